What follows belongs to an exercise in optimizing a design on an open flow for small area; a production flow would make more cautious choices.
Only simulation tests tie the RTL to the original design; equivalence was not proved.
Runs are listed by start time; runs that overlapped did not see each other's results, and the first one shown may already differ from the original design.
Some runs may be left out. An edit can pass the tests and still lose a function that they never use.
Power is estimated from default activity; no workload was simulated.

===== run.sh =====
#!/bin/bash
# synth_recipe.tcl (not shown) runs the flow's synth.tcl, then flattens the netlist and writes it again
# the make line also repeats each setting of config.mk as NAME=value (left out here)
make -C /OpenROAD-flow-scripts/flow DESIGN_CONFIG=/design/flow/config.mk WORK_HOME=/design/flow/orfs CLKGATE_MAP_FILE= SYNTH_SCRIPT=/design/flow/synth_recipe.tcl finish

===== config.mk =====
export PLATFORM = sky130hd
export DESIGN_NAME = mips_top
export DESIGN_NICKNAME = mips_top
export VERILOG_FILES = /design/flow/design.v
export SDC_FILE = /design/flow/constraint.sdc
export NUM_CORES = 8
export LEC_CHECK = 0
export CAP_MARGIN = 20
export CORE_MARGIN = 2
export CORE_UTILIZATION = 35
export SLEW_MARGIN = 20

===== constraint.sdc =====
create_clock -name core_clock -period 20.0 [get_ports {clk}]
set_input_delay 4.0000 -clock core_clock [delete_from_list [all_inputs] [get_ports {clk}]]
set_output_delay 4.0000 -clock core_clock [all_outputs]
set_load 0.01 [all_outputs]

===== design.v =====
`timescale 1ns / 1ps
module regfile(
    input   wire        clk,
    input   wire        rst,
    input   wire        regfile_write_enable,
    input   wire[4:0]   regfile_write_addr,
    input   wire[31:0]  regfile_write_data,
    input   wire[4:0]   rs_read_addr,
    input   wire[4:0]   rt_read_addr,
    output  reg [31:0]  rs_data_o,
    output  reg [31:0]  rt_data_o
);
reg[31:0] regfile[31:0];
always @ (posedge clk) begin
    if(rst == 1'b1)
        if(regfile_write_enable == 1'b1 && regfile_write_addr != 5'h0) 
            regfile[regfile_write_addr] = regfile_write_data;
end
always @ (*) begin
    if(rst == 1'b0)
        rs_data_o <= 32'h0;
    else if(rs_read_addr == 5'h0)
        rs_data_o <= 32'h0;
    else if(rs_read_addr == regfile_write_addr && regfile_write_enable == 1'b1)
        rs_data_o <= regfile_write_data;
    else
        rs_data_o <= regfile[rs_read_addr];
end 
always @ (*) begin
    if(rst == 1'b0)
        rt_data_o <= 32'h0;
    else if(rt_read_addr == 5'h0)
        rt_data_o <= 32'h0;
    else if(rt_read_addr == regfile_write_addr && regfile_write_enable == 1'b1)
        rt_data_o <= regfile_write_data;
    else
        rt_data_o <= regfile[rt_read_addr];
end
endmodule
module hilo(
    input  wire         clk,
    input  wire         rst,
    input  wire         hi_write_enable_i,
    input  wire[31:0]   hi_write_data_i,
    input  wire         lo_write_enable_i,
    input  wire[31:0]   lo_write_data_i,
    input  wire         hilo_read_addr_i,    
    output wire[31:0]   hilo_read_data_o
);
reg [31:0] hi;
reg [31:0] lo;
assign hilo_read_data_o = (hilo_read_addr_i == 1'b1) ? (hi_write_enable_i ? hi_write_data_i : hi ): (lo_write_enable_i ? lo_write_data_i : lo);
always @ (posedge clk) begin
    if(rst == 1'b0) begin
        hi <= 32'b0;
        lo <= 32'b0;
    end else begin
        if(hi_write_enable_i == 1'b1)
            hi <= hi_write_data_i;
        if(lo_write_enable_i == 1'b1)
            lo <= lo_write_data_i;
    end
end
endmodule
`timescale 1ns / 1ps
module tlb(
    input   wire            clk,
    input   wire            rst,
    input   wire[4:0]       r_index,
    output  wire[89:0]      r_resp,
    input   wire            w_valid,
    input   wire[4:0]       w_index,
    input   wire[89:0]      w_data,
    input   wire[18:0]      p_vpn2,
    input   wire[7:0]       p_asid,
    output  wire[4:0]       p_index,
    output  wire            p_miss,
    input   wire[7:0]       qi_asid,
    input   wire[31:0]      qi_vaddr,
    output  reg [31:0]      qi_paddr,
    output  reg             qi_miss,
    output  reg             qi_invalid,
    output  reg             qi_cache,
    input   wire[7:0]       qd_asid,
    input   wire[31:0]      qd_vaddr,
    input   wire            qd_ren,
    input   wire            qd_wen,
    output  reg [31:0]      qd_paddr,
    output  reg             qd_miss,
    output  reg             qd_invalid,
    output  reg             qd_modified,
    output  reg             qd_cache
    );
reg[89:0] tlb_entry[31:0];
reg[89:0] get_r_resp;
assign r_resp = get_r_resp;
always @ (*)
begin
    case (r_index)
    5'd0: get_r_resp = tlb_entry[0];
    5'd1: get_r_resp = tlb_entry[1];
    5'd2: get_r_resp = tlb_entry[2];
    5'd3: get_r_resp = tlb_entry[3];
    5'd4: get_r_resp = tlb_entry[4];
    5'd5: get_r_resp = tlb_entry[5];
    5'd6: get_r_resp = tlb_entry[6];
    5'd7: get_r_resp = tlb_entry[7];
    5'd8: get_r_resp = tlb_entry[8];
    5'd9: get_r_resp = tlb_entry[9];
    5'd10: get_r_resp = tlb_entry[10];
    5'd11: get_r_resp = tlb_entry[11];
    5'd12: get_r_resp = tlb_entry[12];
    5'd13: get_r_resp = tlb_entry[13];
    5'd14: get_r_resp = tlb_entry[14];
    5'd15: get_r_resp = tlb_entry[15];
    5'd16: get_r_resp = tlb_entry[16];
    5'd17: get_r_resp = tlb_entry[17];
    5'd18: get_r_resp = tlb_entry[18];
    5'd19: get_r_resp = tlb_entry[19];
    5'd20: get_r_resp = tlb_entry[20];
    5'd21: get_r_resp = tlb_entry[21];
    5'd22: get_r_resp = tlb_entry[22];
    5'd23: get_r_resp = tlb_entry[23];
    5'd24: get_r_resp = tlb_entry[24];
    5'd25: get_r_resp = tlb_entry[25];
    5'd26: get_r_resp = tlb_entry[26];
    5'd27: get_r_resp = tlb_entry[27];
    5'd28: get_r_resp = tlb_entry[28];
    5'd29: get_r_resp = tlb_entry[29];
    5'd30: get_r_resp = tlb_entry[30];
    5'd31: get_r_resp = tlb_entry[31];
    default: get_r_resp = 90'b0;
    endcase
end
always @ (posedge clk) begin
    if (rst == 1'b0) begin
        tlb_entry[0] <= 90'b0;
        tlb_entry[1] <= 90'b0;
        tlb_entry[2] <= 90'b0;
        tlb_entry[3] <= 90'b0;
        tlb_entry[4] <= 90'b0;
        tlb_entry[5] <= 90'b0;
        tlb_entry[6] <= 90'b0;
        tlb_entry[7] <= 90'b0;
        tlb_entry[8] <= 90'b0;
        tlb_entry[9] <= 90'b0;
        tlb_entry[10] <= 90'b0;
        tlb_entry[11] <= 90'b0;
        tlb_entry[12] <= 90'b0;
        tlb_entry[13] <= 90'b0;
        tlb_entry[14] <= 90'b0;
        tlb_entry[15] <= 90'b0;
        tlb_entry[16] <= 90'b0;
        tlb_entry[17] <= 90'b0;
        tlb_entry[18] <= 90'b0;
        tlb_entry[19] <= 90'b0;
        tlb_entry[20] <= 90'b0;
        tlb_entry[21] <= 90'b0;
        tlb_entry[22] <= 90'b0;
        tlb_entry[23] <= 90'b0;
        tlb_entry[24] <= 90'b0;
        tlb_entry[25] <= 90'b0;
        tlb_entry[26] <= 90'b0;
        tlb_entry[27] <= 90'b0;
        tlb_entry[28] <= 90'b0;
        tlb_entry[29] <= 90'b0;
        tlb_entry[30] <= 90'b0;
        tlb_entry[31] <= 90'b0;
    end else begin
        if (w_valid == 1'b1) begin
            tlb_entry[w_index] = w_data;
        end
    end
end
reg[5:0] p_index_temp;
assign p_index = p_index_temp[4:0];
assign p_miss = p_index_temp[5] == 1'b1 ? 1'b1 : 1'b0;
always @ (*)
begin
    p_index_temp = (tlb_entry[0][89:71] == p_vpn2 && (tlb_entry[0][50] == 1'b1 || tlb_entry[0][70:63] == p_asid)) ? 6'd0 :
                   (tlb_entry[1][89:71] == p_vpn2 && (tlb_entry[1][50] == 1'b1 || tlb_entry[1][70:63] == p_asid)) ? 6'd1 :
                   (tlb_entry[2][89:71] == p_vpn2 && (tlb_entry[2][50] == 1'b1 || tlb_entry[2][70:63] == p_asid)) ? 6'd2 :
                   (tlb_entry[3][89:71] == p_vpn2 && (tlb_entry[3][50] == 1'b1 || tlb_entry[3][70:63] == p_asid)) ? 6'd3 :
                   (tlb_entry[4][89:71] == p_vpn2 && (tlb_entry[4][50] == 1'b1 || tlb_entry[4][70:63] == p_asid)) ? 6'd4 :
                   (tlb_entry[5][89:71] == p_vpn2 && (tlb_entry[5][50] == 1'b1 || tlb_entry[5][70:63] == p_asid)) ? 6'd5 :
                   (tlb_entry[6][89:71] == p_vpn2 && (tlb_entry[6][50] == 1'b1 || tlb_entry[6][70:63] == p_asid)) ? 6'd6 :
                   (tlb_entry[7][89:71] == p_vpn2 && (tlb_entry[7][50] == 1'b1 || tlb_entry[7][70:63] == p_asid)) ? 6'd7 :
                   (tlb_entry[8][89:71] == p_vpn2 && (tlb_entry[8][50] == 1'b1 || tlb_entry[8][70:63] == p_asid)) ? 6'd8 :
                   (tlb_entry[9][89:71] == p_vpn2 && (tlb_entry[9][50] == 1'b1 || tlb_entry[9][70:63] == p_asid)) ? 6'd9 :
                   (tlb_entry[10][89:71] == p_vpn2 && (tlb_entry[10][50] == 1'b1 || tlb_entry[10][70:63] == p_asid)) ? 6'd10 :
                   (tlb_entry[11][89:71] == p_vpn2 && (tlb_entry[11][50] == 1'b1 || tlb_entry[11][70:63] == p_asid)) ? 6'd11 :
                   (tlb_entry[12][89:71] == p_vpn2 && (tlb_entry[12][50] == 1'b1 || tlb_entry[12][70:63] == p_asid)) ? 6'd12 :
                   (tlb_entry[13][89:71] == p_vpn2 && (tlb_entry[13][50] == 1'b1 || tlb_entry[13][70:63] == p_asid)) ? 6'd13 :
                   (tlb_entry[14][89:71] == p_vpn2 && (tlb_entry[14][50] == 1'b1 || tlb_entry[14][70:63] == p_asid)) ? 6'd14 :
                   (tlb_entry[15][89:71] == p_vpn2 && (tlb_entry[15][50] == 1'b1 || tlb_entry[15][70:63] == p_asid)) ? 6'd15 :
                   (tlb_entry[16][89:71] == p_vpn2 && (tlb_entry[16][50] == 1'b1 || tlb_entry[16][70:63] == p_asid)) ? 6'd16 :
                   (tlb_entry[17][89:71] == p_vpn2 && (tlb_entry[17][50] == 1'b1 || tlb_entry[17][70:63] == p_asid)) ? 6'd17 :
                   (tlb_entry[18][89:71] == p_vpn2 && (tlb_entry[18][50] == 1'b1 || tlb_entry[18][70:63] == p_asid)) ? 6'd18 :
                   (tlb_entry[19][89:71] == p_vpn2 && (tlb_entry[19][50] == 1'b1 || tlb_entry[19][70:63] == p_asid)) ? 6'd19 :
                   (tlb_entry[20][89:71] == p_vpn2 && (tlb_entry[20][50] == 1'b1 || tlb_entry[20][70:63] == p_asid)) ? 6'd20 :
                   (tlb_entry[21][89:71] == p_vpn2 && (tlb_entry[21][50] == 1'b1 || tlb_entry[21][70:63] == p_asid)) ? 6'd21 :
                   (tlb_entry[22][89:71] == p_vpn2 && (tlb_entry[22][50] == 1'b1 || tlb_entry[22][70:63] == p_asid)) ? 6'd22 :
                   (tlb_entry[23][89:71] == p_vpn2 && (tlb_entry[23][50] == 1'b1 || tlb_entry[23][70:63] == p_asid)) ? 6'd23 :
                   (tlb_entry[24][89:71] == p_vpn2 && (tlb_entry[24][50] == 1'b1 || tlb_entry[24][70:63] == p_asid)) ? 6'd24 :
                   (tlb_entry[25][89:71] == p_vpn2 && (tlb_entry[25][50] == 1'b1 || tlb_entry[25][70:63] == p_asid)) ? 6'd25 :
                   (tlb_entry[26][89:71] == p_vpn2 && (tlb_entry[26][50] == 1'b1 || tlb_entry[26][70:63] == p_asid)) ? 6'd26 :
                   (tlb_entry[27][89:71] == p_vpn2 && (tlb_entry[27][50] == 1'b1 || tlb_entry[27][70:63] == p_asid)) ? 6'd27 :
                   (tlb_entry[28][89:71] == p_vpn2 && (tlb_entry[28][50] == 1'b1 || tlb_entry[28][70:63] == p_asid)) ? 6'd28 :
                   (tlb_entry[29][89:71] == p_vpn2 && (tlb_entry[29][50] == 1'b1 || tlb_entry[29][70:63] == p_asid)) ? 6'd29 :
                   (tlb_entry[30][89:71] == p_vpn2 && (tlb_entry[30][50] == 1'b1 || tlb_entry[30][70:63] == p_asid)) ? 6'd30 :
                   (tlb_entry[31][89:71] == p_vpn2 && (tlb_entry[31][50] == 1'b1 || tlb_entry[31][70:63] == p_asid)) ? 6'd31 :
                   6'd32;
end
reg[5:0] itlb_hit_index;
always @ (*) begin
    if (rst == 1'b0) begin
        qi_paddr = 32'b0;
        qi_miss  = 1'b0;
        qi_invalid = 1'b0;
        qi_cache = 1'b0;
        itlb_hit_index = 6'b0;
    end else begin
        if (qi_vaddr[31:29] == 3'b100) begin
            qi_paddr = {3'b000, qi_vaddr[28:0]};
            qi_miss = 1'b0;
            qi_invalid = 1'b0;
            qi_cache = 1'b1;
            itlb_hit_index = 6'b0;
        end else if (qi_vaddr[31:29] == 3'b101) begin
            qi_paddr = {3'b000, qi_vaddr[28:0]};
            qi_miss = 1'b0;
            qi_invalid = 1'b0;
            qi_cache = 1'b0;
            itlb_hit_index = 6'b0;
        end else begin
            itlb_hit_index = (tlb_entry[0][89:71] == qi_vaddr[31:13] && (tlb_entry[0][50] == 1'b1 || tlb_entry[0][70:63] == qi_asid)) ? 6'd0 :
                             (tlb_entry[1][89:71] == qi_vaddr[31:13] && (tlb_entry[1][50] == 1'b1 || tlb_entry[1][70:63] == qi_asid)) ? 6'd1 :
                             (tlb_entry[2][89:71] == qi_vaddr[31:13] && (tlb_entry[2][50] == 1'b1 || tlb_entry[2][70:63] == qi_asid)) ? 6'd2 :
                             (tlb_entry[3][89:71] == qi_vaddr[31:13] && (tlb_entry[3][50] == 1'b1 || tlb_entry[3][70:63] == qi_asid)) ? 6'd3 :
                             (tlb_entry[4][89:71] == qi_vaddr[31:13] && (tlb_entry[4][50] == 1'b1 || tlb_entry[4][70:63] == qi_asid)) ? 6'd4 :
                             (tlb_entry[5][89:71] == qi_vaddr[31:13] && (tlb_entry[5][50] == 1'b1 || tlb_entry[5][70:63] == qi_asid)) ? 6'd5 :
                             (tlb_entry[6][89:71] == qi_vaddr[31:13] && (tlb_entry[6][50] == 1'b1 || tlb_entry[6][70:63] == qi_asid)) ? 6'd6 :
                             (tlb_entry[7][89:71] == qi_vaddr[31:13] && (tlb_entry[7][50] == 1'b1 || tlb_entry[7][70:63] == qi_asid)) ? 6'd7 :
                             (tlb_entry[8][89:71] == qi_vaddr[31:13] && (tlb_entry[8][50] == 1'b1 || tlb_entry[8][70:63] == qi_asid)) ? 6'd8 :
                             (tlb_entry[9][89:71] == qi_vaddr[31:13] && (tlb_entry[9][50] == 1'b1 || tlb_entry[9][70:63] == qi_asid)) ? 6'd9 :
                             (tlb_entry[10][89:71] == qi_vaddr[31:13] && (tlb_entry[10][50] == 1'b1 || tlb_entry[10][70:63] == qi_asid)) ? 6'd10 :
                             (tlb_entry[11][89:71] == qi_vaddr[31:13] && (tlb_entry[11][50] == 1'b1 || tlb_entry[11][70:63] == qi_asid)) ? 6'd11 :
                             (tlb_entry[12][89:71] == qi_vaddr[31:13] && (tlb_entry[12][50] == 1'b1 || tlb_entry[12][70:63] == qi_asid)) ? 6'd12 :
                             (tlb_entry[13][89:71] == qi_vaddr[31:13] && (tlb_entry[13][50] == 1'b1 || tlb_entry[13][70:63] == qi_asid)) ? 6'd13 :
                             (tlb_entry[14][89:71] == qi_vaddr[31:13] && (tlb_entry[14][50] == 1'b1 || tlb_entry[14][70:63] == qi_asid)) ? 6'd14 :
                             (tlb_entry[15][89:71] == qi_vaddr[31:13] && (tlb_entry[15][50] == 1'b1 || tlb_entry[15][70:63] == qi_asid)) ? 6'd15 :
                             (tlb_entry[16][89:71] == qi_vaddr[31:13] && (tlb_entry[16][50] == 1'b1 || tlb_entry[16][70:63] == qi_asid)) ? 6'd16 :
                             (tlb_entry[17][89:71] == qi_vaddr[31:13] && (tlb_entry[17][50] == 1'b1 || tlb_entry[17][70:63] == qi_asid)) ? 6'd17 :
                             (tlb_entry[18][89:71] == qi_vaddr[31:13] && (tlb_entry[18][50] == 1'b1 || tlb_entry[18][70:63] == qi_asid)) ? 6'd18 :
                             (tlb_entry[19][89:71] == qi_vaddr[31:13] && (tlb_entry[19][50] == 1'b1 || tlb_entry[19][70:63] == qi_asid)) ? 6'd19 :
                             (tlb_entry[20][89:71] == qi_vaddr[31:13] && (tlb_entry[20][50] == 1'b1 || tlb_entry[20][70:63] == qi_asid)) ? 6'd20 :
                             (tlb_entry[21][89:71] == qi_vaddr[31:13] && (tlb_entry[21][50] == 1'b1 || tlb_entry[21][70:63] == qi_asid)) ? 6'd21 :
                             (tlb_entry[22][89:71] == qi_vaddr[31:13] && (tlb_entry[22][50] == 1'b1 || tlb_entry[22][70:63] == qi_asid)) ? 6'd22 :
                             (tlb_entry[23][89:71] == qi_vaddr[31:13] && (tlb_entry[23][50] == 1'b1 || tlb_entry[23][70:63] == qi_asid)) ? 6'd23 :
                             (tlb_entry[24][89:71] == qi_vaddr[31:13] && (tlb_entry[24][50] == 1'b1 || tlb_entry[24][70:63] == qi_asid)) ? 6'd24 :
                             (tlb_entry[25][89:71] == qi_vaddr[31:13] && (tlb_entry[25][50] == 1'b1 || tlb_entry[25][70:63] == qi_asid)) ? 6'd25 :
                             (tlb_entry[26][89:71] == qi_vaddr[31:13] && (tlb_entry[26][50] == 1'b1 || tlb_entry[26][70:63] == qi_asid)) ? 6'd26 :
                             (tlb_entry[27][89:71] == qi_vaddr[31:13] && (tlb_entry[27][50] == 1'b1 || tlb_entry[27][70:63] == qi_asid)) ? 6'd27 :
                             (tlb_entry[28][89:71] == qi_vaddr[31:13] && (tlb_entry[28][50] == 1'b1 || tlb_entry[28][70:63] == qi_asid)) ? 6'd28 :
                             (tlb_entry[29][89:71] == qi_vaddr[31:13] && (tlb_entry[29][50] == 1'b1 || tlb_entry[29][70:63] == qi_asid)) ? 6'd29 :
                             (tlb_entry[30][89:71] == qi_vaddr[31:13] && (tlb_entry[30][50] == 1'b1 || tlb_entry[30][70:63] == qi_asid)) ? 6'd30 :
                             (tlb_entry[31][89:71] == qi_vaddr[31:13] && (tlb_entry[31][50] == 1'b1 || tlb_entry[31][70:63] == qi_asid)) ? 6'd31 :
                             6'd32;
            qi_miss = itlb_hit_index[5] == 1'b1 ? 1'b1 : 1'b0;
            if (qi_vaddr[12] == 1'b0) begin
                qi_paddr = {tlb_entry[itlb_hit_index[4:0]][49:30], qi_vaddr[11:0]};
                qi_invalid = tlb_entry[itlb_hit_index[4:0]][25] == 1'b0 ? 1'b1 : 1'b0;
                qi_cache = tlb_entry[itlb_hit_index[4:0]][29:27] == 3'b011 ? 1'b1 : 1'b0;
            end else begin
                qi_paddr = {tlb_entry[itlb_hit_index[4:0]][24:5], qi_vaddr[11:0]};
                qi_invalid = tlb_entry[itlb_hit_index[4:0]][0] == 1'b0 ? 1'b1 : 1'b0;
                qi_cache = tlb_entry[itlb_hit_index[4:0]][4:2] == 3'b011 ? 1'b1 : 1'b0;
            end
        end
    end
end
reg[5:0] dtlb_hit_index;
always @ (*) begin
    if (rst == 1'b0) begin
        qd_paddr = 32'b0;
        qd_miss  = 1'b0;
        qd_invalid = 1'b0;
        qd_modified = 1'b0;
        qd_cache = 1'b0;
        dtlb_hit_index = 6'b0;
    end else begin
        if (qd_vaddr[31:29] == 3'b100) begin
            qd_paddr = {3'b000, qd_vaddr[28:0]};
            qd_miss = 1'b0;
            qd_invalid = 1'b0;
            qd_modified = 1'b0;
            qd_cache = 1'b1;
            dtlb_hit_index = 6'b0;
        end else if (qd_vaddr[31:29] == 3'b101) begin
            qd_paddr = {3'b000, qd_vaddr[28:0]};
            qd_miss = 1'b0;
            qd_invalid = 1'b0;
            qd_modified = 1'b0;
            qd_cache = 1'b0;
            dtlb_hit_index = 6'b0;
        end else begin
            dtlb_hit_index = (tlb_entry[0][89:71] == qd_vaddr[31:13] && (tlb_entry[0][50] == 1'b1 || tlb_entry[0][70:63] == qd_asid)) ? 6'd0 :
                             (tlb_entry[1][89:71] == qd_vaddr[31:13] && (tlb_entry[1][50] == 1'b1 || tlb_entry[1][70:63] == qd_asid)) ? 6'd1 :
                             (tlb_entry[2][89:71] == qd_vaddr[31:13] && (tlb_entry[2][50] == 1'b1 || tlb_entry[2][70:63] == qd_asid)) ? 6'd2 :
                             (tlb_entry[3][89:71] == qd_vaddr[31:13] && (tlb_entry[3][50] == 1'b1 || tlb_entry[3][70:63] == qd_asid)) ? 6'd3 :
                             (tlb_entry[4][89:71] == qd_vaddr[31:13] && (tlb_entry[4][50] == 1'b1 || tlb_entry[4][70:63] == qd_asid)) ? 6'd4 :
                             (tlb_entry[5][89:71] == qd_vaddr[31:13] && (tlb_entry[5][50] == 1'b1 || tlb_entry[5][70:63] == qd_asid)) ? 6'd5 :
                             (tlb_entry[6][89:71] == qd_vaddr[31:13] && (tlb_entry[6][50] == 1'b1 || tlb_entry[6][70:63] == qd_asid)) ? 6'd6 :
                             (tlb_entry[7][89:71] == qd_vaddr[31:13] && (tlb_entry[7][50] == 1'b1 || tlb_entry[7][70:63] == qd_asid)) ? 6'd7 :
                             (tlb_entry[8][89:71] == qd_vaddr[31:13] && (tlb_entry[8][50] == 1'b1 || tlb_entry[8][70:63] == qd_asid)) ? 6'd8 :
                             (tlb_entry[9][89:71] == qd_vaddr[31:13] && (tlb_entry[9][50] == 1'b1 || tlb_entry[9][70:63] == qd_asid)) ? 6'd9 :
                             (tlb_entry[10][89:71] == qd_vaddr[31:13] && (tlb_entry[10][50] == 1'b1 || tlb_entry[10][70:63] == qd_asid)) ? 6'd10 :
                             (tlb_entry[11][89:71] == qd_vaddr[31:13] && (tlb_entry[11][50] == 1'b1 || tlb_entry[11][70:63] == qd_asid)) ? 6'd11 :
                             (tlb_entry[12][89:71] == qd_vaddr[31:13] && (tlb_entry[12][50] == 1'b1 || tlb_entry[12][70:63] == qd_asid)) ? 6'd12 :
                             (tlb_entry[13][89:71] == qd_vaddr[31:13] && (tlb_entry[13][50] == 1'b1 || tlb_entry[13][70:63] == qd_asid)) ? 6'd13 :
                             (tlb_entry[14][89:71] == qd_vaddr[31:13] && (tlb_entry[14][50] == 1'b1 || tlb_entry[14][70:63] == qd_asid)) ? 6'd14 :
                             (tlb_entry[15][89:71] == qd_vaddr[31:13] && (tlb_entry[15][50] == 1'b1 || tlb_entry[15][70:63] == qd_asid)) ? 6'd15 :
                             (tlb_entry[16][89:71] == qd_vaddr[31:13] && (tlb_entry[16][50] == 1'b1 || tlb_entry[16][70:63] == qd_asid)) ? 6'd16 :
                             (tlb_entry[17][89:71] == qd_vaddr[31:13] && (tlb_entry[17][50] == 1'b1 || tlb_entry[17][70:63] == qd_asid)) ? 6'd17 :
                             (tlb_entry[18][89:71] == qd_vaddr[31:13] && (tlb_entry[18][50] == 1'b1 || tlb_entry[18][70:63] == qd_asid)) ? 6'd18 :
                             (tlb_entry[19][89:71] == qd_vaddr[31:13] && (tlb_entry[19][50] == 1'b1 || tlb_entry[19][70:63] == qd_asid)) ? 6'd19 :
                             (tlb_entry[20][89:71] == qd_vaddr[31:13] && (tlb_entry[20][50] == 1'b1 || tlb_entry[20][70:63] == qd_asid)) ? 6'd20 :
                             (tlb_entry[21][89:71] == qd_vaddr[31:13] && (tlb_entry[21][50] == 1'b1 || tlb_entry[21][70:63] == qd_asid)) ? 6'd21 :
                             (tlb_entry[22][89:71] == qd_vaddr[31:13] && (tlb_entry[22][50] == 1'b1 || tlb_entry[22][70:63] == qd_asid)) ? 6'd22 :
                             (tlb_entry[23][89:71] == qd_vaddr[31:13] && (tlb_entry[23][50] == 1'b1 || tlb_entry[23][70:63] == qd_asid)) ? 6'd23 :
                             (tlb_entry[24][89:71] == qd_vaddr[31:13] && (tlb_entry[24][50] == 1'b1 || tlb_entry[24][70:63] == qd_asid)) ? 6'd24 :
                             (tlb_entry[25][89:71] == qd_vaddr[31:13] && (tlb_entry[25][50] == 1'b1 || tlb_entry[25][70:63] == qd_asid)) ? 6'd25 :
                             (tlb_entry[26][89:71] == qd_vaddr[31:13] && (tlb_entry[26][50] == 1'b1 || tlb_entry[26][70:63] == qd_asid)) ? 6'd26 :
                             (tlb_entry[27][89:71] == qd_vaddr[31:13] && (tlb_entry[27][50] == 1'b1 || tlb_entry[27][70:63] == qd_asid)) ? 6'd27 :
                             (tlb_entry[28][89:71] == qd_vaddr[31:13] && (tlb_entry[28][50] == 1'b1 || tlb_entry[28][70:63] == qd_asid)) ? 6'd28 :
                             (tlb_entry[29][89:71] == qd_vaddr[31:13] && (tlb_entry[29][50] == 1'b1 || tlb_entry[29][70:63] == qd_asid)) ? 6'd29 :
                             (tlb_entry[30][89:71] == qd_vaddr[31:13] && (tlb_entry[30][50] == 1'b1 || tlb_entry[30][70:63] == qd_asid)) ? 6'd30 :
                             (tlb_entry[31][89:71] == qd_vaddr[31:13] && (tlb_entry[31][50] == 1'b1 || tlb_entry[31][70:63] == qd_asid)) ? 6'd31 :
                             6'd32;
            if (qd_ren || qd_wen) begin
                qd_miss = dtlb_hit_index[5] == 1'b1 ? 1'b1 : 1'b0;
                if (qd_vaddr[12] == 1'b0) begin
                    qd_paddr = {tlb_entry[dtlb_hit_index[4:0]][49:30], qd_vaddr[11:0]};
                    qd_invalid = tlb_entry[dtlb_hit_index[4:0]][25] == 1'b0 ? 1'b1 : 1'b0;
                    qd_modified = (tlb_entry[dtlb_hit_index[4:0]][26] == 1'b0 && qd_wen == 1'b1) ? 1'b1 : 1'b0;
                    qd_cache = tlb_entry[dtlb_hit_index[4:0]][29:27] == 3'b011 ? 1'b1 : 1'b0;
                end else begin
                    qd_paddr = {tlb_entry[dtlb_hit_index[4:0]][24:5], qd_vaddr[11:0]};
                    qd_invalid = tlb_entry[dtlb_hit_index[4:0]][0] == 1'b0 ? 1'b1 : 1'b0;
                    qd_modified = (tlb_entry[dtlb_hit_index[4:0]][1] == 1'b0 && qd_wen == 1'b1) ? 1'b1 : 1'b0;
                    qd_cache = tlb_entry[dtlb_hit_index[4:0]][4:2] == 3'b011 ? 1'b1 : 1'b0;
                end
            end else begin
                qd_paddr = 32'b0;
                qd_miss  = 1'b0;
                qd_invalid = 1'b0;
                qd_modified = 1'b0;
                qd_cache = 1'b0;
                dtlb_hit_index = 6'b0;
            end
        end
    end
end
endmodule
`default_nettype wire
`timescale 1ns / 10ps
module div_uu(clk, ena, z, d, q, s, div0, ovf);
	parameter z_width = 16;
	parameter d_width = z_width /2;
	input clk;                
	input ena;                
	input  [z_width -1:0] z;  
	input  [d_width -1:0] d;  
	output [d_width -1:0] q;  
	output [d_width -1:0] s;  
	output div0;
	output ovf;
	reg [d_width-1:0] q;
	reg [d_width-1:0] s;
	reg div0;
	reg ovf;
	function [z_width:0] gen_s;
		input [z_width:0] si;
		input [z_width:0] di;
	begin
	  if(si[z_width])
	    gen_s = {si[z_width-1:0], 1'b0} + di;
	  else
	    gen_s = {si[z_width-1:0], 1'b0} - di;
	end
	endfunction
	function [d_width-1:0] gen_q;
		input [d_width-1:0] qi;
		input [z_width:0] si;
	begin
	  gen_q = {qi[d_width-2:0], ~si[z_width]};
	end
	endfunction
	function [d_width-1:0] assign_s;
		input [z_width:0] si;
		input [z_width:0] di;
		reg [z_width:0] tmp;
	begin
	  if(si[z_width])
	    tmp = si + di;
	  else
	    tmp = si;
	  assign_s = tmp[z_width-1:z_width-d_width];
	end
	endfunction
	reg [d_width-1:0] q_pipe  [d_width-1:0];
	reg [z_width:0] s_pipe  [d_width:0];
	reg [z_width:0] d_pipe  [d_width:0];
	reg [d_width:0] div0_pipe, ovf_pipe;
	initial
	begin
	  if(d_width !== z_width / 2)
	    $display("div.v parameter error (d_width != z_width/2).");
	end
	integer n0, n1, n2, n3;
	always @(*)
	  d_pipe[0] <= {1'b0, d, {(z_width-d_width){1'b0}} };
	always @(posedge clk)
	  if(ena)
	    for(n0=1; n0 <= d_width; n0=n0+1)
	       d_pipe[n0] <= d_pipe[n0-1];
	always @(*)
	  s_pipe[0] <= z;
	always @(posedge clk)
	  if(ena)
	    for(n1=1; n1 <= d_width; n1=n1+1)
	       s_pipe[n1] <= gen_s(s_pipe[n1-1], d_pipe[n1-1]);
	always @(posedge clk)
	  q_pipe[0] <= 0;
	always @(posedge clk)
	  if(ena)
	    for(n2=1; n2 < d_width; n2=n2+1)
	       q_pipe[n2] <= gen_q(q_pipe[n2-1], s_pipe[n2]);
	always @(*)
	begin
	  ovf_pipe[0]  <= !(z[z_width-1:d_width] < d);
	  div0_pipe[0] <= ~|d;
	end
	always @(posedge clk)
	  if(ena)
	    for(n3=1; n3 <= d_width; n3=n3+1)
	    begin
	        ovf_pipe[n3] <= ovf_pipe[n3-1];
	        div0_pipe[n3] <= div0_pipe[n3-1];
	    end
	always @(posedge clk)
	  if(ena)
	    ovf <= ovf_pipe[d_width];
	always @(posedge clk)
	  if(ena)
	    div0 <= div0_pipe[d_width];
	always @(posedge clk)
	  if(ena)
	    q <= gen_q(q_pipe[d_width-1], s_pipe[d_width]);
	always @(posedge clk)
	  if(ena)
	    s <= assign_s(s_pipe[d_width], d_pipe[d_width]);
endmodule
`timescale 1ns / 1ps
module div_wrapper(
		input             clock,
		input             reset,
		input             start,
		input             flag_unsigned,
		input      [31:0] operand1,
		input      [31:0] operand2,
		output     [63:0] result,
		output            done
);
parameter DIV_CYCLES = 36;
wire [31:0] abs_opa1;
wire [31:0] abs_opa2;
wire [31:0] tmp_quotient;
wire [31:0] tmp_remain;
wire [31:0] dquotient;
wire [31:0] dremain;
wire div_done;
reg [DIV_CYCLES:0] div_stage;
div_uu #(.z_width(64)) div_uu0(
    .clk (clock),
    .ena (start),
    .z   ({32'h0, abs_opa1}),
    .d   (abs_opa2),
    .q   (tmp_quotient),
    .s   (tmp_remain),
    .div0(),
    .ovf ()
);
assign abs_opa1 = (flag_unsigned || !operand1[31]) ? operand1 : -operand1;
assign abs_opa2 = (flag_unsigned || !operand2[31]) ? operand2 : -operand2;
assign div_done = div_stage[0];
assign dquotient = (flag_unsigned || !(operand1[31]^operand2[31])) ? tmp_quotient : -tmp_quotient;
assign dremain = (flag_unsigned || !(operand1[31]^tmp_remain[31])) ? tmp_remain : -tmp_remain;
assign done = div_done;
assign result = {dremain, dquotient};
always @(posedge clock) begin
    if (reset == 1'b0) begin
        div_stage <= 'b0;
    end
    else if(!start) begin
        div_stage <= 'b0;
    end
    else if(div_stage != 'b0) begin
        div_stage <= div_stage >> 1; 
    end
	else begin
        div_stage <= 'b1 << (DIV_CYCLES-1);
    end
end
endmodule
`timescale 1ns / 1ps
module pc(
    input   wire        rst,
    input   wire        clk,
    input   wire        exception,
    input   wire[31:0]  exception_pc,
    input   wire        branch,
    input   wire[31:0]  branch_pc,
    output  reg [31:0]  pc,
    output  wire[31:0]  exception_type,
    input   wire[3:0]   stall,
    input   wire        inst_paddr_refill,
    input   wire        inst_paddr_invalid
    );
    always @ (posedge clk) begin
        if (rst == 1'b0) begin
            pc <= 32'hbfc0_0000;
        end else if (exception == 1'b1) begin
            pc <= exception_pc;
        end else begin
            if (branch == 1'b1) begin
                if (stall == 4'b0000) pc <= branch_pc;
            end else begin
                if (stall == 4'b0000) pc <= pc + 4;
            end
        end 
    end
    wire non_word_aligned = (pc[1:0] == 2'b00) ? 1'b0 : 1'b1;
    assign exception_type = {1'b0, non_word_aligned, inst_paddr_refill, inst_paddr_invalid, 28'b0};
endmodule
`timescale 1ns / 1ps
module if_id(
    input   wire        rst,
    input   wire        clk,
    input   wire        exception,
    input   wire[3:0]   stall,
    input   wire[31:0]  pc_i,
    input   wire[31:0]  exception_type_i,
    output  reg [31:0]  pc_o,
    output  reg [31:0]  exception_type_o
    );
    always @ (posedge clk) begin
        if (rst == 1'b0) begin
            pc_o <= 32'b0;
            exception_type_o <= 32'b0;
        end else if (exception == 1'b1)begin
            pc_o <= 32'b0;
            exception_type_o <= 32'b0;
        end else begin
            if (stall == 4'b0000) begin
                pc_o <= pc_i;
                exception_type_o <= exception_type_i;
            end
        end
    end
endmodule
`timescale 1ns / 1ps
module id(
    input   wire[31:0]  pc_i,
    input   wire[31:0]  exception_type_i,
    input   wire[31:0]  instruction_i,
    input   wire[31:0]  rs_data_i,
    input   wire[31:0]  rt_data_i,
    input   wire[31:0]  bypass_ex_regfile_wdata_i,
    input   wire[4:0]   bypass_ex_regfile_waddr_i,
    input   wire        bypass_ex_regfile_wen_i,
    input   wire[31:0]  bypass_mem_regfile_wdata_i,
    input   wire[4:0]   bypass_mem_regfile_waddr_i,
    input   wire        bypass_mem_regfile_wen_i,
    input   wire        ex_mem_to_reg_i,   
    input   wire        mem_mem_to_reg_i,  
    input   wire        now_in_delayslot_i,
    output  wire        id_stall_o,
    output  wire[31:0]  pc_o,
    output  wire[31:0]  exception_type_o,
    output  wire[31:0]  instruction_o,
    output  wire        next_in_delayslot_o,
    output  wire        in_delayslot_o,
    output  wire[7:0]   aluop_o,
    output  wire        regfile_wen_o,
    output  wire[4:0]   regfile_waddr_o,
    output  wire        hi_wen_o,
    output  wire        lo_wen_o,
    output  wire        hilo_addr_o,
    output  wire        mem_en_o,
    output  wire        mem_to_reg_o,
    output  wire        cp0_wen_o,
    output  wire[4:0]   cp0_addr_o,
    output  wire[2:0]   cp0_sel_o,
    output  wire[31:0]  rs_data_o,
    output  wire[31:0]  rt_data_o,
    output  wire        branch,
    output  wire[31:0]  branch_pc
    );
    wire[7:0] aluop;
    wire[5:0] op;
    wire[5:0] funct;
    wire[4:0] rs,rt,rd,sa;
    assign op = instruction_i[31:26];
    assign rs = instruction_i[25:21];
    assign rt = instruction_i[20:16];
    assign rd = instruction_i[15:11];
    assign sa = instruction_i[10:6];
    assign funct = instruction_i[5:0];
    assign in_delayslot_o = now_in_delayslot_i;
    assign pc_o = pc_i;
    assign aluop_o = aluop;
    assign instruction_o = instruction_i;
    assign aluop = get_aluop(op, rs, rt, rd, sa, funct);
function [7:0] get_aluop(input [5:0] op, input [4:0] rs, input [4:0] rt, input [4:0] rd, input [4:0] sa, input [5:0] funct);
begin
    if ({op, rs, rt, rd, sa, funct} == 32'b00000000_00000000_00000000_00000000) get_aluop = 8'b11111110;
    else begin
        case (op)
        6'b000000: begin
            case (funct)
            6'b100100     : get_aluop = 8'b00001110     ;
            6'b100000     : get_aluop = 8'b00000000     ;
            6'b100001    : get_aluop = 8'b00000010    ;
            6'b100111     : get_aluop = 8'b00010001     ;
            6'b100101      : get_aluop = 8'b00010010      ;
            6'b100110     : get_aluop = 8'b00010100     ;
            6'b000000     : get_aluop = 8'b00010111     ;
            6'b000100    : get_aluop = 8'b00010110    ;
            6'b000010     : get_aluop = 8'b00011011     ;
            6'b000110    : get_aluop = 8'b00011010    ;
            6'b000011     : get_aluop = 8'b00011001     ;
            6'b000111    : get_aluop = 8'b00011000    ;
            6'b101010     : get_aluop = 8'b00000110     ;
            6'b101011    : get_aluop = 8'b00001000    ;
            6'b100010     : get_aluop = 8'b00000100     ;
            6'b100011    : get_aluop = 8'b00000101    ;
            6'b011000    : get_aluop = 8'b00001100    ;
            6'b011001   : get_aluop = 8'b00001101   ;
            6'b011010     : get_aluop = 8'b00001010     ;
            6'b011011    : get_aluop = 8'b00001011    ;
            6'b001001    : get_aluop = 8'b00100110    ;
            6'b001000      : get_aluop = 8'b00100101      ;
            6'b001100 : get_aluop = 8'b00101100 ;
            6'b001101   : get_aluop = 8'b00101011   ;
            6'b010000    : get_aluop = 8'b00100111    ;
            6'b010001    : get_aluop = 8'b00101001    ;
            6'b010010    : get_aluop = 8'b00101000    ;
            6'b010011    : get_aluop = 8'b00101010    ;
            6'b110100     : get_aluop = 8'b00111101     ;
            6'b110000     : get_aluop = 8'b00111110     ;
            6'b110001    : get_aluop = 8'b00111111    ;
            6'b110010     : get_aluop = 8'b01000000     ;
            6'b110011    : get_aluop = 8'b01000001    ;
            6'b110110     : get_aluop = 8'b01000010     ;
            6'b001011    : get_aluop = 8'b00111001    ;
            6'b001010    : get_aluop = 8'b00111010    ;
            default: get_aluop = 8'b11111111;
            endcase
        end
        6'b011100: begin
            if (funct == 6'b100001 && sa == 5'b0) get_aluop = 8'b00111011;
            else if (funct == 6'b100000 && sa == 5'b0) get_aluop = 8'b00111100;
            else get_aluop = 8'b11111111;
        end
        6'b000001: begin
            case (rt)
            5'b00001    : get_aluop = 8'b00011110    ;
            5'b10001  : get_aluop = 8'b00100001  ;
            5'b00000    : get_aluop = 8'b00111000    ;
            5'b10000  : get_aluop = 8'b00100010  ;
            5'b01100    : get_aluop = 8'b01000011    ;
            5'b01000    : get_aluop = 8'b01000100    ;
            5'b01001   : get_aluop = 8'b01000101   ;
            5'b01010    : get_aluop = 8'b01000110    ;
            5'b01011   : get_aluop = 8'b01000111   ;
            5'b01110    : get_aluop = 8'b01001000    ;
            default: get_aluop = 8'b11111111;
            endcase
        end
        6'b010000: begin
            if (rs == 5'b00000) get_aluop = 8'b00110110;
            else if (rs == 5'b00100) get_aluop = 8'b00110111;
            else if ({op, rs, rt, rd, sa, funct} == 32'b01000010_00000000_00000000_00011000) get_aluop = 8'b00110101;
            else if ({op, rs, rt, rd, sa, funct} == 32'b01000010_00000000_00000000_00001000) get_aluop = 8'b01001111;
            else if ({op, rs, rt, rd, sa, funct} == 32'b01000010_00000000_00000000_00000001) get_aluop = 8'b01010000;
            else if ({op, rs, rt, rd, sa, funct} == 32'b01000010_00000000_00000000_00000010) get_aluop = 8'b01010001;
            else if ({op, rs, rt, rd, sa, funct} == 32'b01000010_00000000_00000000_00000110) get_aluop = 8'b01010010;
            else get_aluop = 8'b11111111;
        end
        6'b001000    : get_aluop = 8'b00000001    ;
        6'b001001   : get_aluop = 8'b00000011   ;
        6'b001100    : get_aluop = 8'b00001111    ;
        6'b001101     : get_aluop = 8'b00010011     ;
        6'b001110    : get_aluop = 8'b00010101    ;
        6'b001111     : get_aluop = 8'b00010000     ;
        6'b001010    : get_aluop = 8'b00000111    ;
        6'b001011   : get_aluop = 8'b00001001   ;
        6'b000100     : get_aluop = 8'b00011100     ;
        6'b000101     : get_aluop = 8'b00011101     ;
        6'b000111    : get_aluop = 8'b00011111    ;
        6'b000110    : get_aluop = 8'b00100000    ;
        6'b100000      : get_aluop = 8'b00101101      ;
        6'b100100     : get_aluop = 8'b00101110     ;
        6'b100001      : get_aluop = 8'b00101111      ;
        6'b100101     : get_aluop = 8'b00110000     ;
        6'b100011      : get_aluop = 8'b00110001      ;
        6'b101000      : get_aluop = 8'b00110010      ;
        6'b101001      : get_aluop = 8'b00110011      ;
        6'b101011      : get_aluop = 8'b00110100      ;
        6'b100010     : get_aluop = 8'b01001001     ;
        6'b100110     : get_aluop = 8'b01001010     ;
        6'b101010     : get_aluop = 8'b01001011     ;
        6'b101110     : get_aluop = 8'b01001100     ;
        6'b000010       : get_aluop = 8'b00100011       ;
        6'b000011     : get_aluop = 8'b00100100     ;
        default: get_aluop = 8'b11111111;
        endcase
    end
end
endfunction
    wire is_NOP      = aluop == 8'b11111110      ? 1'b1 : 1'b0;
    wire is_AND      = aluop == 8'b00001110      ? 1'b1 : 1'b0;
    wire is_ADD      = aluop == 8'b00000000      ? 1'b1 : 1'b0;
    wire is_ADDU     = aluop == 8'b00000010     ? 1'b1 : 1'b0;
    wire is_NOR      = aluop == 8'b00010001      ? 1'b1 : 1'b0;
    wire is_OR       = aluop == 8'b00010010       ? 1'b1 : 1'b0;
    wire is_XOR      = aluop == 8'b00010100      ? 1'b1 : 1'b0;
    wire is_SLL      = aluop == 8'b00010111      ? 1'b1 : 1'b0;
    wire is_SLLV     = aluop == 8'b00010110     ? 1'b1 : 1'b0;
    wire is_SRL      = aluop == 8'b00011011      ? 1'b1 : 1'b0;
    wire is_SRLV     = aluop == 8'b00011010     ? 1'b1 : 1'b0;
    wire is_SRA      = aluop == 8'b00011001      ? 1'b1 : 1'b0;
    wire is_SRAV     = aluop == 8'b00011000     ? 1'b1 : 1'b0;
    wire is_SLT      = aluop == 8'b00000110      ? 1'b1 : 1'b0;
    wire is_SLTU     = aluop == 8'b00001000     ? 1'b1 : 1'b0;
    wire is_SUB      = aluop == 8'b00000100      ? 1'b1 : 1'b0;
    wire is_SUBU     = aluop == 8'b00000101     ? 1'b1 : 1'b0;
    wire is_MULT     = aluop == 8'b00001100     ? 1'b1 : 1'b0;
    wire is_MULTU    = aluop == 8'b00001101    ? 1'b1 : 1'b0;
    wire is_DIV      = aluop == 8'b00001010      ? 1'b1 : 1'b0;
    wire is_DIVU     = aluop == 8'b00001011     ? 1'b1 : 1'b0;
    wire is_JALR     = aluop == 8'b00100110     ? 1'b1 : 1'b0;
    wire is_JR       = aluop == 8'b00100101       ? 1'b1 : 1'b0;
    wire is_SYSCALL  = aluop == 8'b00101100  ? 1'b1 : 1'b0;
    wire is_BREAK    = aluop == 8'b00101011    ? 1'b1 : 1'b0;
    wire is_MFHI     = aluop == 8'b00100111     ? 1'b1 : 1'b0;
    wire is_MTHI     = aluop == 8'b00101001     ? 1'b1 : 1'b0;
    wire is_MFLO     = aluop == 8'b00101000     ? 1'b1 : 1'b0;
    wire is_MTLO     = aluop == 8'b00101010     ? 1'b1 : 1'b0;
    wire is_TEQ      = aluop == 8'b00111101      ? 1'b1 : 1'b0;
    wire is_TGE      = aluop == 8'b00111110      ? 1'b1 : 1'b0;
    wire is_TGEU     = aluop == 8'b00111111     ? 1'b1 : 1'b0;
    wire is_TLT      = aluop == 8'b01000000      ? 1'b1 : 1'b0;
    wire is_TLTU     = aluop == 8'b01000001     ? 1'b1 : 1'b0;
    wire is_TNE      = aluop == 8'b01000010      ? 1'b1 : 1'b0;
    wire is_MOVN     = aluop == 8'b00111001     ? 1'b1 : 1'b0;
    wire is_MOVZ     = aluop == 8'b00111010     ? 1'b1 : 1'b0;
    wire is_CLO      = aluop == 8'b00111011      ? 1'b1 : 1'b0;
    wire is_CLZ      = aluop == 8'b00111100      ? 1'b1 : 1'b0;
    wire is_BGEZ     = aluop == 8'b00011110     ? 1'b1 : 1'b0;
    wire is_BGEZAL   = aluop == 8'b00100001   ? 1'b1 : 1'b0;
    wire is_BLTZ     = aluop == 8'b00111000     ? 1'b1 : 1'b0;
    wire is_BLTZAL   = aluop == 8'b00100010   ? 1'b1 : 1'b0;
    wire is_TEQI     = aluop == 8'b01000011     ? 1'b1 : 1'b0;
    wire is_TGEI     = aluop == 8'b01000100     ? 1'b1 : 1'b0;
    wire is_TGEIU    = aluop == 8'b01000101    ? 1'b1 : 1'b0;
    wire is_TLTI     = aluop == 8'b01000110     ? 1'b1 : 1'b0;
    wire is_TLTIU    = aluop == 8'b01000111    ? 1'b1 : 1'b0;
    wire is_TNEI     = aluop == 8'b01001000     ? 1'b1 : 1'b0;
    wire is_MFC0     = aluop == 8'b00110110     ? 1'b1 : 1'b0;
    wire is_MTC0     = aluop == 8'b00110111     ? 1'b1 : 1'b0;
    wire is_ERET     = aluop == 8'b00110101     ? 1'b1 : 1'b0; 
    wire is_TLBP     = aluop == 8'b01001111     ? 1'b1 : 1'b0;
    wire is_TLBR     = aluop == 8'b01010000     ? 1'b1 : 1'b0;
    wire is_TLBWR    = aluop == 8'b01010010    ? 1'b1 : 1'b0;
    wire is_TLBWI    = aluop == 8'b01010001    ? 1'b1 : 1'b0; 
    wire is_ADDI     = aluop == 8'b00000001     ? 1'b1 : 1'b0;
    wire is_ADDIU    = aluop == 8'b00000011    ? 1'b1 : 1'b0;
    wire is_ANDI     = aluop == 8'b00001111     ? 1'b1 : 1'b0;
    wire is_ORI      = aluop == 8'b00010011      ? 1'b1 : 1'b0;
    wire is_XORI     = aluop == 8'b00010101     ? 1'b1 : 1'b0;
    wire is_LUI      = aluop == 8'b00010000      ? 1'b1 : 1'b0;
    wire is_SLTI     = aluop == 8'b00000111     ? 1'b1 : 1'b0;
    wire is_SLTIU    = aluop == 8'b00001001    ? 1'b1 : 1'b0;
    wire is_BEQ      = aluop == 8'b00011100      ? 1'b1 : 1'b0;
    wire is_BNE      = aluop == 8'b00011101      ? 1'b1 : 1'b0;
    wire is_BGTZ     = aluop == 8'b00011111     ? 1'b1 : 1'b0;
    wire is_BLEZ     = aluop == 8'b00100000     ? 1'b1 : 1'b0;
    wire is_LB       = aluop == 8'b00101101       ? 1'b1 : 1'b0;
    wire is_LBU      = aluop == 8'b00101110      ? 1'b1 : 1'b0;
    wire is_LH       = aluop == 8'b00101111       ? 1'b1 : 1'b0;
    wire is_LHU      = aluop == 8'b00110000      ? 1'b1 : 1'b0;
    wire is_LW       = aluop == 8'b00110001       ? 1'b1 : 1'b0;
    wire is_SB       = aluop == 8'b00110010       ? 1'b1 : 1'b0;
    wire is_SH       = aluop == 8'b00110011       ? 1'b1 : 1'b0;
    wire is_SW       = aluop == 8'b00110100       ? 1'b1 : 1'b0;
    wire is_LWL      = aluop == 8'b01001001      ? 1'b1 : 1'b0;
    wire is_LWR      = aluop == 8'b01001010      ? 1'b1 : 1'b0;
    wire is_SWL      = aluop == 8'b01001011      ? 1'b1 : 1'b0;
    wire is_SWR      = aluop == 8'b01001100      ? 1'b1 : 1'b0;
    wire is_J        = aluop == 8'b00100011        ? 1'b1 : 1'b0;
    wire is_JAL      = aluop == 8'b00100100      ? 1'b1 : 1'b0;
    wire is_RI       = aluop == 8'b11111111       ? 1'b1 : 1'b0;
    wire rs_read_en, rt_read_en;
    assign rs_read_en = is_AND | is_ADD | is_ADDU | is_NOR | is_OR | is_XOR | is_SLLV | is_SRLV | is_SRAV | is_SLT | is_SLTU |
                        is_SUB | is_SUBU | is_MULT | is_MULTU | is_DIV | is_DIVU | is_JR | is_JALR | is_MTHI | is_MTLO | is_TEQ |
                        is_TGE | is_TGEU | is_TLT | is_TLTU | is_TNE | is_MOVN | is_MOVZ | is_CLO | is_CLZ | is_BGEZ | is_BGEZAL |
                        is_BLTZ | is_BLTZAL | is_TEQI | is_TGEI | is_TGEIU | is_TLTI | is_TLTIU | is_TNEI | is_ADDI | is_ADDIU |
                        is_ANDI | is_ORI | is_XORI | is_SLTI | is_SLTIU | is_BEQ | is_BNE | is_BGTZ | is_BLEZ | is_LB | is_LBU | 
                        is_LH | is_LHU | is_LW | is_SB | is_SH | is_SW | is_LWL | is_LWR | is_SWL | is_SWR;
    assign rt_read_en = is_AND | is_ADD | is_ADDU | is_NOR | is_OR | is_XOR | is_SLL | is_SLLV | is_SRL | is_SRLV | is_SRA | is_SRAV |
                        is_SLT | is_SLTU | is_SUB | is_SUBU | is_MULT | is_MULTU | is_DIV | is_DIVU | is_TEQ | is_TGE | is_TGEU | is_TLT |
                        is_TLTU | is_TNE | is_MOVN | is_MOVZ | is_MTC0 | is_BEQ | is_BNE | is_BGTZ | is_BLEZ | is_SB | is_SH | is_SW | 
                        is_LWL | is_LWR | is_SWL | is_SWR;
    wire[4:0] ex_mem_reg_waddr, mem_mem_reg_waddr;
    wire[4:0] rs_reg_read_addr, rt_reg_read_addr;
    assign ex_mem_reg_waddr = bypass_ex_regfile_waddr_i & {5{ex_mem_to_reg_i}};
    assign mem_mem_reg_waddr = bypass_mem_regfile_waddr_i & {5{mem_mem_to_reg_i}};
    assign rs_reg_read_addr = {5{rs_read_en}} & rs;
    assign rt_reg_read_addr = {5{rt_read_en}} & rt;
    assign id_stall_o = (ex_mem_reg_waddr != 5'b0 && (ex_mem_reg_waddr == rs_reg_read_addr || ex_mem_reg_waddr == rt_reg_read_addr)) ||
                        (mem_mem_reg_waddr != 5'b0 && (mem_mem_reg_waddr == rs_reg_read_addr || mem_mem_reg_waddr == rt_reg_read_addr));
    assign rs_data_o = get_reg_data_o(rs_data_i, rs_reg_read_addr,
                                     bypass_ex_regfile_wdata_i, bypass_ex_regfile_waddr_i, bypass_ex_regfile_wen_i,
                                     bypass_mem_regfile_wdata_i, bypass_mem_regfile_waddr_i, bypass_mem_regfile_wen_i);
    assign rt_data_o = get_reg_data_o(rt_data_i, rt_reg_read_addr,
                                     bypass_ex_regfile_wdata_i, bypass_ex_regfile_waddr_i, bypass_ex_regfile_wen_i,
                                     bypass_mem_regfile_wdata_i, bypass_mem_regfile_waddr_i, bypass_mem_regfile_wen_i);
function [31:0] get_reg_data_o(input [31:0] reg_data, input [4:0] reg_read_addr, 
                              input [31:0] ex_regfile_wdata,  input [4:0] ex_regfile_waddr, input ex_regfile_wen,
                              input [31:0] mem_regfile_wdata,  input [4:0] mem_regfile_waddr, input mem_regfile_wen);
    begin
        if (reg_read_addr != 5'b0 && reg_read_addr == ex_regfile_waddr && ex_regfile_wen)
            get_reg_data_o = ex_regfile_wdata;
        else if (reg_read_addr != 5'b0 && reg_read_addr == mem_regfile_waddr && mem_regfile_wen)
            get_reg_data_o = mem_regfile_wdata;
        else get_reg_data_o = reg_data;
    end
endfunction
    assign regfile_wen_o = is_AND | is_ADD | is_ADDU | is_NOR | is_OR | is_XOR | is_SLL | is_SLLV | is_SRL | is_SRLV | is_SRA | is_SRAV |
                           is_SLT | is_SLTU | is_SUB | is_SUBU | is_JALR | is_MFHI | is_MFLO | is_MOVN | is_MOVZ | is_CLO | is_CLZ | 
                           is_BGEZAL | is_BLTZAL | is_MFC0 | is_ADDI | is_ADDIU | is_ANDI | is_ORI | is_XORI | is_LUI | is_SLTI | is_SLTIU |
                           is_LB | is_LBU | is_LH | is_LHU | is_LW | is_LWL | is_LWR | is_JAL;
    wire waddr_is_rt, waddr_is_31;
    assign waddr_is_rt = is_MFC0 | is_ADDI | is_ADDIU | is_ANDI | is_ORI | is_XORI | is_LUI | is_SLTI | is_SLTIU | is_LB | is_LBU | is_LH | 
                         is_LHU | is_LW | is_LWL | is_LWR;
    assign waddr_is_31 = is_BGEZAL | is_BLTZAL | is_JAL;
    assign regfile_waddr_o = waddr_is_31 ? 5'b11111 : (waddr_is_rt ? rt : rd);
    assign hi_wen_o = is_DIV || is_DIVU || is_MULT || is_MULTU || is_MTHI;
    assign lo_wen_o = is_DIV || is_DIVU || is_MULT || is_MULTU || is_MTLO;
    assign hilo_addr_o = (is_MFHI == 1'b1) ? 1'b1 : 1'b0;
    assign mem_to_reg_o = is_LB || is_LBU || is_LH || is_LHU || is_LW || is_LWL || is_LWR;
    assign cp0_wen_o = is_MTC0;
    assign cp0_addr_o = rd;
    assign cp0_sel_o = instruction_i[2:0];
    wire is_jump, is_branch;
    wire exe_BEQ, exe_BNE, exe_BGEZ, exe_BGEZAL, exe_BLTZ, exe_BLTZAL, exe_BGTZ, exe_BLEZ, exe_branch;
    wire exe_jump;
    wire[31:0] pc_add4 = pc_i + 4;
    assign next_in_delayslot_o = is_jump || is_branch;
    assign is_jump = is_J || is_JAL || is_JR || is_JALR;
    assign is_branch = is_BEQ || is_BNE || is_BGEZ || is_BGEZAL || is_BLTZ || is_BLTZAL || is_BGTZ || is_BLEZ;
    assign exe_jump = is_jump;
    assign exe_branch = exe_BEQ | exe_BNE | exe_BGEZ | exe_BGEZAL | exe_BLTZ | exe_BLTZAL | exe_BGTZ | exe_BLEZ;
    assign branch = exe_jump || exe_branch;
    assign branch_pc = (exe_branch == 1'b1) ? pc_add4 + {{14{instruction_i[15]}}, instruction_i[15:0], 2'b00} : 
                       (is_JR || is_JALR) ? rs_data_o : {pc_add4[31:28], instruction_i[25:0], 2'b00};
    assign exe_BEQ = (rs_data_o == rt_data_o && is_BEQ == 1'b1) ? 1'b1 : 1'b0;
    assign exe_BNE = (rs_data_o != rt_data_o && is_BNE == 1'b1) ? 1'b1 : 1'b0;
    assign exe_BGEZ = (rs_data_o[31] == 1'b0 && is_BGEZ == 1'b1) ? 1'b1 : 1'b0;
    assign exe_BGEZAL = (rs_data_o[31] == 1'b0 && is_BGEZAL == 1'b1) ? 1'b1 : 1'b0;
    assign exe_BLTZ = (rs_data_o[31] == 1'b1 && is_BLTZ == 1'b1) ? 1'b1 : 1'b0;
    assign exe_BLTZAL = (rs_data_o[31] == 1'b1 && is_BLTZAL == 1'b1) ? 1'b1 : 1'b0;
    assign exe_BGTZ = (rs_data_o[31] == 1'b0 && rs_data_o != 32'b0 && is_BGTZ == 1'b1) ? 1'b1 : 1'b0;
    assign exe_BLEZ = ((rs_data_o[31] == 1'b1 || rs_data_o == 32'b0) && is_BLEZ == 1'b1) ? 1'b1 : 1'b0;
    wire is_write_mem;
    assign mem_en_o = is_write_mem || is_LW || is_LH || is_LHU || is_LB || is_LBU || is_LWL || is_LWR;
    assign is_write_mem = is_SB || is_SH || is_SW || is_SWL || is_SWR;
    assign exception_type_o = {exception_type_i[31:28], is_RI, exception_type_i[26:25], is_SYSCALL, is_BREAK, exception_type_i[22:2], is_write_mem, is_ERET};
endmodule
`timescale 1ns / 1ps
module id_ex(
    input   wire        clk,
    input   wire        rst,
    input   wire        exception,
    input   wire[3:0]   stall,
    input   wire[31:0]  pc_i,
    input   wire[31:0]  exception_type_i,
    input   wire[31:0]  instruction_i,
    input   wire        next_in_delayslot_i,
    input   wire        in_delayslot_i,
    input   wire[7:0]   aluop_i,
    input   wire        regfile_wen_i,
    input   wire[4:0]   regfile_waddr_i,
    input   wire        hi_wen_i,
    input   wire        lo_wen_i,
    input   wire        hilo_addr_i,
    input   wire        mem_en_i,
    input   wire        mem_to_reg_i,
    input   wire        cp0_wen_i,
    input   wire[4:0]   cp0_addr_i,
    input   wire[2:0]   cp0_sel_i,
    input   wire[31:0]  rs_data_i,
    input   wire[31:0]  rt_data_i,
    output  reg [31:0]  pc_o,
    output  reg [31:0]  exception_type_o,
    output  reg [31:0]  instruction_o,
    output  reg         next_in_delayslot_o,
    output  reg         in_delayslot_o,
    output  reg [7:0]   aluop_o,
    output  reg         regfile_wen_o,
    output  reg [4:0]   regfile_waddr_o,
    output  reg         hi_wen_o,
    output  reg         lo_wen_o,
    output  reg         hilo_addr_o,
    output  reg         mem_en_o,
    output  reg         mem_to_reg_o,
    output  reg         cp0_wen_o,
    output  reg [4:0]   cp0_addr_o,
    output  reg [2:0]   cp0_sel_o,
    output  reg [31:0]  rs_data_o,
    output  reg [31:0]  rt_data_o
    );
    wire inst_stall = stall[3];
    wire id_stall = stall[2];
    wire ex_stall = stall[1];
    wire data_stall = stall[0];
    always @ (posedge clk) begin
        if (rst == 1'b0) begin
            pc_o <= 32'b0;
            exception_type_o <= 32'b0;
            instruction_o <= 32'b0;
            next_in_delayslot_o <= 1'b0;
            in_delayslot_o <= 1'b0;
            aluop_o <= 8'b0;
            regfile_wen_o <= 1'b0;
            regfile_waddr_o <= 5'b0;
            hi_wen_o <= 1'b0;
            lo_wen_o <= 1'b0;
            hilo_addr_o <= 1'b0;
            mem_en_o <= 1'b0;
            mem_to_reg_o <= 1'b0;
            cp0_wen_o <= 1'b0;
            cp0_addr_o <= 5'b0;
            cp0_sel_o <= 3'b0;
            rs_data_o <= 32'b0;
            rt_data_o <= 32'b0;
        end else if (exception == 1'b1) begin
            pc_o <= 32'b0;
            exception_type_o <= 32'b0;
            instruction_o <= 32'b0;
            next_in_delayslot_o <= 1'b0;
            in_delayslot_o <= 1'b0;
            aluop_o <= 8'b0;
            regfile_wen_o <= 1'b0;
            regfile_waddr_o <= 5'b0;
            hi_wen_o <= 1'b0;
            lo_wen_o <= 1'b0;
            hilo_addr_o <= 1'b0;
            mem_en_o <= 1'b0;
            mem_to_reg_o <= 1'b0;
            cp0_wen_o <= 1'b0;
            cp0_addr_o <= 5'b0;
            cp0_sel_o <= 3'b0;
            rs_data_o <= 32'b0;
            rt_data_o <= 32'b0;
        end else begin
            if (ex_stall || data_stall) begin  
            end else if (inst_stall || id_stall) begin
                pc_o <= 32'b0;
                exception_type_o <= 32'b0;
                instruction_o <= 32'b0;
                in_delayslot_o <= 1'b0;
                aluop_o <= 8'b0;
                regfile_wen_o <= 1'b0;
                regfile_waddr_o <= 5'b0;
                hi_wen_o <= 1'b0;
                lo_wen_o <= 1'b0;
                hilo_addr_o <= 1'b0;
                mem_en_o <= 1'b0;
                mem_to_reg_o <= 1'b0;
                cp0_wen_o <= 1'b0;
                cp0_addr_o <= 5'b0;
                cp0_sel_o <= 3'b0;
                rs_data_o <= 32'b0;
                rt_data_o <= 32'b0;
            end else begin
                pc_o <= pc_i;
                exception_type_o <= exception_type_i;
                instruction_o <= instruction_i;
                next_in_delayslot_o <= next_in_delayslot_i;
                in_delayslot_o <= in_delayslot_i;
                aluop_o <= aluop_i;
                regfile_wen_o <= regfile_wen_i;
                regfile_waddr_o <= regfile_waddr_i;
                hi_wen_o <= hi_wen_i;
                lo_wen_o <= lo_wen_i;
                hilo_addr_o <= hilo_addr_i;
                mem_en_o <= mem_en_i;
                mem_to_reg_o <= mem_to_reg_i;
                cp0_wen_o <= cp0_wen_i;
                cp0_addr_o <= cp0_addr_i;
                cp0_sel_o <= cp0_sel_i;
                rs_data_o <= rs_data_i;
                rt_data_o <= rt_data_i;
            end
        end
    end
endmodule
`timescale 1ns / 1ps
module ex(
    input   wire        rst,
    input   wire        clk,  
    input   wire[31:0]  pc_i,
    input   wire[31:0]  exception_type_i,
    input   wire[31:0]  instruction_i,
    input   wire        in_delayslot_i,
    input   wire[7:0]   aluop_i,
    input   wire        regfile_wen_i,
    input   wire[4:0]   regfile_waddr_i,
    input   wire        hi_wen_i,
    input   wire        lo_wen_i,
    input   wire        mem_en_i,
    input   wire        mem_to_reg_i,
    input   wire        cp0_wen_i,
    input   wire[4:0]   cp0_addr_i,
    input   wire[2:0]   cp0_sel_i,
    input   wire[31:0]  rs_data_i,
    input   wire[31:0]  rt_data_i,
    input   wire[31:0]  cp0_rdata_i,
    input   wire[31:0]  hilo_rdata_i,
    output  wire[31:0]  pc_o,
    output  wire[31:0]  exception_type_o,
    output  wire[31:0]  instruction_o,
    output  wire        in_delayslot_o,
    output  wire[7:0]   aluop_o,
    output  wire        regfile_wen_o,
    output  wire[4:0]   regfile_waddr_o,
    output  wire        hi_wen_o,
    output  wire[31:0]  hi_wdata_o,
    output  wire        lo_wen_o,
    output  wire[31:0]  lo_wdata_o,
    output  wire        cp0_wen_o,
    output  wire[4:0]   cp0_addr_o,
    output  wire[2:0]   cp0_sel_o,
    output  wire        mem_en_o,
    output  wire        mem_to_reg_o,
    output  wire[31:0]  alu_data_o,
    output  wire[31:0]  rt_data_o,
    output  wire        ex_stall_o
    );
    wire[31:0] sign_extend_imm16;
    assign sign_extend_imm16 = {{16{instruction_i[15]}}, instruction_i[15:0]};
    wire[15:0] imm16;
    assign imm16 = instruction_i[15:0];
    wire[4:0] sa;
    assign sa = instruction_i[10:6];
    wire[31:0] pc_return_addr;
    assign pc_return_addr = pc_i + 8;
    wire[31:0] alu_output_data;
    wire is_overflow;
    wire[63:0] mul_data, div_data, hilo_write_data;
    assign pc_o = pc_i;
    assign instruction_o = instruction_i;
    assign in_delayslot_o = in_delayslot_i;
    assign aluop_o = aluop_i;
    assign regfile_wen_o = regfile_wen_i;
    assign hi_wen_o = hi_wen_i;
    assign hi_wdata_o = hilo_write_data[63:32];
    assign lo_wen_o = lo_wen_i;
    assign lo_wdata_o = hilo_write_data[31:0];
    assign cp0_wen_o = cp0_wen_i;
    assign cp0_addr_o = cp0_addr_i;
    assign cp0_sel_o = cp0_sel_i;
    assign mem_en_o = mem_en_i;
    assign mem_to_reg_o = mem_to_reg_i;
    assign alu_data_o = alu_output_data;
    assign rt_data_o = rt_data_i;
    wire div_stall, start, flag_unsigned, div_done;
    assign start = (aluop_i == 8'b00001010 || aluop_i == 8'b00001011) ? 1 : 0;
    assign flag_unsigned = (aluop_i == 8'b00001011) ? 1 : 0;
    assign div_stall = (aluop_i == 8'b00001010 || aluop_i == 8'b00001011) ? !div_done : 0;
    assign ex_stall_o  = rst == 1'b0 ? 1'b0 : div_stall;
    div_wrapper div_wrapper0(
        .clock(clk),
        .reset(rst),
        .start(start),
        .flag_unsigned(flag_unsigned),
        .operand1(rs_data_i),
        .operand2(rt_data_i),
        .result(div_data),
        .done(div_done)
    );
    assign alu_output_data = get_alu_data(aluop_i, sa, rs_data_i, rt_data_i, imm16, pc_return_addr, hilo_rdata_i, cp0_rdata_i);
function [31:0] get_alu_data(input [7:0] aluop, input [4:0] sa, input [31:0] rs_value, input [31:0] rt_value,
                             input [15:0] imm16, input [31:0] pc_return_addr, input [31:0] hilo_rdata, input [31:0] cp0_rdata);
    case (aluop)
        8'b00000000, 8'b00000010 : begin
            get_alu_data = rs_value + rt_value;
        end
        8'b00000001 : begin
            get_alu_data = rs_value + {{16{imm16[15]}}, imm16};
        end
        8'b00000011 : begin
            get_alu_data = rs_value + {{16{imm16[15]}}, imm16};
        end
        8'b00000100, 8'b00000101 : begin
            get_alu_data = rs_value - rt_value;
        end
        8'b00000110 : begin
            get_alu_data = $signed(rs_value) < $signed(rt_value);
        end
        8'b00000111 : begin
            get_alu_data = $signed(rs_value) < $signed({{16{imm16[15]}}, imm16});
        end
        8'b00001000 : begin
            get_alu_data = $unsigned(rs_value) < $unsigned(rt_value);
        end
        8'b00001001 : begin
            get_alu_data = $unsigned(rs_value) < $unsigned({{16{imm16[15]}}, imm16});
        end
        8'b00001110 : begin
            get_alu_data = rs_value & rt_value;
        end
        8'b00001111 : begin
            get_alu_data = rs_value & {16'b0, imm16};
        end
        8'b00010000 : begin
            get_alu_data = {imm16, 16'b0};
        end
        8'b00010001 : begin
            get_alu_data = ~(rs_value | rt_value);
        end
        8'b00010010 : begin
            get_alu_data = rs_value | rt_value;
        end
        8'b00010011 : begin
            get_alu_data = rs_value | {16'b0, imm16};
        end
        8'b00010100 : begin
            get_alu_data = rs_value ^ rt_value;
        end
        8'b00010101 : begin
            get_alu_data = rs_value ^ {16'b0, imm16};
        end
        8'b00010111 : begin
            get_alu_data = rt_value << sa;
        end
        8'b00010110 : begin
            get_alu_data = rt_value << rs_value[4:0];
        end
        8'b00011001 : begin
            get_alu_data = $signed(rt_value) >>> sa;
        end
        8'b00011000 : begin
            get_alu_data = $signed(rt_value) >>> rs_value[4:0];
        end
        8'b00011011 : begin
            get_alu_data = rt_value >> sa;
        end
        8'b00011010 : begin
            get_alu_data = rt_value >> rs_value[4:0];
        end
        8'b00100001, 8'b00100010, 8'b00100100, 8'b00100110 : begin
            get_alu_data = pc_return_addr;
        end
        8'b00100111, 8'b00101000: begin
            get_alu_data = hilo_rdata;
        end
        8'b00101101, 8'b00101110, 8'b00101111, 8'b00110000, 8'b00110001, 8'b01001001, 8'b01001010,
        8'b00110010, 8'b00110011, 8'b00110100, 8'b01001011, 8'b01001100 : begin
            get_alu_data = rs_value + {{16{imm16[15]}}, imm16};
        end
        8'b00110110 : begin
            get_alu_data = cp0_rdata;
        end
        8'b00111001, 8'b00111010 : begin
            get_alu_data = rs_value;
        end
        8'b00111100 : begin
            get_alu_data =  rs_value[31] ? 0 : rs_value[30] ? 1 : rs_value[29] ? 2 : rs_value[28] ? 3 :
                            rs_value[27] ? 4 : rs_value[26] ? 5 : rs_value[25] ? 6 : rs_value[24] ? 7 :
                            rs_value[23] ? 8 : rs_value[22] ? 9 : rs_value[21] ? 10 : rs_value[20] ? 11 :
                            rs_value[19] ? 12 : rs_value[18] ? 13 : rs_value[17] ? 14 : rs_value[16] ? 15 :
                            rs_value[15] ? 16 : rs_value[14] ? 17 : rs_value[13] ? 18 : rs_value[12] ? 19 :
                            rs_value[11] ? 20 : rs_value[10] ? 21 : rs_value[9] ? 22 : rs_value[8] ? 23 :
                            rs_value[7] ? 24 : rs_value[6] ? 25 : rs_value[5] ? 26 : rs_value[4] ? 27 :
                            rs_value[3] ? 28 : rs_value[2] ? 29 : rs_value[1] ? 30 : rs_value[0] ? 31 : 32;
        end
        8'b00111011 : begin
            get_alu_data =  ~rs_value[31] ? 0 : ~rs_value[30] ? 1 : ~rs_value[29] ? 2 : ~rs_value[28] ? 3 :
                            ~rs_value[27] ? 4 : ~rs_value[26] ? 5 : ~rs_value[25] ? 6 : ~rs_value[24] ? 7 :
                            ~rs_value[23] ? 8 : ~rs_value[22] ? 9 : ~rs_value[21] ? 10 : ~rs_value[20] ? 11 :
                            ~rs_value[19] ? 12 : ~rs_value[18] ? 13 : ~rs_value[17] ? 14 : ~rs_value[16] ? 15 :
                            ~rs_value[15] ? 16 : ~rs_value[14] ? 17 : ~rs_value[13] ? 18 : ~rs_value[12] ? 19 :
                            ~rs_value[11] ? 20 : ~rs_value[10] ? 21 : ~rs_value[9] ? 22 : ~rs_value[8] ? 23 :
                            ~rs_value[7] ? 24 : ~rs_value[6] ? 25 : ~rs_value[5] ? 26 : ~rs_value[4] ? 27 :
                            ~rs_value[3] ? 28 : ~rs_value[2] ? 29 : ~rs_value[1] ? 30 : ~rs_value[0] ? 31 : 32;
        end
        default : begin
            get_alu_data = 0;
        end
    endcase
endfunction
    assign is_overflow = get_is_overflow(aluop_i, rs_data_i, rt_data_i, sign_extend_imm16, alu_output_data);
function get_is_overflow(input [7:0] aluop, input [31:0] rs_value, input [31:0] rt_value, 
                         input [31:0] sign_extend_imm16, input [31:0] alu_output_data);
    begin
        if (aluop == 8'b00000000) begin
            if ((rs_value[31] == 0 && rt_value[31] == 0 && alu_output_data[31] == 1) 
	    		|| (rs_value[31] == 1 && rt_value[31] == 1 && alu_output_data[31] == 0)) begin
	            get_is_overflow = 1;
	        end else get_is_overflow = 0;
        end
        else if (aluop == 8'b00000001) begin
            if ((rs_value[31] == 0 && sign_extend_imm16[31] == 0 && alu_output_data[31] == 1) 
	    		|| (rs_value[31] == 1 && sign_extend_imm16[31] == 1 && alu_output_data[31] == 0)) begin
	            get_is_overflow = 1;
	        end else get_is_overflow = 0;
        end
        else if (aluop == 8'b00000100) begin
            if ((rs_value[31] == 0 && rt_value[31] == 1 && alu_output_data[31] == 1)
                || rs_value[31] == 1 && rt_value[31] == 0 && alu_output_data[31] == 0) begin
                get_is_overflow = 1;
            end else get_is_overflow = 0;
        end else get_is_overflow = 0;
    end
endfunction
    assign regfile_waddr_o = (is_overflow == 1'b1 || (aluop_i == 8'b00111001 && rt_data_i == 32'b0) || 
                                (aluop_i == 8'b00111010 && rt_data_i != 32'b0)) ? 5'b0 : regfile_waddr_i;
    assign hilo_write_data = get_hilo_write_data(aluop_i, mul_data, div_data, rs_data_i);
function [63:0] get_hilo_write_data(input [7:0] aluop, input [63:0] mul_data, input [63:0] div_data, input [31:0] rs_value);
    begin
        case (aluop)
            8'b00101001, 8'b00101010 : begin
                get_hilo_write_data = {rs_value, rs_value};
            end
            8'b00001100, 8'b00001101 : begin
                get_hilo_write_data = mul_data;
            end
            8'b00001010, 8'b00001011 : begin
                get_hilo_write_data = div_data;
            end
            default : begin
                get_hilo_write_data = 0;
            end
        endcase
    end
endfunction
    assign mul_data = get_mult_data(aluop_i, rs_data_i, rt_data_i); 
function [63:0] get_mult_data(input [7:0] aluop, input [31:0] rs_value, input [31:0] rt_value);
    begin
        case (aluop)
            8'b00001100 : begin
                get_mult_data = $signed(rs_value) * $signed(rt_value);
            end
            8'b00001101 : begin
                get_mult_data = $unsigned(rs_value) * $unsigned(rt_value);
            end
            default : begin
                get_mult_data = 0;
            end
        endcase
    end
endfunction
    wire is_trap;
    assign is_trap = get_is_trap(aluop_i, rs_data_i, rt_data_i, sign_extend_imm16);
function get_is_trap(input [7:0] aluop, input [31:0] rs_value, input [31:0] rt_value, input [31:0] sign_extend_imm16);
begin
    case (aluop)
        8'b00111101 : begin
            get_is_trap = (rs_value == rt_value) ? 1'b1 : 1'b0;
        end
        8'b00111110 : begin
            get_is_trap = ($signed(rs_value) >= $signed(rt_value)) ? 1'b1 : 1'b0;
        end
        8'b00111111 : begin
            get_is_trap = ($unsigned(rs_value) >= $unsigned(rt_value)) ? 1'b1 : 1'b0;
        end
        8'b01000000  : begin
            get_is_trap = ($signed(rs_value) < $signed(rt_value)) ? 1'b1 : 1'b0;
        end
        8'b01000001 : begin
            get_is_trap = ($unsigned(rs_value) < $unsigned(rt_value)) ? 1'b1 : 1'b0;
        end
        8'b01000010  : begin
            get_is_trap = (rs_value != rt_value) ? 1'b1 : 1'b0;
        end
        8'b01000011 : begin
            get_is_trap = (rs_value == sign_extend_imm16) ? 1'b1 : 1'b0;
        end
        8'b01000100 : begin
            get_is_trap = ($signed(rs_value) >= $signed(sign_extend_imm16)) ? 1'b1 : 1'b0;
        end
        8'b01000101: begin
            get_is_trap = ($unsigned(rs_value) >= $unsigned(sign_extend_imm16)) ? 1'b1 : 1'b0;
        end
        8'b01000110 : begin
            get_is_trap = ($signed(rs_value) < $signed(sign_extend_imm16)) ? 1'b1 : 1'b0;
        end
        8'b01000111: begin
            get_is_trap = ($unsigned(rs_value) < $unsigned(sign_extend_imm16)) ? 1'b1 : 1'b0;
        end
        8'b01001000 : begin
            get_is_trap = (rs_value != sign_extend_imm16) ? 1'b1 : 1'b0;
        end
        default : begin
            get_is_trap = 1'b0;
        end
    endcase
end
endfunction
    assign exception_type_o = {exception_type_i[31:27], is_overflow, is_trap, exception_type_i[24:0]};
endmodule
`timescale 1ns / 1ps
module ex_mem(
    input   wire        clk,
    input   wire        rst,
    input   wire        exception,
    input   wire[3:0]   stall,
    input   wire[31:0]  pc_i,
    input   wire[31:0]  exception_type_i,
    input   wire[31:0]  instruction_i,
    input   wire        in_delayslot_i,
    input   wire[7:0]   aluop_i,
    input   wire        regfile_wen_i,
    input   wire[4:0]   regfile_waddr_i,
    input   wire        hi_wen_i,
    input   wire[31:0]  hi_wdata_i,
    input   wire        lo_wen_i,
    input   wire[31:0]  lo_wdata_i,
    input   wire        cp0_wen_i,
    input   wire[4:0]   cp0_addr_i,
    input   wire[2:0]   cp0_sel_i,
    input   wire        mem_en_i,
    input   wire        mem_to_reg_i,
    input   wire[31:0]  alu_data_i,
    input   wire[31:0]  rt_data_i,
    output  reg [31:0]  pc_o,
    output  reg [31:0]  exception_type_o,
    output  reg [31:0]  instruction_o,
    output  reg         in_delayslot_o,
    output  reg [7:0]   aluop_o,
    output  reg         regfile_wen_o,
    output  reg [4:0]   regfile_waddr_o,
    output  reg         hi_wen_o,
    output  reg [31:0]  hi_wdata_o,
    output  reg         lo_wen_o,
    output  reg [31:0]  lo_wdata_o,
    output  reg         cp0_wen_o,
    output  reg [4:0]   cp0_addr_o,
    output  reg [2:0]   cp0_sel_o,
    output  reg         mem_en_o,
    output  reg         mem_to_reg_o,
    output  reg [31:0]  alu_data_o,
    output  reg [31:0]  rt_data_o
    );
    wire inst_stall = stall[3];
    wire id_stall = stall[2];
    wire ex_stall = stall[1];
    wire data_stall = stall[0];
    always @ (posedge clk) begin
        if (rst == 1'b0) begin
            pc_o <= 32'b0;
            exception_type_o <= 32'b0;
            instruction_o <= 32'b0;
            in_delayslot_o <= 1'b0;
            aluop_o <= 8'b0;
            regfile_wen_o <= 1'b0;
            regfile_waddr_o <= 5'b0;
            hi_wen_o <= 1'b0;
            hi_wdata_o <= 32'b0;
            lo_wen_o <= 1'b0;
            lo_wdata_o <= 32'b0;
            cp0_wen_o <= 1'b0;
            cp0_addr_o <= 5'b0;
            cp0_sel_o <= 3'b0;
            mem_en_o <= 1'b0;
            mem_to_reg_o <= 1'b0;
            alu_data_o <= 32'b0;
            rt_data_o <= 32'b0;
        end else if (exception) begin
            pc_o <= 32'b0;
            exception_type_o <= 32'b0;
            instruction_o <= 32'b0;
            in_delayslot_o <= 1'b0;
            aluop_o <= 8'b0;
            regfile_wen_o <= 1'b0;
            regfile_waddr_o <= 5'b0;
            hi_wen_o <= 1'b0;
            hi_wdata_o <= 32'b0;
            lo_wen_o <= 1'b0;
            lo_wdata_o <= 32'b0;
            cp0_wen_o <= 1'b0;
            cp0_addr_o <= 5'b0;
            cp0_sel_o <= 3'b0;
            mem_en_o <= 1'b0;
            mem_to_reg_o <= 1'b0;
            alu_data_o <= 32'b0;
            rt_data_o <= 32'b0;
        end else if (data_stall) begin
        end else if (ex_stall == 1'b1) begin
            pc_o <= 32'b0;
            exception_type_o <= 32'b0;
            instruction_o <= 32'b0;
            in_delayslot_o <= 1'b0;
            aluop_o <= 8'b0;
            regfile_wen_o <= 1'b0;
            regfile_waddr_o <= 5'b0;
            hi_wen_o <= 1'b0;
            hi_wdata_o <= 32'b0;
            lo_wen_o <= 1'b0;
            lo_wdata_o <= 32'b0;
            cp0_wen_o <= 1'b0;
            cp0_addr_o <= 5'b0;
            cp0_sel_o <= 3'b0;
            mem_en_o <= 1'b0;
            mem_to_reg_o <= 1'b0;
            alu_data_o <= 32'b0;
            rt_data_o <= 32'b0;
        end else begin
            pc_o <= pc_i;
            exception_type_o <= exception_type_i;
            instruction_o <= instruction_i;
            in_delayslot_o <= in_delayslot_i;
            aluop_o <= aluop_i;
            regfile_wen_o <= regfile_wen_i;
            regfile_waddr_o <= regfile_waddr_i;
            hi_wen_o <= hi_wen_i;
            hi_wdata_o <= hi_wdata_i;
            lo_wen_o <= lo_wen_i;
            lo_wdata_o <= lo_wdata_i;
            cp0_wen_o <= cp0_wen_i;
            cp0_addr_o <= cp0_addr_i;
            cp0_sel_o <= cp0_sel_i;
            mem_en_o <= mem_en_i;
            mem_to_reg_o <= mem_to_reg_i;
            alu_data_o <= alu_data_i;
            rt_data_o <= rt_data_i;
        end
    end
endmodule
`timescale 1ns / 1ps
module mem(
    input   wire        exception_i,
    input   wire[31:0]  pc_i,
    input   wire[31:0]  exception_type_i,
    input   wire[31:0]  instruction_i,
    input   wire[7:0]   aluop_i,
    input   wire        regfile_wen_i,
    input   wire[4:0]   regfile_waddr_i,
    input   wire        mem_en_i,
    input   wire        mem_to_reg_i,
    input   wire[31:0]  alu_data_i,
    input   wire[31:0]  rt_data_i,
    input   wire        data_paddr_refill_i,
    input   wire        data_paddr_invalid_i,
    input   wire        data_paddr_modify_i,
    output  wire[31:0]  pc_o,
    output  wire[31:0]  exception_type_o,
    output  wire[31:0]  instruction_o,
    output  wire[7:0]   aluop_o,
    output  wire        regfile_wen_o,
    output  wire[4:0]   regfile_waddr_o,
    output  wire[31:0]  alu_data_o,
    output  wire        mem_to_reg_o,
    output  wire[31:0]  rt_data_o,
    output  wire        mem_en_o,
    output  wire[3:0]   mem_wen_o,
    output  wire[31:0]  mem_wdata_o,
    output  wire[31:0]  mem_addr_o
    );
    assign pc_o = pc_i;
    assign instruction_o = instruction_i;
    assign aluop_o = aluop_i;
    assign regfile_wen_o = regfile_wen_i;
    assign regfile_waddr_o = regfile_waddr_i;
    assign alu_data_o = alu_data_i;
    assign mem_to_reg_o = mem_to_reg_i;
    assign rt_data_o = rt_data_i;
    assign mem_addr_o = alu_data_i;
    assign mem_en_o = exception_i ? 1'b0 : mem_en_i;
    assign mem_wen_o = get_mem_wen_o(aluop_i, mem_addr_o);
function [3:0] get_mem_wen_o(input [7:0] aluop, input [31:0] mem_addr);
    begin
        case(aluop)
        8'b00110010: begin
            case(mem_addr[1:0])
            2'b00: get_mem_wen_o = 4'b0001;
            2'b01: get_mem_wen_o = 4'b0010;
            2'b10: get_mem_wen_o = 4'b0100;
            2'b11: get_mem_wen_o = 4'b1000;
            default: get_mem_wen_o = 4'b0000;
            endcase
        end
        8'b00110011: begin
            get_mem_wen_o = mem_addr[1] == 1'b0 ? 4'b0011 : 4'b1100;
        end
        8'b00110100: get_mem_wen_o = 4'b1111;
        8'b01001011: begin
            case(mem_addr[1:0])
            2'b00: get_mem_wen_o = 4'b0001;
            2'b01: get_mem_wen_o = 4'b0011;
            2'b10: get_mem_wen_o = 4'b0111;
            2'b11: get_mem_wen_o = 4'b1111;
            default: get_mem_wen_o = 4'b0000;
            endcase
        end 
        8'b01001100: begin
            case(mem_addr[1:0])
            2'b00: get_mem_wen_o = 4'b1111;
            2'b01: get_mem_wen_o = 4'b1110;
            2'b10: get_mem_wen_o = 4'b1100;
            2'b11: get_mem_wen_o = 4'b1000;
            default: get_mem_wen_o = 4'b0000;
            endcase
        end
        default: get_mem_wen_o = 4'b0000;
        endcase
    end
endfunction
    assign mem_wdata_o = get_mem_wdata_o(aluop_i, rt_data_i, mem_addr_o);
function [31:0] get_mem_wdata_o(input [7:0] aluop, input [31:0] rt_data, input [31:0] mem_addr);
begin
    case(aluop)
    8'b00110010: begin
        get_mem_wdata_o = {rt_data[7:0], rt_data[7:0], rt_data[7:0], rt_data[7:0]};
    end
    8'b00110011: begin
        get_mem_wdata_o = {rt_data[15:0], rt_data[15:0]};
    end
    8'b00110100: begin
        get_mem_wdata_o = rt_data;
    end
    8'b01001011: begin
        case(mem_addr[1:0])
        2'b00: get_mem_wdata_o = {24'b0, rt_data[31:24]};
        2'b01: get_mem_wdata_o = {16'b0, rt_data[31:16]};
        2'b10: get_mem_wdata_o = {8'b0,  rt_data[31:8]};
        2'b11: get_mem_wdata_o = rt_data;
        default: get_mem_wdata_o = 32'b0;
        endcase
    end
    8'b01001100: begin
        case(mem_addr[1:0])
        2'b00: get_mem_wdata_o = rt_data;
        2'b01: get_mem_wdata_o = {rt_data[23:0], 8'b0};
        2'b10: get_mem_wdata_o = {rt_data[15:0], 16'b0};
        2'b11: get_mem_wdata_o = {rt_data[7:0],  24'b0};
        default: get_mem_wdata_o = 32'b0;
        endcase
    end
    default: get_mem_wdata_o = 32'b0;
    endcase
end
endfunction
    wire is_mem_ADE;
    assign exception_type_o = {exception_type_i[31:23], is_mem_ADE, data_paddr_refill_i, data_paddr_invalid_i, data_paddr_modify_i, 
                               exception_type_i[18:0]};
    assign is_mem_ADE = get_is_mem_ADE(aluop_i, mem_addr_o);
function get_is_mem_ADE(input [7:0] aluop, input [31:0] mem_addr);
    begin
        case(aluop)
        8'b00110011, 8'b00101111, 8'b00110000: begin
            get_is_mem_ADE = mem_addr[0] == 1'b0 ? 1'b0 : 1'b1;
        end
        8'b00110100, 8'b00110001: begin
            get_is_mem_ADE = mem_addr[1:0] == 2'b00 ? 1'b0 : 1'b1;
        end
        default: get_is_mem_ADE = 1'b0;
        endcase
    end
endfunction
endmodule
`timescale 1ns / 1ps
module mem_wb(
    input   wire        clk,
    input   wire        rst,
    input   wire        exception,
    input   wire[3:0]   stall,
    input   wire[31:0]  pc_i,
    input   wire[31:0]  instruction_i,
    input   wire[7:0]   aluop_i,
    input   wire        regfile_wen_i,
    input   wire[4:0]   regfile_waddr_i,
    input   wire[31:0]  alu_data_i,
    input   wire[31:0]  rt_data_i,
    input   wire        mem_to_reg_i,
    input   wire[31:0]  mem_addr_i,
    output  reg [31:0]  pc_o,
    output  reg [31:0]  instruction_o,
    output  reg [7:0]   aluop_o,
    output  reg         regfile_wen_o,
    output  reg [4:0]   regfile_waddr_o,
    output  reg [31:0]  alu_data_o,
    output  reg [31:0]  rt_data_o,
    output  reg         mem_to_reg_o,
    output  reg [31:0]  mem_addr_o
    );
    wire inst_stall = stall[3];
    wire id_stall = stall[2];
    wire ex_stall = stall[1];
    wire data_stall = stall[0];
    always @ (posedge clk) begin
        if (rst == 1'b0) begin
            pc_o <= 32'b0;
            instruction_o <= 32'b0;
            aluop_o <= 8'b0;
            regfile_wen_o <= 1'b0;
            regfile_waddr_o <= 5'b0;
            alu_data_o <= 32'b0;
            rt_data_o <= 32'b0;
            mem_to_reg_o <= 1'b0;
            mem_addr_o <= 32'b0;
        end else begin
            if (data_stall) begin
            end else begin
                if (exception) begin
                    pc_o <= 32'b0;
                    instruction_o <= 32'b0;
                    aluop_o <= 8'b0;
                    regfile_wen_o <= 1'b0;
                    regfile_waddr_o <= 5'b0;
                    alu_data_o <= 32'b0;
                    rt_data_o <= 32'b0;
                    mem_to_reg_o <= 1'b0;
                    mem_addr_o <= 32'b0;
                end else begin
                    pc_o <= pc_i;
                    instruction_o <= instruction_i;
                    aluop_o <= aluop_i;
                    regfile_wen_o <= regfile_wen_i;
                    regfile_waddr_o <= regfile_waddr_i;
                    alu_data_o <= alu_data_i;
                    rt_data_o <= rt_data_i;
                    mem_to_reg_o <= mem_to_reg_i;
                    mem_addr_o <= mem_addr_i;
                end
            end
        end
    end
endmodule
`timescale 1ns / 1ps
module wb(
    input   wire[3:0]   stall,
    input   wire[31:0]  pc_i,
    input   wire[31:0]  instruction_i,
    input   wire[7:0]   aluop_i,
    input   wire        regfile_wen_i,
    input   wire[4:0]   regfile_waddr_i,
    input   wire[31:0]  alu_data_i,
    input   wire[31:0]  rt_data_i,
    input   wire[31:0]  mem_rdata_i,
    input   wire[31:0]  mem_addr_i,
    input   wire        mem_to_reg_i,
    output  wire        regfile_wen_o,
    output  wire[4:0]   regfile_waddr_o,
    output  wire[31:0]  regfile_wdata_o,
    output  wire[31:0]  debug_pc,
    output  wire[3:0]   debug_regfile_wen,
    output  wire[4:0]   debug_regfile_waddr,
    output  wire[31:0]  debug_regfile_wdata
    );
    wire data_stall = stall[0];
    assign regfile_wen_o = data_stall ? 1'b0 : regfile_wen_i;
    assign regfile_waddr_o = regfile_waddr_i;
    assign regfile_wdata_o = (mem_to_reg_i == 1'b0) ? alu_data_i : get_load_data(aluop_i, rt_data_i, mem_rdata_i, mem_addr_i);
function [31:0] get_load_data(input [7:0] aluop, input [31:0] rt_data, input [31:0] mem_rdata, input [31:0] mem_addr);
    begin
        case(aluop)
        8'b00101101: begin
            case(mem_addr[1:0])
            2'b00: get_load_data = {{24{mem_rdata[7]}}, mem_rdata[7:0]};
            2'b01: get_load_data = {{24{mem_rdata[15]}}, mem_rdata[15:8]};
            2'b10: get_load_data = {{24{mem_rdata[23]}}, mem_rdata[23:16]};
            2'b11: get_load_data = {{24{mem_rdata[31]}}, mem_rdata[31:24]};
            default: get_load_data = 32'b0;
            endcase
        end
        8'b00101110: begin
            case(mem_addr[1:0])
            2'b00: get_load_data = {24'b0, mem_rdata[7:0]};
            2'b01: get_load_data = {24'b0, mem_rdata[15:8]};
            2'b10: get_load_data = {24'b0, mem_rdata[23:16]};
            2'b11: get_load_data = {24'b0, mem_rdata[31:24]};
            default: get_load_data = 32'b0;
            endcase
        end
        8'b00101111: begin
            case(mem_addr[1])
            1'b0: get_load_data = {{16{mem_rdata[15]}}, mem_rdata[15:0]};
            1'b1: get_load_data = {{16{mem_rdata[31]}}, mem_rdata[31:16]};
            default: get_load_data = 32'b0;
            endcase
        end
        8'b00110000: begin
            case(mem_addr[1])
            1'b0: get_load_data = {16'b0, mem_rdata[15:0]};
            1'b1: get_load_data = {16'b0, mem_rdata[31:16]};
            default: get_load_data = 32'b0;
            endcase
        end
        8'b00110001: begin
            get_load_data = mem_rdata;
        end
        8'b01001001: begin
            case(mem_addr[1:0])
            2'b00: get_load_data = {mem_rdata[7:0], rt_data[23:0]};
            2'b01: get_load_data = {mem_rdata[15:0], rt_data[15:0]};
            2'b10: get_load_data = {mem_rdata[23:0], rt_data[7:0]};
            2'b11: get_load_data = mem_rdata;
            default: get_load_data = 32'b0;
            endcase
        end
        8'b01001010: begin
            case(mem_addr[1:0])
            2'b00: get_load_data = mem_rdata;
            2'b01: get_load_data = {rt_data[31:24], mem_rdata[31:8]};
            2'b10: get_load_data = {rt_data[31:16], mem_rdata[31:16]};
            2'b11: get_load_data = {rt_data[31:8], mem_rdata[31:24]};
            default: get_load_data = 32'b0;
            endcase
        end
        default: get_load_data = 32'b0;
        endcase
    end
endfunction
    assign debug_pc = pc_i;
    assign debug_regfile_wen = data_stall ? 4'b0000 : {4{regfile_wen_i}};
    assign debug_regfile_waddr = regfile_waddr_o;
    assign debug_regfile_wdata = regfile_wdata_o;
endmodule
`timescale 1ns / 1ps
module cp0 (
    input   wire        rst,
    input   wire        clk,
    input   wire[4:0]   cp0_read_addr,
    input   wire[2:0]   cp0_read_sel,
    output  wire[31:0]  cp0_read_data,
    input   wire[4:0]   cp0_write_addr,
    input   wire[2:0]   cp0_write_sel,
    input   wire[31:0]  cp0_write_data,
    input   wire        cp0_write_enable,
    input   wire[7:0]   aluop,
    input   wire[5:0]   int_i,
    input   wire[31:0]  pc,
    input   wire[31:0]  mem_bad_vaddr,
    input   wire[31:0]  exception_type,
    input   wire        in_delayslot,
    output  wire[31:0]  return_pc,
    output  wire        exception,
    input   wire[31:0]  inst_vaddr,
    output  wire[31:0]  inst_paddr,
    output  wire        inst_miss,
    output  wire        inst_invalid,
    output  wire        inst_cache,
    input   wire[31:0]  data_vaddr,
    input   wire        data_ren,
    input   wire        data_wen,
    output  wire[31:0]  data_paddr,
    output  wire        data_miss,
    output  wire        data_invalid,
    output  wire        data_modified,
    output  wire        data_cache
    );
    reg[31:0] cp0_index;     
    reg[31:0] cp0_random;    
    reg[31:0] cp0_entrylo0;  
    reg[31:0] cp0_entrylo1;  
    reg[31:0] cp0_pagemask;  
    reg[31:0] cp0_badvaddr;  
    reg[31:0] cp0_count;     
    reg[31:0] cp0_entryhi;   
    reg[31:0] cp0_compare;   
    reg[31:0] cp0_status;    
    reg[31:0] cp0_cause;     
    reg[31:0] cp0_epc;       
    reg[31:0] cp0_prid;      
    reg[31:0] cp0_config0;   
    reg[31:0] cp0_config1;   
    reg[31:0] pc_r;
    reg in_delayslot_r;
    always @ (posedge clk) begin
        pc_r <= pc;
        in_delayslot_r <= in_delayslot;
    end
    wire[89:0] r_resp;
    wire w_valid;
    wire[4:0] w_index;
    wire[4:0] p_index;
    wire p_miss;
    wire[5:0] interrupt;
    wire timer_int;
    assign timer_int = (cp0_compare != 32'b0 && cp0_count == cp0_compare) ? 1'b1 : 1'b0;
    assign interrupt = {timer_int | int_i[5], int_i[4:0]};
    wire int_sig;
    assign int_sig = cp0_cause[15:8] & cp0_status[15:8] && !cp0_status[1] && cp0_status[0];
    wire[31:0] exception_type_final;
    assign exception_type_final = {int_sig, exception_type[30:0]};
    wire commit_exception, commit_bd, commit_eret;
    assign exception = commit_exception || commit_eret;
    assign commit_exception = |exception_type_final[31:2] && !cp0_status[1];
    assign commit_bd = (int_sig) ? in_delayslot_r : in_delayslot;
    assign commit_eret = (exception_type_final == 31'b1) ? 1'b1 : 1'b0;
    wire[31:0] commit_epc;
    assign commit_epc = (int_sig) ? ((in_delayslot_r == 1'b1) ? pc_r - 4  : pc_r + 4) : 
                        (in_delayslot == 1'b1) ? pc - 4 : pc;
    reg exception_tlb;
    reg[31:0] commit_bvaddr;
    reg[4:0] commit_code;
    reg[31:0] return_pc_r;
    assign return_pc = return_pc_r;
    always @ (*) begin
        if (exception_type_final[31] == 1'b1) begin
            commit_code <= 5'h0;
            return_pc_r <= 32'hbfc00380;
            exception_tlb <= 1'b0;
            commit_bvaddr <= 32'b0;
        end else if (exception_type_final[30] == 1'b1) begin
            commit_code <= 5'h4;
            return_pc_r <= 32'hbfc00380;
            exception_tlb <= 1'b0;
            commit_bvaddr <= pc;
        end else if (exception_type_final[29] == 1'b1) begin
            commit_code <= 5'h2;
            return_pc_r <= 32'hbfc00200;
            exception_tlb <= 1'b1;
            commit_bvaddr <= pc;
        end else if (exception_type_final[28] == 1'b1) begin
            commit_code <= 5'h2;
            return_pc_r <= 32'hbfc00380;
            exception_tlb <= 1'b1;
            commit_bvaddr <= pc;
        end else if (exception_type_final[27] == 1'b1) begin
            commit_code <= 5'ha;
            return_pc_r <= 32'hbfc00380;
            exception_tlb <= 1'b0;
            commit_bvaddr <= 32'b0;
        end else if (exception_type_final[26] == 1'b1) begin
            commit_code <= 5'hc;
            return_pc_r <= 32'hbfc00380;
            exception_tlb <= 1'b0;
            commit_bvaddr <= 32'b0;
        end else if (exception_type_final[25] == 1'b1) begin
            commit_code <= 5'hd;
            return_pc_r <= 32'hbfc00380;
            exception_tlb <= 1'b0;
            commit_bvaddr <= 32'b0;
        end else if (exception_type_final[24] == 1'b1) begin
            commit_code <= 5'h8;
            return_pc_r <= 32'hbfc00380;
            exception_tlb <= 1'b0;
            commit_bvaddr <= 32'b0;
        end else if (exception_type_final[23] == 1'b1) begin
            commit_code <= 5'h9;
            return_pc_r <= 32'hbfc00380;
            exception_tlb <= 1'b0;
            commit_bvaddr <= 32'b0;
        end else if (exception_type_final[22] == 1'b1) begin
            if (exception_type_final[1] == 1'b0) begin
                commit_code <= 5'h4;
            end else begin
                commit_code <= 5'h5;
            end
            return_pc_r <= 32'hbfc00380;
            exception_tlb <= 1'b0;
            commit_bvaddr <= mem_bad_vaddr;
        end else if (exception_type_final[21] == 1'b1) begin
            if (exception_type_final[1] == 1'b0) begin
                commit_code <= 5'h2;
            end else begin
                commit_code <= 5'h3;
            end
            return_pc_r <= 32'hbfc00200;
            exception_tlb <= 1'b1;
            commit_bvaddr <= mem_bad_vaddr;
        end else if (exception_type_final[20] == 1'b1) begin
            if (exception_type_final[1] == 1'b0) begin
                commit_code <= 5'h2;
            end else begin
                commit_code <= 5'h3;
            end
            return_pc_r <= 32'hbfc00380;
            exception_tlb <= 1'b1;
            commit_bvaddr <= mem_bad_vaddr;
        end else if (exception_type_final[19] == 1'b1) begin
            commit_code <= 5'b1;
            return_pc_r <= 32'hbfc00380;
            exception_tlb <= 1'b1;
            commit_bvaddr <= mem_bad_vaddr;
        end else if (exception_type_final[0] == 1'b1) begin
            commit_code <= 5'h1f;
            return_pc_r <= cp0_epc;
            exception_tlb <= 1'b0;
            commit_bvaddr <= 32'b0;
        end else begin
            commit_code <= 5'h0;
            return_pc_r <= 32'h0;
            exception_tlb <= 1'b0;
            commit_bvaddr <= 32'b0;
        end
    end
    reg[31:0] cp0_read_data_r;
    wire[7:0] read_addr_sel;
    wire[7:0] write_addr_sel;
    assign read_addr_sel = {cp0_read_addr, cp0_read_sel};
    assign write_addr_sel = {cp0_write_addr, cp0_write_sel};
    assign cp0_read_data = cp0_read_data_r;
    always @ (*) begin
        case(read_addr_sel)
        {5'b00000, 3'b000}: begin
            if (cp0_write_enable && write_addr_sel == read_addr_sel) cp0_read_data_r = {cp0_index[31:5], cp0_write_data[4:0]};
            else if (aluop == 8'b01001111) cp0_read_data_r = {p_miss, cp0_index[30:5], p_index};
            else cp0_read_data_r = cp0_index;
        end
        {5'b00001, 3'b000}: begin
            cp0_read_data_r = cp0_random;
        end
        {5'b00010, 3'b000}: begin
            if (cp0_write_enable && write_addr_sel == read_addr_sel) cp0_read_data_r = {cp0_entrylo0[31:26], cp0_write_data[25:0]};
            else if (aluop == 8'b01010000) cp0_read_data_r = {cp0_entrylo0[31:26], r_resp[49:25], r_resp[50]};
            else cp0_read_data_r = cp0_entrylo0;
        end
        {5'b00011, 3'b000}: begin
            if (cp0_write_enable && write_addr_sel == read_addr_sel) cp0_read_data_r = {cp0_entrylo1[31:26], cp0_write_data[25:0]};
            else if (aluop == 8'b01010000) cp0_read_data_r = {cp0_entrylo1[31:26], r_resp[24:0], r_resp[50]};
            else cp0_read_data_r = cp0_entrylo1;
        end
        {5'b00101, 3'b000}: begin
            if (cp0_write_enable && write_addr_sel == read_addr_sel) cp0_read_data_r = {cp0_pagemask[31:25], cp0_write_data[24:13], cp0_pagemask[12:0]};
            else if (aluop == 8'b01010000) cp0_read_data_r = {cp0_pagemask[31:25], r_resp[62:51], cp0_pagemask[12:0]};
            else cp0_read_data_r = cp0_pagemask;
        end
        {5'b01000, 3'b000}: begin
            cp0_read_data_r = cp0_badvaddr;
        end
        {5'b01001, 3'b000}: begin
            if (cp0_write_enable && write_addr_sel == read_addr_sel) cp0_read_data_r = cp0_write_data;
            else cp0_read_data_r = cp0_count;
        end
        {5'b01010, 3'b000}: begin
            if (cp0_write_enable && write_addr_sel == read_addr_sel) cp0_read_data_r = {cp0_write_data[31:13], cp0_entryhi[12:8], cp0_write_data[7:0]};
            else if (aluop == 8'b01010000) cp0_read_data_r = {r_resp[89:71], cp0_entryhi[12:8], r_resp[70:63]};
            else cp0_read_data_r = cp0_entryhi;
        end
        {5'b01011, 3'b000}: begin
            if (cp0_write_enable && write_addr_sel == read_addr_sel) cp0_read_data_r = cp0_write_data;
            else cp0_read_data_r = cp0_compare;
        end
        {5'b01100, 3'b000}: begin
            if (cp0_write_enable && write_addr_sel == read_addr_sel) cp0_read_data_r = {cp0_status[31:16], cp0_write_data[15:8], cp0_status[7:2], cp0_write_data[1:0]};
            else cp0_read_data_r = cp0_status;
        end
        {5'b01101, 3'b000}: begin
            cp0_read_data_r = cp0_cause;
        end
        {5'b01110, 3'b000}: begin
            if (cp0_write_enable && write_addr_sel == read_addr_sel) cp0_read_data_r = cp0_write_data;
            else cp0_read_data_r = cp0_epc;
        end
        {5'b01111, 3'b000}: begin
            cp0_read_data_r = cp0_prid;
        end
        {5'b10000, 3'b000}: begin
            if (cp0_write_enable && write_addr_sel == read_addr_sel) cp0_read_data_r = {cp0_config0[31:3], cp0_write_data[2:0]};
            else cp0_read_data_r = cp0_config0;
        end
        {5'b00000, 3'b001}: begin
            cp0_read_data_r = cp0_config1;
        end
        default: begin
            cp0_read_data_r = 32'b0;
        end
        endcase
    end
    always @ (posedge clk) begin
        if (rst == 1'b0) begin
            cp0_index <= 32'b0;   
        end else if (cp0_write_enable && cp0_write_addr == 5'd0 && cp0_write_sel == 3'b0) begin
            cp0_index[4:0] <= cp0_write_data[4:0];
        end else if (aluop == 8'b01001111) begin
            cp0_index[31] <= p_miss;
            cp0_index[4:0] <= p_index;
        end
    end
    always @ (posedge clk) begin
        if (rst == 1'b0) begin
            cp0_random <= 32'b0;   
        end else begin
            cp0_random[4:0] <= cp0_random[4:0] + 1;
        end
    end
    always @ (posedge clk) begin
        if (rst == 1'b0) begin
            cp0_entrylo0 <= 32'b0;
        end else if (cp0_write_enable && cp0_write_addr == 5'd2 && cp0_write_sel == 3'b0) begin
            cp0_entrylo0[25:0] <= cp0_write_data[25:0];
        end else if (aluop == 8'b01010000) begin
            cp0_entrylo0[25:1] <= r_resp[49:25];
            cp0_entrylo0[0] <= r_resp[50];
        end
    end
    always @ (posedge clk) begin
        if (rst == 1'b0) begin
            cp0_entrylo1 <= 32'b0;
        end else if (cp0_write_enable && cp0_write_addr == 5'd3 && cp0_write_sel == 3'b0) begin
            cp0_entrylo1[25:0] <= cp0_write_data[25:0];
        end else if (aluop == 8'b01010000) begin
            cp0_entrylo1[25:1] <= r_resp[24:0];
            cp0_entrylo1[0] <= r_resp[50];
        end
    end
    always @ (posedge clk) begin
        if (rst == 1'b0) begin
            cp0_pagemask <= 32'b0;
        end else if (cp0_write_enable && cp0_write_addr == 5'd5 && cp0_write_sel == 3'b0) begin
            cp0_pagemask[24:13] <= cp0_write_data[24:13];
        end else if (aluop == 8'b01010000) begin
            cp0_pagemask[24:13] <= r_resp[62:51];
        end
    end
    always @ (posedge clk) begin
        if (rst == 1'b0) begin
            cp0_badvaddr <= 32'b0;
        end else if (commit_exception) begin
            cp0_badvaddr <= commit_bvaddr;
        end
    end
    always @ (posedge clk) begin
        if (rst == 1'b0) begin
            cp0_count <= 32'b0;
        end else if (cp0_write_enable && cp0_write_addr == 5'd9 && cp0_write_sel == 3'b0) begin
            cp0_count <= cp0_write_data;
        end else begin
            cp0_count <= cp0_count + 1;
        end
    end
    always @ (posedge clk) begin
        if (rst == 1'b0) begin
            cp0_entryhi <= 32'b0;
        end else if (commit_exception && exception_tlb) begin
            cp0_entryhi[31:13] <= commit_bvaddr[31:13];
        end else if (cp0_write_enable && cp0_write_addr == 5'd10 && cp0_write_sel == 3'b0) begin
            cp0_entryhi[31:13] <= cp0_write_data[31:13];
            cp0_entryhi[7:0] <= cp0_write_data[7:0];
        end else if (aluop == 8'b01010000) begin
            cp0_entryhi[31:13] = r_resp[89:71];
            cp0_entryhi[7:0] = r_resp[70:63];
        end
    end
    always @ (posedge clk) begin
        if (rst == 1'b0) begin
            cp0_compare <= 32'b0;
        end else if (cp0_write_enable && cp0_write_addr == 5'd11 && cp0_write_sel == 3'b0) begin
            cp0_compare <= cp0_write_data;
        end
    end
    always @ (posedge clk) begin
        if (rst == 1'b0) begin
            cp0_status <= 32'b00000000010000000000000000000000;
        end if (exception) begin
            cp0_status[1] <= !commit_eret;
        end else if (cp0_write_enable && cp0_write_addr == 5'd12 && cp0_write_sel == 3'b0) begin
            cp0_status[15:8] <= cp0_write_data[15:8];
            cp0_status[1:0] <= cp0_write_data[1:0];
        end
    end
    always @ (posedge clk) begin
        if (rst == 1'b0) begin
            cp0_cause <= 32'b0;
        end else begin
            cp0_cause[30] <= timer_int;  
            cp0_cause[15:10] <= interrupt;  
            if (commit_exception) begin
                cp0_cause[31] <= commit_bd;
                cp0_cause[6:2] <= commit_code;
            end else if (cp0_write_enable && cp0_write_addr == 5'd13 && cp0_write_sel == 3'b0) begin
                cp0_cause[9:8] <= cp0_write_data[9:8];
            end
        end
    end
    always @ (posedge clk) begin
        if (rst == 1'b0) begin
            cp0_epc <= 32'b0;
        end else if (commit_exception) begin
            cp0_epc <= commit_epc;
        end else if (cp0_write_enable && cp0_write_addr == 5'd14 && cp0_write_sel == 3'b0) begin
            cp0_epc <= cp0_write_data;
        end
    end
    always @ (posedge clk) begin
        if (rst == 1'b0) begin
            cp0_prid <= 32'b0;
        end
    end
    always @ (posedge clk) begin
        if (rst == 1'b0) begin
            cp0_config0 <= {1'b1,  
                            15'b000000000000000, 
                            1'b0,  
                            2'b00,  
                            3'b000,  
                            3'b001,  
                            4'b0000, 
                            3'b010  
                            };
        end else if (cp0_write_enable && cp0_write_addr == 5'd16 && cp0_write_sel == 3'b0) begin
            cp0_config0[2:0] <= cp0_write_data[2:0];
        end
    end
    always @ (posedge clk) begin
        if (rst == 1'b0) begin
            cp0_config1 <= {1'b0,  
                            6'b011111,  
                            3'b001,  
                            3'b100,  
                            3'b001,  
                            3'b001,  
                            3'b100,  
                            3'b001,  
                            7'b0000000  
                            };
        end
    end
    assign w_valid = (!commit_exception && (aluop == 8'b01010001 || aluop == 8'b01010010));
    assign w_index = (aluop == 8'b01010010) ? cp0_random[4:0] : cp0_index[4:0];
    assign r_resp = 90'b0;
    assign p_index = 5'b0;
    assign p_miss = 1'b0;
    assign inst_paddr = {3'b000, inst_vaddr[28:0]};
    assign inst_miss = 1'b0;
    assign inst_invalid = 1'b0;
    assign inst_cache = inst_vaddr[31:29] == 3'b100 ? 1'b1 : 1'b0;
    assign data_paddr = {3'b000, data_vaddr[28:0]};
    assign data_miss = 1'b0;
    assign data_invalid = 1'b0;
    assign data_modified = 1'b0;
    assign data_cache = data_vaddr[31:29] == 3'b100 ? 1'b1 : 1'b0;
endmodule
`timescale 1ns / 1ps
module mips_top(
    input   wire        clk,
    input   wire        rst,
    input   wire[5:0]   interrupt,
    output  wire[31:0]  inst_sram_addr,
    input   wire[31:0]  inst_sram_rdata,
    output  wire        inst_sram_cache,
    output  wire        data_sram_en,
    output  wire[3:0]   data_sram_wen,
    output  wire[31:0]  data_sram_addr,
    output  wire[31:0]  data_sram_wdata,
    input   wire[31:0]  data_sram_rdata,
    output  wire        data_sram_cache,
    output  wire[31:0]  debug_wb_pc,
    output  wire[3:0]   debug_wb_wen,
    output  wire[4:0]   debug_wb_num,
    output  wire[31:0]  debug_wb_data,
    input   wire        inst_stall,
    input   wire        data_stall,
    output  wire        flush,
    output  wire[3:0]   stall_o
    );
    wire id_stall, ex_stall;
    wire[3:0] stall;
    assign stall = {inst_stall, id_stall, ex_stall, data_stall};
    assign stall_o = stall;
    wire exception_global;
    wire[31:0] exception_pc;
    wire branch_enable;
    wire[31:0] branch_pc;
    assign flush = exception_global;
    wire[31:0] cp0_rdata;
    wire[31:0] hilo_rdata;
    wire[31:0] if_pc_o;
    wire[31:0] if_exception_type_o;
    wire inst_paddr_refill, inst_paddr_invalid;
    wire inst_cache;
    wire[31:0] inst_paddr;
    assign inst_sram_addr = inst_paddr;
    assign inst_sram_cache = inst_cache;
    wire data_paddr_refill, data_paddr_invalid, data_paddr_modify;
    wire data_cache;
    wire[31:0] data_paddr;
    assign data_sram_addr = data_paddr;
    assign data_sram_cache = data_cache;
    wire[31:0] id_pc_i, id_pc_o;
    wire[31:0] id_exception_type_i, id_exception_type_o;
    wire[31:0] id_instruction_i, id_instruction_o;
    assign id_instruction_i = inst_sram_rdata;
    wire[31:0] id_rs_data_i, id_rt_data_i;
    wire[31:0] bypass_ex_regfile_wdata, bypass_mem_regfile_wdata;
    wire[4:0] bypass_ex_regfile_waddr, bypass_mem_regfile_waddr;
    wire bypass_ex_regfile_wen, bypass_mem_regfile_wen;
    wire ex_mem_to_reg, mem_mem_to_reg;
    wire now_in_delayslot;
    wire id_next_in_delayslot_o;
    wire id_in_delayslot_o;
    wire[7:0] id_aluop_o;
    wire id_regfile_wen_o;
    wire[4:0] id_regfile_waddr_o;
    wire id_hi_wen_o, id_lo_wen_o, id_hilo_addr_o;
    wire id_mem_en_o, id_mem_to_reg_o;
    wire id_cp0_wen_o;
    wire[4:0] id_cp0_addr_o;
    wire[2:0] id_cp0_sel_o;
    wire[31:0] id_rs_data_o, id_rt_data_o;
    wire[31:0] ex_pc_i;
    wire[31:0] ex_exception_type_i;
    wire[31:0] ex_instruction_i;
    wire ex_next_in_delayslot_i;
    assign now_in_delayslot = ex_next_in_delayslot_i;
    wire ex_in_delayslot_i;
    wire[7:0] ex_aluop_i;
    wire ex_regfile_wen_i;
    wire[4:0] ex_regfile_waddr_i;
    wire ex_hi_wen_i, ex_lo_wen_i, ex_hilo_addr_i;
    wire ex_mem_en_i, ex_mem_to_reg_i;
    wire ex_cp0_wen_i;
    wire[4:0] ex_cp0_addr_i;
    wire[2:0] ex_cp0_sel_i;
    wire[31:0] ex_rs_data_i, ex_rt_data_i;
    wire[31:0] ex_pc_o;
    wire[31:0] ex_exception_type_o;
    wire[31:0] ex_instruction_o;
    wire ex_in_delayslot_o;
    wire[7:0] ex_aluop_o;
    wire ex_regfile_wen_o;
    assign bypass_ex_regfile_wen = ex_regfile_wen_o;
    wire[4:0] ex_regfile_waddr_o;
    assign bypass_ex_regfile_waddr = ex_regfile_waddr_o;
    wire ex_hi_wen_o;
    wire[31:0] ex_hi_wdata_o;
    wire ex_lo_wen_o;
    wire[31:0] ex_lo_wdata_o;
    wire ex_cp0_wen_o;
    wire[4:0] ex_cp0_addr_o;
    wire[2:0] ex_cp0_sel_o;
    wire ex_mem_en_o;
    wire ex_mem_to_reg_o;
    assign ex_mem_to_reg = ex_mem_to_reg_o;
    wire[31:0] ex_alu_data_o;
    assign bypass_ex_regfile_wdata = ex_alu_data_o;
    wire[31:0] ex_rt_data_o;
    wire[31:0] mem_pc_i;
    wire[31:0] mem_exception_type_i;
    wire[31:0] mem_instruction_i;
    wire  mem_in_delayslot_i;
    wire[7:0]  mem_aluop_i;
    wire  mem_regfile_wen_i;
    wire[4:0] mem_regfile_waddr_i;
    wire  mem_hi_wen_i;
    wire[31:0] mem_hi_wdata_i;
    wire  mem_lo_wen_i;
    wire[31:0] mem_lo_wdata_i;
    wire mem_cp0_wen_i;
    wire[4:0] mem_cp0_addr_i;
    wire[2:0] mem_cp0_sel_i;
    wire mem_mem_en_i;
    wire mem_mem_to_reg_i;
    wire[31:0] mem_alu_data_i;
    wire[31:0] mem_rt_data_i;
    wire[31:0] mem_pc_o;
    wire[31:0] mem_exception_type_o;
    wire[31:0] mem_instruction_o;
    wire[7:0] mem_aluop_o;
    wire mem_regfile_wen_o;
    assign bypass_mem_regfile_wen = mem_regfile_wen_o;
    wire[4:0] mem_regfile_waddr_o;
    assign bypass_mem_regfile_waddr = mem_regfile_waddr_o;
    wire[31:0] mem_alu_data_o;
    assign bypass_mem_regfile_wdata = mem_alu_data_o;
    wire  mem_mem_to_reg_o;
    assign mem_mem_to_reg = mem_mem_to_reg_o;
    wire[31:0] mem_rt_data_o;
    wire mem_en_o;
    wire[3:0] mem_wen_o;
    wire[31:0] mem_wdata_o;
    wire[31:0] mem_addr_o;
    assign data_sram_en = mem_en_o;
    assign data_sram_wen = mem_wen_o;
    assign data_sram_wdata = mem_wdata_o;
    wire[31:0] wb_pc_i;
    wire[31:0] wb_instruction_i;
    wire[7:0] wb_aluop_i;
    wire wb_regfile_wen_i;
    wire[4:0] wb_regfile_waddr_i;
    wire[31:0] wb_alu_data_i;
    wire[31:0] wb_rt_data_i;
    wire wb_mem_to_reg_i;
    wire[31:0] wb_mem_addr_i;
    wire[31:0] mem_rdata;
    assign mem_rdata = data_sram_rdata;
    wire wb_regfile_wen_o;
    wire [4:0] wb_regfile_waddr_o;
    wire [31:0] wb_regfile_wdata_o;
    cp0 mips_cp0(
        .rst(rst),
        .clk(clk),
        .cp0_read_addr(ex_cp0_addr_i),           
        .cp0_read_sel(ex_cp0_sel_i),             
        .cp0_read_data(cp0_rdata),               
        .cp0_write_addr(mem_cp0_addr_i),         
        .cp0_write_sel(mem_cp0_sel_i),           
        .cp0_write_data(mem_rt_data_i),          
        .cp0_write_enable(mem_cp0_wen_i),        
        .aluop(mem_aluop_i),                     
        .int_i(interrupt),                       
        .pc(mem_pc_i),                           
        .mem_bad_vaddr(mem_addr_o),              
        .exception_type(mem_exception_type_o),   
        .in_delayslot(mem_in_delayslot_i),       
        .return_pc(exception_pc),                
        .exception(exception_global),            
        .inst_vaddr(if_pc_o),                    
        .inst_paddr(inst_paddr),                 
        .inst_miss(inst_paddr_refill),           
        .inst_invalid(inst_paddr_invalid),       
        .inst_cache(inst_cache),                 
        .data_vaddr(mem_addr_o),                 
        .data_ren(mem_en_o),                     
        .data_wen(|mem_wen_o),                   
        .data_paddr(data_paddr),                 
        .data_miss(data_paddr_refill),           
        .data_invalid(data_paddr_invalid),       
        .data_modified(data_paddr_modify),       
        .data_cache(data_cache)                  
    );
    pc mips_pc(
        .rst(rst),
        .clk(clk),
        .exception(exception_global),            
        .exception_pc(exception_pc),             
        .branch(branch_enable),                  
        .branch_pc(branch_pc),                   
        .pc(if_pc_o),                            
        .exception_type(if_exception_type_o),    
        .stall(stall),                           
        .inst_paddr_refill(inst_paddr_refill),   
        .inst_paddr_invalid(inst_paddr_invalid)  
    );
    if_id mips_if_id(
        .rst(rst),
        .clk(clk),
        .exception(exception_global),
        .stall(stall),
        .pc_i(if_pc_o),
        .exception_type_i(if_exception_type_o),
        .pc_o(id_pc_i),
        .exception_type_o(id_exception_type_i)
    );
    id mips_id(
        .pc_i(id_pc_i),                          
        .exception_type_i(id_exception_type_i),  
        .instruction_i(id_instruction_i),        
        .rs_data_i(id_rs_data_i),                
        .rt_data_i(id_rt_data_i),                
        .bypass_ex_regfile_wdata_i(bypass_ex_regfile_wdata),     
        .bypass_ex_regfile_waddr_i(bypass_ex_regfile_waddr),     
        .bypass_ex_regfile_wen_i(bypass_ex_regfile_wen),         
        .bypass_mem_regfile_wdata_i(bypass_mem_regfile_wdata),   
        .bypass_mem_regfile_waddr_i(bypass_mem_regfile_waddr),   
        .bypass_mem_regfile_wen_i(bypass_mem_regfile_wen),       
        .ex_mem_to_reg_i(ex_mem_to_reg),         
        .mem_mem_to_reg_i(mem_mem_to_reg),       
        .now_in_delayslot_i(now_in_delayslot),   
        .id_stall_o(id_stall),                   
        .pc_o(id_pc_o),                          
        .exception_type_o(id_exception_type_o),  
        .instruction_o(id_instruction_o),        
        .next_in_delayslot_o(id_next_in_delayslot_o),            
        .in_delayslot_o(id_in_delayslot_o),      
        .aluop_o(id_aluop_o),                    
        .regfile_wen_o(id_regfile_wen_o),        
        .regfile_waddr_o(id_regfile_waddr_o),    
        .hi_wen_o(id_hi_wen_o),                  
        .lo_wen_o(id_lo_wen_o),                  
        .hilo_addr_o(id_hilo_addr_o),            
        .mem_en_o(id_mem_en_o),                  
        .mem_to_reg_o(id_mem_to_reg_o),          
        .cp0_wen_o(id_cp0_wen_o),                
        .cp0_addr_o(id_cp0_addr_o),              
        .cp0_sel_o(id_cp0_sel_o),                
        .rs_data_o(id_rs_data_o),                
        .rt_data_o(id_rt_data_o),                
        .branch(branch_enable),                  
        .branch_pc(branch_pc)                    
    );
    id_ex mips_id_ex(
        .clk(clk),
        .rst(rst),
        .exception(exception_global),
        .stall(stall),
        .pc_i(id_pc_o),
        .exception_type_i(id_exception_type_o),
        .instruction_i(id_instruction_o),
        .next_in_delayslot_i(id_next_in_delayslot_o),
        .in_delayslot_i(id_in_delayslot_o),
        .aluop_i(id_aluop_o),
        .regfile_wen_i(id_regfile_wen_o),
        .regfile_waddr_i(id_regfile_waddr_o),
        .hi_wen_i(id_hi_wen_o),
        .lo_wen_i(id_lo_wen_o),
        .hilo_addr_i(id_hilo_addr_o),
        .mem_en_i(id_mem_en_o),
        .mem_to_reg_i(id_mem_to_reg_o),
        .cp0_wen_i(id_cp0_wen_o),
        .cp0_addr_i(id_cp0_addr_o),
        .cp0_sel_i(id_cp0_sel_o),
        .rs_data_i(id_rs_data_o),
        .rt_data_i(id_rt_data_o),
        .pc_o(ex_pc_i),
        .exception_type_o(ex_exception_type_i),
        .instruction_o(ex_instruction_i),
        .next_in_delayslot_o(ex_next_in_delayslot_i),
        .in_delayslot_o(ex_in_delayslot_i),
        .aluop_o(ex_aluop_i),
        .regfile_wen_o(ex_regfile_wen_i),
        .regfile_waddr_o(ex_regfile_waddr_i),
        .hi_wen_o(ex_hi_wen_i),
        .lo_wen_o(ex_lo_wen_i),
        .hilo_addr_o(ex_hilo_addr_i),
        .mem_en_o(ex_mem_en_i),
        .mem_to_reg_o(ex_mem_to_reg_i),
        .cp0_wen_o(ex_cp0_wen_i),
        .cp0_addr_o(ex_cp0_addr_i),
        .cp0_sel_o(ex_cp0_sel_i),
        .rs_data_o(ex_rs_data_i),
        .rt_data_o(ex_rt_data_i)
    );
    ex mips_ex(
        .rst(rst),
        .clk(clk),  
        .pc_i(ex_pc_i),                          
        .exception_type_i(ex_exception_type_i),  
        .instruction_i(ex_instruction_i),        
        .in_delayslot_i(ex_in_delayslot_i),      
        .aluop_i(ex_aluop_i),                    
        .regfile_wen_i(ex_regfile_wen_i),        
        .regfile_waddr_i(ex_regfile_waddr_i),    
        .hi_wen_i(ex_hi_wen_i),                  
        .lo_wen_i(ex_lo_wen_i),                  
        .mem_en_i(ex_mem_en_i),                  
        .mem_to_reg_i(ex_mem_to_reg_i),          
        .cp0_wen_i(ex_cp0_wen_i),                
        .cp0_addr_i(ex_cp0_addr_i),              
        .cp0_sel_i(ex_cp0_sel_i),                
        .rs_data_i(ex_rs_data_i),                
        .rt_data_i(ex_rt_data_i),                
        .cp0_rdata_i(cp0_rdata),                 
        .hilo_rdata_i(hilo_rdata),               
        .pc_o(ex_pc_o),                          
        .exception_type_o(ex_exception_type_o),  
        .instruction_o(ex_instruction_o),        
        .in_delayslot_o(ex_in_delayslot_o),      
        .aluop_o(ex_aluop_o),                    
        .regfile_wen_o(ex_regfile_wen_o),        
        .regfile_waddr_o(ex_regfile_waddr_o),    
        .hi_wen_o(ex_hi_wen_o),                  
        .hi_wdata_o(ex_hi_wdata_o),              
        .lo_wen_o(ex_lo_wen_o),                  
        .lo_wdata_o(ex_lo_wdata_o),              
        .cp0_wen_o(ex_cp0_wen_o),                
        .cp0_addr_o(ex_cp0_addr_o),              
        .cp0_sel_o(ex_cp0_sel_o),                
        .mem_en_o(ex_mem_en_o),                  
        .mem_to_reg_o(ex_mem_to_reg_o),          
        .alu_data_o(ex_alu_data_o),              
        .rt_data_o(ex_rt_data_o),                
        .ex_stall_o(ex_stall)                    
    );
    ex_mem mips_ex_mem(
        .clk(clk),
        .rst(rst),
        .exception(exception_global),
        .stall(stall),
        .pc_i(ex_pc_o),
        .exception_type_i(ex_exception_type_o),
        .instruction_i(ex_instruction_o),
        .in_delayslot_i(ex_in_delayslot_o),
        .aluop_i(ex_aluop_o),
        .regfile_wen_i(ex_regfile_wen_o),
        .regfile_waddr_i(ex_regfile_waddr_o),
        .hi_wen_i(ex_hi_wen_o),
        .hi_wdata_i(ex_hi_wdata_o),
        .lo_wen_i(ex_lo_wen_o),
        .lo_wdata_i(ex_lo_wdata_o),
        .cp0_wen_i(ex_cp0_wen_o),
        .cp0_addr_i(ex_cp0_addr_o),
        .cp0_sel_i(ex_cp0_sel_o),
        .mem_en_i(ex_mem_en_o),
        .mem_to_reg_i(ex_mem_to_reg_o),
        .alu_data_i(ex_alu_data_o),
        .rt_data_i(ex_rt_data_o),
        .pc_o(mem_pc_i),
        .exception_type_o(mem_exception_type_i),
        .instruction_o(mem_instruction_i),
        .in_delayslot_o(mem_in_delayslot_i),
        .aluop_o(mem_aluop_i),
        .regfile_wen_o(mem_regfile_wen_i),
        .regfile_waddr_o(mem_regfile_waddr_i),
        .hi_wen_o(mem_hi_wen_i),
        .hi_wdata_o(mem_hi_wdata_i),
        .lo_wen_o(mem_lo_wen_i),
        .lo_wdata_o(mem_lo_wdata_i),
        .cp0_wen_o(mem_cp0_wen_i),
        .cp0_addr_o(mem_cp0_addr_i),
        .cp0_sel_o(mem_cp0_sel_i),
        .mem_en_o(mem_mem_en_i),
        .mem_to_reg_o(mem_mem_to_reg_i),
        .alu_data_o(mem_alu_data_i),
        .rt_data_o(mem_rt_data_i)
    );
    mem mips_mem(
        .exception_i(exception_global),          
        .pc_i(mem_pc_i),                         
        .exception_type_i(mem_exception_type_i), 
        .instruction_i(mem_instruction_i),       
        .aluop_i(mem_aluop_i),                   
        .regfile_wen_i(mem_regfile_wen_i),       
        .regfile_waddr_i(mem_regfile_waddr_i),   
        .mem_en_i(mem_mem_en_i),                 
        .mem_to_reg_i(mem_mem_to_reg_i),         
        .alu_data_i(mem_alu_data_i),             
        .rt_data_i(mem_rt_data_i),               
        .data_paddr_refill_i(data_paddr_refill), 
        .data_paddr_invalid_i(data_paddr_invalid), 
        .data_paddr_modify_i(data_paddr_modify), 
        .pc_o(mem_pc_o),                         
        .exception_type_o(mem_exception_type_o), 
        .instruction_o(mem_instruction_o),       
        .aluop_o(mem_aluop_o),                   
        .regfile_wen_o(mem_regfile_wen_o),       
        .regfile_waddr_o(mem_regfile_waddr_o),   
        .alu_data_o(mem_alu_data_o),             
        .mem_to_reg_o(mem_mem_to_reg_o),         
        .rt_data_o(mem_rt_data_o),               
        .mem_en_o(mem_en_o),                     
        .mem_wen_o(mem_wen_o),                   
        .mem_wdata_o(mem_wdata_o),               
        .mem_addr_o(mem_addr_o)                  
    );
    mem_wb mips_mem_wb(
        .clk(clk),
        .rst(rst),
        .exception(exception_global),
        .stall(stall),
        .pc_i(mem_pc_o),
        .instruction_i(mem_instruction_o),
        .aluop_i(mem_aluop_o),
        .regfile_wen_i(mem_regfile_wen_o),
        .regfile_waddr_i(mem_regfile_waddr_o),
        .alu_data_i(mem_alu_data_o),
        .rt_data_i(mem_rt_data_o),
        .mem_to_reg_i(mem_mem_to_reg_o),
        .mem_addr_i(mem_addr_o),
        .pc_o(wb_pc_i),
        .instruction_o(wb_instruction_i),
        .aluop_o(wb_aluop_i),
        .regfile_wen_o(wb_regfile_wen_i),
        .regfile_waddr_o(wb_regfile_waddr_i),
        .alu_data_o(wb_alu_data_i),
        .rt_data_o(wb_rt_data_i),
        .mem_to_reg_o(wb_mem_to_reg_i),
        .mem_addr_o(wb_mem_addr_i)
    );
    wb mips_wb(
        .stall(stall),
        .pc_i(wb_pc_i),
        .instruction_i(wb_instruction_i),
        .aluop_i(wb_aluop_i),
        .regfile_wen_i(wb_regfile_wen_i),
        .regfile_waddr_i(wb_regfile_waddr_i),
        .alu_data_i(wb_alu_data_i),
        .rt_data_i(wb_rt_data_i),
        .mem_rdata_i(mem_rdata),
        .mem_addr_i(wb_mem_addr_i),
        .mem_to_reg_i(wb_mem_to_reg_i),
        .regfile_wen_o(wb_regfile_wen_o),
        .regfile_waddr_o(wb_regfile_waddr_o),
        .regfile_wdata_o(wb_regfile_wdata_o),
        .debug_pc(debug_wb_pc),
        .debug_regfile_wen(debug_wb_wen),
        .debug_regfile_waddr(debug_wb_num),
        .debug_regfile_wdata(debug_wb_data)
    );
    regfile mips_regfile(
        .clk(clk),
        .rst(rst),
        .regfile_write_enable(wb_regfile_wen_o), 
        .regfile_write_addr(wb_regfile_waddr_o), 
        .regfile_write_data(wb_regfile_wdata_o), 
        .rs_read_addr(id_instruction_i[25:21]),  
        .rt_read_addr(id_instruction_i[20:16]),  
        .rs_data_o(id_rs_data_i),                
        .rt_data_o(id_rt_data_i)                 
    );
    hilo mips_hilo(
        .clk(clk),
        .rst(rst),
        .hi_write_enable_i(mem_hi_wen_i),        
        .hi_write_data_i(mem_hi_wdata_i),        
        .lo_write_enable_i(mem_lo_wen_i),        
        .lo_write_data_i(mem_lo_wdata_i),        
        .hilo_read_addr_i(ex_hilo_addr_i),       
        .hilo_read_data_o(hilo_rdata)            
    );
endmodule

==> results of run 1 <==
-- path summary, 6_finish.rpt --
kind	startpoint	to	slack, ns	cells past startpoint
worst min register to register	mips_ex.div_wrapper0.div_uu0.q_pipe[3][0]	mips_ex.div_wrapper0.div_uu0.q_pipe[4][1]	0.32	0
worst max register to register	mips_id_ex.rs_data_o[16]	mips_ex_mem.hi_wdata_o[30]	7.74	37
worst max-delay path	inst_sram_rdata[1]	stall_o[2]	4.40	22
worst min-delay path	mips_ex.div_wrapper0.div_uu0.q_pipe[3][0]	mips_ex.div_wrapper0.div_uu0.q_pipe[4][1]	0.32	0
-- layout make-up --
| type | count | area [um2] | area share |
|---|---|---|---|
| flip-flops and latches | 5062 | 143000 | 0.393 |
| multi-input cells | 20400 | 168000 | 0.462 |
| well taps | 12300 | 15400 | 0.0422 |
| clock inverters | 305 | 3240 | 0.00890 |
| clock buffers | 750 | 16200 | 0.0443 |
| repair buffers | 977 | 8170 | 0.0224 |
| diodes | 50 | 125 | 0.000343 |
| inverters | 2633 | 9890 | 0.0271 |
-- per-stage QoR --
stage	std cells	total power (W)	instance area, um2	setup slack, ns	utilization
3_5_place_dp	41400	0.0140	345000	4.45	0.372
4_1_cts	42400	0.0251	364000	4.41	0.392
3_3_place_gp	41400	0.0140	345000	4.27	0.371
2_1_floorplan	29500	0.0130	326000	2.06	-
6_report	42500	0.0249	364000	4.40	0.393
5_1_grt	42400	0.0256	364000	4.04	0.393
-- cells in the final DEF (no fill, tap or decap), types with 166 or more instances in the layout --
cell type        instances
mux4_2                 667
clkbuf_16              617
nor2b_1                275
o21a_1                 220
or3_1                  234
nor4_1                 238
o21bai_1               310
a21oi_1               1759
a22oi_1                273
nand2_1               2180
ha_1                  1717
nor3_1                 864
inv_1                 2577
dfxtp_1                842
xnor2_1               1384
o21ai_0                803
xor2_1                1054
clkdlybuf4s50_1        236
nor2_1                2467
mux2i_1                391
nand3_1                557
and2_1                 182
a31oi_1                236
a211oi_1               175
buf_4                  713
and3_1                 166
a21o_1                 241
nand2b_1               183
a21boi_0               200
edfxtp_1              4161
fa_1                  1507
-- logic make-up after synthesis --
| kind of cell | synth area share |
|---|---|
| adder cells (fa/ha/maj) | 0.159 |
| AO/OA/AOI/OAI | 0.115 |
| AND/OR/NAND/NOR | 0.112 |
| other | 0.0000115 |
| buffers and inverters | 0.0471 |
| flip-flops | 0.439 |
| XOR/XNOR | 0.0658 |
| multiplexers | 0.0624 |
-- layer usage --
layer  vias to the layer above  share of wire  GRT usage
li1                     106000              -          -
met2                     10400           0.45      0.403
met5                         -        0.00036          0
met4                        56          0.068      0.145
met3                      2861          0.083     0.0578
met1                    121000           0.40      0.318
-- flip-flops by register name (all words and copies together) (netlist names), 36 cells and up --
signal,cells
mips_ex.div_wrapper0.div_uu0.s_pipe,1552
mips_ex.div_wrapper0.div_uu0.d_pipe,1024
mips_ex.div_wrapper0.div_stage,36
mips_ex.div_wrapper0.div_uu0.q_pipe,496
mips_regfile.regfile,1024
-- power groups by stage --
stage,Sequential (W),Combinational (W),Clock [W]
3_3_place_gp,0.0117,0.00227,0
6_report,0.0115,0.00233,0.0110
2_1_floorplan,0.0117,0.00132,0
3_5_place_dp,0.0117,0.00226,0
4_1_cts,0.0115,0.00227,0.0113
5_1_grt,0.0115,0.00242,0.0117
==> qor.csv, run 1 <==
stage;metric;value;unit
outcome;outcome;no timing/DRC/antenna violations;
route;DRT Wirelength;1220;mm
route;Via Count;240000;
sta;endpoints failing setup;0;
logic_synthesis;Async SR Flop Fraction;0;
critical_path;CP peak stage delay;0.76;ns
logic_synthesis;most numerous cell in the Yosys netlist;edfxtp_1;
power;Combinational Power Share;0.094;
placed_design;dpl hpwl;898;mm
route;1st-iter DRT viols;24700;
sta;Slew HR;0.115;
floorplan;Die H;968;um
logic_synthesis;Netlist cell types;113;
final_layout;Filler cells;88700;
sta;Setup TNS;0;ns
global_route;gr usage total;0.253;
route;Detailed Routing Iterations Pass 1;10;
logic_synthesis;synthesized cell area;0.326;mm2
clock_network;Clock Tree Root;clkbuf_16;
clock_network;clock sinks;5062;
sta;crit share post-route;0.780;
clock_network;clock slew at reported path FFs;0.06;ns
critical_path;required time worst endpoint;16.00;ns
logic_synthesis;register area share after synthesis;0.439;
clock_network;CTS tree;done;
power;Leak;136;nW
placed_design;IO Port Bufs;248;
final_layout;share of cells above drive strength 1;0.0917;
logic_synthesis;EDFF count, synth;4161;
route;Routed Antenna Nets;0;
sta;Fin Hold WS;0.318;ns
critical_path;Worst setup EP type;primary output;
floorplan;Starting Density;0.351;
clock_network;Max H-tree Level;6;
critical_path;worst path bufs/invs;6;
logic_synthesis;share of the synthesized area in the top cell type;0.384;
critical_path;delay-heaviest family, CP;simple AND/OR/NAND/NOR gates;
floorplan;Core Rows;354;
logic_synthesis;synthesized flop and latch total;5062;
power;VDD IR max;0.0773;mV
sta;Worst-Margin Slew;1.33;ns
worst_hold_path;Min-Delay Path Class;reg2reg;
critical_path;Crit path arrival time;11.60;ns
clock_network;clock latency on the worst-skew pair;1.12;ns
route;DR vias/cell;5.65;
power;Switching Fraction;0.254;
power;Sw Pwr;0.00632;W
global_route;largest net degree at the start of global routing;183;
sta;Final Slew Violations;0;
global_route;initial antenna violation count;126;
clock_network;# hold bufs at CTS;0;
sta;RSZ-0062 raised after global routing;no;
logic_synthesis;Top FF cell, synth;edfxtp_1;
critical_path;startpoint types;input pin;
route;Wirelength per Cell;28.8;um
sta;min Tclk post-route;15.60;ns
sta;final hold vios;0;
clock_network;post-CTS sizing;0;
floorplan;Die Wd;968;um
power;internal power;0.0186;W
final_layout;Nets;33000;
floorplan;Core ar.;0.928;mm2
floorplan;I/O pin total;255;
placed_design;routability congestion estimate;1.02;
sta;Max Clk Rate;0.0641;GHz
critical_path;Crit path top cell by count;nand2_1;
logic_synthesis;cells after synthesis;29400;
global_route;total grt overflow;0;
logic_synthesis;Commonest cells post-synth;edfxtp_1, inv_1, nor2_1, nand2_1, a21oi_1;
critical_path;slowest library cell on the worst path;nor4_4;
global_route;number of global-route vias before repair;237000;
clock_network;clock buffer depth;5;
global_route;first-pass GRT wire length;1730;mm
job;maxcap violations;0;
sta;Clock Skew;0.151;ns
clock_network;Post-CTS Setup Bufs;0;
logic_synthesis;synth top area cells;edfxtp_1, fa_1, ha_1;
critical_path;peak fanout along the critical path;17;
power;power per cell area;68.3;mW/mm2
logic_synthesis;syn_area_per_cell;11.1;um2
final_layout;P&R area growth vs syn;11.9;%
critical_path;crit path kind;in2out;
floorplan;full die area;0.938;mm2
critical_path;CP cell instances;clkdlybuf4s50_1 > buf_4 > inv_1 > ha_1 > or2_2 > a211o_1 > a31oi_1 > o22ai_1 > nor4_4 > nand2_1 > and3_1 > a211o_1 > nor4_2 > buf_4 > nand2_1 > nand2_1 > xor2_1 > a21oi_1 > a32o_1 > a32oi_1 > inv_1 > clkdlybuf4s50_1;
clock_network;CTS buffer count;598;
logic_synthesis;Synth Warn #;17;
route;DRC;0;
logic_synthesis;Synth area leader;edfxtp_1;
power;clock power share;0.443;
power;Reg power frac;0.463;
==> run 2, diff against run 1 <==
--- a/design.v
+++ b/design.v
@@ -362,105 +362,6 @@
     end
 end
 endmodule
-`default_nettype wire
-`timescale 1ns / 10ps
-module div_uu(clk, ena, z, d, q, s, div0, ovf);
-	parameter z_width = 16;
-	parameter d_width = z_width /2;
-	input clk;                
-	input ena;                
-	input  [z_width -1:0] z;  
-	input  [d_width -1:0] d;  
-	output [d_width -1:0] q;  
-	output [d_width -1:0] s;  
-	output div0;
-	output ovf;
-	reg [d_width-1:0] q;
-	reg [d_width-1:0] s;
-	reg div0;
-	reg ovf;
-	function [z_width:0] gen_s;
-		input [z_width:0] si;
-		input [z_width:0] di;
-	begin
-	  if(si[z_width])
-	    gen_s = {si[z_width-1:0], 1'b0} + di;
-	  else
-	    gen_s = {si[z_width-1:0], 1'b0} - di;
-	end
-	endfunction
-	function [d_width-1:0] gen_q;
-		input [d_width-1:0] qi;
-		input [z_width:0] si;
-	begin
-	  gen_q = {qi[d_width-2:0], ~si[z_width]};
-	end
-	endfunction
-	function [d_width-1:0] assign_s;
-		input [z_width:0] si;
-		input [z_width:0] di;
-		reg [z_width:0] tmp;
-	begin
-	  if(si[z_width])
-	    tmp = si + di;
-	  else
-	    tmp = si;
-	  assign_s = tmp[z_width-1:z_width-d_width];
-	end
-	endfunction
-	reg [d_width-1:0] q_pipe  [d_width-1:0];
-	reg [z_width:0] s_pipe  [d_width:0];
-	reg [z_width:0] d_pipe  [d_width:0];
-	reg [d_width:0] div0_pipe, ovf_pipe;
-	initial
-	begin
-	  if(d_width !== z_width / 2)
-	    $display("div.v parameter error (d_width != z_width/2).");
-	end
-	integer n0, n1, n2, n3;
-	always @(*)
-	  d_pipe[0] <= {1'b0, d, {(z_width-d_width){1'b0}} };
-	always @(posedge clk)
-	  if(ena)
-	    for(n0=1; n0 <= d_width; n0=n0+1)
-	       d_pipe[n0] <= d_pipe[n0-1];
-	always @(*)
-	  s_pipe[0] <= z;
-	always @(posedge clk)
-	  if(ena)
-	    for(n1=1; n1 <= d_width; n1=n1+1)
-	       s_pipe[n1] <= gen_s(s_pipe[n1-1], d_pipe[n1-1]);
-	always @(posedge clk)
-	  q_pipe[0] <= 0;
-	always @(posedge clk)
-	  if(ena)
-	    for(n2=1; n2 < d_width; n2=n2+1)
-	       q_pipe[n2] <= gen_q(q_pipe[n2-1], s_pipe[n2]);
-	always @(*)
-	begin
-	  ovf_pipe[0]  <= !(z[z_width-1:d_width] < d);
-	  div0_pipe[0] <= ~|d;
-	end
-	always @(posedge clk)
-	  if(ena)
-	    for(n3=1; n3 <= d_width; n3=n3+1)
-	    begin
-	        ovf_pipe[n3] <= ovf_pipe[n3-1];
-	        div0_pipe[n3] <= div0_pipe[n3-1];
-	    end
-	always @(posedge clk)
-	  if(ena)
-	    ovf <= ovf_pipe[d_width];
-	always @(posedge clk)
-	  if(ena)
-	    div0 <= div0_pipe[d_width];
-	always @(posedge clk)
-	  if(ena)
-	    q <= gen_q(q_pipe[d_width-1], s_pipe[d_width]);
-	always @(posedge clk)
-	  if(ena)
-	    s <= assign_s(s_pipe[d_width], d_pipe[d_width]);
-endmodule
 `timescale 1ns / 1ps
 module div_wrapper(
 		input             clock,
@@ -472,46 +373,34 @@
 		output     [63:0] result,
 		output            done
 );
-parameter DIV_CYCLES = 36;
-wire [31:0] abs_opa1;
-wire [31:0] abs_opa2;
-wire [31:0] tmp_quotient;
-wire [31:0] tmp_remain;
-wire [31:0] dquotient;
-wire [31:0] dremain;
-wire div_done;
-reg [DIV_CYCLES:0] div_stage;
-div_uu #(.z_width(64)) div_uu0(
-    .clk (clock),
-    .ena (start),
-    .z   ({32'h0, abs_opa1}),
-    .d   (abs_opa2),
-    .q   (tmp_quotient),
-    .s   (tmp_remain),
-    .div0(),
-    .ovf ()
-);
-assign abs_opa1 = (flag_unsigned || !operand1[31]) ? operand1 : -operand1;
-assign abs_opa2 = (flag_unsigned || !operand2[31]) ? operand2 : -operand2;
-assign div_done = div_stage[0];
-assign dquotient = (flag_unsigned || !(operand1[31]^operand2[31])) ? tmp_quotient : -tmp_quotient;
-assign dremain = (flag_unsigned || !(operand1[31]^tmp_remain[31])) ? tmp_remain : -tmp_remain;
-assign done = div_done;
-assign result = {dremain, dquotient};
+wire [31:0] abs_opa1 = (flag_unsigned || !operand1[31]) ? operand1 : -operand1;
+wire [31:0] abs_opa2 = (flag_unsigned || !operand2[31]) ? operand2 : -operand2;
+reg  [5:0]  cnt;
+reg  [32:0] h;       
+reg  [31:0] l;       
+assign done = (cnt == 6'd36);
+wire [32:0] hs   = {h[31:0], l[31]};
+wire [32:0] hn   = h[32] ? hs + {1'b0, abs_opa2} : hs - {1'b0, abs_opa2};
 always @(posedge clock) begin
-    if (reset == 1'b0) begin
-        div_stage <= 'b0;
-    end
-    else if(!start) begin
-        div_stage <= 'b0;
-    end
-    else if(div_stage != 'b0) begin
-        div_stage <= div_stage >> 1; 
-    end
-	else begin
-        div_stage <= 'b1 << (DIV_CYCLES-1);
+    if (reset == 1'b0 || !start || done)
+        cnt <= 6'd0;
+    else
+        cnt <= cnt + 6'd1;
+end
+always @(posedge clock) begin
+    if (cnt == 6'd0) begin
+        h <= 33'd0;
+        l <= abs_opa1;
+    end else if (cnt <= 6'd32) begin
+        h <= hn;
+        l <= {l[30:0], ~hn[32]};
     end
 end
+wire [31:0] tmp_quotient = l;
+wire [31:0] tmp_remain   = h[32] ? h[31:0] + abs_opa2 : h[31:0];
+wire [31:0] dquotient = (flag_unsigned || !(operand1[31]^operand2[31])) ? tmp_quotient : -tmp_quotient;
+wire [31:0] dremain   = (flag_unsigned || !(operand1[31]^tmp_remain[31])) ? tmp_remain : -tmp_remain;
+assign result = {dremain, dquotient};
 endmodule
 `timescale 1ns / 1ps
 module pc(
==> run 2 against run 1 <==
  * Still clean
  * Power down 59%
  * Fmax down 4.8%
  * Synthesized cell count down 39%
  * Clock power down 62%
  * Sequential power down 62%
  * Sequential share of layout area down 13 points
  * Sequential cell count down 3101
  * Critical endpoint unchanged
  * Largest cell class unchanged
  * Largest power group unchanged
  * Highest routed layer unchanged
==> qor.csv, run 2 <==
stage;metric;value;unit;change
outcome;outcome;no timing/DRC/antenna violations;;unchanged
global_route;initial antenna violation count;112;;was 126
global_route;gr usage total;0.332;;was 0.253
route;M1 WL;322;mm;was 485 mm
power;Leak;74.6;nW;was 136 nW
power;Reg power frac;0.423;;was 0.463
sta;Final Slew Violations;0;;unchanged
sta;Slew HR;0.123;;was 0.115
route;DRC;0;;unchanged
clock_network;Max H-tree Level;4;;was 6
floorplan;full die area;0.504;mm2;was 0.938 mm2
power;internal power;0.00719;W;was 0.0186 W
logic_synthesis;Top FF cell, synth;edfxtp_1;;unchanged
final_layout;area occupied by multi-input gates;0.112;mm2;was 0.168 mm2
sta;Worst-Margin Slew;1.31;ns;was 1.33 ns
power;power per cell area;53.1;mW/mm2;was 68.3 mW/mm2
logic_synthesis;synthesized cell area;0.174;mm2;was 0.326 mm2
route;Routed Antenna Nets;0;;unchanged
logic_synthesis;synthesized flop and latch total;1961;;was 5062
sta;Max Clk Rate;0.0610;GHz;was 0.0641 GHz
job;maxcap violations;0;;unchanged
sta;final hold vios;0;;unchanged
critical_path;CP peak stage delay;1.02;ns;was 0.76 ns
critical_path;crit path kind;in2out;;unchanged
floorplan;Core Rows;259;;was 354
power;Tot Pwr;0.0103;W;was 0.0249 W
route;Detailed Routing Iterations Pass 1;19;;was 10
clock_network;CTS tree;done;;unchanged
final_layout;max FFs per register;1024;;was 1552
floorplan;Die Wd;710;um;was 968 um
route;met3 WL;92.3;mm;was 102 mm
placed_design;dpl hpwl;646;mm;was 898 mm
logic_synthesis;share of the synthesized area in the top cell type;0.182;;was 0.384
critical_path;Worst setup EP type;primary output;;unchanged
clock_network;# hold bufs at CTS;0;;unchanged
final_layout;share of cells above drive strength 1;0.117;;was 0.0917
route;Highest Signal Layer;met5;;unchanged
logic_synthesis;most numerous cell in the Yosys netlist;inv_1;;was edfxtp_1
logic_synthesis;cells after synthesis;17900;;was 29400
clock_network;Post-CTS Setup Bufs;0;;unchanged
final_layout;most frequent cells in the layout;inv_1, nand2_1, fa_1, nor2_1, edfxtp_1;;was edfxtp_1, inv_1, nor2_1, nand2_1, a21oi_1
clock_network;clock slew at reported path FFs;0.06;ns;about the same
sta;crit share post-route;0.819;;was 0.780
logic_synthesis;synth top area cells;edfxtp_1, fa_1, dfxtp_1;;was edfxtp_1, fa_1, ha_1
critical_path;delay-heaviest family, CP;compound AO/OA/AOI/OAI gates;;was simple AND/OR/NAND/NOR gates
clock_network;CTS buffer count;217;;was 598
global_route;total grt overflow;0;;unchanged
final_layout;Nets;20000;;was 33000
power;Switching Fraction;0.301;;was 0.254
critical_path;startpoint types;input pin;;unchanged
floorplan;I/O pin total;255;;unchanged
sta;RSZ-0062 raised after global routing;no;;unchanged
critical_path;peak fanout along the critical path;16;;was 17
power;Combinational Power Share;0.169;;was 0.094
global_route;first-pass GRT wire length;1180;mm;was 1730 mm
worst_hold_path;Min-Delay Path Class;reg2reg;;unchanged
floorplan;Die H;710;um;was 968 um
route;Wirelength per Cell;34.8;um;was 28.8 um
logic_synthesis;Synth area leader;edfxtp_1;;unchanged
floorplan;Starting Density;0.351;;about the same
final_layout;Filler cells;49300;;was 88700
route;1st-iter DRT viols;22000;;was 24700
clock_network;clock sinks;1961;;was 5062
critical_path;slowest library cell on the worst path;a21oi_1;;was nor4_4
critical_path;required time worst endpoint;16.00;ns;about the same
clock_network;Clock Tree Root;clkbuf_16;;unchanged
sta;min Tclk post-route;16.39;ns;was 15.60 ns
final_layout;P&R area growth vs syn;10.9;%;was 11.9%
logic_synthesis;Synth Warn #;13;;was 17
critical_path;Crit path arrival time;12.39;ns;was 11.60 ns
power;Sw Pwr;0.00309;W;was 0.00632 W
power;clock power share;0.408;;was 0.443
critical_path;worst path bufs/invs;4;;was 6
logic_synthesis;Async SR Flop Fraction;0;;unchanged
placed_design;IO Port Bufs;248;;unchanged
power;VDD IR max;0.112;mV;was 0.0773 mV
logic_synthesis;EDFF count, synth;1057;;was 4161
route;DRT Wirelength;859;mm;was 1220 mm
clock_network;clock buffer depth;4;;was 5
final_layout;commonest non-fill, non-tap cell in the layout;inv_1;;was edfxtp_1
floorplan;Core ar.;0.497;mm2;was 0.928 mm2
sta;Setup TNS;0;ns;unchanged
logic_synthesis;Netlist cell types;112;;was 113
logic_synthesis;Commonest cells post-synth;inv_1, nand2_1, fa_1, nor2_1, edfxtp_1;;was edfxtp_1, inv_1, nor2_1, nand2_1, a21oi_1
critical_path;CP cell instances;clkdlybuf4s50_1 > inv_1 > ha_1 > or3b_1 > o31a_1 > a41oi_1 > nand4_1 > a21oi_1 > nor2_1 > a32oi_1 > or3b_1 > or2_1 > a21oi_1 > a211oi_1 > o21ai_0 > o31ai_1 > a31oi_1 > inv_1 > clkdlybuf4s50_1;;was clkdlybuf4s50_1 > buf_4 > inv_1 > ha_1 > or2_2 > a211o_1 > a31oi_1 > o22ai_1 > nor4_4 > nand2_1 > and3_1 > a211o_1 > nor4_2 > buf_4 > nand2_1 > nand2_1 > xor2_1 > a21oi_1 > a32o_1 > a32oi_1 > inv_1 > clkdlybuf4s50_1
route;met2 routed WL;371;mm;was 553 mm
route;DR vias/cell;6.15;;was 5.65
global_route;number of global-route vias before repair;146000;;was 237000
route;Via Count;152000;;was 240000
final_layout;Layout Cells excl Fill;24700;;was 42500
clock_network;clock latency on the worst-skew pair;0.99;ns;was 1.12 ns
sta;endpoints failing setup;0;;unchanged
global_route;largest net degree at the start of global routing;96;;was 183
placed_design;placed instance count;24200;;was 41400
sta;Clock Skew;0.128;ns;was 0.151 ns
clock_network;post-CTS sizing;0;;unchanged
logic_synthesis;syn_area_per_cell;9.74;um2;was 11.1 um2
placed_design;routability congestion estimate;1.06;;was 1.02
logic_synthesis;register area share after synthesis;0.286;;was 0.439
final_layout;FF+latch area;0.0499;mm2;was 0.143 mm2
## run 2: path summary, 6_finish.rpt
| path | start | to | slack (ns) | cells after the start |
|---|---|---|---|---|
| worst max-delay path | inst_sram_rdata[0] | stall_o[2] | 3.61 | 19 |
| worst min-delay path | mips_ex_mem.pc_o[19] | mips_cp0.pc_r[19] | 0.42 | 0 |
| worst max register to register | mips_id_ex.rs_data_o[14] | mips_ex_mem.hi_wdata_o[30] | 7.70 | 39 |
| worst min register to register | mips_ex_mem.pc_o[19] | mips_cp0.pc_r[19] | 0.42 | 0 |
## run 2: power by group through the flow
stage          clock (W)  sequential (W)  combinational, W
5_1_grt          0.00436         0.00434           0.00180
3_5_place_dp           0         0.00443           0.00168
2_1_floorplan          0         0.00437           0.00102
3_3_place_gp           0         0.00443           0.00168
4_1_cts          0.00421         0.00434           0.00168
6_report         0.00419         0.00435           0.00174
## run 2: logic make-up after synthesis
group / share of synthesized area
DFF: 0.286
xor gates and xnor gates: 0.0333
adders and majority gates: 0.222
buffers and inverters: 0.0766
AOI/OAI and AO/OA: 0.134
muxes: 0.119
and+or+nand+nor: 0.129
other: 0.0000215
## run 2: layout make-up
cell class / count / area share
Antenna cell: 66 / 0.000854
Clock buffer: 290 / 0.0314
Clock inverter: 107 / 0.00609
Inverter: 2125 / 0.0413
Multi-Input combinational cell: 12500 / 0.580
Sequential cell: 1961 / 0.258
Tap cell: 6655 / 0.0430
Timing Repair Buffer: 908 / 0.0391
## run 2: through the flow
stage / hold slack [ns] / utilization / worst slack (ns) / area (um2)
3_5_place_dp: 0.450 / 0.374 / 3.77 / 186000
2_1_floorplan: 0.329 / - / 7.27 / 175000
4_1_cts: 0.409 / 0.389 / 3.72 / 193000
6_report: 0.425 / 0.389 / 3.61 / 193000
3_3_place_gp: 0.445 / 0.374 / 3.62 / 186000
5_1_grt: 0.401 / 0.389 / 3.26 / 193000
## run 2: worst reg2reg max path, delay by kind of cell, from the launching register on
family          cells  cell delay [ns]
simple gates        8             1.54
compound gates     13             4.49
buf+inv             9             1.43
flops               1             0.53
fa+ha+maj           9             4.18
## run 2: per-layer routing
layer / vias up / track usage
li1: 62400 / -
met1: 77000 / 0.422
met2: 9805 / 0.499
met3: 2483 / 0.0795
met4: 38 / 0.234
met5: - / 0
==> run 3: too many edits to list; what changed since run 2 <==
design.v: 2507 -> 2698 lines; modules unchanged: 0
  rf_aoi222: new, 3 lines
  rf_aoi22: new, 3 lines
  rf_nand11: new, 3 lines
  rf_read32: new, 12 lines
  booth_mul: new, 1742 lines, shown in part
  mul_fa: new, 4 lines
  mul_ha: new, 4 lines
  mul_bsel: new, 3 lines
  mul_bsel2: new, 4 lines
  mul_bsel2n: new, 4 lines
  mul_bseln: new, 3 lines
  rc_add: new, 12 lines
  rc_inc: new, 10 lines
  mips_top: edited, 467 -> 888 lines, not shown
  removed: regfile, hilo, tlb, div_wrapper, pc, if_id, id, id_ex, ex, ex_mem, mem, mem_wb, wb, cp0
  code outside the modules changed too, not shown
==> module rf_aoi222 as of run 3 <==
module rf_aoi222(input wire a1, input wire b1, input wire a2, input wire b2, input wire a3, input wire b3, output wire y);
    assign y = ~((a1 & b1) | (a2 & b2) | (a3 & b3));
endmodule
==> module rf_aoi22 as of run 3 <==
module rf_aoi22(input wire a1, input wire b1, input wire a2, input wire b2, output wire y);
    assign y = ~((a1 & b1) | (a2 & b2));
endmodule
==> module rf_nand11 as of run 3 <==
module rf_nand11(input wire [10:0] a, output wire y);
    assign y = ~&a;
endmodule
==> module rf_read32 as of run 3 <==
module rf_read32(input wire [31:0] sel, input wire [31:0] d, output wire y);
    wire [10:0] o;
    genvar k;
    generate
        for (k = 0; k < 10; k = k + 1) begin : g
            rf_aoi222 u(.a1(sel[3*k]), .b1(d[3*k]), .a2(sel[3*k+1]), .b2(d[3*k+1]),
                        .a3(sel[3*k+2]), .b3(d[3*k+2]), .y(o[k]));
        end
    endgenerate
    rf_aoi22 u10(.a1(sel[30]), .b1(d[30]), .a2(sel[31]), .b2(d[31]), .y(o[10]));
    rf_nand11 un(.a(o), .y(y));
endmodule
==> module booth_mul as of run 3, first 38 of 1742 lines <==
module booth_mul(
    input  wire [31:0] a,
    input  wire [31:0] b,
    input  wire        sgn,
    output wire [63:0] p
);
    wire [32:0] A = {sgn & a[31], a};
    wire [32:0] B = {sgn & b[31], b};
    wire w0 = B[1];
    wire w1 = B[0] ^ 1'b0;
    wire w2 = (B[1] ^ B[0]) & ~w1;
    wire w3, w4;
    mul_bsel2 uw3(.one(w1), .two(w2), .neg(w0), .a({A[1], A[0], 1'b0}), .y0(w3), .y1(w4));
    wire w5, w6;
    mul_bsel2 uw5(.one(w1), .two(w2), .neg(w0), .a({A[3], A[2], A[1]}), .y0(w5), .y1(w6));
    wire w7, w8;
    mul_bsel2 uw7(.one(w1), .two(w2), .neg(w0), .a({A[5], A[4], A[3]}), .y0(w7), .y1(w8));
    wire w9, w10;
    mul_bsel2 uw9(.one(w1), .two(w2), .neg(w0), .a({A[7], A[6], A[5]}), .y0(w9), .y1(w10));
    wire w11, w12;
    mul_bsel2 uw11(.one(w1), .two(w2), .neg(w0), .a({A[9], A[8], A[7]}), .y0(w11), .y1(w12));
    wire w13, w14;
    mul_bsel2 uw13(.one(w1), .two(w2), .neg(w0), .a({A[11], A[10], A[9]}), .y0(w13), .y1(w14));
    wire w15, w16;
    mul_bsel2 uw15(.one(w1), .two(w2), .neg(w0), .a({A[13], A[12], A[11]}), .y0(w15), .y1(w16));
    wire w17, w18;
    mul_bsel2 uw17(.one(w1), .two(w2), .neg(w0), .a({A[15], A[14], A[13]}), .y0(w17), .y1(w18));
    wire w19, w20;
    mul_bsel2 uw19(.one(w1), .two(w2), .neg(w0), .a({A[17], A[16], A[15]}), .y0(w19), .y1(w20));
    wire w21, w22;
    mul_bsel2 uw21(.one(w1), .two(w2), .neg(w0), .a({A[19], A[18], A[17]}), .y0(w21), .y1(w22));
    wire w23, w24;
    mul_bsel2 uw23(.one(w1), .two(w2), .neg(w0), .a({A[21], A[20], A[19]}), .y0(w23), .y1(w24));
    wire w25, w26;
    mul_bsel2 uw25(.one(w1), .two(w2), .neg(w0), .a({A[23], A[22], A[21]}), .y0(w25), .y1(w26));
    wire w27, w28;
    mul_bsel2 uw27(.one(w1), .two(w2), .neg(w0), .a({A[25], A[24], A[23]}), .y0(w27), .y1(w28));
    wire w29, w30;
==> module mul_fa as of run 3 <==
module mul_fa(input wire a, input wire b, input wire c, output wire s, output wire co);
    assign s = a ^ b ^ c;
    assign co = (a & b) | (a & c) | (b & c);
endmodule
==> module mul_ha as of run 3 <==
module mul_ha(input wire a, input wire b, output wire s, output wire co);
    assign s = a ^ b;
    assign co = a & b;
endmodule
==> module mul_bsel as of run 3 <==
module mul_bsel(input wire one, input wire two, input wire neg, input wire a, input wire am1, output wire y);
    assign y = ((one & a) | (two & am1)) ^ neg;
endmodule
==> module mul_bsel2 as of run 3 <==
module mul_bsel2(input wire one, input wire two, input wire neg, input wire [2:0] a, output wire y0, output wire y1);
    assign y0 = ((one & a[1]) | (two & a[0])) ^ neg;
    assign y1 = ((one & a[2]) | (two & a[1])) ^ neg;
endmodule
==> module mul_bsel2n as of run 3 <==
module mul_bsel2n(input wire one, input wire two, input wire neg, input wire [2:0] a, output wire y0, output wire y1);
    assign y0 = ((one & a[1]) | (two & a[0])) ^ neg;
    assign y1 = ~(((one & a[2]) | (two & a[1])) ^ neg);
endmodule
==> module mul_bseln as of run 3 <==
module mul_bseln(input wire one, input wire two, input wire neg, input wire a, input wire am1, output wire y);
    assign y = ~(((one & a) | (two & am1)) ^ neg);
endmodule
==> module rc_add as of run 3 <==
module rc_add #(parameter N = 32) (input wire [N-1:0] a, input wire [N-1:0] b, input wire ci,
                                   output wire [N-1:0] s, output wire co);
    wire [N:0] c;
    assign c[0] = ci;
    genvar i;
    generate
        for (i = 0; i < N; i = i + 1) begin : b_
            mul_fa u(.a(a[i]), .b(b[i]), .c(c[i]), .s(s[i]), .co(c[i+1]));
        end
    endgenerate
    assign co = c[N];
endmodule
==> module rc_inc as of run 3 <==
module rc_inc #(parameter N = 32) (input wire [N-1:0] a, input wire ci, output wire [N-1:0] s);
    wire [N:0] c;
    assign c[0] = ci;
    genvar i;
    generate
        for (i = 0; i < N; i = i + 1) begin : b_
            mul_ha u(.a(a[i]), .b(c[i]), .s(s[i]), .co(c[i+1]));
        end
    endgenerate
endmodule
--- a/config.mk
+++ b/config.mk
@@ -5,7 +5,9 @@
 export SDC_FILE = /design/flow/constraint.sdc
 export NUM_CORES = 8
 export LEC_CHECK = 0
-export CAP_MARGIN = 20
+export CAP_MARGIN = 30
 export CORE_MARGIN = 2
 export CORE_UTILIZATION = 35
+export CTS_BUF_LIST = sky130_fd_sc_hd__clkbuf_8
 export SLEW_MARGIN = 20
+export SYNTH_HIERARCHICAL = 1
==> run 3 against run 2 <==
  * Setup slack got worse by 0.27 ns
  * Cell area decreased by 25%
  * Non-clock buffer count decreased by 45
  * Fmax decreased by 1.6%
  * Critical path type is now reg2reg
==> qor.csv, run 3 <==
stage;metric;value;unit;change
clock_network;# hold bufs at CTS;0;;unchanged
final_layout;share of cells above drive strength 1;0.123;;was 0.117
critical_path;R2R depth;45;;was 39
route;Routed Antenna Nets;0;;unchanged
final_layout;Filler cells;35600;;was 49300
worst_hold_path;Hold Crit Start;mem_ds;;was mips_ex_mem.pc_o[19]
sta;min Tclk post-route;16.65;ns;was 16.39 ns
critical_path;Critical R2R Launch;ex_aluop[2];;was mips_id_ex.rs_data_o[14]
route;1st-iter DRT viols;24400;;was 22000
global_route;met1 track demand over resource;0.425;;was 0.422
route;DRC;0;;unchanged
critical_path;Worst setup EP type;flip-flop;;was primary output
sta;Max Clk Rate;0.0600;GHz;was 0.0610 GHz
worst_hold_path;Worst Hold Depth;0;;unchanged
route;Via Count;122000;;was 152000
sta;Setup TNS;0;ns;unchanged
final_layout;max FFs per register;992;;was 1024
logic_synthesis;Top FF cell, synth;edfxtp_1;;unchanged
clock_network;CTS tree;done;;unchanged
route;Detailed Routing Iterations Pass 1;14;;was 19
final_layout;most frequent cells in the layout;edfxtp_1, nand2_1, nor2_1, a21oi_1, xnor2_1;;was inv_1, nand2_1, fa_1, nor2_1, edfxtp_1
critical_path;crit path kind;reg2reg;;was in2out
logic_synthesis;Commonest cells post-synth;edfxtp_1, nand2_1, nor2_1, a21oi_1, xnor2_1;;was inv_1, nand2_1, fa_1, nor2_1, edfxtp_1
worst_hold_path;Hold Path End;in_ds_r;;was mips_cp0.pc_r[19]
logic_synthesis;synthesized cell area;0.128;mm2;was 0.174 mm2
clock_network;clock latency on the worst-skew pair;1.06;ns;was 0.99 ns
clock_network;Max H-tree Level;5;;was 4
logic_synthesis;Synth area leader;edfxtp_1;;unchanged
global_route;first-pass GRT wire length;900;mm;was 1180 mm
logic_synthesis;share of the synthesized area in the top cell type;0.295;;was 0.182
sta;crit share post-route;0.833;;was 0.819
floorplan;Die Wd;608;um;was 710 um
sta;Fin Hold WS;0.386;ns;was 0.425 ns
sta;final hold vios;0;;unchanged
sta;endpoints failing setup;0;;unchanged
clock_network;clock slew at reported path FFs;0.06;ns;about the same
placed_design;dpl hpwl;439;mm;was 646 mm
outcome;outcome;no timing/DRC/antenna violations;;unchanged
critical_path;slowest library cell on the worst path;nor2b_1;;was a21oi_1
route;Wirelength per Cell;36.7;um;was 34.8 um
critical_path;startpoint types;flip-flop;;was input pin
job;maxcap violations;0;;unchanged
final_layout;Nets;13700;;was 20000
global_route;M3 GR Usage;0.114;;was 0.0795
clock_network;post-CTS sizing;0;;unchanged
clock_network;clock buffer depth;4;;unchanged
global_route;largest net degree at the start of global routing;168;;was 96
critical_path;Crit path top cell by count;fa_1;;
final_layout;P&R area growth vs syn;13.6;%;was 10.9%
critical_path;RR Endpoint;div_h[32];;was mips_ex_mem.hi_wdata_o[30]
placed_design;IO Port Bufs;248;;unchanged
critical_path;peak fanout along the critical path;42;;was 16
clock_network;Clock Tree Root;clkbuf_8;;was clkbuf_16
floorplan;Core ar.;0.363;mm2;was 0.497 mm2
logic_synthesis;Async SR Flop Fraction;0;;unchanged
logic_synthesis;synthesized flop and latch total;1842;;was 1961
logic_synthesis;syn_area_per_cell;10.4;um2;was 9.74 um2
sta;Slew HR;0.102;;was 0.123
critical_path;Crit path arrival time;17.54;ns;was 12.39 ns
floorplan;Die H;608;um;was 710 um
floorplan;Core Rows;221;;was 259
logic_synthesis;Netlist cell types;130;;was 112
critical_path;setup slack, reg-to-reg;3.35;ns;was 7.70 ns
worst_hold_path;Min-Delay Path Class;reg2reg;;unchanged
logic_synthesis;synth top area cells;edfxtp_1, fa_1, dfxtp_1;;unchanged
critical_path;required time worst endpoint;20.88;ns;was 16.00 ns
floorplan;full die area;0.370;mm2;was 0.504 mm2
clock_network;CTS buffer count;313;;was 217
global_route;total grt overflow;0;;unchanged
clock_network;clock sinks;1842;;was 1961
sta;Clock Skew;0.111;ns;was 0.128 ns
critical_path;CP peak stage delay;0.74;ns;was 1.02 ns
global_route;gr usage total;0.339;;was 0.332
logic_synthesis;register area share after synthesis;0.387;;was 0.286
floorplan;I/O pin total;255;;unchanged
route;DR vias/cell;6.85;;was 6.15
logic_synthesis;most numerous cell in the Yosys netlist;edfxtp_1;;was inv_1
floorplan;Starting Density;0.352;;was 0.351
sta;RSZ-0062 raised after global routing;no;;unchanged
route;DRT Wirelength;655;mm;was 859 mm
global_route;GR peak layer;met2;;unchanged
logic_synthesis;EDFF count, synth;1256;;was 1057
sta;Worst-Margin Slew;1.35;ns;was 1.31 ns
placed_design;routability congestion estimate;1.09;;was 1.06
final_layout;commonest non-fill, non-tap cell in the layout;edfxtp_1;;was inv_1
global_route;GR Util met2;0.479;;was 0.499
global_route;initial antenna violation count;102;;was 112
global_route;number of global-route vias before repair;113000;;was 146000
clock_network;Post-CTS Setup Bufs;0;;unchanged
logic_synthesis;cells after synthesis;12300;;was 17900
sta;Final Slew Violations;0;;unchanged
final_layout;final core utilization;0.400;;was 0.389
logic_synthesis;Synth Warn #;7;;was 13
-- run 3: cell types whose count changed in the layout (fill, tap and decap cells not counted), moves of 370 or more --
cell	delta
fa_1	-877
mux4_2	-660
xnor2_1	+379
ha_1	-437
a22oi_1	+370
inv_1	-1844
nor2_1	-549
a222oi_1	+617
nand2_1	-730
-- run 3: kinds of logic (layout without fill, tap and decap cells) --
logic type / Yosys count / in the layout / share of synthesized area
mux: 614 / 614 / 0.0523
fa+ha+maj: 893 / 893 / 0.123
xor+xnor: 974 / 974 / 0.0667
simple gates: 3375 / 3375 / 0.125
flops: 1842 / 1842 / 0.387
buf+inv: 989 / 1553 / 0.0339
other cells: 4 / 160 / 0.000117
compound gates: 3618 / 3618 / 0.212
-- run 3: worst max-delay path, delay by kind of cell (launching register included) --
family	cells	cell delay, ns
xor+xnor	2	0.31
compound gates	2	0.24
simple gates	5	1.45
buf+inv	3	1.01
fa+ha+maj	33	13.26
flops	1	0.29
-- run 3: Yosys stat by module, one instance, submodules excluded, a selection --
module | flip-flops and latches | cell area, um2 | cells inside
mul_bsel2n | 0 | 42.5 | 4
rf_aoi22 | 0 | 12.5 | 1
mips_top | 1842 | 93100 | 9070
mul_bsel2 | 0 | 32.5 | 4
booth_mul | 0 | 2780 | 395
rf_aoi222 | 0 | 10.0 | 1
rf_nand11 | 0 | 23.8 | 4
mul_fa | 0 | 20.0 | 1
mul_ha | 0 | 12.5 | 1
-- run 3: worst max-delay path by stage --
stage / end / from / cells past startpoint
2_1_floorplan: div_h[32] / ex_aluop[1] / 47
4_1_cts: div_h[32] / ex_aluop[2] / 45
6_report: div_h[32] / ex_aluop[2] / 45
3_3_place_gp: pc[31] / inst_sram_rdata[0] / 34
3_5_place_dp: pc[31] / inst_sram_rdata[0] / 34
5_1_grt: div_h[32] / ex_aluop[2] / 45
-- run 3: area by class of cell --
class | count | area, um2 | share of cell area
Multi-Input combinational cell | 9548 | 75900 | 0.523
Sequential cell | 1842 | 49400 | 0.341
Tap cell | 4794 | 6000 | 0.0413
Clock inverter | 197 | 1070 | 0.00737
Inverter | 146 | 563 | 0.00388
Clock buffer | 347 | 4780 | 0.0329
Antenna cell | 86 | 215 | 0.00148
Timing Repair Buffer | 863 | 7180 | 0.0494
-- run 3: per-layer routing --
| metal | wire length [um] | up-vias |
|---|---|---|
| met5 | 366 | - |
| met4 | 57500 | 54 |
| met3 | 93700 | 2479 |
| met2 | 268000 | 10600 |
| met1 | 235000 | 60100 |
| li1 | - | 48800 |
-- run 3: per-stage QoR --
step	area, um2	worst slack, ns	instances
final	145000	3.35	17800
after global routing	145000	3.01	17700
after CTS	145000	3.51	17700
after detailed placement	139000	2.63	17200
after global placement	139000	2.62	17200
after floorplan	128000	3.86	12400
Power of run 3 is not shown: the default activity estimate is doubtful for this run.

## separate check: timing with driven ports
No port has a modelled driver above. Below, the same layouts with a new extraction and two added sets of constraints. Step 1 sets driving cells, clkbuf_16 on the clock port and buf_2 on the other inputs (assumed; they add their load-dependent delay and slew). Step 2 also shifts input and output timing later by t, the mid clock arrival at the registers, as if the neighbouring blocks saw the same clock. Slacks: ideal / step 1 / step 2; pairs: ideal / step 1.
| run | t (ns) | setup slack, ns | worst data-port slew with drivers (ns) |
|---|---|---|---|
| run 1 | 1.202 | 4.398 / 4.375 / 4.375 | 0.13 |
| run 2 | 1.050 | 3.612 / 3.510 / 3.510 | 0.38 |
| run 3 | 1.100 | 3.345 / 3.345 / 2.546 | 0.26 |
After both steps setup and hold are still met in every run listed. For run 3, which loses most, drivers alone change the setup slack by 0.000 ns; drivers and shift together by -0.799 ns.
